From an optimization exercise on the open Yosys and OpenROAD flow, aimed at small area; shortcuts taken in it are not production practice. Where RTL was checked, it was by simulation tests only, not by an equivalence proof against the original. Order is by start time. A run may have started before the one above it ended, and the first run may already hold edits. Not every run is shown, and edits may drop behaviour that the tests do not exercise. No functional check of the RTL was part of runs 1 to 4.

[flow/design.v]
`timescale 1ns / 1ps
module baud_rate_generator (
    input          clk,          
    input          rst,          
    input          load_divisor, 
    input  [7:0]   dll,          
    input  [7:0]   dlm,          
    output reg     baud_tick,    
    output reg     tick16        
);
    reg [15:0] divisor_reg;       
    reg [15:0] count_16x;         
    reg [3:0]  baud_tick_counter; 
    wire [15:0] divisor_value = {dlm, dll};
    always @(posedge clk or posedge rst) begin
        if (rst) begin
            divisor_reg       <= 16'd651;  
            count_16x         <= 16'd0;
            baud_tick_counter <= 4'd0;
            baud_tick         <= 1'b0;
            tick16            <= 1'b0;
        end else begin
            if (load_divisor) begin
                divisor_reg       <= divisor_value;
                count_16x         <= 16'd0;
                baud_tick_counter <= 4'd0;
                baud_tick         <= 1'b0;
                tick16            <= 1'b0;
            end else begin
                baud_tick <= 1'b0;
                tick16    <= 1'b0;
                if (count_16x == divisor_reg - 1) begin
                    count_16x <= 16'd0;    
                    tick16    <= 1'b1;     
                    if (baud_tick_counter == 4'd15) begin
                        baud_tick_counter <= 4'd0;    
                        baud_tick         <= 1'b1;    
                    end else begin
                        baud_tick_counter <= baud_tick_counter + 1; 
                    end
                end else begin
                    count_16x <= count_16x + 1; 
                end
            end
        end
    end
endmodule
`timescale 1ns / 1ps
module fifo (
    input clk,
    input rst,
    input wr_en,
    input rd_en,
    input [7:0] din,
    output wire [7:0] dout,  
    output reg [4:0] count,
    output full,
    output empty
);
    reg [7:0] mem [0:15];  
    reg [3:0] rd_ptr, wr_ptr;
    assign full  = (count == 5'd16);  
    assign empty = (count == 0);
    assign dout = mem[rd_ptr];  
    always @(posedge clk or posedge rst) begin
        if (rst) begin
            count <= 0;
            rd_ptr <= 0;
            wr_ptr <= 0;
        end else begin
            if (wr_en && !full) begin
                mem[wr_ptr] <= din;
                wr_ptr <= (wr_ptr == 15) ? 0 : wr_ptr + 1;
            end
            if (rd_en && !empty) begin
                rd_ptr <= (rd_ptr == 15) ? 0 : rd_ptr + 1;
            end
            case ({wr_en && !full, rd_en && !empty})
                2'b01: count <= count - 1;  
                2'b10: count <= count + 1;  
                2'b11: count <= count;      
                default: count <= count;    
            endcase
        end
    end
endmodule
`timescale 1ns/1ps
module registers (
    input clk, rst, cs, wr,
    input [2:0] addr,
    input [7:0] wdata, rbr, iir, lsr, thr,
    output [7:0]  dll, dlm, ier, lcr, scr,
    output reg write_thr, read_rbr, load_divisor, fifo_rst_tx, fifo_rst_rx,
    output reg [7:0] rdata
);
    reg [7:0] fcr;
    wire dlab = lcr[7];   
    reg [7:0] scr_reg;
    reg [7:0] lcr_reg;
    reg [7:0] dll_reg;
    reg [7:0] dlm_reg;
    reg [7:0] ier_reg;
    reg [7:0] iir_reg;
    reg [7:0] lsr_reg;
    always @(posedge clk or posedge rst) begin
        if (rst) begin
            dll_reg <= 8'd0;
            dlm_reg <= 8'd0;
            ier_reg <= 8'd0;
            lcr_reg <= 8'd0;
            scr_reg <= 8'd0;
            fcr <= 8'd0;
            write_thr <= 1'b0;
            load_divisor <= 1'b0;
            fifo_rst_tx <= 1'b0;
            fifo_rst_rx <= 1'b0;
        end else begin
            write_thr <= 1'b0;
            load_divisor <= 1'b0;
            fifo_rst_tx <= 1'b0;
            fifo_rst_rx <= 1'b0;
            if (cs && wr) begin
                case (addr)
                    3'd0: begin
                        if (dlab) begin
                            dll_reg <= wdata;
                            load_divisor <= 1'b1;
                        end else begin
                            write_thr <= 1'b1;
                        end
                    end
                    3'd1: begin
                        if (dlab) begin
                            dlm_reg <= wdata;
                            load_divisor <= 1'b1;
                        end else begin
                            ier_reg <= wdata;
                        end
                    end
                    3'd2: begin
                        fcr <= wdata;
                        fifo_rst_rx <= wdata[1];  
                        fifo_rst_tx <= wdata[2];
                    end
                    3'd3: lcr_reg <= wdata;
                    3'd7: scr_reg <= wdata;
                    default: ;  
                endcase
            end
        end
    end
    assign dll = dll_reg;
    assign dlm = dlm_reg;
    assign ier = ier_reg;
    assign lcr = lcr_reg;
    assign scr = scr_reg;
    always @(*) begin
        rdata = 8'd0;
        read_rbr = 1'b0;
        if (cs && !wr) begin
            case (addr)
                3'd0: begin
                    if (dlab) begin
                        rdata = dll_reg;
                   end else begin
                        rdata = rbr;
                        read_rbr = 1'b1;
                    end
                end
                3'd1: begin  
                    if (dlab) begin
                        rdata = dlm_reg;
                    end else begin
                        rdata = ier_reg;
                    end
                end
                3'd2: begin  
                    rdata = iir;
                end
                3'd3: begin  
                    rdata = lcr_reg;
                end
                3'd5: begin  
                    rdata = lsr;
                end
                3'd7: begin  
                    rdata = scr_reg;
                end
                default: begin
                    rdata = 8'h00;  
                end
            endcase
        end
    end
endmodule
`timescale 1ns/1ps
module tx (
    input        clk,
    input        rst,
    input        baud_tick,
    input        write_thr,
    input  [7:0] thr_data,
    input  [7:0] lcr,
    output       stx,
    output reg   thr_empty,
    output reg   tx_done
);
    localparam IDLE   = 3'd0,
               START  = 3'd1,
               DATA   = 3'd2,
               PARITY = 3'd3,
               STOP   = 3'd4;
    reg [2:0]  state, next_state;
    reg [3:0]  tick_count;
    reg [7:0]  shift_reg;
    reg [7:0]  tx_data_latched;   
    reg        parity_bit;
    reg        stx_reg;
    reg [2:0]  bit_count;
    wire [1:0] word_len_sel = lcr[1:0];
    wire [3:0] word_len = (word_len_sel == 2'b00) ? 4'd5 :
                          (word_len_sel == 2'b01) ? 4'd6 :
                          (word_len_sel == 2'b10) ? 4'd7 : 4'd8;
    wire       parity_en   = lcr[3];
    wire       even_parity = lcr[4];
    wire       stop_bit2   = lcr[2];
    always @(posedge clk or posedge rst) begin
        if (rst)
            state <= IDLE;
        else
            state <= next_state;
    end
    always @(*) begin
        next_state = state;
        case (state)
            IDLE:   if (write_thr) next_state = START;
            START:  if (baud_tick) next_state = DATA;
            DATA:   if (baud_tick && (bit_count == word_len - 1))
                        next_state = parity_en ? PARITY : STOP;
            PARITY: if (baud_tick) next_state = STOP;
            STOP:   if (baud_tick) next_state = IDLE;
        endcase
    end
    always @(posedge clk or posedge rst) begin
        if (rst) begin
            tick_count     <= 0;
            bit_count      <= 0;
            tx_done        <= 0;
            shift_reg      <= 0;
            tx_data_latched <= 8'h00;
            parity_bit     <= 1'b0;
        end else begin
            tx_done <= 0;
            if (write_thr) begin
                tx_data_latched <= thr_data;
            end
            if (baud_tick) begin
                tick_count <= 0;
                case (state)
                    START: begin
                        shift_reg <= tx_data_latched;  
                        bit_count <= 0;
                        if (parity_en)
                            parity_bit <= even_parity ? ~(^tx_data_latched) : ^tx_data_latched;
                    end
                    DATA: begin
                        if (bit_count < word_len - 1) begin
                            shift_reg <= shift_reg >> 1;
                            bit_count <= bit_count + 1;
                        end
                    end
                    STOP: begin
                        tx_done <= 1;
                    end
                endcase
            end else if (state != IDLE) begin
                tick_count <= tick_count + 1;
            end
        end
    end
    always @(*) begin
        case (state)
            IDLE:    stx_reg = 1'b1;
            START:   stx_reg = 1'b0;
            DATA:    stx_reg = shift_reg[0];
            PARITY:  stx_reg = parity_bit;
            STOP:    stx_reg = 1'b1;
            default: stx_reg = 1'b1;
        endcase
    end
    assign stx = stx_reg;
    always @(*) begin
        thr_empty = (state == IDLE);
    end
endmodule
`timescale 1ns/1ps
module rx(
  input        clk, rst,
  input        baud_tick,    
  input        tick16,       
  input        srx,          
  input  [7:0] lcr,          
  output reg [7:0] rbr,      
  output reg     rbr_full,   
  output reg     frame_err,  
  output reg     parity_err  
);
  localparam IDLE=0, START=1, DATA=2, STOP=3;
  reg [1:0]  state;
  reg [3:0]  os_count;     
  reg [2:0]  bit_count;    
  reg [7:0]  shift_reg;    
  reg [1:0]  srx_sync;     
  reg        srx_prev;     
  reg calculated_parity;
  integer j;
  reg rbr_full_d;
  wire [3:0] word_len = (lcr[1:0]==2'b11) ? 8 :
                         (lcr[1:0]==2'b10) ? 7 :
                         (lcr[1:0]==2'b01) ? 6 : 5;
  wire parity_en = lcr[3];  
  wire even_parity = lcr[4];  
  reg expected_parity_bit_value;
  always @(posedge clk) begin
    srx_sync <= {srx_sync[0], srx};
    srx_prev <= srx_sync[1]; 
  end
  always @(posedge clk or posedge rst) begin
    if (rst) begin
        state       <= IDLE;
        os_count    <= 4'd0;
        bit_count   <= 3'd0;
        rbr_full    <= 1'b0;
        rbr_full_d<=1'b0;
        frame_err   <= 1'b0;
        parity_err  <= 1'b0;
        shift_reg   <= 8'd0;
    end else begin
        rbr_full    <= 1'b0; 
        rbr_full_d<=rbr_full;
        frame_err   <= 1'b0; 
        case (state)
            IDLE: begin
                if (srx_sync[1] == 1'b0) begin 
                    state    <= START;
                    os_count <= 4'd0; 
                end
            end
            START: begin
                if (tick16) begin 
                    os_count <= os_count + 1;
                    if (os_count == 8) begin  
                        if (srx_sync[1] == 1'b0) begin 
                            state       <= DATA;
                            os_count    <= 4'd0; 
                            bit_count   <= 3'd0; 
                        end else begin
                            frame_err <= 1'b1;
                            state     <= IDLE;
                        end
                    end
                end
            end
            DATA: begin
                if (tick16) begin 
                    os_count <= os_count + 1;
                    if (os_count == 8) begin 
                        shift_reg[bit_count] <= srx_sync[1]; 
                    end
                    if (os_count == 15) begin 
                        if (bit_count == word_len - 1) begin  
                            state       <= STOP;
                            os_count    <= 4'd0; 
                        end else begin
                            bit_count   <= bit_count + 1; 
                            os_count    <= 4'd0; 
                        end
                    end
                end
            end
            STOP: begin
                if (tick16) begin 
                    os_count <= os_count + 1;
                    if (os_count == 8) begin
                        if (srx_sync[1] != 1'b1) frame_err <= 1'b1; 
                    end
                    if (os_count == 15) begin 
                        rbr_full <= 1'b1; 
                        rbr      <= shift_reg; 
                        state    <= IDLE; 
                        os_count <= 4'd0; 
                    end
                end
            end
            default: state <= IDLE; 
        endcase
    end
end
endmodule
`timescale 1ns / 1ps
module uart_16550 (
    input         clk,         
    input         rst,         
    input         cs,          
    input         wr,          
    input  [2:0]  addr,        
    input  [7:0]  wdata,       
    output [7:0]  rdata,       
    output        irq,         
    input         rx,          
    output        tx,          
    output        out1,        
    output        out2         
);
    wire [7:0] rbr, iir, lsr, thr;
    wire [7:0] dll, dlm, ier, lcr, scr;
    wire write_thr, read_rbr, load_divisor;
    wire fifo_rst_tx, fifo_rst_rx;
    wire tick16;
    wire baud_tick;
    wire tx_done, thr_empty;
    wire rbr_full, frame_err, parity_err;
    wire [7:0] tx_fifo_out, rx_fifo_out;
    wire [4:0] tx_fifo_count, rx_fifo_count;
    wire tx_fifo_full, tx_fifo_empty;
    wire rx_fifo_full, rx_fifo_empty;
    wire tx_fifo_wr = write_thr && !lcr[7];  
    wire tx_fifo_rd = (thr_empty && !tx_fifo_empty);  
    wire rx_fifo_wr = rbr_full;
    wire rx_fifo_rd = read_rbr;
     wire [7:0] rx_rbr_output;  
    wire rx_rbr_full_output;   
    assign rbr_full = rx_rbr_full_output;
    reg rx_fifo_wr_delayed;
    always @(posedge clk or posedge rst) begin
        if (rst) begin
            rx_fifo_wr_delayed <= 1'b0;
        end else begin
            rx_fifo_wr_delayed <= rx_rbr_full_output;  
        end
    end
    assign lsr = {
        1'b0,                       
        (thr_empty && tx_fifo_empty),  
        thr_empty,                  
        frame_err,                  
        parity_err,                 
        1'b0,                       
        (rx_fifo_full && rbr_full),  
        !rx_fifo_empty              
    };
    assign iir = 8'b0000_0100;  
    assign out1 = 1'b0;
    assign out2 = 1'b0;
    registers reg_file (
        .clk(clk),
        .rst(rst),
        .cs(cs),
        .wr(wr),
        .addr(addr),
        .wdata(wdata),
        .rbr(rx_fifo_empty ? 8'h00 : rx_fifo_out),  
        .iir(iir),
        .lsr(lsr),
        .thr(tx_fifo_out),  
        .rdata(rdata),
        .dll(dll),
        .dlm(dlm),
        .ier(ier),
        .lcr(lcr),
        .scr(scr),
        .write_thr(write_thr),
        .read_rbr(read_rbr),
        .load_divisor(load_divisor),
        .fifo_rst_tx(fifo_rst_tx),
        .fifo_rst_rx(fifo_rst_rx)
    );
    baud_rate_generator baud_gen (
        .clk(clk),
        .rst(rst),
        .load_divisor(load_divisor),
        .dll(dll),
        .dlm(dlm),
        .baud_tick(baud_tick),
        .tick16(tick16)
    );
    fifo tx_fifo (
        .clk(clk),
        .rst(rst | fifo_rst_tx),
        .wr_en(tx_fifo_wr),
        .rd_en(tx_fifo_rd),
        .din(wdata),  
        .dout(tx_fifo_out),  
        .count(tx_fifo_count),
        .full(tx_fifo_full),
        .empty(tx_fifo_empty)
    );
    fifo rx_fifo (
        .clk(clk),
        .rst(rst | fifo_rst_rx),
        .wr_en(rx_fifo_wr_delayed),
        .rd_en(read_rbr),
        .din(rx_rbr_output),  
        .dout(rx_fifo_out),  
        .count(rx_fifo_count),
        .full(rx_fifo_full),
        .empty(rx_fifo_empty)
    );
    tx transmitter (
        .clk(clk),
        .rst(rst),
        .baud_tick(baud_tick),
        .write_thr(tx_fifo_rd),  
        .thr_data(tx_fifo_out),
        .lcr(lcr),
        .stx(tx),
        .thr_empty(thr_empty),
        .tx_done(tx_done)
    );
    rx receiver (
        .clk(clk),
        .rst(rst),
        .baud_tick(baud_tick),
        .tick16(tick16),
        .srx(rx),  
        .lcr(lcr),
        .rbr(rx_rbr_output),
        .rbr_full(rx_rbr_full_output),
        .frame_err(frame_err),
        .parity_err(parity_err)
    );
    assign irq = !rx_fifo_empty && ier[0];
endmodule
[flow/run.sh]
#!/bin/bash
# synth_recipe.tcl (not shown) runs the flow's synth.tcl, then flattens the netlist and writes it again
# the make line also repeats each setting of config.mk as NAME=value (left out here)
make -C /OpenROAD-flow-scripts/flow DESIGN_CONFIG=/design/flow/config.mk WORK_HOME=/design/flow/orfs CLKGATE_MAP_FILE= SYNTH_SCRIPT=/design/flow/synth_recipe.tcl finish
[flow/config.mk]
export PLATFORM = sky130hd
export DESIGN_NAME = uart_16550
export DESIGN_NICKNAME = uart_16550
export VERILOG_FILES = /design/flow/design.v
export SDC_FILE = /design/flow/constraint.sdc
export NUM_CORES = 4
export LEC_CHECK = 0
export CAP_MARGIN = 20
export CORE_MARGIN = 2
export CORE_UTILIZATION = 40
export PLACE_DENSITY = 0.6
export SLEW_MARGIN = 20
[flow/constraint.sdc]
create_clock -name core_clock -period 10.0 [get_ports {clk}]
set_input_delay 2.0000 -clock core_clock [delete_from_list [all_inputs] [get_ports {clk}]]
set_output_delay 2.0000 -clock core_clock [all_outputs]
set_load 0.01 [all_outputs]
==> flow_summary.json, run 1 <==
{
  "hold_path.class": "reg -> async",
  "io_pins": 28,
  "fin_setup_tns_ns": 0,
  "grt_setup_unrepaired": "no",
  "dpl.hpwl_um": 28110,
  "overflow": 0,
  "grtUsageTotal": 0.1889,
  "drv_slew": 0,
  "synthMuxAreaShare": 0.06414,
  "synth_top_family_by_area": "compound AO/OA/AOI/OAI gates",
  "min_period_ns": 6.983,
  "place.gp.congestion": 0.8486,
  "seq_area_frac_synth": 0.6388,
  "die_y_um": 218.5,
  "end_kind": "output pin",
  "cp_max_fo": 22,
  "worst_pin_slew_ns": 1.097,
  "n_fill_cell": 4071,
  "antenna_left": 0,
  "synth_fa_ha_area_frac": 0.02938,
  "hold_violations": 0,
  "grt_max_degree": 65,
  "syn_to_final_growth_pct": 12.45,
  "relSlewSlack": 0.2662,
  "worstSetupPathType": "in -> out",
  "die_w_um": 218.5,
  "synth_xor_area_frac": 0.02666,
  "die_area_um2": 47720,
  "start_util": 0.4054,
  "cts_setup_buffers": 0,
  "ctsResizeCount": 0,
  "syn-cell-area_um2": 18400,
  "grt_pass1_wl_um": 68920,
  "async_flop_share": 0.3621,
  "critPathRequiredTime_ns": 8.00,
  "yosys_warnings": 7,
  "antenna_found_initial": 2,
  "nNetsFinal": 1495,
  "cap_viol_max_count": 0,
  "cts_tree": "done",
  "clock_path_buffers": 3,
  "post-route-period-util": 0.6983,
  "ys_ff_latch": 417,
  "synth-simple-area-share": 0.09950,
  "vias": 11676,
  "cp.arrival_ns": 4.98,
  "h-tree-depth": 2,
  "synth_compound_area_frac": 0.1143,
  "rows": 78,
  "final_common_cell": "edfxtp_1",
  "setup_violations": 0,
  "drive_gt1_frac": 0.1250,
  "drcViolationCount": 0,
  "routed_wl_um": 44220,
  "synth_edf_count": 264,
  "synthCells": 1420,
  "drt_iter0_markers": 1374,
  "core_area_um2": 45380,
  "max_freq_mhz": 143.2,
  "clk_pin_slew_ns": 0.06,
  "avgRoutedWirePerCell_um": 21.32,
  "yosysTopAreaCell": "edfxtp_1",
  "root_buffer": "clkbuf_16",
  "numPortBuffers": 25,
  "stdcell_count": 2074,
  "dr.pass1.iters": 6,
  "via_per_inst": 5.630,
  "yosysUniqueCellTypes": 78,
  "avgSynthCellArea_um2": 12.96,
  "synth_top_area_frac": 0.4309,
  "startpoint_type": "primary input",
  "grt_pass1_vias": 11416,
  "synthTopCellsByArea": "edfxtp_1 43%, dfrtp_1 20%, mux2_2 4.0%",
  "layout_common_cells": "264 x edfxtp_1, 146 x dfrtp_1, 122 x nand2_1, 102 x nor2_1, 70 x o21ai_0",
  "reg2reg_depth": 12,
  "postCtsHoldBufs": 0,
  "holdWs_ns": 0.3103,
  "status": "no timing/DRC/antenna violations",
  "placedCellCount": 1991,
  "clock_skew_ns": 0.02919,
  "cts_made_buffers": 44,
  "synth_top_flop_cell": "edfxtp_1",
  "clock-sinks": 417,
  "clkLatencyLatePin_ns": 0.58
}
## synthesized netlist by cell type, drive strengths merged (9+ instances only)
master	number
mux4	10
a22oi	27
xnor2	38
o21ai	72
a221oi	19
edfxtp	264
a21oi	45
clkbuf	55
nor2b	14
nor2	103
and2	14
ha	40
inv	45
nor3	29
and3	9
a31oi	13
a22o	23
a21o	11
mux2	67
nand2b	9
mux2i	20
nand4	10
dfrtp	146
buf	23
nand2	122
a222oi	28
xor2	18
nand3	50
## worst max-delay path, stage by stage
cell             delay (ns)
clkdlybuf4s50_1        0.81
nor3_1                 0.69
and2_1                 0.33
o21ai_0                0.15
a21oi_1                0.38
clkdlybuf4s50_1        0.62
## per-layer routing
metal  vias up  track usage  share of wire
li1       5374            -              -
met1      5873       0.2773           0.46
met2       359       0.2833           0.45
met3        68      0.03605          0.064
met4         2      0.05760          0.025
met5         -            0        0.00018
## kinds of logic after synthesis
group | after synthesis
flops | 417
mux | 97
xor+xnor | 56
simple gates | 389
compound gates | 295
other cells | 1
fa+ha+maj | 42
buf+inv | 123
## metrics by stage
step	setup WS, ns	area (um^2)	utilization
3_3_place_gp	3.237	19260	0.4243
6_report	3.017	20690	0.4558
2_1_floorplan	4.681	18400	-
4_1_cts	3.141	20670	0.4556
5_1_grt	2.888	20680	0.4558
3_5_place_dp	3.150	19270	0.4246
## worst paths after layout
| kind | from | to | slack (ns) |
|---|---|---|---|
| worst min register to register | reg_file.fifo_rst_rx | rx_fifo.rd_ptr[1] | 0.31 |
| worst max register to register | rx_fifo.count[1] | rx_fifo.count[4] | 6.53 |
| worst max-delay path | addr[1] | rdata[1] | 3.02 |
| worst min-delay path | reg_file.fifo_rst_rx | rx_fifo.rd_ptr[1] | 0.31 |
| max in group asynchronous | rst | baud_gen.baud_tick_counter[3] | 6.43 |
| min in group core_clock | receiver.srx_sync[0] | receiver.srx_sync[1] | 0.33 |
## layout make-up
type,count,area [um^2],area share
diodes,2,5.005,0.0002419
flip-flops and latches,417,11750,0.5681
repair buffers,48,422.9,0.02044
clock inverters,23,220.2,0.01065
clock buffers,58,1184,0.05722
multi-input cells,881,6180,0.2987
well taps,600,750.7,0.03629
inverters,45,171.4,0.008286
Power of run 1 is not shown: the default activity estimate is doubtful for this run.
==> run 2, diff against run 1 <==
==> flow/design.v (replaced) <==
`timescale 1ns / 1ps
module fifo (
    input        clk,
    input        rst,
    input        wr_en,
    input        rd_en,
    input  [7:0] din,
    output [7:0] dout,
    output       full,
    output       empty
);
    reg [7:0] mem [0:15];
    reg [4:0] wp, rp;
    wire same = (wp[3:0] == rp[3:0]);
    assign empty = same & (wp[4] == rp[4]);
    assign full  = same & (wp[4] != rp[4]);
    assign dout  = mem[rp[3:0]];
    wire do_wr = wr_en & ~full;
    wire do_rd = rd_en & ~empty;
    always @(posedge clk)
        if (do_wr) mem[wp[3:0]] <= din;
    always @(posedge clk or posedge rst) begin
        if (rst) begin
            wp <= 5'd0;
            rp <= 5'd0;
        end else begin
            if (do_wr) wp <= wp + 5'd1;
            if (do_rd) rp <= rp + 5'd1;
        end
    end
endmodule
`timescale 1ns / 1ps
module uart_16550 (
    input         clk,
    input         rst,
    input         cs,
    input         wr,
    input  [2:0]  addr,
    input  [7:0]  wdata,
    output reg [7:0] rdata,
    output        irq,
    input         rx,
    output        tx,
    output        out1,
    output        out2
);
    reg [7:0] dll, dlm, ier, lcr, scr;
    reg       write_thr, load_div, frst_tx, frst_rx;
    wire dlab = lcr[7];
    wire wen  = cs & wr;
    wire ren  = cs & ~wr;
    always @(posedge clk or posedge rst) begin
        if (rst) begin
            dll <= 8'd0;
            dlm <= 8'd0;
            ier <= 8'd0;
            lcr <= 8'd0;
            scr <= 8'd0;
            write_thr <= 1'b0;
            load_div  <= 1'b0;
            frst_tx   <= 1'b0;
            frst_rx   <= 1'b0;
        end else begin
            write_thr <= wen & (addr == 3'd0) & ~dlab;
            load_div  <= wen & (addr[2:1] == 2'd0) & dlab;
            frst_rx   <= wen & (addr == 3'd2) & wdata[1];
            frst_tx   <= wen & (addr == 3'd2) & wdata[2];
            if (wen & (addr == 3'd0) & dlab)  dll <= wdata;
            if (wen & (addr == 3'd1) & dlab)  dlm <= wdata;
            if (wen & (addr == 3'd1) & ~dlab) ier <= wdata;
            if (wen & (addr == 3'd3))         lcr <= wdata;
            if (wen & (addr == 3'd7))         scr <= wdata;
        end
    end
    wire [2:0] wlm1 = {1'b1, lcr[1:0]};    
    reg [15:0] bcnt;
    reg [3:0]  btc;
    reg        tick16, baud_tick, loaded;
    wire [15:0] binc = bcnt + 16'd1;
    wire [15:0] div  = loaded ? {dlm, dll} : 16'd651;
    wire        hit  = (binc == div);
    always @(posedge clk or posedge rst) begin
        if (rst) begin
            bcnt      <= 16'd0;
            btc       <= 4'd0;
            tick16    <= 1'b0;
            baud_tick <= 1'b0;
            loaded    <= 1'b0;
        end else begin
            if (load_div) loaded <= 1'b1;
            bcnt      <= (load_div | hit) ? 16'd0 : binc;
            tick16    <= ~load_div & hit;
            baud_tick <= ~load_div & hit & (btc == 4'd15);
            if (load_div)  btc <= 4'd0;
            else if (hit)  btc <= btc + 4'd1;
        end
    end
    wire [7:0] txf_dout, rxf_dout;
    wire       txf_full, txf_empty, rxf_full, rxf_empty;
    wire [7:0] rsh;
    reg        rbr_full, rxf_wr;
    wire read_rbr = ren & (addr == 3'd0) & ~dlab;
    localparam T_IDLE = 3'd0, T_START = 3'd1, T_DATA = 3'd2, T_PAR = 3'd3, T_STOP = 3'd4;
    reg  [2:0] ts;
    wire tidle  = (ts == T_IDLE);
    wire tx_pop = tidle & ~txf_empty;
    fifo tx_fifo (
        .clk(clk), .rst(rst | frst_tx),
        .wr_en(write_thr), .rd_en(tx_pop), .din(wdata),
        .dout(txf_dout), .full(txf_full), .empty(txf_empty)
    );
    fifo rx_fifo (
        .clk(clk), .rst(rst | frst_rx),
        .wr_en(rxf_wr), .rd_en(read_rbr), .din(rsh),
        .dout(rxf_dout), .full(rxf_full), .empty(rxf_empty)
    );
    reg [2:0] tbc;
    reg [7:0] tlat;
    reg       tpar;
    always @(posedge clk or posedge rst) begin
        if (rst) begin
            ts   <= T_IDLE;
            tpar <= 1'b0;
        end else begin
            case (ts)
                T_IDLE:  if (tx_pop) ts <= T_START;
                T_START: if (baud_tick) ts <= T_DATA;
                T_DATA:  if (baud_tick && tbc == wlm1) ts <= lcr[3] ? T_PAR : T_STOP;
                T_PAR:   if (baud_tick) ts <= T_STOP;
                T_STOP:  if (baud_tick) ts <= T_IDLE;
                default: ts <= ts;
            endcase
            if (baud_tick && ts == T_START && lcr[3])
                tpar <= lcr[4] ? ~^tlat : ^tlat;
        end
    end
    always @(posedge clk) begin
        if (tx_pop) tlat <= txf_dout;
        if (baud_tick) begin
            if (ts == T_START) tbc <= 3'd0;
            else if (ts == T_DATA && tbc < wlm1) tbc <= tbc + 3'd1;
        end
    end
    reg stx;
    always @(*) begin
        case (ts)
            T_START: stx = 1'b0;
            T_DATA:  stx = tlat[tbc];
            T_PAR:   stx = tpar;
            default: stx = 1'b1;
        endcase
    end
    assign tx = stx;
    reg [1:0] sync;
    wire      s = sync[1];
    always @(posedge clk) sync <= {sync[0], rx};
    localparam R_IDLE = 2'd0, R_START = 2'd1, R_DATA = 2'd2, R_STOP = 2'd3;
    reg [1:0] rs;
    reg [3:0] ros;
    reg [2:0] rbc;
    reg [4:0] rsh_lo;    
    reg [2:0] rsh_hi;    
    reg       ferr;
    assign rsh = {rsh_hi, rsh_lo};
    wire os8  = (ros == 4'd8);
    wire os15 = (ros == 4'd15);
    wire smp  = tick16 & os8;
    wire rend = tick16 & os15;
    always @(posedge clk or posedge rst) begin
        if (rst) begin
            rs       <= R_IDLE;
            rbr_full <= 1'b0;
            rxf_wr   <= 1'b0;
            ferr     <= 1'b0;
            rsh_hi   <= 3'd0;
        end else begin
            rxf_wr   <= rbr_full;
            rbr_full <= (rs == R_STOP) & rend;
            ferr     <= smp & (((rs == R_START) & s) | ((rs == R_STOP) & ~s));
            case (rs)
                R_IDLE:  if (~s) rs <= R_START;
                R_START: if (smp) rs <= s ? R_IDLE : R_DATA;
                R_DATA:  if (rend && rbc == wlm1) rs <= R_STOP;
                R_STOP:  if (rend) rs <= R_IDLE;
            endcase
            if (rs == R_DATA && smp) begin
                if (rbc == 3'd5) rsh_hi[0] <= s;
                if (rbc == 3'd6) rsh_hi[1] <= s;
                if (rbc == 3'd7) rsh_hi[2] <= s;
            end
        end
    end
    always @(posedge clk) begin
        if (rs == R_IDLE) begin
            if (~s) ros <= 4'd0;
        end else if (tick16) begin
            ros <= (rs == R_START && os8 && ~s) ? 4'd0 : ros + 4'd1;
        end
        if (rs == R_START && smp && ~s) rbc <= 3'd0;
        else if (rs == R_DATA && rend && rbc != wlm1) rbc <= rbc + 3'd1;
        if (rs == R_DATA && smp) begin
            if (rbc == 3'd0) rsh_lo[0] <= s;
            if (rbc == 3'd1) rsh_lo[1] <= s;
            if (rbc == 3'd2) rsh_lo[2] <= s;
            if (rbc == 3'd3) rsh_lo[3] <= s;
            if (rbc == 3'd4) rsh_lo[4] <= s;
        end
    end
    wire [7:0] lsr = {1'b0, tidle & txf_empty, tidle, ferr, 1'b0, 1'b0,
                      rxf_full & rbr_full, ~rxf_empty};
    always @(*) begin
        rdata = 8'd0;
        if (ren) begin
            case (addr)
                3'd0: rdata = dlab ? dll : (rxf_empty ? 8'd0 : rxf_dout);
                3'd1: rdata = dlab ? dlm : ier;
                3'd2: rdata = 8'h04;
                3'd3: rdata = lcr;
                3'd5: rdata = lsr;
                3'd7: rdata = scr;
                default: rdata = 8'd0;
            endcase
        end
    end
    assign irq  = ~rxf_empty & ier[0];
    assign out1 = 1'b0;
    assign out2 = 1'b0;
endmodule
--- a/flow/config.mk
+++ b/flow/config.mk
@@ -9,4 +9,5 @@
 export CORE_MARGIN = 2
 export CORE_UTILIZATION = 40
+export CTS_BUF_LIST = sky130_fd_sc_hd__clkbuf_4
 export PLACE_DENSITY = 0.6
 export SLEW_MARGIN = 20
==> flow_summary.json, run 2 <==
{
  "synthCells": 1066,
  "io_pins": 28,
  "crit_family": "buffers and inverters",
  "yosysTopAreaCell": "edfxtp_1",
  "synth_common_cells": "276 x edfxtp_1, 99 x dfrtp_1, 82 x mux4_2",
  "drv_slew": 0,
  "n_fill_cell": 3631,
  "post-synth-top-count-cell": "edfxtp_1",
  "worst_pin_slew_ns": 1.030,
  "r2r_slack_ns": 6.51,
  "postCtsHoldBufs": 0,
  "post-route-period-util": 0.7408,
  "final_common_cell": "edfxtp_1",
  "drive_gt1_frac": 0.2563,
  "startpoint_type": "primary input",
  "cp_slowest_cell": "a211oi_1",
  "rows": 74,
  "min_period_ns": 7.408,
  "place.gp.congestion": 0.8678,
  "synth_edf_count": 276,
  "seq_area_frac_synth": 0.6502,
  "synth_top_family_by_area": "multiplexers",
  "numPortBuffers": 25,
  "synth_top_area_frac": 0.4960,
  "ys_ff_latch": 380,
  "drt_iter0_markers": 718,
  "max_freq_mhz": 135.0,
  "yosysUniqueCellTypes": 74,
  "layout_common_cells": "276 x edfxtp_1, 138 x clkbuf_4, 97 x dfrtp_1, 82 x mux4_2, 79 x nor2_1",
  "grt_pass1_wl_um": 57120,
  "avgSynthCellArea_um2": 15.68,
  "r2r_start": "bcnt[0]",
  "h-tree-depth": 3,
  "status": "no timing/DRC/antenna violations",
  "antenna_found_initial": 2,
  "cts_made_buffers": 98,
  "nNetsFinal": 1188,
  "synthTopCellsByArea": "edfxtp_1 50%, dfrtp_1 15%, mux4_2 11%",
  "min_from": "sync[0]",
  "fin_setup_tns_ns": 0,
  "synth_compound_area_frac": 0.04185,
  "antenna_left": 0,
  "root_buffer": "clkbuf_4",
  "cp_num_buf_inv": 2,
  "clock_skew_ns": 0.04528,
  "die_w_um": 208.4,
  "clock_path_buffers": 3,
  "grt_max_degree": 61,
  "synth_xor_area_frac": 0.03377,
  "critPathRequiredTime_ns": 8.00,
  "end_kind": "output pin",
  "via_per_inst": 5.365,
  "cts_tree": "done",
  "grt_pass1_vias": 9696,
  "cp_cell_sequence": "clkdlybuf4s50_1 > or3_1 > a211oi_1 > a21oi_1 > nor2_1 > clkdlybuf4s50_1",
  "routed_wl_um": 36600,
  "placed_cell_area_um2": 17510,
  "die_area_um2": 43430,
  "finalInstanceArea_um2": 18790,
  "async_flop_share": 0.2605,
  "overflow": 0,
  "vias": 9454,
  "clock-sinks": 380,
  "grtUsageTotal": 0.1739,
  "synth_top_flop_cell": "edfxtp_1",
  "cp_max_fo": 20,
  "synth-simple-area-share": 0.08708,
  "hold_violations": 0,
  "synth_fa_ha_area_frac": 0.01722,
  "drcViolationCount": 0,
  "clkLatencyLatePin_ns": 0.82,
  "cap_viol_max_count": 0,
  "critPathMaxStageDelay_ns": 0.80,
  "relSlewSlack": 0.3038,
  "fin_util": 0.4580,
  "worstSetupPathType": "in -> out",
  "clk_pin_slew_ns": 0.06,
  "crit_top_cell": "clkdlybuf4s50_1",
  "avgRoutedWirePerCell_um": 20.77,
  "yosys_warnings": 2,
  "grt_setup_unrepaired": "no",
  "cp.arrival_ns": 5.41,
  "dpl.hpwl_um": 23530,
  "synthMuxAreaShare": 0.1491,
  "hold_path.class": "reg -> reg",
  "ctsResizeCount": 0,
  "syn_to_final_growth_pct": 12.41,
  "die_y_um": 208.4,
  "cts_setup_buffers": 0,
  "start_util": 0.4074,
  "crit_start": "addr[2]",
  "syn-cell-area_um2": 16710,
  "setup_violations": 0,
  "core_area_um2": 41020,
  "dr.pass1.iters": 5
}
[run 2: changes by cell type in the layout (fill, tap and decap cells not counted), moves of 25 or more]
cell	before	now
a22oi_1	27	2
mux4_2	10	82
clkbuf_4	0	138
nand3_1	50	24
a222oi_1	28	2
dfrtp_1	146	97
nand2_1	122	55
o21ai_0	70	22
clkbuf_16	44	0
[run 2: layer usage]
layer	vias up	global-route usage	share of wire
li1	4336	-	-
met5	-	0	0
met1	4797	0.2304	0.44
met3	57	0.04347	0.055
met2	264	0.2763	0.48
met4	0	0.06847	0.024
[run 2: metrics by stage]
step,setup slack [ns],hold WS [ns],cells
finish,2.592,0.3429,1762
global route,2.397,0.3430,1762
CTS,2.671,0.3494,1757
detailed placement,2.682,0.3419,1581
global placement,2.716,0.3449,1581
floorplan,4.466,0.3096,1067
[run 2: final timing paths]
check,endpoint,depth (start not counted)
setup reg to reg,bcnt[6],8
hold reg to reg,sync[1],0
setup / recovery,rdata[7],6
max in group asynchronous,btc[3],3
hold / removal,sync[1],0
min in group asynchronous,rx_fifo.rp[3],1
[run 2: layout make-up]
type	instances	area (um^2)	area share
Sequential cell	380	10870	0.5785
Multi-Input combinational cell	604	5518	0.2937
Clock buffer	138	1036	0.05515
Tap cell	532	665.6	0.03543
Timing Repair Buffer	40	362.8	0.01932
Clock inverter	38	227.7	0.01212
Inverter	25	95.09	0.005062
Antenna cell	5	12.51	0.0006660
[run 2: kinds of logic (layout without fill, tap and decap cells)]
logic type,count (synthesis),in the layout
flops,380,380
simple gates,278,278
mux,141,141
compound gates,99,99
buf+inv,83,241
xor+xnor,61,61
fa+ha+maj,23,23
other cells,1,7
Power of run 2 is not shown: the default activity estimate is doubtful for this run.
==> run 3, diff against run 2 <==
--- a/flow/config.mk
+++ b/flow/config.mk
@@ -6,8 +6,10 @@
 export NUM_CORES = 4
 export LEC_CHECK = 0
+export ABC_AREA = 1
 export CAP_MARGIN = 20
 export CORE_MARGIN = 2
-export CORE_UTILIZATION = 40
-export CTS_BUF_LIST = sky130_fd_sc_hd__clkbuf_4
-export PLACE_DENSITY = 0.6
+export CORE_UTILIZATION = 60
+export CTS_BUF_LIST = sky130_fd_sc_hd__clkbuf_2 sky130_fd_sc_hd__clkbuf_4
+export CTS_CLUSTER_SIZE = 30
+export PLACE_DENSITY = 0.75
 export SLEW_MARGIN = 20
==> flow_summary.json, run 3 <==
{
  "via_per_inst": 5.750,
  "grt_pass1_vias": 11326,
  "cp.arrival_ns": 4.41,
  "cp_num_buf_inv": 4,
  "root_buffer": "clkbuf_4",
  "stdcell_count": 2075,
  "rows": 60,
  "whs_endpoint": "sync[1]",
  "core_area_um2": 27100,
  "antenna_left": 0,
  "wl_met1_um": 16160,
  "hold_violations": 0,
  "yosys_warnings": 2,
  "ctsResizeCount": 0,
  "synth_top_flop_cell": "edfxtp_1",
  "min_period_ns": 6.411,
  "drcViolationCount": 0,
  "cp_slowest_cell": "clkdlybuf4s50_1",
  "crit_family": "buffers and inverters",
  "drt_iter0_markers": 1490,
  "drive_gt1_frac": 0.09577,
  "vias": 11932,
  "synthCells": 1559,
  "grt_max_degree": 70,
  "numPortBuffers": 25,
  "syn_to_final_growth_pct": 10.73,
  "cts_tree": "done",
  "worstSetupPathType": "in -> out",
  "cap_viol_max_count": 0,
  "clock_skew_ns": 0.05487,
  "critPathMaxStageDelay_ns": 0.56,
  "r2r-end": "rx_fifo.mem[11][7]",
  "avgSynthCellArea_um2": 10.67,
  "routed_wl_um": 38110,
  "n_fill_cell": 2043,
  "die_w_um": 170.5,
  "worst_pin_slew_ns": 1.036,
  "clock-sinks": 380,
  "clk_pin_slew_ns": 0.06,
  "fin_setup_tns_ns": 0,
  "postCtsHoldBufs": 0,
  "grt_setup_unrepaired": "no",
  "met2_wirelength_um": 17790,
  "grt_pass1_wl_um": 59870,
  "nNetsFinal": 1667,
  "holdPathStages": 0,
  "overflow": 0,
  "max_freq_mhz": 156.0,
  "synth_common_cells": "276 x edfxtp_1, 262 x nand2_1, 259 x nor2_1",
  "die_area_um2": 29080,
  "grtUsageTotal": 0.2690,
  "final_common_cell": "edfxtp_1",
  "clock_path_buffers": 3,
  "fin_util": 0.6799,
  "dpl.hpwl_um": 24420,
  "setup_violations": 0,
  "cts_setup_buffers": 0,
  "post-synth-top-count-cell": "edfxtp_1",
  "top_layer_used": "met4",
  "io_pins": 28,
  "placedCellCount": 1907,
  "setup_ws_ns": 3.589,
  "end_kind": "output pin",
  "post-route-period-util": 0.6411,
  "reg2reg_depth": 8,
  "ys_ff_latch": 380,
  "r2r_start": "rx_fifo.rp[0]",
  "startpoint_type": "primary input",
  "avgRoutedWirePerCell_um": 18.37,
  "hold_path.class": "reg -> reg",
  "synth_top_area_frac": 0.4980,
  "syn-cell-area_um2": 16640,
  "h-tree-depth": 3,
  "r2r_slack_ns": 7.12,
  "min_from": "sync[0]",
  "async_flop_share": 0.2605,
  "dr_wl_met3_um": 3423,
  "layout_common_cells": "276 x edfxtp_1, 262 x nand2_1, 259 x nor2_1, 154 x o21ai_0, 129 x clkbuf_4",
  "cp_cell_sequence": "clkdlybuf4s50_1 > inv_1 > nand2_1 > nor2_1 > clkinv_1 > o311ai_0 > nor2_1 > a21oi_1 > clkdlybuf4s50_1",
  "yosysUniqueCellTypes": 42,
  "die_y_um": 170.5,
  "synthTopCellsByArea": "edfxtp_1 50%, dfrtp_1 15%, nand2_1 5.9%",
  "clkLatencyLatePin_ns": 0.70,
  "start_util": 0.6140,
  "dpl_worst_slack_ns": 3.647,
  "cp_max_fo": 10,
  "place.gp.congestion": 0.8647,
  "yosysTopAreaCell": "edfxtp_1",
  "dr.pass1.iters": 6,
  "cts_made_buffers": 91,
  "antenna_found_initial": 1,
  "drv_slew": 0,
  "relSlewSlack": 0.3071,
  "seq_area_frac_synth": 0.6529,
  "critPathRequiredTime_ns": 8.00,
  "synth_edf_count": 276,
  "status": "no timing/DRC/antenna violations"
}
run 3: cell types whose count changed in the layout (fill, tap and decap cells not counted), moves of 17 or more:
cell      change
inv_1        +93
mux2_2       -43
mux4_2       -82
nand2_1     +207
nand3_1      +52
nor2_1      +180
o21ai_0     +132
o221ai_1     +29
o22ai_1      +17
o32ai_1      +20
xnor2_1      -22
run 3: routing by layer:
| metal | up-vias | GRT usage |
|---|---|---|
| met5 | - | 0 |
| met4 | 0 | 0.08175 |
| met3 | 67 | 0.06084 |
| met2 | 514 | 0.4154 |
| met1 | 5738 | 0.3861 |
| li1 | 5613 | - |
run 3: final cells by class:
type	count	area (um^2)	area share
antenna	1	2.502	0.0001358
clock buffer	129	968.4	0.05256
clock inverter	38	267.8	0.01453
inverter	126	474.2	0.02574
multi-input combinational	996	5066	0.2749
sequential	380	10870	0.5900
tap	372	465.4	0.02526
timing repair buffer	33	310.3	0.01684
run 3: worst register-to-register path, cell delays in order, from the launching register on:
cell and delay (ns):
dfrtp_2 0.34, buf_4 0.55, xor2_1 0.19, nor4_1 0.08, nand2_1 0.15, nand2_1 0.18, nor2_1 0.18, nand2_1 0.11
nor2_1 0.71
run 3: per-stage QoR:
stage | hold WS [ns] | instance area, um^2
after floorplan | 0.3096 | 16640
after global placement | 0.3099 | 17190
after detailed placement | 0.3259 | 17190
after CTS | 0.3395 | 18420
after global routing | 0.3398 | 18430
final | 0.3331 | 18430
run 3: worst max path at each step:
stage                       start       end  slack (ns)  depth (start not counted)
final                     addr[2]  rdata[6]        3.59                          9
after global routing      addr[2]  rdata[6]        3.38                          9
after CTS                 addr[2]  rdata[6]        3.63                          9
after detailed placement  addr[2]  rdata[6]        3.65                          9
after global placement    addr[1]  rdata[6]        3.67                          9
after floorplan           addr[1]  rdata[6]        4.93                          7
run 3: logic make-up after synthesis:
| family | share of synthesized area |
|---|---|
| simple gates | 0.1569 |
| fa+ha+maj | 0.01729 |
| xor+xnor | 0.02158 |
| other cells | 0.0002253 |
| mux | 0.009022 |
| compound gates | 0.09917 |
| flops | 0.6529 |
| buf+inv | 0.04286 |
Power of run 3 is not shown: the default activity estimate is doubtful for this run.
==> run 4, diff against run 3 <==
--- a/flow/design.v
+++ b/flow/design.v
@@ -10,22 +10,20 @@
     output       empty
 );
-    reg [7:0] mem [0:15];
-    reg [4:0] wp, rp;
-    wire same = (wp[3:0] == rp[3:0]);
-    assign empty = same & (wp[4] == rp[4]);
-    assign full  = same & (wp[4] != rp[4]);
-    assign dout  = mem[rp[3:0]];
+    reg [127:0] mem;
+    reg [4:0]   head;
+    assign empty = head[4];
+    assign full  = (head == 5'd15);
+    assign dout  = mem[head[3:0]*8 +: 8];
     wire do_wr = wr_en & ~full;
     wire do_rd = rd_en & ~empty;
     always @(posedge clk)
-        if (do_wr) mem[wp[3:0]] <= din;
-    always @(posedge clk or posedge rst) begin
-        if (rst) begin
-            wp <= 5'd0;
-            rp <= 5'd0;
-        end else begin
-            if (do_wr) wp <= wp + 5'd1;
-            if (do_rd) rp <= rp + 5'd1;
-        end
+        if (do_wr) mem <= {mem[119:0], din};
+    always @(posedge clk or posedge rst) begin
+        if (rst)
+            head <= 5'h1f;
+        else if (do_wr & ~do_rd)
+            head <= head + 5'd1;
+        else if (do_rd & ~do_wr)
+            head <= head - 5'd1;
     end
 endmodule
==> flow/config.mk (replaced) <==
export PLATFORM = sky130hd
export DESIGN_NAME = uart_16550
export DESIGN_NICKNAME = uart_16550
export VERILOG_FILES = /design/flow/design.v
export SDC_FILE = /design/flow/constraint.sdc
export NUM_CORES = 4
export LEC_CHECK = 0
export CAP_MARGIN = 20
export CORE_MARGIN = 2
export CORE_UTILIZATION = 60
export CTS_BUF_LIST = sky130_fd_sc_hd__clkbuf_8
export PLACE_DENSITY = 0.75
export SLEW_MARGIN = 20
==> flow_summary.json, run 4 <==
{
  "status": "no timing/DRC/antenna violations",
  "startpoint_type": "primary input",
  "critPathRequiredTime_ns": 8.00,
  "numPortBuffers": 25,
  "drive_gt1_frac": 0.2308,
  "end_kind": "output pin",
  "root_buffer": "clkbuf_8",
  "rows": 59,
  "place.gp.congestion": 0.8868,
  "cts_made_buffers": 58,
  "grt_setup_unrepaired": "no",
  "cts_setup_buffers": 0,
  "critPathMaxStageDelay_ns": 0.85,
  "yosysTopAreaCell": "edfxtp_1",
  "synth_edf_count": 276,
  "grt_pass1_vias": 8619,
  "hold_violations": 0,
  "post-route-period-util": 0.7056,
  "via_per_inst": 6.111,
  "relSlewSlack": 0.3910,
  "overflow": 0,
  "h-tree-depth": 2,
  "clock-sinks": 370,
  "dpl.hpwl_um": 18150,
  "dr.pass1.iters": 6,
  "hold_path.class": "reg -> reg",
  "setup_violations": 0,
  "postCtsHoldBufs": 0,
  "avgSynthCellArea_um2": 16.60,
  "antenna_found_initial": 0,
  "cts_tree": "done",
  "grt_pass1_wl_um": 47110,
  "synth_top_area_frac": 0.5180,
  "clock_path_buffers": 3,
  "max_freq_mhz": 141.7,
  "die_area_um2": 27990,
  "cap_viol_max_count": 0,
  "yosys_warnings": 2,
  "seq_area_frac_synth": 0.6643,
  "cp_max_fo": 24,
  "start_util": 0.6122,
  "drt_iter0_markers": 830,
  "syn_to_final_growth_pct": 11.16,
  "vias": 8562,
  "routed_wl_um": 29270,
  "clk_pin_slew_ns": 0.05,
  "fin_setup_tns_ns": 0,
  "nNetsFinal": 1055,
  "core_area_um2": 26130,
  "synth_top_flop_cell": "edfxtp_1",
  "antenna_left": 0,
  "syn-cell-area_um2": 16000,
  "grt_max_degree": 98,
  "drv_slew": 0,
  "min_period_ns": 7.056,
  "clkLatencyLatePin_ns": 0.61,
  "drcViolationCount": 0,
  "post-synth-top-count-cell": "edfxtp_1",
  "io_pins": 28,
  "ys_ff_latch": 370,
  "final_common_cell": "edfxtp_1",
  "clock_skew_ns": 0.03138,
  "async_flop_share": 0.2405,
  "r2r_slack_ns": 6.51,
  "ctsResizeCount": 0,
  "layout_common_cells": "276 x edfxtp_1, 82 x mux4_2, 79 x dfrtp_1, 65 x nor2_1, 65 x clkbuf_8",
  "crit_family": "buffers and inverters",
  "crit_top_cell": "clkdlybuf4s50_1",
  "worstSetupPathType": "in -> out",
  "cp_slowest_cell": "clkdlybuf4s50_1",
  "synthCells": 964,
  "insertedDiodeCount": 0,
  "synth_common_cells": "276 x edfxtp_1, 82 x mux4_2, 79 x dfrtp_1",
  "worst_pin_slew_ns": 0.9020,
  "n_fill_cell": 1743,
  "cp.arrival_ns": 5.06,
  "cp_cell_sequence": "clkdlybuf4s50_1 > or2_2 > nor4_1 > buf_4 > nand2_1 > a31oi_1 > clkdlybuf4s50_1",
  "grtUsageTotal": 0.2161,
  "avgRoutedWirePerCell_um": 20.89,
  "synthTopCellsByArea": "edfxtp_1 52%, dfrtp_1 12%, mux4_2 12%",
  "yosysUniqueCellTypes": 79,
  "die_w_um": 167.3,
  "cp_num_buf_inv": 3,
  "die_y_um": 167.3
}
[run 4: cell count changes after synthesis, moves of 21 or more]
| cell | previous run | this run |
|---|---|---|
| nand2_1 | 262 | 41 |
| o22ai_1 | 22 | 1 |
| nor2_1 | 259 | 65 |
| o21ai_0 | 154 | 21 |
| inv_1 | 118 | 28 |
| clkbuf_1 | 48 | 24 |
| mux4_2 | 0 | 82 |
| nand3_1 | 76 | 25 |
| o221ai_1 | 30 | 0 |
| mux2_2 | 0 | 48 |
[run 4: cell families after synthesis]
logic type      Yosys count  synth area share
fa+ha+maj                23           0.01893
buf+inv                  69           0.01752
compound gates          104           0.04450
mux                     143            0.1575
flops                   370            0.6643
simple gates            209           0.06796
xor+xnor                 45           0.02909
other cells               1         0.0002344
[run 4: metal layers]
| metal | up-vias | GRT usage | wire length [um] |
|---|---|---|---|
| met3 | 52 | 0.04396 | 2034 |
| met2 | 261 | 0.3182 | 13200 |
| li1 | 3884 | - | - |
| met5 | - | 0 | 0 |
| met4 | 0 | 0.07032 | 703 |
| met1 | 4365 | 0.3307 | 13340 |
[run 4: cell type report]
class	instances	area (um^2)	area share
Clock inverter	45	316.6	0.01780
Multi-Input combinational cell	526	5110	0.2873
Sequential cell	370	10630	0.5976
Timing Repair Buffer	32	310.3	0.01745
Clock buffer	65	894.6	0.05030
Inverter	28	106.4	0.005980
Tap cell	335	419.2	0.02357
[run 4: final timing paths]
kind	end	from	depth (start not counted)
setup / recovery	rdata[6]	addr[1]	7
hold / removal	sync[1]	sync[0]	0
setup reg to reg	baud_tick	bcnt[4]	7
hold reg to reg	sync[1]	sync[0]	0
max in group asynchronous	bcnt[13]	rst	3
min in group asynchronous	rx_fifo.head[0]	frst_rx	1
[run 4: per-stage QoR]
step	util	setup WS (ns)	instance area [um^2]	hold WS (ns)	cells
floorplan	-	1.103	16000	0.3096	965
finish	0.6806	2.944	17780	0.3452	1401
detailed placement	0.6339	2.994	16570	0.3302	1291
global placement	0.6339	3.026	16570	0.3151	1291
CTS	0.6803	2.983	17780	0.3432	1401
global route	0.6806	2.730	17780	0.3599	1401
Power of run 4 is not shown: the default activity estimate is doubtful for this run.
==> run 5, diff against run 4 <==
==> flow/design.v (replaced) <==
`timescale 1ns / 1ps
module baud_rate_generator (
    input        clk,
    input        rst,
    input        load_div,
    input  [7:0] dll,
    input  [7:0] dlm,
    output reg   tick16,
    output       baud_tick
);
    reg [15:0] cnt;      
    reg [3:0]  sub;
    reg        loaded;
    wire [15:0] div = loaded ? {dlm, dll} : 16'd651;
    wire        hit = (cnt == 16'd1);
    always @(posedge clk or posedge rst) begin
        if (rst) begin
            cnt    <= 16'd651;
            sub    <= 4'd0;
            tick16 <= 1'b0;
            loaded <= 1'b0;
        end else begin
            if (load_div) loaded <= 1'b1;
            if (load_div)  cnt <= {dlm, dll};
            else if (hit)  cnt <= div;
            else           cnt <= cnt - 16'd1;
            tick16 <= ~load_div & hit;
            if (load_div)  sub <= 4'd0;
            else if (hit)  sub <= sub + 4'd1;
        end
    end
    assign baud_tick = tick16 & (sub == 4'd0);
endmodule
`timescale 1ns / 1ps
module fifo (
    input        clk,
    input        rst,
    input        wr_en,
    input        rd_en,
    input  [7:0] din,
    output [7:0] dout,
    output       full,
    output       empty
);
    reg [127:0] mem;
    reg [4:0]   head;
    assign empty = head[4];
    assign full  = (head == 5'd15);
    assign dout  = mem[head[3:0]*8 +: 8];
    wire do_wr = wr_en & ~full;
    wire do_rd = rd_en & ~empty;
    always @(posedge clk)
        if (do_wr) mem <= {mem[119:0], din};
    always @(posedge clk or posedge rst) begin
        if (rst)
            head <= 5'h1f;
        else if (do_wr & ~do_rd)
            head <= head + 5'd1;
        else if (do_rd & ~do_wr)
            head <= head - 5'd1;
    end
endmodule
`timescale 1ns / 1ps
module registers (
    input            clk,
    input            rst,
    input            cs,
    input            wr,
    input      [2:0] addr,
    input      [7:0] wdata,
    output reg [7:0] dll,
    output reg [7:0] dlm,
    output reg [7:0] ier,
    output reg [7:0] lcr,
    output reg [7:0] scr,
    output reg       write_thr,
    output reg       load_div,
    output reg       frst_tx,
    output reg       frst_rx
);
    wire dlab = lcr[7];
    wire wen  = cs & wr;
    always @(posedge clk or posedge rst) begin
        if (rst) begin
            dll <= 8'd0;
            dlm <= 8'd0;
            ier <= 8'd0;
            lcr <= 8'd0;
            scr <= 8'd0;
            write_thr <= 1'b0;
            load_div  <= 1'b0;
            frst_tx   <= 1'b0;
            frst_rx   <= 1'b0;
        end else begin
            write_thr <= wen & (addr == 3'd0) & ~dlab;
            load_div  <= wen & (addr[2:1] == 2'd0) & dlab;
            frst_rx   <= wen & (addr == 3'd2) & wdata[1];
            frst_tx   <= wen & (addr == 3'd2) & wdata[2];
            if (wen & (addr == 3'd0) & dlab)  dll <= wdata;
            if (wen & (addr == 3'd1) & dlab)  dlm <= wdata;
            if (wen & (addr == 3'd1) & ~dlab) ier <= wdata;
            if (wen & (addr == 3'd3))         lcr <= wdata;
            if (wen & (addr == 3'd7))         scr <= wdata;
        end
    end
endmodule
`timescale 1ns / 1ps
module tx (
    input        clk,
    input        rst,
    input        baud_tick,
    input        fifo_empty,
    input  [7:0] fifo_dout,
    input  [7:0] lcr,
    output       pop,
    output       idle,
    output reg   stx
);
    localparam IDLE = 3'd0, START = 3'd1, DATA = 3'd2, PAR = 3'd3, STOP = 3'd4;
    reg [2:0] st;
    reg [2:0] bitc;
    reg [7:0] dat;
    reg       par;
    wire [2:0] last = {1'b1, lcr[1:0]};    
    assign idle = (st == IDLE);
    assign pop  = idle & ~fifo_empty;
    always @(posedge clk or posedge rst) begin
        if (rst) begin
            st  <= IDLE;
            par <= 1'b0;
        end else begin
            case (st)
                IDLE:  if (pop) st <= START;
                START: if (baud_tick) st <= DATA;
                DATA:  if (baud_tick && bitc == last) st <= lcr[3] ? PAR : STOP;
                PAR:   if (baud_tick) st <= STOP;
                STOP:  if (baud_tick) st <= IDLE;
                default: st <= st;
            endcase
            if (baud_tick && st == START && lcr[3])
                par <= lcr[4] ? ~^dat : ^dat;
        end
    end
    always @(posedge clk) begin
        if (pop) dat <= fifo_dout;
        if (baud_tick) begin
            if (st == START) bitc <= 3'd0;
            else if (st == DATA && bitc < last) bitc <= bitc + 3'd1;
        end
    end
    always @(*) begin
        case (st)
            START:   stx = 1'b0;
            DATA:    stx = dat[bitc];
            PAR:     stx = par;
            default: stx = 1'b1;
        endcase
    end
endmodule
`timescale 1ns / 1ps
module rx (
    input            clk,
    input            rst,
    input            tick16,
    input            srx,
    input      [7:0] lcr,
    output     [7:0] sh,
    output reg       done,
    output reg       ferr
);
    localparam IDLE = 2'd0, START = 2'd1, DATA = 2'd2, STOP = 2'd3;
    reg [1:0] sync;
    reg [1:0] st;
    reg [3:0] os;
    reg [2:0] bitc;
    reg [4:0] sh_lo;    
    reg [2:0] sh_hi;
    wire s = sync[1];
    always @(posedge clk) sync <= {sync[0], srx};
    wire [2:0] last = {1'b1, lcr[1:0]};
    wire smp  = tick16 & (os == 4'd8);
    wire bend = tick16 & (os == 4'd15);
    assign sh = {sh_hi, sh_lo};
    always @(posedge clk or posedge rst) begin
        if (rst) begin
            st    <= IDLE;
            done  <= 1'b0;
            ferr  <= 1'b0;
            sh_hi <= 3'd0;
        end else begin
            done <= (st == STOP) & bend;
            ferr <= smp & (((st == START) & s) | ((st == STOP) & ~s));
            case (st)
                IDLE:  if (~s) st <= START;
                START: if (smp) st <= s ? IDLE : DATA;
                DATA:  if (bend && bitc == last) st <= STOP;
                STOP:  if (bend) st <= IDLE;
            endcase
            if (st == DATA && smp) begin
                if (bitc == 3'd5) sh_hi[0] <= s;
                if (bitc == 3'd6) sh_hi[1] <= s;
                if (bitc == 3'd7) sh_hi[2] <= s;
            end
        end
    end
    always @(posedge clk) begin
        if (st == IDLE) begin
            if (~s) os <= 4'd0;
        end else if (tick16) begin
            os <= (st == START && os == 4'd8 && ~s) ? 4'd0 : os + 4'd1;
        end
        if (st == START && smp && ~s) bitc <= 3'd0;
        else if (st == DATA && bend && bitc != last) bitc <= bitc + 3'd1;
        if (st == DATA && smp) begin
            if (bitc == 3'd0) sh_lo[0] <= s;
            if (bitc == 3'd1) sh_lo[1] <= s;
            if (bitc == 3'd2) sh_lo[2] <= s;
            if (bitc == 3'd3) sh_lo[3] <= s;
            if (bitc == 3'd4) sh_lo[4] <= s;
        end
    end
endmodule
`timescale 1ns / 1ps
module uart_16550 (
    input         clk,
    input         rst,
    input         cs,
    input         wr,
    input  [2:0]  addr,
    input  [7:0]  wdata,
    output reg [7:0] rdata,
    output        irq,
    input         rx,
    output        tx,
    output        out1,
    output        out2
);
    wire [7:0] dll, dlm, ier, lcr, scr;
    wire       write_thr, load_div, frst_tx, frst_rx;
    wire       tick16, baud_tick;
    wire [7:0] txf_dout, rxf_dout, rsh;
    wire       txf_full, txf_empty, rxf_full, rxf_empty;
    wire       tx_pop, tx_idle;
    wire       rx_done, ferr;
    reg        rxf_wr;
    wire dlab     = lcr[7];
    wire read_rbr = cs & ~wr & (addr == 3'd0) & ~dlab;
    registers reg_file (
        .clk(clk), .rst(rst), .cs(cs), .wr(wr), .addr(addr), .wdata(wdata),
        .dll(dll), .dlm(dlm), .ier(ier), .lcr(lcr), .scr(scr),
        .write_thr(write_thr), .load_div(load_div), .frst_tx(frst_tx), .frst_rx(frst_rx)
    );
    baud_rate_generator baud_gen (
        .clk(clk), .rst(rst), .load_div(load_div), .dll(dll), .dlm(dlm),
        .tick16(tick16), .baud_tick(baud_tick)
    );
    fifo tx_fifo (
        .clk(clk), .rst(rst | frst_tx),
        .wr_en(write_thr), .rd_en(tx_pop), .din(wdata),
        .dout(txf_dout), .full(txf_full), .empty(txf_empty)
    );
    always @(posedge clk or posedge rst)
        if (rst) rxf_wr <= 1'b0;
        else     rxf_wr <= rx_done;
    fifo rx_fifo (
        .clk(clk), .rst(rst | frst_rx),
        .wr_en(rxf_wr), .rd_en(read_rbr), .din(rsh),
        .dout(rxf_dout), .full(rxf_full), .empty(rxf_empty)
    );
    tx transmitter (
        .clk(clk), .rst(rst), .baud_tick(baud_tick),
        .fifo_empty(txf_empty), .fifo_dout(txf_dout), .lcr(lcr),
        .pop(tx_pop), .idle(tx_idle), .stx(tx)
    );
    rx receiver (
        .clk(clk), .rst(rst), .tick16(tick16), .srx(rx), .lcr(lcr),
        .sh(rsh), .done(rx_done), .ferr(ferr)
    );
    wire [7:0] lsr = {1'b0, tx_idle & txf_empty, tx_idle, ferr, 1'b0, 1'b0,
                      rxf_full & rx_done, ~rxf_empty};
    always @(*) begin
        rdata = 8'd0;
        if (cs & ~wr) begin
            case (addr)
                3'd0: rdata = dlab ? dll : (rxf_empty ? 8'd0 : rxf_dout);
                3'd1: rdata = dlab ? dlm : ier;
                3'd2: rdata = 8'h04;
                3'd3: rdata = lcr;
                3'd5: rdata = lsr;
                3'd7: rdata = scr;
                default: rdata = 8'd0;
            endcase
        end
    end
    assign irq  = ~rxf_empty & ier[0];
    assign out1 = 1'b0;
    assign out2 = 1'b0;
endmodule
--- a/flow/config.mk
+++ b/flow/config.mk
@@ -9,5 +9,7 @@
 export CORE_MARGIN = 2
 export CORE_UTILIZATION = 60
-export CTS_BUF_LIST = sky130_fd_sc_hd__clkbuf_8
+export CTS_BUF_LIST = sky130_fd_sc_hd__clkbuf_16
+export CTS_CLUSTER_DIAMETER = 80
+export CTS_CLUSTER_SIZE = 22
 export PLACE_DENSITY = 0.75
 export SLEW_MARGIN = 20
==> flow_summary.json, run 5 <==
{
  "status": "no timing/DRC/antenna violations",
  "clock-sinks": 369,
  "synthTopCellsByArea": "edfxtp_1 53%, dfrtp_1 12%, mux4_2 10%",
  "cp_num_buf_inv": 2,
  "min_period_ns": 6.845,
  "syn_to_final_growth_pct": 7.288,
  "fin_util": 0.6589,
  "grt_max_degree": 87,
  "stdcell_count": 1277,
  "h-tree-depth": 1,
  "dpl.hpwl_um": 16850,
  "yosysTopAreaCell": "edfxtp_1",
  "yosys_warnings": 6,
  "cts_tree": "done",
  "drt_iter0_markers": 759,
  "overflow": 0,
  "synth_top_area_frac": 0.5328,
  "placedCellCount": 1241,
  "routed_wl_um": 26890,
  "drive_gt1_frac": 0.1932,
  "cts_made_buffers": 20,
  "whs_endpoint": "receiver.sync[1]",
  "die_area_um2": 27230,
  "cp_slowest_cell": "clkdlybuf4s50_1",
  "cp_max_fo": 25,
  "start_util": 0.6142,
  "drv_slew": 0,
  "synthCells": 928,
  "worstSetupPathType": "in -> out",
  "rows": 58,
  "post-synth-top-count-cell": "edfxtp_1",
  "async_flop_share": 0.2385,
  "yosysUniqueCellTypes": 66,
  "numPortBuffers": 25,
  "fin_setup_tns_ns": 0,
  "grtUsageTotal": 0.2068,
  "nNetsFinal": 974,
  "seq_area_frac_synth": 0.6820,
  "r2r_slack_ns": 6.61,
  "dr.pass1.iters": 4,
  "antenna_left": 0,
  "syn-cell-area_um2": 15550,
  "die_w_um": 165.0,
  "reg2reg_depth": 10,
  "post-route-period-util": 0.6845,
  "insertedDiodeCount": 0,
  "drcViolationCount": 0,
  "crit_top_cell": "clkdlybuf4s50_1",
  "holdPathStages": 0,
  "avgRoutedWirePerCell_um": 21.06,
  "layout_common_cells": "276 x edfxtp_1, 73 x dfrtp_1, 70 x mux4_2, 54 x mux2_2, 43 x nor2_1",
  "setup_violations": 0,
  "postCtsHoldBufs": 0,
  "io_pins": 28,
  "clock_skew_ns": 0.01659,
  "synth_edf_count": 276,
  "place.gp.congestion": 0.8707,
  "r2r-end": "tx_fifo.head[4]",
  "worst_pin_slew_ns": 1.030,
  "startpoint_type": "primary input",
  "hold_violations": 0,
  "clk_pin_slew_ns": 0.08,
  "critPathRequiredTime_ns": 8.00,
  "critPathMaxStageDelay_ns": 0.85,
  "cp_cell_sequence": "clkdlybuf4s50_1 > or3b_1 > nor4b_1 > a31oi_1 > o21ai_0 > clkdlybuf4s50_1",
  "core_area_um2": 25330,
  "holdWs_ns": 0.3353,
  "vias": 7875,
  "cts_setup_buffers": 0,
  "grt_pass1_vias": 7632,
  "root_buffer": "clkbuf_16",
  "clkLatencyLatePin_ns": 0.52,
  "clock_path_buffers": 3,
  "hold_path.class": "reg -> reg",
  "r2r_start": "tx_fifo.head[1]",
  "cap_viol_max_count": 0,
  "relSlewSlack": 0.3135,
  "crit_family": "buffers and inverters",
  "via_per_inst": 6.167,
  "die_y_um": 165.0,
  "min_from": "receiver.sync[0]",
  "grt_setup_unrepaired": "no",
  "final_common_cell": "edfxtp_1",
  "synth_common_cells": "276 x edfxtp_1, 73 x dfrtp_1, 70 x mux4_2",
  "max_freq_mhz": 146.1,
  "antenna_found_initial": 0,
  "synth_top_flop_cell": "edfxtp_1",
  "cp.arrival_ns": 4.85,
  "grt_pass1_wl_um": 43210,
  "ctsResizeCount": 0,
  "ys_ff_latch": 369,
  "avgSynthCellArea_um2": 16.76,
  "end_kind": "output pin"
}
==> run 5: per-stage QoR <==
stage | area [um^2] | setup slack (ns)
final | 16690 | 3.155
after global routing | 16690 | 2.984
after CTS | 16680 | 3.167
after detailed placement | 16090 | 3.155
after global placement | 16050 | 3.268
after floorplan | 15560 | 1.097
==> run 5: routing by layer <==
layer  vias to the layer above  global-route usage  share of wire
li1                       3588                   -              -
met1                      4084              0.3417           0.48
met2                       175              0.3006           0.45
met3                        28             0.02486          0.045
met4                         0             0.04387          0.018
met5                         -                   0              0
==> run 5: how the worst max path moves through the flow <==
stage          cells after the start              end       startpoint  slack, ns
2_1_floorplan                     14  rx_fifo.head[4]  rx_fifo.head[0]       1.10
3_3_place_gp                       6         rdata[3]          addr[1]       3.27
3_5_place_dp                       6         rdata[3]          addr[1]       3.16
4_1_cts                            6         rdata[3]          addr[1]       3.17
5_1_grt                            7         rdata[1]          addr[1]       2.98
6_report                           6         rdata[3]          addr[1]       3.15
==> run 5: cell type report <==
cell class / instances / area, um^2
timing repair buffer: 31 / 319.1
clock buffer: 21 / 525.5
fill: 1712 / 8638
tap: 330 / 412.9
clock inverter: 15 / 70.07
inverter: 24 / 91.34
multi-input combinational: 487 / 4661
sequential: 369 / 10610
==> run 5: cell families (layout without fill, tap and decap cells) <==
family,after synthesis,after routing,share of synthesized area
AO/OA/AOI/OAI,109,109,0.04311
AND/OR/NAND/NOR,169,169,0.05832
flip-flops,369,369,0.6820
XOR/XNOR,38,38,0.02140
adder cells (fa/ha/maj),25,25,0.02108
buffers and inverters,73,91,0.02051
other,1,2,0.0002411
multiplexers,144,144,0.1533
==> run 5: worst reg2reg max path: cells and delay by family (launching register included) <==
family | cells | cell delay [ns]
AO/OA/AOI/OAI | 3 | 0.86
AND/OR/NAND/NOR | 2 | 0.32
buffers and inverters | 1 | 0.15
XOR/XNOR | 2 | 0.24
adder cells (fa/ha/maj) | 2 | 0.66
flip-flops | 1 | 1.10
Power of run 5 is not shown: the default activity estimate is doubtful for this run.
==> run 6, diff against run 5 <==
==> flow/flow/run.sh (new file) <==
#!/bin/bash
# Layout flow: the standard ORFS flow (standard.sh) with three changes.
#  1. Synthesis is synth_recipe.tcl unchanged except that Yosys's abc pass maps
#     the combinational logic with flow/area.abc, an area-oriented ABC script,
#     instead of ORFS's speed script. Registers are mapped before abc runs, so
#     they are the same cells with the same names as in the standard synthesis.
#  2. CTS uses clkbuf_16 only, with larger sink clusters, and no dummy loads.
#  3. The port buffers are buf_1 cells.
# Every tool's output goes to orfs/logs (ORFS's own per-step logs) and to
# flow.log in this folder.
set -euo pipefail
W=$(pwd)

{
  printf 'proc abc {args} {\n'
  printf '  set i [lsearch -exact $args -script]\n'
  printf '  if {$i >= 0} { lset args [expr {$i + 1}] %s }\n' "$W/flow/area.abc"
  printf '  yosys abc {*}$args\n'
  printf '}\n'
  cat synth_recipe.tcl
} > own_synth.tcl
sed "s#$W/synth_recipe.tcl#$W/own_synth.tcl#g" standard.sh > own_standard.sh
grep -q own_synth.tcl own_standard.sh

export CTS_ARGS="-sink_clustering_enable -repair_clock_nets -dont_use_dummy_load -buf_list sky130_fd_sc_hd__clkbuf_16 -sink_clustering_size 22 -sink_clustering_max_diameter 80"
export BUFFER_PORTS_ARGS="-buffer_cell sky130_fd_sc_hd__buf_1"

bash own_standard.sh > flow.log 2>&1
test -f out/final.def
==> flow/flow/area.abc (new file) <==
strash
dc2
dch -f
amap
==> flow/standard.sh (new file) <==
#!/bin/bash
# synth_recipe.tcl (not shown) runs the flow's synth.tcl, then flattens the netlist and writes it again
# the make line also repeats each setting of config.mk as NAME=value (left out here)
make -C /OpenROAD-flow-scripts/flow DESIGN_CONFIG=/design/flow/config.mk WORK_HOME=/design/flow/orfs CLKGATE_MAP_FILE= SYNTH_SCRIPT=/design/flow/synth_recipe.tcl "${@:-finish}"
--- a/flow/config.mk
+++ b/flow/config.mk
@@ -9,7 +9,4 @@
 export CORE_MARGIN = 2
 export CORE_UTILIZATION = 60
-export CTS_BUF_LIST = sky130_fd_sc_hd__clkbuf_16
-export CTS_CLUSTER_DIAMETER = 80
-export CTS_CLUSTER_SIZE = 22
 export PLACE_DENSITY = 0.75
 export SLEW_MARGIN = 20
removed: flow/run.sh
==> flow_summary.json, run 6 <==
{
  "status": "no timing/DRC/antenna violations",
  "cp.arrival_ns": 3.91,
  "layout_common_cells": "276 x edfxtp_1, 126 x o22ai_1, 118 x clkinv_1, 91 x nor2_1, 73 x dfrtp_1",
  "avgRoutedWirePerCell_um": 21.21,
  "clk_pin_slew_ns": 0.08,
  "die_y_um": 162.1,
  "post-route-period-util": 0.5914,
  "io_pins": 28,
  "min_period_ns": 5.914,
  "critPathRequiredTime_ns": 8.00,
  "r2r_start": "tx_fifo.head[1]",
  "ys_ff_latch": 369,
  "whs_endpoint": "receiver.sync[1]",
  "yosysUniqueCellTypes": 48,
  "synth-simple-area-share": 0.06575,
  "clock_path_buffers": 3,
  "relSlewSlack": 0.2889,
  "synth_top_area_frac": 0.5527,
  "cap_viol_max_count": 0,
  "via_per_inst": 6.490,
  "post-synth-top-count-cell": "edfxtp_1",
  "dpl.hpwl_um": 20230,
  "clkLatencyLatePin_ns": 0.52,
  "cts_tree": "done",
  "hold_violations": 0,
  "avgSynthCellArea_um2": 13.46,
  "startpoint_type": "primary input",
  "grtUsageTotal": 0.2423,
  "r2r_slack_ns": 5.08,
  "synth_top_flop_cell": "edfxtp_1",
  "worstSetupPathType": "in -> out",
  "drcViolationCount": 0,
  "synth_xor_area_frac": 0.001168,
  "synth_top_family_by_area": "compound AO/OA/AOI/OAI gates",
  "async_flop_share": 0.2385,
  "seq_area_frac_synth": 0.7075,
  "setup_violations": 0,
  "drt_iter0_markers": 1132,
  "yosys_warnings": 6,
  "synth_edf_count": 276,
  "holdPathStages": 0,
  "overflow": 0,
  "grt_pass1_vias": 9278,
  "drive_gt1_frac": 0.04110,
  "cts_setup_buffers": 0,
  "reg2reg_depth": 11,
  "syn-cell-area_um2": 15000,
  "antenna_left": 0,
  "ctsResizeCount": 0,
  "numPortBuffers": 25,
  "dr.pass1.iters": 6,
  "grt_pass1_wl_um": 50400,
  "core_area_um2": 24460,
  "clock-sinks": 369,
  "vias": 9690,
  "die_w_um": 162.1,
  "synth_fa_ha_area_frac": 0.02186,
  "max_freq_mhz": 169.1,
  "drv_slew": 0,
  "routed_wl_um": 31660,
  "h-tree-depth": 1,
  "grt_max_degree": 90,
  "start_util": 0.6130,
  "min_from": "receiver.sync[0]",
  "n_fill_cell": 1764,
  "fin_setup_tns_ns": 0,
  "hold_path.class": "reg -> reg",
  "final_common_cell": "edfxtp_1",
  "rows": 57,
  "synth_common_cells": "276 x edfxtp_1, 126 x o22ai_1, 119 x clkinv_1",
  "cts_made_buffers": 20,
  "synth_compound_area_frac": 0.1727,
  "nNetsFinal": 1211,
  "end_kind": "output pin",
  "synthTopCellsByArea": "edfxtp_1 55%, dfrtp_1 12%, o22ai_1 5.3%",
  "antenna_found_initial": 1,
  "grt_setup_unrepaired": "no",
  "place.gp.congestion": 0.9127,
  "worst_pin_slew_ns": 1.067,
  "die_area_um2": 26270,
  "synthCells": 1114,
  "clock_skew_ns": 0.01664,
  "r2r-end": "tx_fifo.head[4]",
  "cp_max_fo": 9,
  "root_buffer": "clkbuf_16",
  "yosysTopAreaCell": "edfxtp_1",
  "synthMuxAreaShare": 0,
  "postCtsHoldBufs": 0,
  "syn_to_final_growth_pct": 7.267
}
==> run 6: cell count changes after synthesis, moves of 25 or more <==
cell / previous run / this run
clkbuf_1: 25 / 0
clkinv_1: 0 / 119
mux2_2: 54 / 0
mux4_2: 70 / 0
nor2_1: 43 / 91
o221ai_1: 0 / 45
o22ai_1: 4 / 126
==> run 6: critical path, stage by stage <==
cell	delay (ns)
buf_1	0.12
clkinv_1	0.12
nand3_1	0.28
nor3_1	0.53
clkinv_1	0.26
nor2_1	0.15
o31ai_1	0.10
a21oi_1	0.16
buf_1	0.19
==> run 6: layer usage <==
layer  track usage  share of wire  vias up
li1              -              -     4503
met1        0.3673           0.44     4739
met2        0.3660           0.46      399
met3       0.04418          0.080       49
met4       0.06798          0.021        0
met5             0              0        -
==> run 6: kinds of logic after synthesis <==
logic type | Yosys count
compound gates | 374
xor+xnor | 2
fa+ha+maj | 25
buf+inv | 121
flops | 369
other cells | 1
simple gates | 222
==> run 6: final cells by class <==
type                            count  area (um^2)  share of cell area
Tap cell                          324        405.4             0.02520
Inverter                          119        446.7             0.02777
Clock buffer                       20        500.5             0.03111
Timing Repair Buffer               35        188.9             0.01175
Multi-Input combinational cell    625         3933              0.2445
Antenna cell                        1        2.502           0.0001556
Sequential cell                   369        10610              0.6595
==> run 6: worst max-delay path by stage <==
| stage | to | start | depth (start not counted) | slack (ns) |
|---|---|---|---|---|
| 2_1_floorplan | rx_fifo.head[4] | rx_fifo.head[2] | 14 | 2.04 |
| 3_3_place_gp | rdata[2] | addr[1] | 8 | 4.23 |
| 3_5_place_dp | rdata[4] | addr[0] | 9 | 4.16 |
| 4_1_cts | rdata[4] | addr[0] | 9 | 4.13 |
| 5_1_grt | rdata[4] | addr[0] | 9 | 3.88 |
| 6_report | rdata[4] | addr[0] | 9 | 4.09 |
==> run 6: per-stage QoR <==
step | util | instance area, um^2 | hold slack [ns] | setup slack [ns] | instances
finish | 0.6576 | 16090 | 0.3439 | 4.086 | 1493
global route | 0.6575 | 16080 | 0.3448 | 3.883 | 1492
CTS | 0.6563 | 16060 | 0.3433 | 4.133 | 1491
detailed placement | 0.6359 | 15550 | 0.3233 | 4.157 | 1471
global placement | 0.6359 | 15550 | 0.3147 | 4.234 | 1471
floorplan | - | 15000 | 0.3096 | 2.040 | 1115
Power of run 6 is not shown: the default activity estimate is doubtful for this run.
==> run 7, diff against run 6 <==
==> flow/run.sh (new file) <==
#!/bin/bash
# synth_recipe.tcl (not shown) runs the flow's synth.tcl, then flattens the netlist and writes it again
# the make line also repeats each setting of config.mk as NAME=value (left out here)
make -C /OpenROAD-flow-scripts/flow DESIGN_CONFIG=/design/flow/config.mk WORK_HOME=/design/flow/orfs CLKGATE_MAP_FILE= SYNTH_SCRIPT=/design/flow/synth_recipe.tcl finish
--- a/flow/config.mk
+++ b/flow/config.mk
@@ -9,4 +9,7 @@
 export CORE_MARGIN = 2
 export CORE_UTILIZATION = 60
+export CTS_BUF_LIST = sky130_fd_sc_hd__clkbuf_16
+export CTS_CLUSTER_DIAMETER = 100
+export CTS_CLUSTER_SIZE = 28
 export PLACE_DENSITY = 0.75
 export SLEW_MARGIN = 20
removed: flow/flow/run.sh
removed: flow/flow/area.abc
removed: flow/standard.sh
==> flow_summary.json, run 7 <==
{
  "status": "no timing/DRC/antenna violations",
  "post-route-period-util": 0.6872,
  "yosysTopAreaCell": "edfxtp_1",
  "die_area_um2": 27230,
  "cp_max_fo": 25,
  "cts_tree": "done",
  "whs_endpoint": "receiver.sync[1]",
  "hold_path.class": "reg -> reg",
  "via_per_inst": 6.166,
  "drt_iter0_markers": 737,
  "routed_wl_um": 26820,
  "clock-sinks": 369,
  "synth_common_cells": "276 x edfxtp_1, 73 x dfrtp_1, 70 x mux4_2",
  "r2r-end": "tx_fifo.head[4]",
  "drv_slew": 0,
  "rows": 58,
  "clk_pin_slew_ns": 0.10,
  "synthTopCellsByArea": "edfxtp_1 53%, dfrtp_1 12%, mux4_2 10%",
  "io_pins": 28,
  "layout_common_cells": "276 x edfxtp_1, 73 x dfrtp_1, 70 x mux4_2, 54 x mux2_2, 43 x nor2_1",
  "synth_top_area_frac": 0.5328,
  "die_w_um": 165.0,
  "grt_max_degree": 87,
  "r2r_start": "tx_fifo.head[0]",
  "drive_gt1_frac": 0.1904,
  "placedCellCount": 1241,
  "fin_setup_tns_ns": 0,
  "grt_pass1_vias": 7589,
  "clkLatencyLatePin_ns": 0.51,
  "yosysUniqueCellTypes": 66,
  "worstSetupPathType": "in -> out",
  "grt_setup_unrepaired": "no",
  "postCtsHoldBufs": 0,
  "holdWs_ns": 0.3412,
  "h-tree-depth": 1,
  "critPathMaxStageDelay_ns": 0.85,
  "place.gp.congestion": 0.8707,
  "reg2reg_depth": 11,
  "root_buffer": "clkbuf_16",
  "hold_violations": 0,
  "cp.arrival_ns": 4.87,
  "avgSynthCellArea_um2": 16.76,
  "r2r_slack_ns": 6.62,
  "final_common_cell": "edfxtp_1",
  "core_area_um2": 25330,
  "startpoint_type": "primary input",
  "cts_made_buffers": 17,
  "clock_skew_ns": 0.03059,
  "nNetsFinal": 971,
  "syn-cell-area_um2": 15550,
  "yosys_warnings": 6,
  "end_kind": "output pin",
  "insertedDiodeCount": 0,
  "drcViolationCount": 0,
  "synth_edf_count": 276,
  "stdcell_count": 1270,
  "multi_input_area_um2": 4661,
  "async_flop_share": 0.2385,
  "dpl.hpwl_um": 16850,
  "cp_slowest_cell": "clkdlybuf4s50_1",
  "ctsResizeCount": 0,
  "grt_pass1_wl_um": 42960,
  "seq_area_frac_synth": 0.6820,
  "avgRoutedWirePerCell_um": 21.12,
  "antenna_found_initial": 0,
  "max_freq_mhz": 145.5,
  "min_period_ns": 6.872,
  "min_from": "receiver.sync[0]",
  "holdPathStages": 0,
  "cp_cell_sequence": "clkdlybuf4s50_1 > or3b_1 > nor4b_1 > a31oi_1 > o21ai_0 > clkdlybuf4s50_1",
  "ff_latch_area_um2": 10610,
  "synth_top_flop_cell": "edfxtp_1",
  "dr.pass1.iters": 5,
  "die_y_um": 165.0,
  "worst_pin_slew_ns": 1.031,
  "overflow": 0,
  "cap_viol_max_count": 0,
  "synthCells": 928,
  "vias": 7831,
  "critPathRequiredTime_ns": 8.00,
  "relSlewSlack": 0.3127,
  "clock_path_buffers": 3,
  "start_util": 0.6142,
  "post-synth-top-count-cell": "edfxtp_1",
  "numPortBuffers": 25,
  "ys_ff_latch": 369,
  "antenna_left": 0,
  "crit_top_cell": "clkdlybuf4s50_1",
  "syn_to_final_growth_pct": 6.596,
  "grtUsageTotal": 0.2053,
  "setup_violations": 0,
  "cts_setup_buffers": 0,
  "n_fill_cell": 1722
}
-- run 7: cell count changes after synthesis, moves of 16 or more --
cell / delta
o221ai_1: -45
nand2_1: -24
mux2_2: +54
o22ai_1: -122
nor2_1: -48
xnor2_1: +24
a221oi_1: -16
clkinv_1: -119
clkbuf_1: +25
mux2i_1: +20
inv_1: +24
a22oi_1: -23
mux4_2: +70
-- run 7: kinds of logic after synthesis --
logic type,synth area share
AOI/OAI and AO/OA,0.04311
xor gates and xnor gates,0.02140
adders and majority gates,0.02108
buffers and inverters,0.02051
DFF,0.6820
muxes,0.1533
other,0.0002411
and+or+nand+nor,0.05832
-- run 7: per-layer routing --
layer / part of all wire / track usage
met4: 0.015 / 0.03913
met2: 0.45 / 0.3004
met3: 0.058 / 0.02536
met1: 0.47 / 0.3391
met5: 0 / 0
-- run 7: critical path: cells and delay by family --
kind                   cells  cell delay [ns]
AO/OA/AOI/OAI              2             0.36
buffers and inverters      2             1.48
AND/OR/NAND/NOR            2             1.02
-- run 7: final cells by class --
class / instances / share of cell area
Multi-Input combinational cell: 487 / 0.2811
Sequential cell: 369 / 0.6398
Timing Repair Buffer: 31 / 0.01924
Clock buffer: 17 / 0.02566
Clock inverter: 12 / 0.003773
Inverter: 24 / 0.005509
Tap cell: 330 / 0.02490
-- run 7: worst max-delay path by stage --
stage / startpoint / to / depth (start not counted)
after detailed placement: addr[1] / rdata[3] / 6
after global routing: addr[1] / rdata[1] / 7
after CTS: addr[1] / rdata[3] / 6
after global placement: addr[1] / rdata[3] / 6
final: addr[1] / rdata[3] / 6
after floorplan: rx_fifo.head[0] / rx_fifo.head[4] / 14
-- run 7: stage by stage --
| step | util | area (um^2) | setup WS [ns] |
|---|---|---|---|
| after floorplan | - | 15560 | 1.097 |
| after global routing | 0.6547 | 16580 | 2.984 |
| final | 0.6547 | 16580 | 3.128 |
| after CTS | 0.6545 | 16580 | 3.167 |
| after detailed placement | 0.6353 | 16090 | 3.155 |
| after global placement | 0.6338 | 16050 | 3.268 |
Power of run 7 is not shown: the default activity estimate is doubtful for this run.
==> run 8, diff against run 7 <==
==> flow/flow/run.sh (new file) <==
#!/bin/bash
# Layout flow: the standard ORFS flow (standard.sh) with three changes.
#  1. Synthesis is synth_recipe.tcl unchanged except that Yosys's abc pass maps
#     the combinational logic with flow/area.abc, an area-oriented ABC script,
#     instead of ORFS's speed script. Registers are mapped before abc runs, so
#     they are the same cells with the same names as in the standard synthesis.
#  2. CTS uses clkbuf_16 only, with larger sink clusters, and no dummy loads.
#  3. The port buffers are buf_1 cells.
# Every tool's output goes to orfs/logs (ORFS's own per-step logs) and to
# flow.log in this folder.
set -euo pipefail
W=$(pwd)

{
  printf 'proc abc {args} {\n'
  printf '  set i [lsearch -exact $args -script]\n'
  printf '  if {$i >= 0} { lset args [expr {$i + 1}] %s }\n' "$W/flow/area.abc"
  printf '  yosys abc {*}$args\n'
  printf '}\n'
  cat synth_recipe.tcl
} > own_synth.tcl
sed "s#$W/synth_recipe.tcl#$W/own_synth.tcl#g" standard.sh > own_standard.sh
grep -q own_synth.tcl own_standard.sh

export CTS_ARGS="-sink_clustering_enable -repair_clock_nets -dont_use_dummy_load -buf_list sky130_fd_sc_hd__clkbuf_16 -sink_clustering_size 30 -sink_clustering_max_diameter 100"
export BUFFER_PORTS_ARGS="-buffer_cell sky130_fd_sc_hd__buf_1"

bash own_standard.sh > flow.log 2>&1
test -f out/final.def
==> flow/flow/area.abc (new file) <==
strash
dc2
dch -f
amap
==> flow/standard.sh (new file) <==
#!/bin/bash
# synth_recipe.tcl (not shown) runs the flow's synth.tcl, then flattens the netlist and writes it again
# the make line also repeats each setting of config.mk as NAME=value (left out here)
make -C /OpenROAD-flow-scripts/flow DESIGN_CONFIG=/design/flow/config.mk WORK_HOME=/design/flow/orfs CLKGATE_MAP_FILE= SYNTH_SCRIPT=/design/flow/synth_recipe.tcl "${@:-finish}"
--- a/flow/config.mk
+++ b/flow/config.mk
@@ -9,7 +9,4 @@
 export CORE_MARGIN = 2
 export CORE_UTILIZATION = 60
-export CTS_BUF_LIST = sky130_fd_sc_hd__clkbuf_16
-export CTS_CLUSTER_DIAMETER = 100
-export CTS_CLUSTER_SIZE = 28
 export PLACE_DENSITY = 0.75
 export SLEW_MARGIN = 20
removed: flow/run.sh
==> flow_summary.json, run 8 <==
{
  "status": "no timing/DRC/antenna violations",
  "vias": 9697,
  "postCtsHoldBufs": 0,
  "synth_top_area_frac": 0.5527,
  "routed_wl_um": 31430,
  "fin_setup_tns_ns": 0,
  "dr_wl_met3_um": 2494,
  "die_area_um2": 26270,
  "drt_iter0_markers": 1190,
  "syn_to_final_growth_pct": 6.600,
  "relSlewSlack": 0.2863,
  "dpl_worst_slack_ns": 4.157,
  "crit_family": "simple AND/OR/NAND/NOR gates",
  "synth_common_cells": "276 x edfxtp_1, 126 x o22ai_1, 119 x clkinv_1",
  "place.gp.congestion": 0.9127,
  "max_freq_mhz": 169.7,
  "setup_ws_ns": 4.107,
  "n_fill_cell": 1783,
  "cp_num_cells": 9,
  "clkLatencyLatePin_ns": 0.52,
  "cp_num_buf_inv": 4,
  "grt_pass1_vias": 9187,
  "clock_path_buffers": 3,
  "ys_ff_latch": 369,
  "grtUsageTotal": 0.2400,
  "met2_wirelength_um": 14380,
  "layout_common_cells": "276 x edfxtp_1, 126 x o22ai_1, 118 x clkinv_1, 91 x nor2_1, 73 x dfrtp_1",
  "root_buffer": "clkbuf_16",
  "fin_util": 0.6535,
  "h-tree-depth": 1,
  "post-synth-top-count-cell": "edfxtp_1",
  "drive_gt1_frac": 0.03780,
  "avgRoutedWirePerCell_um": 21.11,
  "dpl.hpwl_um": 20230,
  "avgSynthCellArea_um2": 13.46,
  "cp.arrival_ns": 3.89,
  "dr.pass1.iters": 5,
  "grt_max_degree": 90,
  "yosysUniqueCellTypes": 48,
  "cp_max_fo": 9,
  "grt_pass1_wl_um": 50000,
  "synthTopCellsByArea": "edfxtp_1 55%, dfrtp_1 12%, o22ai_1 5.3%",
  "reg2reg_depth": 11,
  "drcViolationCount": 0,
  "cts_tree": "done",
  "synthCells": 1114,
  "holdWs_ns": 0.3479,
  "holdPathStages": 0,
  "die_w_um": 162.1,
  "seq_area_frac_synth": 0.7075,
  "cts_setup_buffers": 0,
  "nNetsFinal": 1207,
  "setup_violations": 0,
  "clock-sinks": 369,
  "antenna_left": 0,
  "antenna_found_initial": 1,
  "rows": 57,
  "cap_viol_max_count": 0,
  "clk_pin_slew_ns": 0.11,
  "critPathRequiredTime_ns": 8.00,
  "yosysTopAreaCell": "edfxtp_1",
  "top_layer_used": "met4",
  "hold_path.class": "reg -> reg",
  "drv_slew": 0,
  "die_y_um": 162.1,
  "yosys_warnings": 6,
  "cp_slowest_cell": "nor3_1",
  "numPortBuffers": 25,
  "clock_skew_ns": 0.05281,
  "startpoint_type": "primary input",
  "critPathMaxStageDelay_ns": 0.54,
  "core_area_um2": 24460,
  "hold_violations": 0,
  "wl_met1_um": 13810,
  "ctsResizeCount": 0,
  "start_util": 0.6130,
  "worstSetupPathType": "in -> out",
  "overflow": 0,
  "worst_pin_slew_ns": 1.071,
  "io_pins": 28,
  "post-route-period-util": 0.5893,
  "cp_cell_sequence": "buf_1 > clkinv_1 > nand3_1 > nor3_1 > clkinv_1 > nor2_1 > o31ai_1 > a21oi_1 > buf_1",
  "final_common_cell": "edfxtp_1",
  "async_flop_share": 0.2385,
  "end_kind": "output pin",
  "syn-cell-area_um2": 15000,
  "via_per_inst": 6.512,
  "grt_setup_unrepaired": "no",
  "synth_edf_count": 276,
  "cts_made_buffers": 16,
  "synth_top_flop_cell": "edfxtp_1",
  "min_period_ns": 5.893
}
[run 8: cells by family after synthesis]
family / Yosys count / share of synthesized area
buf+inv: 121 / 0.03079
simple gates: 222 / 0.06575
flops: 369 / 0.7075
other cells: 1 / 0.0002501
compound gates: 374 / 0.1727
fa+ha+maj: 25 / 0.02186
xor+xnor: 2 / 0.001168
[run 8: area by class of cell]
type                    count  area, um^2  area share
clock buffers              16       400.4     0.02505
multi-input cells         625        3933      0.2460
diodes                      1       2.502   0.0001565
repair buffers             35       188.9     0.01182
inverters                 119       446.7     0.02794
flip-flops and latches    369       10610      0.6637
well taps                 324       405.4     0.02536
[run 8: worst paths after layout]
| kind | from | endpoint | slack [ns] |
|---|---|---|---|
| max in group asynchronous | rst | baud_gen.cnt[5] | 7.22 |
| hold reg to reg | receiver.sync[0] | receiver.sync[1] | 0.35 |
| min in group asynchronous | reg_file.frst_rx | rx_fifo.head[4] | 0.60 |
| setup / recovery | addr[0] | rdata[4] | 4.11 |
| hold / removal | receiver.sync[0] | receiver.sync[1] | 0.35 |
| setup reg to reg | tx_fifo.head[1] | tx_fifo.head[4] | 5.16 |
[run 8: per-stage QoR]
step,cell area [um^2],cells
2_1_floorplan,15000,1115
3_3_place_gp,15550,1471
3_5_place_dp,15550,1471
4_1_cts,15960,1487
5_1_grt,15980,1488
6_report,15990,1489
[run 8: layer usage]
metal  global-route usage  up-vias
li1                     -     4500
met1               0.3693     4787
met2               0.3573      353
met3              0.04520       57
met4              0.06396        0
met5                    0        -
Power of run 8 is not shown: the default activity estimate is doubtful for this run.
==> run 9, diff against run 8 <==
--- a/flow/flow/run.sh
+++ b/flow/flow/run.sh
@@ -23,5 +23,5 @@
 grep -q own_synth.tcl own_standard.sh
 
-export CTS_ARGS="-sink_clustering_enable -repair_clock_nets -dont_use_dummy_load -buf_list sky130_fd_sc_hd__clkbuf_16 -sink_clustering_size 30 -sink_clustering_max_diameter 100"
+export CTS_ARGS="-sink_clustering_enable -repair_clock_nets -dont_use_dummy_load -buf_list sky130_fd_sc_hd__clkbuf_8 -sink_clustering_size 14 -sink_clustering_max_diameter 60"
 export BUFFER_PORTS_ARGS="-buffer_cell sky130_fd_sc_hd__buf_1"
 
==> flow_summary.json, run 9 <==
{
  "synthCells": 1114,
  "r2r_slack_ns": 5.09,
  "seq_area_frac_synth": 0.7075,
  "cts_made_buffers": 30,
  "n_fill_cell": 1786,
  "synth_common_cells": "276 x edfxtp_1, 126 x o22ai_1, 119 x clkinv_1",
  "drt_iter0_markers": 1152,
  "synth_compound_area_frac": 0.1727,
  "grt_max_degree": 90,
  "fin_setup_tns_ns": 0,
  "hold_path.class": "reg -> reg",
  "start_util": 0.6130,
  "met2_wirelength_um": 14410,
  "synth_top_area_frac": 0.5527,
  "dpl.hpwl_um": 20230,
  "synthMuxAreaShare": 0,
  "dr_wl_met3_um": 2490,
  "cp_max_fo": 9,
  "synth_top_family_by_area": "compound AO/OA/AOI/OAI gates",
  "synth_edf_count": 276,
  "yosysUniqueCellTypes": 48,
  "place.gp.congestion": 0.9127,
  "cp.arrival_ns": 3.88,
  "die_y_um": 162.1,
  "die_w_um": 162.1,
  "post-route-period-util": 0.5882,
  "critPathRequiredTime_ns": 8.00,
  "avgSynthCellArea_um2": 13.46,
  "antenna_left": 0,
  "cp_slowest_cell": "nor3_1",
  "nNetsFinal": 1221,
  "yosys_warnings": 6,
  "holdWs_ns": 0.3344,
  "syn_to_final_growth_pct": 6.616,
  "async_flop_share": 0.2385,
  "drv_slew": 0,
  "clock_path_buffers": 3,
  "clock-sinks": 369,
  "rows": 57,
  "layout_common_cells": "276 x edfxtp_1, 126 x o22ai_1, 118 x clkinv_1, 91 x nor2_1, 73 x dfrtp_1",
  "cts_setup_buffers": 0,
  "die_area_um2": 26270,
  "worst_pin_slew_ns": 1.061,
  "end_kind": "output pin",
  "grt_setup_unrepaired": "no",
  "cp_num_buf_inv": 4,
  "final_common_cell": "edfxtp_1",
  "synth_xor_area_frac": 0.001168,
  "clock_skew_ns": 0.02252,
  "vias": 9733,
  "grtUsageTotal": 0.2432,
  "status": "no timing/DRC/antenna violations",
  "drive_gt1_frac": 0.04924,
  "synth_top_flop_cell": "edfxtp_1",
  "cp_cell_sequence": "buf_1 > clkinv_1 > nand3_1 > nor3_1 > clkinv_1 > nor2_1 > o31ai_1 > a21oi_1 > buf_1",
  "dr.pass1.iters": 5,
  "core_area_um2": 24460,
  "crit_family": "simple AND/OR/NAND/NOR gates",
  "yosysTopAreaCell": "edfxtp_1",
  "worstSetupPathType": "in -> out",
  "startpoint_type": "primary input",
  "overflow": 0,
  "ctsResizeCount": 0,
  "synth_fa_ha_area_frac": 0.02186,
  "numPortBuffers": 25,
  "grt_pass1_vias": 9368,
  "wl_met1_um": 14080,
  "routed_wl_um": 31790,
  "drcViolationCount": 0,
  "insertedDiodeCount": 0,
  "max_freq_mhz": 170.0,
  "hold_violations": 0,
  "clk_pin_slew_ns": 0.09,
  "grt_pass1_wl_um": 50600,
  "clkLatencyLatePin_ns": 0.59,
  "min_period_ns": 5.882,
  "setup_violations": 0,
  "io_pins": 28,
  "syn-cell-area_um2": 15000,
  "top_layer_used": "met4",
  "synthTopCellsByArea": "edfxtp_1 55%, dfrtp_1 12%, o22ai_1 5.3%",
  "h-tree-depth": 1,
  "root_buffer": "clkbuf_8",
  "critPathMaxStageDelay_ns": 0.53,
  "postCtsHoldBufs": 0,
  "antenna_found_initial": 0,
  "relSlewSlack": 0.2924,
  "via_per_inst": 6.480,
  "ys_ff_latch": 369,
  "synth-simple-area-share": 0.06575,
  "post-synth-top-count-cell": "edfxtp_1",
  "cts_tree": "done",
  "avgRoutedWirePerCell_um": 21.16,
  "cap_viol_max_count": 0
}
## run 9: kinds of logic (layout without fill, tap and decap cells)
group | count (synthesis) | in the layout
compound gates | 374 | 374
xor+xnor | 2 | 2
fa+ha+maj | 25 | 25
buf+inv | 121 | 184
flops | 369 | 369
other cells | 1 | 2
simple gates | 222 | 222
## run 9: worst reg2reg max path, cell delays in order (launching register included)
cell and delay (ns):
dfstp_2 0.97, clkinv_1 0.92, o41a_2 1.17, ha_1 0.43, clkinv_1 0.12, ha_1 0.28
a21o_1 0.19, a21oi_1 0.18, nor2_1 0.06, a211oi_1 0.31, nand2_1 0.09, o21ai_0 0.09
## run 9: final timing paths
kind,from,cells after the start,to
setup reg to reg,tx_fifo.head[1],11,tx_fifo.head[4]
min in group asynchronous,reg_file.frst_rx,1,rx_fifo.head[3]
hold reg to reg,receiver.sync[0],0,receiver.sync[1]
max in group asynchronous,rst,3,baud_gen.cnt[12]
hold / removal,receiver.sync[0],0,receiver.sync[1]
setup / recovery,addr[0],9,rdata[4]
## run 9: per-stage QoR
stage                 util  instance area, um^2  cells  setup slack (ns)
floorplan                -                15000   1115             2.040
global placement    0.6359                15550   1471             4.234
detailed placement  0.6359                15550   1471             4.157
CTS                 0.6528                15970   1501             4.133
global route        0.6536                15990   1502             3.843
finish              0.6536                15990   1502             4.118
## run 9: per-layer routing
layer  global-route usage  vias up
li1                     -     4530
met3              0.04494       70
met5                    0        -
met4              0.07160        0
met1               0.3707     4733
met2               0.3632      400
## run 9: cell type report
class	instances	area, um^2	area share
flip-flops and latches	369	10610	0.6636
multi-input cells	625	3933	0.2460
inverters	119	446.7	0.02794
clock buffers	30	412.9	0.02583
well taps	324	405.4	0.02536
repair buffers	35	181.4	0.01135
Power of run 9 is not shown: the default activity estimate is doubtful for this run.
==> run 10, diff against run 9 <==
--- a/flow/design.v
+++ b/flow/design.v
@@ -9,12 +9,12 @@
     output       baud_tick
 );
-    reg [15:0] cnt;      
+    reg [15:0] ncnt;     
     reg [3:0]  sub;
     reg        loaded;
-    wire [15:0] div = loaded ? {dlm, dll} : 16'd651;
-    wire        hit = (cnt == 16'd1);
-    always @(posedge clk or posedge rst) begin
-        if (rst) begin
-            cnt    <= 16'd651;
+    wire [15:0] div = (loaded | load_div) ? {dlm, dll} : 16'd651;
+    wire        hit = (ncnt == 16'hfffe);    
+    always @(posedge clk or posedge rst) begin
+        if (rst) begin
+            ncnt   <= ~16'd651;
             sub    <= 4'd0;
             tick16 <= 1'b0;
@@ -22,7 +22,5 @@
         end else begin
             if (load_div) loaded <= 1'b1;
-            if (load_div)  cnt <= {dlm, dll};
-            else if (hit)  cnt <= div;
-            else           cnt <= cnt - 16'd1;
+            ncnt   <= (load_div | hit) ? ~div : ncnt + 16'd1;
             tick16 <= ~load_div & hit;
             if (load_div)  sub <= 4'd0;
@@ -144,8 +142,6 @@
     always @(posedge clk) begin
         if (pop) dat <= fifo_dout;
-        if (baud_tick) begin
-            if (st == START) bitc <= 3'd0;
-            else if (st == DATA && bitc < last) bitc <= bitc + 3'd1;
-        end
+        if (st != DATA)                   bitc <= 3'd0;
+        else if (baud_tick && bitc < last) bitc <= bitc + 3'd1;
     end
     always @(*) begin
@@ -169,5 +165,5 @@
     output reg       ferr
 );
-    localparam IDLE = 2'd0, START = 2'd1, DATA = 2'd2, STOP = 2'd3;
+    localparam IDLE = 2'd0, START = 2'd3, DATA = 2'd2, STOP = 2'd1;
     reg [1:0] sync;
     reg [1:0] st;
@@ -179,6 +175,6 @@
     always @(posedge clk) sync <= {sync[0], srx};
     wire [2:0] last = {1'b1, lcr[1:0]};
-    wire smp  = tick16 & (os == 4'd8);
-    wire bend = tick16 & (os == 4'd15);
+    wire smp  = tick16 & (os == 4'd1);
+    wire bend = tick16 & (os == 4'd8);
     assign sh = {sh_hi, sh_lo};
     always @(posedge clk or posedge rst) begin
@@ -190,8 +186,8 @@
         end else begin
             done <= (st == STOP) & bend;
-            ferr <= smp & (((st == START) & s) | ((st == STOP) & ~s));
+            ferr <= ((st == START) & bend & s) | ((st == STOP) & smp & ~s);
             case (st)
                 IDLE:  if (~s) st <= START;
-                START: if (smp) st <= s ? IDLE : DATA;
+                START: if (bend) st <= s ? IDLE : DATA;
                 DATA:  if (bend && bitc == last) st <= STOP;
                 STOP:  if (bend) st <= IDLE;
@@ -205,11 +201,8 @@
     end
     always @(posedge clk) begin
-        if (st == IDLE) begin
-            if (~s) os <= 4'd0;
-        end else if (tick16) begin
-            os <= (st == START && os == 4'd8 && ~s) ? 4'd0 : os + 4'd1;
-        end
-        if (st == START && smp && ~s) bitc <= 3'd0;
-        else if (st == DATA && bend && bitc != last) bitc <= bitc + 3'd1;
+        if (st == IDLE)  os <= 4'd0;
+        else if (tick16) os <= os + 4'd1;
+        if (st != DATA)  bitc <= 3'd0;
+        else if (bend)   bitc <= bitc + 3'd1;
         if (st == DATA && smp) begin
             if (bitc == 3'd0) sh_lo[0] <= s;
--- a/flow/flow/run.sh
+++ b/flow/flow/run.sh
@@ -23,5 +23,5 @@
 grep -q own_synth.tcl own_standard.sh
 
-export CTS_ARGS="-sink_clustering_enable -repair_clock_nets -dont_use_dummy_load -buf_list sky130_fd_sc_hd__clkbuf_8 -sink_clustering_size 14 -sink_clustering_max_diameter 60"
+export CTS_ARGS="-sink_clustering_enable -repair_clock_nets -dont_use_dummy_load -buf_list sky130_fd_sc_hd__clkbuf_8 -sink_clustering_size 18 -sink_clustering_max_diameter 70"
 export BUFFER_PORTS_ARGS="-buffer_cell sky130_fd_sc_hd__buf_1"
 
==> flow/flow/area.abc (replaced) <==
&get -n
&st
&syn2
&synch2
&put
dch -f
amap
==> flow_summary.json, run 10 <==
{
  "hold_violations": 0,
  "holdWs_ns": 0.3409,
  "rows": 57,
  "final_common_cell": "edfxtp_1",
  "synth_top_flop_cell": "edfxtp_1",
  "insertedDiodeCount": 0,
  "syn_to_final_growth_pct": 6.390,
  "antenna_left": 0,
  "yosys_warnings": 6,
  "async_flop_share": 0.2385,
  "avgSynthCellArea_um2": 13.83,
  "via_per_inst": 6.581,
  "drcViolationCount": 0,
  "nNetsFinal": 1178,
  "clock-sinks": 369,
  "setup_violations": 0,
  "avgRoutedWirePerCell_um": 21.03,
  "numPortBuffers": 25,
  "syn-cell-area_um2": 14840,
  "vias": 9588,
  "h-tree-depth": 1,
  "cp.arrival_ns": 4.15,
  "worst_pin_slew_ns": 0.9955,
  "layout_common_cells": "269 x edfxtp_1, 98 x nor2_1, 79 x clkinv_1, 67 x dfrtp_1, 66 x a221oi_1",
  "overflow": 0,
  "worstSetupPathType": "reg -> out",
  "drv_slew": 0,
  "clk_pin_slew_ns": 0.11,
  "grt_pass1_vias": 8898,
  "synth_common_cells": "269 x edfxtp_1, 98 x nor2_1, 81 x clkinv_1",
  "clkLatencyLatePin_ns": 0.57,
  "stdcell_count": 1457,
  "drive_gt1_frac": 0.05384,
  "cap_viol_max_count": 0,
  "root_buffer": "clkbuf_8",
  "yosysUniqueCellTypes": 48,
  "die_w_um": 161.3,
  "cts_tree": "done",
  "min_period_ns": 6.152,
  "end_kind": "output pin",
  "post-synth-top-count-cell": "edfxtp_1",
  "fin_setup_tns_ns": 0,
  "grt_setup_unrepaired": "no",
  "ctsResizeCount": 0,
  "synthCells": 1073,
  "synthTopCellsByArea": "edfxtp_1 54%, dfrtp_1 11%, a221oi_1 3.9%",
  "start_util": 0.6103,
  "cp_max_fo": 34,
  "grt_pass1_wl_um": 48310,
  "postCtsHoldBufs": 0,
  "n_fill_cell": 1809,
  "die_area_um2": 26010,
  "cts_setup_buffers": 0,
  "grt_max_degree": 83,
  "critPathRequiredTime_ns": 8.00,
  "clock_path_buffers": 3,
  "place.gp.congestion": 0.8717,
  "synth_edf_count": 269,
  "startpoint_type": "flip-flop",
  "dr.pass1.iters": 5,
  "placedCellCount": 1432,
  "seq_area_frac_synth": 0.7106,
  "io_pins": 28,
  "post-route-period-util": 0.6152,
  "max_freq_mhz": 162.6,
  "die_y_um": 161.3,
  "relSlewSlack": 0.3364,
  "hold_path.class": "reg -> reg",
  "antenna_found_initial": 0,
  "dpl.hpwl_um": 19060,
  "ys_ff_latch": 369,
  "cts_made_buffers": 24,
  "core_area_um2": 24320,
  "drt_iter0_markers": 1352,
  "grtUsageTotal": 0.2328,
  "routed_wl_um": 30640,
  "yosysTopAreaCell": "edfxtp_1",
  "status": "no timing/DRC/antenna violations",
  "clock_skew_ns": 0.02791,
  "synth_top_area_frac": 0.5443
}
[run 10: cells by family (layout without fill, tap and decap cells)]
kind of cell | after synthesis | after routing | share of synthesized area
DFF | 369 | 369 | 0.7106
AOI/OAI and AO/OA | 347 | 347 | 0.1712
and+or+nand+nor | 245 | 245 | 0.07208
buffers and inverters | 83 | 142 | 0.02150
adders and majority gates | 27 | 27 | 0.02377
other | 1 | 2 | 0.0002527
xor gates and xnor gates | 1 | 1 | 0.0005902
[run 10: metal layers]
layer	up-vias	global-route usage	share of wire	routed length (um)
met5	-	0	0	0
met3	54	0.03287	0.074	2260
met1	4701	0.3702	0.46	14050
met2	395	0.3461	0.45	13680
li1	4438	-	-	-
met4	0	0.05479	0.021	646
[run 10: worst max-delay path: stages, from the launching register on]
cell	delay (ns)
dfstp_2	1.01
clkinv_1	0.54
clkbuf_16	0.35
a221oi_1	0.27
nor3_1	0.09
nor4_1	0.60
o21ai_0	0.19
a22oi_1	0.26
nor2_1	0.07
buf_1	0.16
[run 10: metrics by stage]
stage | util | setup slack [ns] | instance area, um^2
after detailed placement | 0.6341 | 4.076 | 15420
after global routing | 0.6493 | 3.729 | 15790
final | 0.6493 | 3.848 | 15790
after floorplan | - | 0.5856 | 14850
after CTS | 0.6477 | 3.403 | 15750
after global placement | 0.6341 | 4.079 | 15420
[run 10: layout make-up]
| cell class | instances | area, um^2 | area share |
|---|---|---|---|
| multi-input cells | 622 | 3998 | 0.2532 |
| flip-flops and latches | 369 | 10550 | 0.6679 |
| inverters | 81 | 305.3 | 0.01933 |
| well taps | 324 | 405.4 | 0.02567 |
| repair buffers | 37 | 205.2 | 0.01300 |
| clock buffers | 24 | 330.3 | 0.02092 |
[run 10: worst paths after layout]
check                                    to              from  depth (start not counted)  slack (ns)
setup / recovery                   rdata[3]   rx_fifo.head[1]                          9        3.85
hold / removal             receiver.sync[1]  receiver.sync[0]                          0        0.34
setup reg to reg            rx_fifo.head[4]   rx_fifo.head[1]                         12        5.37
hold reg to reg            receiver.sync[1]  receiver.sync[0]                          0        0.34
max in group asynchronous   reg_file.dlm[2]               rst                          3        7.79
min in group asynchronous   rx_fifo.head[4]  reg_file.frst_rx                          1        0.57
Power of run 10 is not shown: the default activity estimate is doubtful for this run.
==> run 11, diff against run 10 <==
--- a/flow/flow/run.sh
+++ b/flow/flow/run.sh
@@ -23,5 +23,5 @@
 grep -q own_synth.tcl own_standard.sh
 
-export CTS_ARGS="-sink_clustering_enable -repair_clock_nets -dont_use_dummy_load -buf_list sky130_fd_sc_hd__clkbuf_8 -sink_clustering_size 18 -sink_clustering_max_diameter 70"
+export CTS_ARGS="-sink_clustering_enable -repair_clock_nets -dont_use_dummy_load -buf_list sky130_fd_sc_hd__clkbuf_8 -sink_clustering_size 15 -sink_clustering_max_diameter 60"
 export BUFFER_PORTS_ARGS="-buffer_cell sky130_fd_sc_hd__buf_1"
 
==> flow_summary.json, run 11 <==
{
  "drcViolationCount": 0,
  "cp_cell_sequence": "clkinv_1 > buf_16 > a221oi_1 > nor3_1 > nor4_1 > o21ai_0 > a22oi_1 > nor2_1 > buf_1",
  "critPathRequiredTime_ns": 8.00,
  "seq_area_frac_synth": 0.7106,
  "yosysUniqueCellTypes": 48,
  "h-tree-depth": 1,
  "clock-sinks": 369,
  "grt_max_degree": 83,
  "startpoint_type": "flip-flop",
  "cap_viol_max_count": 0,
  "cp.arrival_ns": 4.10,
  "syn-cell-area_um2": 14840,
  "cts_setup_buffers": 0,
  "multi_input_area_um2": 3998,
  "overflow": 0,
  "die_w_um": 161.3,
  "grt_setup_unrepaired": "no",
  "yosys_warnings": 6,
  "clkLatencyLatePin_ns": 0.61,
  "async_flop_share": 0.2385,
  "synth_edf_count": 269,
  "synth_top_area_frac": 0.5443,
  "hold_path.class": "reg -> reg",
  "avgRoutedWirePerCell_um": 20.96,
  "ys_ff_latch": 369,
  "worstSetupPathType": "reg -> out",
  "drt_iter0_markers": 1247,
  "ctsResizeCount": 0,
  "start_util": 0.6103,
  "final_common_cell": "edfxtp_1",
  "dpl.hpwl_um": 19060,
  "n_fill_cell": 1798,
  "core_area_um2": 24320,
  "clock_skew_ns": 0.06249,
  "avgSynthCellArea_um2": 13.83,
  "r2r_slack_ns": 5.51,
  "status": "no timing/DRC/antenna violations",
  "post-route-period-util": 0.6096,
  "dr.pass1.iters": 5,
  "rows": 57,
  "yosysTopAreaCell": "edfxtp_1",
  "nNetsFinal": 1185,
  "synth_top_flop_cell": "edfxtp_1",
  "postCtsHoldBufs": 0,
  "fin_setup_tns_ns": 0,
  "die_y_um": 161.3,
  "ff_latch_area_um2": 10550,
  "end_kind": "output pin",
  "cp_max_fo": 34,
  "grt_pass1_wl_um": 48600,
  "post-synth-top-count-cell": "edfxtp_1",
  "root_buffer": "clkbuf_8",
  "insertedDiodeCount": 0,
  "setup_violations": 0,
  "layout_common_cells": "269 x edfxtp_1, 98 x nor2_1, 79 x clkinv_1, 67 x dfrtp_1, 66 x a221oi_1",
  "relSlewSlack": 0.3370,
  "synthCells": 1073,
  "clock_path_buffers": 3,
  "io_pins": 28,
  "vias": 9653,
  "clk_pin_slew_ns": 0.09,
  "routed_wl_um": 30690,
  "cts_made_buffers": 31,
  "antenna_found_initial": 0,
  "critPathMaxStageDelay_ns": 1.00,
  "syn_to_final_growth_pct": 7.056,
  "cts_tree": "done",
  "antenna_left": 0,
  "min_period_ns": 6.096,
  "synth_common_cells": "269 x edfxtp_1, 98 x nor2_1, 81 x clkinv_1",
  "die_area_um2": 26010,
  "place.gp.congestion": 0.8717,
  "via_per_inst": 6.594,
  "max_freq_mhz": 164.1,
  "cp_slowest_cell": "dfstp_2",
  "drv_slew": 0,
  "grt_pass1_vias": 8940,
  "synthTopCellsByArea": "edfxtp_1 54%, dfrtp_1 11%, a221oi_1 3.9%",
  "hold_violations": 0,
  "drive_gt1_frac": 0.05965,
  "grtUsageTotal": 0.2349,
  "worst_pin_slew_ns": 0.9945,
  "numPortBuffers": 25
}
run 11: cell count changes in the layout (fill, tap and decap cells not counted):
cell	previous run	this run
clkbuf_16	1	0
buf_16	0	1
clkbuf_8	24	31
run 11: worst max-delay path, delay by kind of cell (launching register included):
kind / cells / cell delay [ns]
AO/OA/AOI/OAI: 3 / 0.72
flip-flops: 1 / 1.00
AND/OR/NAND/NOR: 3 / 0.74
buffers and inverters: 3 / 0.99
run 11: path summary, 6_finish.rpt:
kind	startpoint	depth (start not counted)	to
worst min-delay path	receiver.sync[0]	0	receiver.sync[1]
worst max register to register	rx_fifo.head[1]	12	rx_fifo.head[4]
min in group asynchronous	reg_file.frst_rx	1	rx_fifo.head[4]
max in group asynchronous	rst	3	reg_file.dlm[2]
worst max-delay path	rx_fifo.head[1]	9	rdata[3]
worst min register to register	receiver.sync[0]	0	receiver.sync[1]
run 11: kinds of logic after synthesis:
family | share of synthesized area
DFF | 0.7106
AOI/OAI and AO/OA | 0.1712
and+or+nand+nor | 0.07208
buffers and inverters | 0.02150
adders and majority gates | 0.02377
xor gates and xnor gates | 0.0005902
other | 0.0002527
run 11: per-stage QoR:
stage	util	setup slack [ns]	instances	hold WS (ns)	cell area, um^2
final	0.6533	3.904	1464	0.3367	15890
after floorplan	-	0.5856	1074	0.3096	14850
after global routing	0.6533	3.756	1464	0.3590	15890
after CTS	0.6516	3.375	1463	0.3396	15850
after detailed placement	0.6341	4.076	1432	0.3147	15420
after global placement	0.6341	4.079	1432	0.3158	15420
run 11: area by class of cell:
class | count | area share
Tap cell | 324 | 0.02551
Timing Repair Buffer | 37 | 0.01307
Clock buffer | 31 | 0.02685
Multi-Input combinational cell | 622 | 0.2516
Sequential cell | 369 | 0.6638
Inverter | 81 | 0.01921
run 11: metal layers:
metal  vias up  track usage  part of all wire
met4         0      0.06250             0.027
met2       405       0.3480              0.44
met5         -            0                 0
met1      4733       0.3702              0.46
met3        59      0.03467             0.068
li1       4456            -                 -
Power of run 11 is not shown: the default activity estimate is doubtful for this run.
==> run 12, diff against run 11 <==
--- a/flow/flow/run.sh
+++ b/flow/flow/run.sh
@@ -23,5 +23,5 @@
 grep -q own_synth.tcl own_standard.sh
 
-export CTS_ARGS="-sink_clustering_enable -repair_clock_nets -dont_use_dummy_load -buf_list sky130_fd_sc_hd__clkbuf_8 -sink_clustering_size 15 -sink_clustering_max_diameter 60"
+export CTS_ARGS="-sink_clustering_enable -repair_clock_nets -dont_use_dummy_load -buf_list sky130_fd_sc_hd__clkbuf_8 -sink_clustering_size 20 -sink_clustering_max_diameter 50"
 export BUFFER_PORTS_ARGS="-buffer_cell sky130_fd_sc_hd__buf_1"
 
==> flow_summary.json, run 12 <==
{
  "via_per_inst": 6.572,
  "placed_cell_area_um2": 15420,
  "async_flop_share": 0.2385,
  "routed_wl_um": 30660,
  "seq_area_frac_synth": 0.7106,
  "met2_wirelength_um": 13670,
  "cts_tree": "done",
  "yosysTopAreaCell": "edfxtp_1",
  "clkLatencyLatePin_ns": 0.55,
  "clock-sinks": 369,
  "synth_edf_count": 269,
  "io_pins": 28,
  "ff_latch_area_um2": 10550,
  "antenna_found_initial": 0,
  "post-synth-top-count-cell": "edfxtp_1",
  "grt_pass1_wl_um": 48450,
  "ys_ff_latch": 369,
  "cts_made_buffers": 35,
  "drt_iter0_markers": 1206,
  "root_buffer": "clkbuf_8",
  "clk_pin_slew_ns": 0.10,
  "wl_met1_um": 14040,
  "finalInstanceArea_um2": 15940,
  "min_period_ns": 6.104,
  "grt_setup_unrepaired": "no",
  "die_y_um": 161.3,
  "drv_slew": 0,
  "place.gp.congestion": 0.8717,
  "die_area_um2": 26010,
  "vias": 9648,
  "drive_gt1_frac": 0.06294,
  "avgSynthCellArea_um2": 13.83,
  "layout_common_cells": "269 x edfxtp_1, 98 x nor2_1, 79 x clkinv_1, 67 x dfrtp_1, 66 x a221oi_1",
  "rows": 57,
  "final_common_cell": "edfxtp_1",
  "stdcell_count": 1468,
  "h-tree-depth": 2,
  "core_area_um2": 24320,
  "placedCellCount": 1432,
  "cp_max_fo": 34,
  "n_fill_cell": 1778,
  "fin_setup_tns_ns": 0,
  "nNetsFinal": 1189,
  "worstSetupPathType": "reg -> out",
  "cp.arrival_ns": 4.10,
  "avgRoutedWirePerCell_um": 20.89,
  "clock_skew_ns": 0.09119,
  "dpl.hpwl_um": 19060,
  "end_kind": "output pin",
  "synth_common_cells": "269 x edfxtp_1, 98 x nor2_1, 81 x clkinv_1",
  "cts_setup_buffers": 0,
  "critPathRequiredTime_ns": 8.00,
  "grt_max_degree": 83,
  "grtUsageTotal": 0.2343,
  "die_w_um": 161.3,
  "synthTopCellsByArea": "edfxtp_1 54%, dfrtp_1 11%, a221oi_1 3.9%",
  "status": "no timing/DRC/antenna violations",
  "dr_wl_met3_um": 2167,
  "yosysUniqueCellTypes": 48,
  "start_util": 0.6103,
  "cap_viol_max_count": 0,
  "hold_path.class": "reg -> reg",
  "synth_top_area_frac": 0.5443,
  "grt_pass1_vias": 8975,
  "clock_path_buffers": 3,
  "top_layer_used": "met4",
  "drcViolationCount": 0,
  "hold_violations": 0,
  "setup_violations": 0,
  "max_freq_mhz": 163.8,
  "synth_top_flop_cell": "edfxtp_1",
  "yosys_warnings": 6,
  "syn_to_final_growth_pct": 7.427,
  "overflow": 0,
  "dr.pass1.iters": 7,
  "antenna_left": 0,
  "postCtsHoldBufs": 0,
  "startpoint_type": "flip-flop",
  "post-route-period-util": 0.6104,
  "numPortBuffers": 25,
  "synthCells": 1073,
  "multi_input_area_um2": 3998,
  "syn-cell-area_um2": 14840,
  "worst_pin_slew_ns": 0.9890,
  "relSlewSlack": 0.3407,
  "ctsResizeCount": 0,
  "insertedDiodeCount": 0
}
## run 12: cell types whose count changed in the layout (fill, tap and decap cells not counted)
| cell | previous run | this run |
|---|---|---|
| clkbuf_8 | 31 | 35 |
## run 12: per-layer routing
layer,GRT usage,up-vias
met4,0.07589,0
met2,0.3435,410
li1,-,4458
met1,0.3651,4722
met3,0.03647,58
met5,0,-
## run 12: final cells by class
type	count	share of cell area
Sequential cell	369	0.6615
Timing Repair Buffer	37	0.01303
Clock buffer	35	0.03021
Multi-Input combinational cell	622	0.2507
Tap cell	324	0.02543
Inverter	81	0.01915
## run 12: stage by stage
step	hold WS, ns	setup slack (ns)	util
global placement	0.3158	4.079	0.6341
global route	0.3423	3.819	0.6556
CTS	0.3259	3.428	0.6539
floorplan	0.3096	0.5856	-
finish	0.3220	3.896	0.6556
detailed placement	0.3147	4.076	0.6341
## run 12: critical path, stage by stage (launching register included)
cell and delay [ns]:
dfstp_2 1.00, clkinv_1 0.51, buf_16 0.30, a221oi_1 0.27, nor3_1 0.09, nor4_1 0.65
o21ai_0 0.21, a22oi_1 0.26, nor2_1 0.07, buf_1 0.16
## run 12: kinds of logic after synthesis
kind of cell	after synthesis	synth area share
xor+xnor	1	0.0005902
flops	369	0.7106
other cells	1	0.0002527
fa+ha+maj	27	0.02377
buf+inv	83	0.02150
compound gates	347	0.1712
simple gates	245	0.07208
## run 12: final timing paths
check	start	endpoint	slack, ns	depth (start not counted)
worst min register to register	receiver.sync[0]	receiver.sync[1]	0.32	0
worst max register to register	rx_fifo.head[1]	rx_fifo.head[4]	5.49	12
worst max-delay path	rx_fifo.head[1]	rdata[3]	3.90	9
worst min-delay path	receiver.sync[0]	receiver.sync[1]	0.32	0
max in group asynchronous	rst	reg_file.scr[7]	7.71	3
min in group asynchronous	reg_file.frst_rx	rx_fifo.head[1]	0.56	1
Power of run 12 is not shown: the default activity estimate is doubtful for this run.
==> run 13, diff against run 12 <==
--- a/flow/flow/run.sh
+++ b/flow/flow/run.sh
@@ -23,5 +23,5 @@
 grep -q own_synth.tcl own_standard.sh
 
-export CTS_ARGS="-sink_clustering_enable -repair_clock_nets -dont_use_dummy_load -buf_list sky130_fd_sc_hd__clkbuf_8 -sink_clustering_size 20 -sink_clustering_max_diameter 50"
+export CTS_ARGS="-sink_clustering_enable -repair_clock_nets -dont_use_dummy_load -buf_list sky130_fd_sc_hd__clkbuf_8 -sink_clustering_size 22 -sink_clustering_max_diameter 55"
 export BUFFER_PORTS_ARGS="-buffer_cell sky130_fd_sc_hd__buf_1"
 
==> flow_summary.json, run 13 <==
{
  "grt_setup_unrepaired": "no",
  "post-synth-top-count-cell": "edfxtp_1",
  "syn_to_final_growth_pct": 7.427,
  "grt_pass1_vias": 8965,
  "drv_slew": 0,
  "hold_violations": 0,
  "ys_ff_latch": 369,
  "post-route-period-util": 0.6155,
  "dr.pass1.iters": 5,
  "antenna_left": 0,
  "multi_input_area_um2": 3998,
  "antenna_found_initial": 0,
  "n_fill_cell": 1786,
  "clock-sinks": 369,
  "root_buffer": "clkbuf_8",
  "fin_setup_tns_ns": 0,
  "drt_iter0_markers": 1285,
  "overflow": 0,
  "die_y_um": 161.3,
  "synthTopCellsByArea": "edfxtp_1 54%, dfrtp_1 11%, a221oi_1 3.9%",
  "via_per_inst": 6.534,
  "start_util": 0.6103,
  "cts_setup_buffers": 0,
  "nNetsFinal": 1189,
  "r2r_slack_ns": 5.42,
  "relSlewSlack": 0.3361,
  "cp_max_fo": 34,
  "routed_wl_um": 30690,
  "min_period_ns": 6.155,
  "vias": 9592,
  "grt_pass1_wl_um": 48560,
  "die_w_um": 161.3,
  "drcViolationCount": 0,
  "startpoint_type": "flip-flop",
  "async_flop_share": 0.2385,
  "cts_made_buffers": 35,
  "cap_viol_max_count": 0,
  "hold_path.class": "reg -> reg",
  "syn-cell-area_um2": 14840,
  "synthCells": 1073,
  "yosys_warnings": 6,
  "setup_violations": 0,
  "synth_top_flop_cell": "edfxtp_1",
  "synth_common_cells": "269 x edfxtp_1, 98 x nor2_1, 81 x clkinv_1",
  "grtUsageTotal": 0.2355,
  "yosysUniqueCellTypes": 48,
  "end_kind": "output pin",
  "layout_common_cells": "269 x edfxtp_1, 98 x nor2_1, 79 x clkinv_1, 67 x dfrtp_1, 66 x a221oi_1",
  "worstSetupPathType": "reg -> out",
  "yosysTopAreaCell": "edfxtp_1",
  "status": "no timing/DRC/antenna violations",
  "clk_pin_slew_ns": 0.10,
  "avgRoutedWirePerCell_um": 20.91,
  "h-tree-depth": 2,
  "rows": 57,
  "dpl.hpwl_um": 19060,
  "ctsResizeCount": 0,
  "synth_edf_count": 269,
  "avgSynthCellArea_um2": 13.83,
  "ff_latch_area_um2": 10550,
  "die_area_um2": 26010,
  "clock_skew_ns": 0.07844,
  "critPathRequiredTime_ns": 8.00,
  "fin_util": 0.6556,
  "cp.arrival_ns": 4.16,
  "numPortBuffers": 25,
  "place.gp.congestion": 0.8717,
  "insertedDiodeCount": 0,
  "io_pins": 28,
  "clkLatencyLatePin_ns": 0.56,
  "seq_area_frac_synth": 0.7106,
  "postCtsHoldBufs": 0,
  "clock_path_buffers": 3,
  "max_freq_mhz": 162.5,
  "grt_max_degree": 83,
  "final_common_cell": "edfxtp_1",
  "cts_tree": "done",
  "worst_pin_slew_ns": 0.9958,
  "synth_top_area_frac": 0.5443,
  "drive_gt1_frac": 0.06294,
  "core_area_um2": 24320
}
run 13: path summary, 6_finish.rpt:
check,from,cells after the start,endpoint
worst max register to register,rx_fifo.head[1],12,rx_fifo.head[4]
min in group asynchronous,reg_file.frst_rx,1,rx_fifo.head[0]
worst min-delay path,receiver.sync[0],0,receiver.sync[1]
max in group asynchronous,rst,3,reg_file.ier[3]
worst min register to register,receiver.sync[0],0,receiver.sync[1]
worst max-delay path,rx_fifo.head[1],9,rdata[3]
run 13: critical path, cell delays in order (launching register included):
cell and delay (ns):
dfstp_2 1.02, clkinv_1 0.54, buf_16 0.32, a221oi_1 0.27, nor3_1 0.09, nor4_1 0.62, o21ai_0 0.21, a22oi_1 0.27
nor2_1 0.07, buf_1 0.16
run 13: area by class of cell:
type,count,area share
clock buffers,35,0.03021
inverters,81,0.01915
multi-input cells,622,0.2507
flip-flops and latches,369,0.6615
well taps,324,0.02543
repair buffers,37,0.01303
run 13: routing by layer:
layer | wire length, um | GRT usage | up-vias
met3 | 2079 | 0.03724 | 56
li1 | - | - | 4455
met4 | 705 | 0.07224 | 0
met1 | 14150 | 0.3662 | 4691
met2 | 13760 | 0.3478 | 390
met5 | 0 | 0 | -
run 13: per-stage QoR:
stage | setup slack, ns | std cells | area [um^2] | hold WS (ns)
6_report | 3.845 | 1468 | 15940 | 0.3474
5_1_grt | 3.796 | 1468 | 15940 | 0.3715
4_1_cts | 3.421 | 1467 | 15900 | 0.3500
3_5_place_dp | 4.076 | 1432 | 15420 | 0.3147
3_3_place_gp | 4.079 | 1432 | 15420 | 0.3158
2_1_floorplan | 0.5856 | 1074 | 14850 | 0.3096
run 13: kinds of logic (layout without fill, tap and decap cells):
group,Yosys count,count (layout),synth area share
AOI/OAI and AO/OA,347,347,0.1712
xor gates and xnor gates,1,1,0.0005902
adders and majority gates,27,27,0.02377
buffers and inverters,83,153,0.02150
DFF,369,369,0.7106
other,1,2,0.0002527
and+or+nand+nor,245,245,0.07208
Power of run 13 is not shown: the default activity estimate is doubtful for this run.
==> run 14, diff against run 13 <==
--- a/flow/design.v
+++ b/flow/design.v
@@ -272,17 +272,17 @@
     wire [7:0] lsr = {1'b0, tx_idle & txf_empty, tx_idle, ferr, 1'b0, 1'b0,
                       rxf_full & rx_done, ~rxf_empty};
+    wire rd    = cs & ~wr;
+    wire s_dll = rd & (addr == 3'd0) & dlab;
+    wire s_rbr = rd & (addr == 3'd0) & ~dlab & ~rxf_empty;
+    wire s_dlm = rd & (addr == 3'd1) & dlab;
+    wire s_ier = rd & (addr == 3'd1) & ~dlab;
+    wire s_iir = rd & (addr == 3'd2);
+    wire s_lcr = rd & (addr == 3'd3);
+    wire s_lsr = rd & (addr == 3'd5);
+    wire s_scr = rd & (addr == 3'd7);
     always @(*) begin
-        rdata = 8'd0;
-        if (cs & ~wr) begin
-            case (addr)
-                3'd0: rdata = dlab ? dll : (rxf_empty ? 8'd0 : rxf_dout);
-                3'd1: rdata = dlab ? dlm : ier;
-                3'd2: rdata = 8'h04;
-                3'd3: rdata = lcr;
-                3'd5: rdata = lsr;
-                3'd7: rdata = scr;
-                default: rdata = 8'd0;
-            endcase
-        end
+        rdata = ({8{s_dll}} & dll) | ({8{s_rbr}} & rxf_dout) | ({8{s_dlm}} & dlm) |
+                ({8{s_ier}} & ier) | ({8{s_lcr}} & lcr) | ({8{s_lsr}} & lsr) |
+                ({8{s_scr}} & scr) | {5'd0, s_iir, 2'd0};
     end
     assign irq  = ~rxf_empty & ier[0];
--- a/flow/flow/run.sh
+++ b/flow/flow/run.sh
@@ -23,5 +23,5 @@
 grep -q own_synth.tcl own_standard.sh
 
-export CTS_ARGS="-sink_clustering_enable -repair_clock_nets -dont_use_dummy_load -buf_list sky130_fd_sc_hd__clkbuf_8 -sink_clustering_size 22 -sink_clustering_max_diameter 55"
+export CTS_ARGS="-sink_clustering_enable -repair_clock_nets -dont_use_dummy_load -buf_list {sky130_fd_sc_hd__clkbuf_4 sky130_fd_sc_hd__clkbuf_8} -sink_clustering_size 18 -sink_clustering_max_diameter 70"
 export BUFFER_PORTS_ARGS="-buffer_cell sky130_fd_sc_hd__buf_1"
 
==> flow_summary.json, run 14 <==
{
  "clock-sinks": 369,
  "r2r-end": "rx_fifo.head[4]",
  "grt_max_degree": 79,
  "grt_pass1_vias": 9063,
  "core_area_um2": 24250,
  "cts_tree": "done",
  "post-route-period-util": 0.6172,
  "clock_path_buffers": 3,
  "cts_made_buffers": 24,
  "dpl.hpwl_um": 19900,
  "routed_wl_um": 31150,
  "clock_skew_ns": 0.03909,
  "relSlewSlack": 0.3695,
  "critPathRequiredTime_ns": 8.00,
  "met2_wirelength_um": 14160,
  "r2r_start": "rx_fifo.head[0]",
  "die_y_um": 160.9,
  "n_fill_cell": 1841,
  "ff_latch_area_um2": 10550,
  "grtUsageTotal": 0.2432,
  "dr.pass1.iters": 5,
  "antenna_found_initial": 1,
  "multi_input_area_um2": 3877,
  "synth_common_cells": "269 x edfxtp_1, 106 x nor2_1, 94 x clkinv_1",
  "clkLatencyLatePin_ns": 0.58,
  "cp_max_fo": 8,
  "postCtsHoldBufs": 0,
  "max_freq_mhz": 162.0,
  "startpoint_type": "primary input",
  "drv_slew": 0,
  "overflow": 0,
  "synth_top_area_frac": 0.5466,
  "min_from": "receiver.sync[0]",
  "reg2reg_depth": 13,
  "avgRoutedWirePerCell_um": 21.35,
  "worstSetupPathType": "in -> out",
  "place.gp.congestion": 0.8827,
  "rows": 57,
  "die_area_um2": 25900,
  "drt_iter0_markers": 1057,
  "cap_viol_max_count": 0,
  "start_util": 0.6095,
  "synth_edf_count": 269,
  "dr_wl_met3_um": 2057,
  "clk_pin_slew_ns": 0.10,
  "final_common_cell": "edfxtp_1",
  "synth_top_flop_cell": "edfxtp_1",
  "numPortBuffers": 25,
  "hold_violations": 0,
  "whs_endpoint": "receiver.sync[1]",
  "insertedDiodeCount": 0,
  "io_pins": 28,
  "min_period_ns": 6.172,
  "syn-cell-area_um2": 14780,
  "holdPathStages": 0,
  "die_w_um": 160.9,
  "hold_path.class": "reg -> reg",
  "drcViolationCount": 0,
  "grt_pass1_wl_um": 49520,
  "worst_pin_slew_ns": 0.9457,
  "drive_gt1_frac": 0.05374,
  "synthTopCellsByArea": "edfxtp_1 55%, dfrtp_1 11%, a221oi_1 4.0%",
  "async_flop_share": 0.2385,
  "setup_violations": 0,
  "via_per_inst": 6.532,
  "fin_setup_tns_ns": 0,
  "grt_setup_unrepaired": "no",
  "cp.arrival_ns": 4.17,
  "root_buffer": "clkbuf_8",
  "yosys_warnings": 6,
  "syn_to_final_growth_pct": 6.425,
  "h-tree-depth": 1,
  "post-synth-top-count-cell": "edfxtp_1",
  "vias": 9530,
  "end_kind": "output pin",
  "yosysTopAreaCell": "edfxtp_1",
  "yosysUniqueCellTypes": 44,
  "nNetsFinal": 1179,
  "status": "no timing/DRC/antenna violations",
  "seq_area_frac_synth": 0.7136,
  "r2r_slack_ns": 5.88,
  "wl_met1_um": 13970,
  "cts_setup_buffers": 0,
  "top_layer_used": "met5",
  "synthCells": 1074,
  "avgSynthCellArea_um2": 13.76,
  "antenna_left": 0,
  "layout_common_cells": "269 x edfxtp_1, 106 x nor2_1, 93 x clkinv_1, 71 x a21oi_1",
  "ys_ff_latch": 369,
  "ctsResizeCount": 0
}
## run 14: kinds of logic after synthesis
| family | Yosys count | share of synthesized area |
|---|---|---|
| XOR/XNOR | 1 | 0.0005927 |
| flip-flops | 369 | 0.7136 |
| AND/OR/NAND/NOR | 243 | 0.07289 |
| other | 1 | 0.0002537 |
| AO/OA/AOI/OAI | 338 | 0.1647 |
| buffers and inverters | 96 | 0.02489 |
| adder cells (fa/ha/maj) | 26 | 0.02303 |
## run 14: metrics by stage
stage	setup WS (ns)	instances	hold slack (ns)	instance area (um^2)	utilization
detailed placement	4.015	1434	0.3374	15370	0.6337
global placement	3.996	1433	0.3125	15360	0.6334
floorplan	0.5550	1075	0.3096	14780	-
finish	3.828	1459	0.3544	15730	0.6487
CTS	4.006	1458	0.3585	15700	0.6474
global route	3.818	1459	0.3673	15730	0.6487
## run 14: routing by layer
metal	track usage	vias to the layer above
li1	-	4407
met1	0.3743	4720
met2	0.3625	340
met3	0.03848	61
met4	0.07630	2
met5	0	-
## run 14: worst max-delay path by stage
| stage | from | endpoint | slack (ns) |
|---|---|---|---|
| final | addr[0] | rdata[2] | 3.83 |
| after global routing | rx_fifo.head[0] | rdata[4] | 3.82 |
| after CTS | addr[0] | rdata[2] | 4.01 |
| after detailed placement | addr[0] | rdata[2] | 4.01 |
| after global placement | addr[0] | rdata[2] | 4.00 |
| after floorplan | rx_fifo.head[1] | rx_fifo.head[4] | 0.55 |
## run 14: critical path: stages
cell	delay [ns]
buf_1	0.28
clkinv_1	0.26
o21ai_0	0.21
a21oi_1	0.09
a2111oi_0	0.73
o21ai_0	0.38
buf_1	0.22
## run 14: area by class of cell
cell class                      count  share of cell area
Sequential cell                   369              0.6708
Multi-Input combinational cell    610              0.2465
Tap cell                          324             0.02577
Inverter                           94             0.02251
Clock buffer                       24             0.02100
Timing Repair Buffer               38             0.01344
Power of run 14 is not shown: the default activity estimate is doubtful for this run.
==> run 15, diff against run 14 <==
--- a/flow/flow/run.sh
+++ b/flow/flow/run.sh
@@ -23,5 +23,5 @@
 grep -q own_synth.tcl own_standard.sh
 
-export CTS_ARGS="-sink_clustering_enable -repair_clock_nets -dont_use_dummy_load -buf_list {sky130_fd_sc_hd__clkbuf_4 sky130_fd_sc_hd__clkbuf_8} -sink_clustering_size 18 -sink_clustering_max_diameter 70"
+export CTS_ARGS="-sink_clustering_enable -repair_clock_nets -dont_use_dummy_load -buf_list sky130_fd_sc_hd__clkbuf_8 -sink_clustering_size 18 -sink_clustering_max_diameter 70"
 export BUFFER_PORTS_ARGS="-buffer_cell sky130_fd_sc_hd__buf_1"
 
==> flow_summary.json, run 15 <==
{
  "rows": 57,
  "cp_slowest_cell": "a2111oi_0",
  "r2r_slack_ns": 5.88,
  "layout_common_cells": "269 x edfxtp_1, 106 x nor2_1, 93 x clkinv_1, 71 x a21oi_1",
  "fin_setup_tns_ns": 0,
  "hold_path.class": "reg -> reg",
  "end_kind": "output pin",
  "synth_top_area_frac": 0.5466,
  "routed_wl_um": 31150,
  "cts_setup_buffers": 0,
  "yosys_warnings": 6,
  "ctsResizeCount": 0,
  "die_y_um": 160.9,
  "min_from": "receiver.sync[0]",
  "worstSetupPathType": "in -> out",
  "synth_top_flop_cell": "edfxtp_1",
  "seq_area_frac_synth": 0.7136,
  "synthTopCellsByArea": "edfxtp_1 55%, dfrtp_1 11%, a221oi_1 4.0%",
  "overflow": 0,
  "stdcell_count": 1459,
  "syn_to_final_growth_pct": 6.425,
  "place.gp.congestion": 0.8827,
  "cts_made_buffers": 24,
  "clock-sinks": 369,
  "yosysUniqueCellTypes": 44,
  "startpoint_type": "primary input",
  "numPortBuffers": 25,
  "post-synth-top-count-cell": "edfxtp_1",
  "grt_pass1_wl_um": 49520,
  "relSlewSlack": 0.3695,
  "drcViolationCount": 0,
  "placedCellCount": 1434,
  "vias": 9530,
  "wl_met1_um": 13970,
  "drv_slew": 0,
  "status": "no timing/DRC/antenna violations",
  "postCtsHoldBufs": 0,
  "clock_path_buffers": 3,
  "cp.arrival_ns": 4.17,
  "r2r-end": "rx_fifo.head[4]",
  "drive_gt1_frac": 0.05374,
  "avgRoutedWirePerCell_um": 21.35,
  "h-tree-depth": 1,
  "grt_max_degree": 79,
  "io_pins": 28,
  "clkLatencyLatePin_ns": 0.58,
  "min_period_ns": 6.172,
  "dpl.hpwl_um": 19900,
  "whs_endpoint": "receiver.sync[1]",
  "die_w_um": 160.9,
  "fin_util": 0.6487,
  "cp_max_fo": 8,
  "dr.pass1.iters": 5,
  "setup_violations": 0,
  "hold_violations": 0,
  "synth_edf_count": 269,
  "die_area_um2": 25900,
  "antenna_found_initial": 1,
  "synthCells": 1074,
  "critPathRequiredTime_ns": 8.00,
  "synth_common_cells": "269 x edfxtp_1, 106 x nor2_1, 94 x clkinv_1",
  "cap_viol_max_count": 0,
  "nNetsFinal": 1179,
  "antenna_left": 0,
  "grt_pass1_vias": 9063,
  "cp_num_buf_inv": 3,
  "final_common_cell": "edfxtp_1",
  "syn-cell-area_um2": 14780,
  "r2r_start": "rx_fifo.head[0]",
  "holdPathStages": 0,
  "ys_ff_latch": 369,
  "grt_setup_unrepaired": "no",
  "async_flop_share": 0.2385,
  "avgSynthCellArea_um2": 13.76,
  "clk_pin_slew_ns": 0.10,
  "clock_skew_ns": 0.03909,
  "grtUsageTotal": 0.2432,
  "cp_cell_sequence": "buf_1 > clkinv_1 > o21ai_0 > a21oi_1 > a2111oi_0 > o21ai_0 > buf_1",
  "critPathMaxStageDelay_ns": 0.73,
  "max_freq_mhz": 162.0,
  "crit_family": "compound AO/OA/AOI/OAI gates",
  "root_buffer": "clkbuf_8",
  "start_util": 0.6095,
  "insertedDiodeCount": 0,
  "met2_wirelength_um": 14160,
  "yosysTopAreaCell": "edfxtp_1",
  "post-route-period-util": 0.6172,
  "core_area_um2": 24250,
  "drt_iter0_markers": 1057,
  "reg2reg_depth": 13,
  "cts_tree": "done",
  "top_layer_used": "met5",
  "via_per_inst": 6.532,
  "worst_pin_slew_ns": 0.9457,
  "dr_wl_met3_um": 2057
}
## run 15: worst max-delay path by stage
stage,start,endpoint,depth (start not counted)
after floorplan,rx_fifo.head[1],rx_fifo.head[4],12
after global routing,rx_fifo.head[0],rdata[4],7
after CTS,addr[0],rdata[2],7
after global placement,addr[0],rdata[2],7
after detailed placement,addr[0],rdata[2],7
final,addr[0],rdata[2],7
## run 15: kinds of logic (layout without fill, tap and decap cells)
kind of cell             count (synthesis)  count (layout)  synth area share
buffers and inverters                   96             156           0.02489
XOR/XNOR                                 1               1         0.0005927
flip-flops                             369             369            0.7136
adder cells (fa/ha/maj)                 26              26           0.02303
AND/OR/NAND/NOR                        243             243           0.07289
other                                    1               2         0.0002537
AO/OA/AOI/OAI                          338             338            0.1647
## run 15: per-layer routing
layer / track usage / vias up
met1: 0.3743 / 4720
li1: - / 4407
met4: 0.07630 / 2
met2: 0.3625 / 340
met3: 0.03848 / 61
met5: 0 / -
## run 15: area by class of cell
class	instances	area, um^2
fill	1841	8519
multi-input combinational	610	3877
sequential	369	10550
timing repair buffer	38	211.5
tap	324	405.4
inverter	94	354.1
clock buffer	24	330.3
## run 15: stage by stage
| step | worst slack, ns | hold slack (ns) | area [um^2] |
|---|---|---|---|
| CTS | 4.006 | 0.3585 | 15700 |
| finish | 3.828 | 0.3544 | 15730 |
| floorplan | 0.5550 | 0.3096 | 14780 |
| global route | 3.818 | 0.3673 | 15730 |
| detailed placement | 4.015 | 0.3374 | 15370 |
| global placement | 3.996 | 0.3125 | 15360 |
Power of run 15 is not shown: the default activity estimate is doubtful for this run.
==> run 16, diff against run 15 <==
--- a/flow/config.mk
+++ b/flow/config.mk
@@ -8,5 +8,5 @@
 export CAP_MARGIN = 20
 export CORE_MARGIN = 2
-export CORE_UTILIZATION = 60
-export PLACE_DENSITY = 0.75
+export CORE_UTILIZATION = 50
+export PLACE_DENSITY = 0.65
 export SLEW_MARGIN = 20
==> flow_summary.json, run 16 <==
{
  "yosysTopAreaCell": "edfxtp_1",
  "hold_path.class": "reg -> reg",
  "drive_gt1_frac": 0.05467,
  "ctsResizeCount": 0,
  "max_freq_mhz": 159.4,
  "die_y_um": 175.9,
  "drv_slew": 0,
  "via_per_inst": 6.156,
  "end_kind": "output pin",
  "yosys_warnings": 6,
  "drt_iter0_markers": 905,
  "dr.pass1.iters": 5,
  "cap_viol_max_count": 0,
  "synth_top_area_frac": 0.5466,
  "nNetsFinal": 1178,
  "worstSetupPathType": "in -> out",
  "routed_wl_um": 31630,
  "die_w_um": 175.9,
  "ys_ff_latch": 369,
  "yosysUniqueCellTypes": 44,
  "grt_setup_unrepaired": "no",
  "antenna_found_initial": 0,
  "setup_violations": 0,
  "async_flop_share": 0.2385,
  "fin_setup_tns_ns": 0,
  "synth_edf_count": 269,
  "startpoint_type": "primary input",
  "cts_tree": "done",
  "insertedDiodeCount": 0,
  "drcViolationCount": 0,
  "vias": 9345,
  "start_util": 0.5108,
  "rows": 62,
  "relSlewSlack": 0.3393,
  "die_area_um2": 30950,
  "cp.arrival_ns": 4.28,
  "grt_pass1_wl_um": 49980,
  "synthCells": 1074,
  "grtUsageTotal": 0.2039,
  "synthTopCellsByArea": "edfxtp_1 55%, dfrtp_1 11%, a221oi_1 4.0%",
  "final_common_cell": "edfxtp_1",
  "clk_pin_slew_ns": 0.10,
  "synth_top_flop_cell": "edfxtp_1",
  "cts_made_buffers": 24,
  "syn-cell-area_um2": 14780,
  "cp_max_fo": 8,
  "root_buffer": "clkbuf_8",
  "postCtsHoldBufs": 0,
  "clkLatencyLatePin_ns": 0.57,
  "core_area_um2": 28940,
  "grt_max_degree": 79,
  "post-synth-top-count-cell": "edfxtp_1",
  "avgRoutedWirePerCell_um": 20.84,
  "overflow": 0,
  "seq_area_frac_synth": 0.7136,
  "h-tree-depth": 1,
  "avgSynthCellArea_um2": 13.76,
  "critPathRequiredTime_ns": 8.00,
  "dpl.hpwl_um": 19550,
  "io_pins": 28,
  "post-route-period-util": 0.6275,
  "layout_common_cells": "269 x edfxtp_1, 105 x nor2_1, 92 x clkinv_1, 71 x a21oi_1",
  "syn_to_final_growth_pct": 6.773,
  "min_period_ns": 6.275,
  "worst_pin_slew_ns": 0.9820,
  "place.gp.congestion": 0.9279,
  "cts_setup_buffers": 0,
  "synth_common_cells": "269 x edfxtp_1, 106 x nor2_1, 94 x clkinv_1",
  "clock_path_buffers": 3,
  "numPortBuffers": 25,
  "status": "no timing/DRC/antenna violations",
  "antenna_left": 0,
  "clock-sinks": 369,
  "hold_violations": 0,
  "grt_pass1_vias": 8907,
  "clock_skew_ns": 0.01406
}
[run 16: through the flow]
stage	area (um^2)	setup WS [ns]	utilization	instances	hold slack, ns
after floorplan	14780	0.5550	-	1075	0.3096
after global placement	15440	4.014	0.5337	1494	0.3179
after global routing	15780	3.745	0.5454	1518	0.3423
final	15780	3.725	0.5454	1518	0.3349
after CTS	15780	3.917	0.5452	1518	0.3425
after detailed placement	15440	3.927	0.5338	1494	0.3154
[run 16: cells by family after synthesis]
family,synth area share
compound gates,0.1647
xor+xnor,0.0005927
fa+ha+maj,0.02303
buf+inv,0.02489
flops,0.7136
other cells,0.0002537
simple gates,0.07289
[run 16: area by class of cell]
cell class              instances  area [um^2]
inverters                      94        355.3
flip-flops and latches        369        10550
fillers                      2347        13160
multi-input cells             610         3880
clock buffers                  24        330.3
well taps                     384        480.5
repair buffers                 37        187.7
[run 16: routing by layer]
layer | vias up | part of all wire | GRT usage
li1 | 4396 | - | -
met1 | 4634 | 0.47 | 0.3120
met2 | 259 | 0.45 | 0.3074
met3 | 56 | 0.055 | 0.02662
met4 | 0 | 0.026 | 0.06061
met5 | - | 0 | 0
[run 16: critical path: stages]
cell       delay, ns
buf_1           0.25
clkinv_1        0.24
o21ai_0         0.30
a21oi_1         0.13
a2111oi_0       0.78
o21ai_0         0.36
buf_1           0.22
[run 16: final timing paths]
check	cells after the start	to	slack (ns)	from
min in group asynchronous	1	tx_fifo.head[4]	0.56	reg_file.frst_tx
hold reg to reg	0	receiver.sync[1]	0.33	receiver.sync[0]
setup reg to reg	12	rx_fifo.head[4]	6.20	rx_fifo.head[1]
setup / recovery	7	rdata[2]	3.72	addr[0]
max in group asynchronous	3	baud_gen.sub[0]	7.84	rst
hold / removal	0	receiver.sync[1]	0.33	receiver.sync[0]
Power of run 16 is not shown: the default activity estimate is doubtful for this run.
==> run 17, diff against run 16 <==
--- a/flow/flow/run.sh
+++ b/flow/flow/run.sh
@@ -23,5 +23,5 @@
 grep -q own_synth.tcl own_standard.sh
 
-export CTS_ARGS="-sink_clustering_enable -repair_clock_nets -dont_use_dummy_load -buf_list sky130_fd_sc_hd__clkbuf_8 -sink_clustering_size 18 -sink_clustering_max_diameter 70"
+export CTS_ARGS="-sink_clustering_enable -repair_clock_nets -dont_use_dummy_load -buf_list sky130_fd_sc_hd__clkbuf_8 -sink_clustering_size 20 -sink_clustering_max_diameter 75"
 export BUFFER_PORTS_ARGS="-buffer_cell sky130_fd_sc_hd__buf_1"
 
--- a/flow/config.mk
+++ b/flow/config.mk
@@ -8,5 +8,5 @@
 export CAP_MARGIN = 20
 export CORE_MARGIN = 2
-export CORE_UTILIZATION = 50
-export PLACE_DENSITY = 0.65
+export CORE_UTILIZATION = 60
+export PLACE_DENSITY = 0.75
 export SLEW_MARGIN = 20
==> flow_summary.json, run 17 <==
{
  "critPathRequiredTime_ns": 8.00,
  "postCtsHoldBufs": 0,
  "clock_path_buffers": 3,
  "dr.pass1.iters": 5,
  "seq_area_frac_synth": 0.7136,
  "cap_viol_max_count": 0,
  "clock_skew_ns": 0.05795,
  "grt_pass1_wl_um": 49600,
  "avgSynthCellArea_um2": 13.76,
  "vias": 9563,
  "clock-sinks": 369,
  "syn-cell-area_um2": 14780,
  "post-route-period-util": 0.6120,
  "cp_num_buf_inv": 3,
  "post-synth-top-count-cell": "edfxtp_1",
  "holdPathStages": 0,
  "drive_gt1_frac": 0.05207,
  "h-tree-depth": 1,
  "worstSetupPathType": "in -> out",
  "die_w_um": 160.9,
  "critPathMaxStageDelay_ns": 0.71,
  "whs_endpoint": "receiver.sync[1]",
  "die_y_um": 160.9,
  "synthCells": 1074,
  "routed_wl_um": 31240,
  "core_area_um2": 24250,
  "layout_common_cells": "269 x edfxtp_1, 106 x nor2_1, 93 x clkinv_1, 71 x a21oi_1",
  "cp_num_cells": 7,
  "crit_family": "compound AO/OA/AOI/OAI gates",
  "root_buffer": "clkbuf_8",
  "drt_iter0_markers": 974,
  "drcViolationCount": 0,
  "synth_top_flop_cell": "edfxtp_1",
  "cts_tree": "done",
  "setup_violations": 0,
  "dpl.hpwl_um": 19900,
  "cp.arrival_ns": 4.12,
  "io_pins": 28,
  "crit_start": "addr[0]",
  "final_common_cell": "edfxtp_1",
  "async_flop_share": 0.2385,
  "clkLatencyLatePin_ns": 0.57,
  "synth_top_area_frac": 0.5466,
  "yosysTopAreaCell": "edfxtp_1",
  "antenna_left": 0,
  "reg2reg_depth": 13,
  "grt_pass1_vias": 9004,
  "yosysUniqueCellTypes": 44,
  "min_period_ns": 6.120,
  "cp_cell_sequence": "buf_1 > clkinv_1 > o21ai_0 > a21oi_1 > a2111oi_0 > o21ai_0 > buf_1",
  "insertedDiodeCount": 0,
  "n_fill_cell": 1849,
  "synthTopCellsByArea": "edfxtp_1 55%, dfrtp_1 11%, a221oi_1 4.0%",
  "status": "no timing/DRC/antenna violations",
  "overflow": 0,
  "synth_edf_count": 269,
  "antenna_found_initial": 1,
  "startpoint_type": "primary input",
  "ctsResizeCount": 0,
  "grt_max_degree": 79,
  "grt_setup_unrepaired": "no",
  "drv_slew": 0,
  "clk_pin_slew_ns": 0.11,
  "min_from": "receiver.sync[0]",
  "cts_setup_buffers": 0,
  "r2r-end": "rx_fifo.head[4]",
  "place.gp.congestion": 0.8827,
  "numPortBuffers": 25,
  "via_per_inst": 6.563,
  "relSlewSlack": 0.3688,
  "cp_slowest_cell": "a2111oi_0",
  "fin_setup_tns_ns": 0,
  "r2r_slack_ns": 5.85,
  "die_area_um2": 25900,
  "start_util": 0.6095,
  "yosys_warnings": 6,
  "cp_max_fo": 8,
  "avgRoutedWirePerCell_um": 21.44,
  "ys_ff_latch": 369,
  "hold_path.class": "reg -> reg",
  "grtUsageTotal": 0.2431,
  "rows": 57,
  "syn_to_final_growth_pct": 6.239,
  "nNetsFinal": 1177,
  "end_kind": "output pin",
  "hold_violations": 0,
  "r2r_start": "rx_fifo.head[0]",
  "worst_pin_slew_ns": 0.9468,
  "cts_made_buffers": 22,
  "synth_common_cells": "269 x edfxtp_1, 106 x nor2_1, 94 x clkinv_1",
  "max_freq_mhz": 163.4
}
-- run 17: layer usage --
metal / wire length, um / part of all wire / track usage
met5: 13 / 0.00042 / 0
met2: 14300 / 0.46 / 0.3636
met3: 2240 / 0.072 / 0.03667
met4: 790 / 0.025 / 0.07183
met1: 13890 / 0.44 / 0.3763
-- run 17: stage by stage --
stage | hold WS (ns) | cell area, um^2 | setup WS (ns) | instances | utilization
finish | 0.3613 | 15700 | 3.880 | 1457 | 0.6475
detailed placement | 0.3374 | 15370 | 4.015 | 1434 | 0.6337
global placement | 0.3125 | 15360 | 3.996 | 1433 | 0.6334
CTS | 0.3670 | 15670 | 4.006 | 1456 | 0.6462
global route | 0.3776 | 15700 | 3.824 | 1457 | 0.6475
floorplan | 0.3096 | 14780 | 0.5550 | 1075 | -
-- run 17: cells by family (layout without fill, tap and decap cells) --
| logic type | Yosys count | count (layout) | synth area share |
|---|---|---|---|
| other | 1 | 2 | 0.0002537 |
| buffers and inverters | 96 | 154 | 0.02489 |
| adder cells (fa/ha/maj) | 26 | 26 | 0.02303 |
| AND/OR/NAND/NOR | 243 | 243 | 0.07289 |
| XOR/XNOR | 1 | 1 | 0.0005927 |
| flip-flops | 369 | 369 | 0.7136 |
| AO/OA/AOI/OAI | 338 | 338 | 0.1647 |
-- run 17: worst reg2reg max path, stage by stage (launching register included) --
cell and delay (ns):
dfstp_2 1.08, clkinv_1 0.40, buf_4 0.35, nor4_1 0.67
nor2b_4 0.09, ha_1 0.26, clkinv_1 0.11, ha_1 0.26
a21o_1 0.18, a21oi_1 0.19, nor2_1 0.06, a211oi_1 0.25
nor2_1 0.07, a21oi_1 0.12
-- run 17: how the worst max path moves through the flow --
stage / end / slack, ns
6_report: rdata[2] / 3.88
5_1_grt: rdata[4] / 3.82
4_1_cts: rdata[2] / 4.01
3_5_place_dp: rdata[2] / 4.01
3_3_place_gp: rdata[2] / 4.00
2_1_floorplan: rx_fifo.head[4] / 0.55
-- run 17: final cells by class --
type | count | area, um^2 | share of cell area
flip-flops and latches | 369 | 10550 | 0.6719
multi-input cells | 610 | 3877 | 0.2470
well taps | 324 | 405.4 | 0.02582
inverters | 94 | 354.1 | 0.02255
clock buffers | 22 | 302.8 | 0.01928
repair buffers | 38 | 211.5 | 0.01347
Power of run 17 is not shown: the default activity estimate is doubtful for this run.
==> run 18, diff against run 17 <==
--- a/flow/design.v
+++ b/flow/design.v
@@ -6,4 +6,6 @@
     input  [7:0] dll,
     input  [7:0] dlm,
+    input        dll_ok,
+    input        dlm_ok,
     output reg   tick16,
     output       baud_tick
@@ -11,6 +13,6 @@
     reg [15:0] ncnt;     
     reg [3:0]  sub;
-    reg        loaded;
-    wire [15:0] div = (loaded | load_div) ? {dlm, dll} : 16'd651;
+    wire        loaded = dll_ok | dlm_ok;
+    wire [15:0] div = loaded ? {dlm & {8{dlm_ok}}, dll & {8{dll_ok}}} : 16'd651;
     wire        hit = (ncnt == 16'hfffe);    
     always @(posedge clk or posedge rst) begin
@@ -19,7 +21,5 @@
             sub    <= 4'd0;
             tick16 <= 1'b0;
-            loaded <= 1'b0;
         end else begin
-            if (load_div) loaded <= 1'b1;
             ncnt   <= (load_div | hit) ? ~div : ncnt + 16'd1;
             tick16 <= ~load_div & hit;
@@ -72,4 +72,8 @@
     output reg [7:0] lcr,
     output reg [7:0] scr,
+    output reg       dll_ok,
+    output reg       dlm_ok,
+    output reg       ier_ok,
+    output reg       scr_ok,
     output reg       write_thr,
     output reg       load_div,
@@ -79,11 +83,15 @@
     wire dlab = lcr[7];
     wire wen  = cs & wr;
+    wire we_dll = wen & (addr == 3'd0) & dlab;
+    wire we_dlm = wen & (addr == 3'd1) & dlab;
+    wire we_ier = wen & (addr == 3'd1) & ~dlab;
+    wire we_scr = wen & (addr == 3'd7);
     always @(posedge clk or posedge rst) begin
         if (rst) begin
-            dll <= 8'd0;
-            dlm <= 8'd0;
-            ier <= 8'd0;
-            lcr <= 8'd0;
-            scr <= 8'd0;
+            lcr       <= 8'd0;
+            dll_ok    <= 1'b0;
+            dlm_ok    <= 1'b0;
+            ier_ok    <= 1'b0;
+            scr_ok    <= 1'b0;
             write_thr <= 1'b0;
             load_div  <= 1'b0;
@@ -92,13 +100,19 @@
         end else begin
             write_thr <= wen & (addr == 3'd0) & ~dlab;
-            load_div  <= wen & (addr[2:1] == 2'd0) & dlab;
+            load_div  <= we_dll | we_dlm;
             frst_rx   <= wen & (addr == 3'd2) & wdata[1];
             frst_tx   <= wen & (addr == 3'd2) & wdata[2];
-            if (wen & (addr == 3'd0) & dlab)  dll <= wdata;
-            if (wen & (addr == 3'd1) & dlab)  dlm <= wdata;
-            if (wen & (addr == 3'd1) & ~dlab) ier <= wdata;
-            if (wen & (addr == 3'd3))         lcr <= wdata;
-            if (wen & (addr == 3'd7))         scr <= wdata;
-        end
+            if (we_dll) dll_ok <= 1'b1;
+            if (we_dlm) dlm_ok <= 1'b1;
+            if (we_ier) ier_ok <= 1'b1;
+            if (we_scr) scr_ok <= 1'b1;
+            if (wen & (addr == 3'd3)) lcr <= wdata;
+        end
+    end
+    always @(posedge clk) begin
+        if (we_dll) dll <= wdata;
+        if (we_dlm) dlm <= wdata;
+        if (we_ier) ier <= wdata;
+        if (we_scr) scr <= wdata;
     end
 endmodule
@@ -230,4 +244,5 @@
 );
     wire [7:0] dll, dlm, ier, lcr, scr;
+    wire       dll_ok, dlm_ok, ier_ok, scr_ok;
     wire       write_thr, load_div, frst_tx, frst_rx;
     wire       tick16, baud_tick;
@@ -242,8 +257,10 @@
         .clk(clk), .rst(rst), .cs(cs), .wr(wr), .addr(addr), .wdata(wdata),
         .dll(dll), .dlm(dlm), .ier(ier), .lcr(lcr), .scr(scr),
+        .dll_ok(dll_ok), .dlm_ok(dlm_ok), .ier_ok(ier_ok), .scr_ok(scr_ok),
         .write_thr(write_thr), .load_div(load_div), .frst_tx(frst_tx), .frst_rx(frst_rx)
     );
     baud_rate_generator baud_gen (
         .clk(clk), .rst(rst), .load_div(load_div), .dll(dll), .dlm(dlm),
+        .dll_ok(dll_ok), .dlm_ok(dlm_ok),
         .tick16(tick16), .baud_tick(baud_tick)
     );
@@ -273,12 +290,12 @@
                       rxf_full & rx_done, ~rxf_empty};
     wire rd    = cs & ~wr;
-    wire s_dll = rd & (addr == 3'd0) & dlab;
+    wire s_dll = rd & (addr == 3'd0) & dlab & dll_ok;
     wire s_rbr = rd & (addr == 3'd0) & ~dlab & ~rxf_empty;
-    wire s_dlm = rd & (addr == 3'd1) & dlab;
-    wire s_ier = rd & (addr == 3'd1) & ~dlab;
+    wire s_dlm = rd & (addr == 3'd1) & dlab & dlm_ok;
+    wire s_ier = rd & (addr == 3'd1) & ~dlab & ier_ok;
     wire s_iir = rd & (addr == 3'd2);
     wire s_lcr = rd & (addr == 3'd3);
     wire s_lsr = rd & (addr == 3'd5);
-    wire s_scr = rd & (addr == 3'd7);
+    wire s_scr = rd & (addr == 3'd7) & scr_ok;
     always @(*) begin
         rdata = ({8{s_dll}} & dll) | ({8{s_rbr}} & rxf_dout) | ({8{s_dlm}} & dlm) |
@@ -286,5 +303,5 @@
                 ({8{s_scr}} & scr) | {5'd0, s_iir, 2'd0};
     end
-    assign irq  = ~rxf_empty & ier[0];
+    assign irq  = ~rxf_empty & ier[0] & ier_ok;
     assign out1 = 1'b0;
     assign out2 = 1'b0;
--- a/flow/flow/run.sh
+++ b/flow/flow/run.sh
@@ -23,5 +23,5 @@
 grep -q own_synth.tcl own_standard.sh
 
-export CTS_ARGS="-sink_clustering_enable -repair_clock_nets -dont_use_dummy_load -buf_list sky130_fd_sc_hd__clkbuf_8 -sink_clustering_size 20 -sink_clustering_max_diameter 75"
+export CTS_ARGS="-sink_clustering_enable -repair_clock_nets -dont_use_dummy_load -buf_list sky130_fd_sc_hd__clkbuf_8 -sink_clustering_size 18 -sink_clustering_max_diameter 70"
 export BUFFER_PORTS_ARGS="-buffer_cell sky130_fd_sc_hd__buf_1"
 
--- a/flow/config.mk
+++ b/flow/config.mk
@@ -8,5 +8,5 @@
 export CAP_MARGIN = 20
 export CORE_MARGIN = 2
-export CORE_UTILIZATION = 60
-export PLACE_DENSITY = 0.75
+export CORE_UTILIZATION = 50
+export PLACE_DENSITY = 0.65
 export SLEW_MARGIN = 20
==> flow_summary.json, run 18 <==
{
  "status": "no timing/DRC/antenna violations",
  "crit_family": "buffers and inverters",
  "ctsResizeCount": 0,
  "overflow": 0,
  "critPathMaxStageDelay_ns": 0.96,
  "clock-sinks": 372,
  "relSlewSlack": 0.3329,
  "die_y_um": 175.7,
  "clock_skew_ns": 0.03926,
  "postCtsHoldBufs": 0,
  "multi_input_area_um2": 3676,
  "die_area_um2": 30870,
  "drv_slew": 0,
  "nNetsFinal": 1114,
  "avgRoutedWirePerCell_um": 21.08,
  "die_w_um": 175.7,
  "drt_iter0_markers": 1061,
  "startpoint_type": "flip-flop",
  "avgSynthCellArea_um2": 14.66,
  "min_period_ns": 6.678,
  "dpl.hpwl_um": 19150,
  "fin_setup_tns_ns": 0,
  "cp.arrival_ns": 4.68,
  "setup_violations": 0,
  "worstSetupPathType": "reg -> out",
  "end_kind": "output pin",
  "synth_top_area_frac": 0.6133,
  "max_freq_mhz": 149.7,
  "dr.pass1.iters": 5,
  "clock_path_buffers": 3,
  "core_area_um2": 28860,
  "antenna_left": 0,
  "synth_common_cells": "301 x edfxtp_1, 83 x nor2_1, 74 x clkinv_1",
  "async_flop_share": 0.1586,
  "start_util": 0.5107,
  "rows": 62,
  "io_pins": 28,
  "via_per_inst": 6.239,
  "worst_pin_slew_ns": 1.001,
  "layout_common_cells": "301 x edfxtp_1, 83 x nor2_1, 73 x clkinv_1, 69 x a221oi_1, 51 x a21oi_1",
  "clk_pin_slew_ns": 0.11,
  "crit_top_cell": "buf_4",
  "syn_to_final_growth_pct": 7.030,
  "grt_max_degree": 83,
  "grt_pass1_wl_um": 48560,
  "ys_ff_latch": 372,
  "insertedDiodeCount": 0,
  "drcViolationCount": 0,
  "grtUsageTotal": 0.1980,
  "syn-cell-area_um2": 14740,
  "yosysUniqueCellTypes": 51,
  "h-tree-depth": 1,
  "synth_edf_count": 301,
  "routed_wl_um": 30650,
  "grt_setup_unrepaired": "no",
  "final_common_cell": "edfxtp_1",
  "synth_top_flop_cell": "edfxtp_1",
  "drive_gt1_frac": 0.06075,
  "antenna_found_initial": 0,
  "root_buffer": "clkbuf_8",
  "post-synth-top-count-cell": "edfxtp_1",
  "place.gp.congestion": 0.8047,
  "clkLatencyLatePin_ns": 0.58,
  "grt_pass1_vias": 8610,
  "cap_viol_max_count": 0,
  "cts_tree": "done",
  "cp_cell_sequence": "buf_4 > clkinv_1 > buf_4 > a221oi_1 > nor3_1 > nor4_1 > o2111ai_1 > buf_1",
  "vias": 9072,
  "hold_violations": 0,
  "post-route-period-util": 0.6678,
  "cp_slowest_cell": "clkinv_1",
  "seq_area_frac_synth": 0.7316,
  "numPortBuffers": 25,
  "cts_made_buffers": 25,
  "synthTopCellsByArea": "edfxtp_1 61%, dfrtp_1 6.5%, a221oi_1 4.1%",
  "critPathRequiredTime_ns": 8.00,
  "yosys_warnings": 6,
  "cp_num_buf_inv": 4,
  "hold_path.class": "reg -> reg",
  "ff_latch_area_um2": 10780,
  "cp_max_fo": 67,
  "yosysTopAreaCell": "edfxtp_1",
  "cts_setup_buffers": 0,
  "synthCells": 1005,
  "n_fill_cell": 2403
}
==> run 18: cell types whose count changed after synthesis, sizes merged, moves of 4 or more <==
cell / previous run / this run
edfxtp: 269 / 301
dfrtp: 67 / 38
nor2: 106 / 83
a21oi: 71 / 51
clkinv: 94 / 74
o22ai: 55 / 40
o21ai: 25 / 17
nand2: 48 / 41
or2: 3 / 9
a31oi: 6 / 10
==> run 18: path summary, 6_finish.rpt <==
path	startpoint	endpoint	slack [ns]	cells past startpoint
max in group asynchronous	rst	transmitter.par	7.84	3
min in group asynchronous	reg_file.frst_rx	rx_fifo.head[4]	0.61	1
min reg2reg	receiver.sync[0]	receiver.sync[1]	0.35	0
max reg2reg	rx_fifo.head[1]	rx_fifo.head[4]	4.69	15
min	receiver.sync[0]	receiver.sync[1]	0.35	0
max	rx_fifo.head[1]	rdata[2]	3.32	8
==> run 18: cell type report <==
cell class                      count  share of cell area
Sequential cell                   372              0.6835
Multi-Input combinational cell    558              0.2330
Tap cell                          384             0.03046
Clock buffer                       25             0.02181
Inverter                           74             0.01761
Timing Repair Buffer               41             0.01356
==> run 18: kinds of logic (layout without fill, tap and decap cells) <==
group,after synthesis,after routing,synth area share
AOI/OAI and AO/OA,305,305,0.1544
xor gates and xnor gates,1,1,0.0005944
adders and majority gates,26,26,0.02309
buffers and inverters,76,140,0.01987
DFF,372,372,0.7316
other,1,2,0.0002544
and+or+nand+nor,224,224,0.07021
==> run 18: layer usage <==
metal / vias up / share of wire / global-route usage
li1: 4213 / - / -
met1: 4564 / 0.49 / 0.3184
met2: 256 / 0.45 / 0.2940
met3: 39 / 0.046 / 0.01818
met4: 0 / 0.017 / 0.04477
met5: - / 0 / 0
==> run 18: per-stage QoR <==
step	worst slack (ns)	utilization	area [um^2]	hold WS [ns]	instances
floorplan	0.5558	-	14740	0.3096	1006
global placement	3.928	0.5347	15430	0.3173	1429
detailed placement	3.888	0.5347	15430	0.3135	1429
CTS	3.255	0.5466	15770	0.3470	1454
global route	2.996	0.5466	15770	0.3611	1454
finish	3.322	0.5466	15770	0.3459	1454
Power of run 18 is not shown: the default activity estimate is doubtful for this run.
==> run 19, diff against run 18 <==
--- a/flow/flow/run.sh
+++ b/flow/flow/run.sh
@@ -23,5 +23,5 @@
 grep -q own_synth.tcl own_standard.sh
 
-export CTS_ARGS="-sink_clustering_enable -repair_clock_nets -dont_use_dummy_load -buf_list sky130_fd_sc_hd__clkbuf_8 -sink_clustering_size 18 -sink_clustering_max_diameter 70"
+export CTS_ARGS="-sink_clustering_enable -repair_clock_nets -dont_use_dummy_load -buf_list sky130_fd_sc_hd__clkbuf_8 -sink_clustering_size 16 -sink_clustering_max_diameter 70"
 export BUFFER_PORTS_ARGS="-buffer_cell sky130_fd_sc_hd__buf_1"
 
==> flow_summary.json, run 19 <==
{
  "die_y_um": 175.7,
  "root_buffer": "clkbuf_8",
  "min_period_ns": 6.678,
  "clkLatencyLatePin_ns": 0.59,
  "place.gp.congestion": 0.8047,
  "post-route-period-util": 0.6678,
  "grt_setup_unrepaired": "no",
  "async_flop_share": 0.1586,
  "yosys_warnings": 6,
  "layout_common_cells": "301 x edfxtp_1, 83 x nor2_1, 73 x clkinv_1, 69 x a221oi_1, 51 x a21oi_1",
  "cp.arrival_ns": 4.68,
  "dr.pass1.iters": 5,
  "die_area_um2": 30870,
  "hold_violations": 0,
  "cap_viol_max_count": 0,
  "clock-sinks": 372,
  "yosysTopAreaCell": "edfxtp_1",
  "relSlewSlack": 0.3298,
  "synthTopCellsByArea": "edfxtp_1 61%, dfrtp_1 6.5%, a221oi_1 4.1%",
  "clk_pin_slew_ns": 0.10,
  "nNetsFinal": 1117,
  "overflow": 0,
  "seq_area_frac_synth": 0.7316,
  "numPortBuffers": 25,
  "setup_violations": 0,
  "drv_slew": 0,
  "rows": 62,
  "clock_path_buffers": 3,
  "start_util": 0.5107,
  "avgSynthCellArea_um2": 14.66,
  "postCtsHoldBufs": 0,
  "critPathRequiredTime_ns": 8.00,
  "crit_top_cell": "buf_4",
  "cp_cell_sequence": "buf_4 > clkinv_1 > buf_4 > a221oi_1 > nor3_1 > nor4_1 > o221ai_1 > buf_1",
  "vias": 9118,
  "status": "no timing/DRC/antenna violations",
  "via_per_inst": 6.258,
  "synth_top_area_frac": 0.6133,
  "n_fill_cell": 2411,
  "routed_wl_um": 30590,
  "clock_skew_ns": 0.05930,
  "io_pins": 28,
  "h-tree-depth": 1,
  "die_w_um": 175.7,
  "grt_pass1_vias": 8601,
  "cts_made_buffers": 28,
  "ctsResizeCount": 0,
  "syn-cell-area_um2": 14740,
  "core_area_um2": 28860,
  "grt_max_degree": 83,
  "antenna_left": 0,
  "startpoint_type": "flip-flop",
  "synth_edf_count": 301,
  "r2r_slack_ns": 4.72,
  "cts_setup_buffers": 0,
  "grt_pass1_wl_um": 48510,
  "cts_tree": "done",
  "synthCells": 1005,
  "avgRoutedWirePerCell_um": 21.00,
  "drcViolationCount": 0,
  "ys_ff_latch": 372,
  "max_freq_mhz": 149.7,
  "worstSetupPathType": "reg -> out",
  "yosysUniqueCellTypes": 51,
  "grtUsageTotal": 0.1978,
  "synth_common_cells": "301 x edfxtp_1, 83 x nor2_1, 74 x clkinv_1",
  "drt_iter0_markers": 1050,
  "insertedDiodeCount": 0,
  "worst_pin_slew_ns": 1.005,
  "drive_gt1_frac": 0.06337,
  "synth_top_flop_cell": "edfxtp_1",
  "cp_slowest_cell": "clkinv_1",
  "hold_path.class": "reg -> reg",
  "critPathMaxStageDelay_ns": 0.94,
  "final_common_cell": "edfxtp_1",
  "syn_to_final_growth_pct": 7.310,
  "end_kind": "output pin",
  "dpl.hpwl_um": 19150,
  "fin_setup_tns_ns": 0,
  "antenna_found_initial": 0,
  "cp_max_fo": 67,
  "post-synth-top-count-cell": "edfxtp_1"
}
run 19: cell types whose count changed in the layout (fill, tap and decap cells not counted), sizes merged:
cell	delta
clkbuf	+3
run 19: path summary, 6_finish.rpt:
path                                  start                to  depth (start not counted)
setup / recovery            rx_fifo.head[1]          rdata[4]                          8
hold / removal             receiver.sync[0]  receiver.sync[1]                          0
setup reg to reg            rx_fifo.head[1]   rx_fifo.head[4]                         15
hold reg to reg            receiver.sync[0]  receiver.sync[1]                          0
max in group asynchronous               rst  baud_gen.ncnt[9]                          3
min in group asynchronous  reg_file.frst_rx   rx_fifo.head[4]                          1
run 19: through the flow:
step / std cells / utilization / hold slack [ns] / setup slack, ns / area (um^2)
after floorplan: 1006 / - / 0.3096 / 0.5558 / 14740
after global placement: 1429 / 0.5347 / 0.3173 / 3.928 / 15430
after detailed placement: 1429 / 0.5347 / 0.3135 / 3.888 / 15430
after CTS: 1457 / 0.5480 / 0.3446 / 3.253 / 15820
after global routing: 1457 / 0.5480 / 0.3593 / 2.930 / 15820
final: 1457 / 0.5480 / 0.3423 / 3.322 / 15820
run 19: metal layers:
layer / vias up / track usage / routed length (um)
met3: 36 / 0.02489 / 1468
met1: 4631 / 0.3153 / 15040
met5: - / 0 / 0
li1: 4221 / - / -
met4: 0 / 0.03753 / 434
met2: 230 / 0.2953 / 13650
run 19: area by class of cell:
type | count | area [um^2] | share of cell area
clock buffers | 28 | 385.4 | 0.02437
inverters | 74 | 277.8 | 0.01756
multi-input cells | 558 | 3676 | 0.2324
flip-flops and latches | 372 | 10780 | 0.6817
well taps | 384 | 480.5 | 0.03038
repair buffers | 41 | 214.0 | 0.01353
run 19: cell families after synthesis:
kind of cell / after synthesis / share of synthesized area
XOR/XNOR: 1 / 0.0005944
AND/OR/NAND/NOR: 224 / 0.07021
adder cells (fa/ha/maj): 26 / 0.02309
other: 1 / 0.0002544
AO/OA/AOI/OAI: 305 / 0.1544
buffers and inverters: 76 / 0.01987
flip-flops: 372 / 0.7316
run 19: worst max-delay path: cells and delay by family (launching register included):
family / cells / cell delay [ns]
buffers and inverters: 4 / 2.20
AND/OR/NAND/NOR: 2 / 0.74
AO/OA/AOI/OAI: 2 / 0.59
flip-flops: 1 / 0.53
Power of run 19 is not shown: the default activity estimate is doubtful for this run.
==> run 20, diff against run 19 <==
--- a/flow/flow/run.sh
+++ b/flow/flow/run.sh
@@ -23,5 +23,5 @@
 grep -q own_synth.tcl own_standard.sh
 
-export CTS_ARGS="-sink_clustering_enable -repair_clock_nets -dont_use_dummy_load -buf_list sky130_fd_sc_hd__clkbuf_8 -sink_clustering_size 16 -sink_clustering_max_diameter 70"
+export CTS_ARGS="-sink_clustering_enable -repair_clock_nets -dont_use_dummy_load -buf_list sky130_fd_sc_hd__clkbuf_8 -sink_clustering_size 17 -sink_clustering_max_diameter 65"
 export BUFFER_PORTS_ARGS="-buffer_cell sky130_fd_sc_hd__buf_1"
 
==> flow_summary.json, run 20 <==
{
  "cts_tree": "done",
  "grt_setup_unrepaired": "no",
  "routed_wl_um": 30500,
  "cp_max_fo": 67,
  "cap_viol_max_count": 0,
  "drive_gt1_frac": 0.06337,
  "numPortBuffers": 25,
  "synthCells": 1005,
  "cp.arrival_ns": 4.67,
  "seq_area_frac_synth": 0.7316,
  "worst_pin_slew_ns": 0.9990,
  "grt_pass1_wl_um": 48590,
  "end_kind": "output pin",
  "die_w_um": 175.7,
  "overflow": 0,
  "nNetsFinal": 1117,
  "avgRoutedWirePerCell_um": 20.93,
  "crit_top_cell": "buf_4",
  "die_y_um": 175.7,
  "ctsResizeCount": 0,
  "status": "no timing/DRC/antenna violations",
  "synth_common_cells": "301 x edfxtp_1, 83 x nor2_1, 74 x clkinv_1",
  "drt_iter0_markers": 1028,
  "drcViolationCount": 0,
  "stdcell_count": 1457,
  "hold_path.class": "reg -> reg",
  "synthTopCellsByArea": "edfxtp_1 61%, dfrtp_1 6.5%, a221oi_1 4.1%",
  "synth_top_flop_cell": "edfxtp_1",
  "r2r_slack_ns": 4.71,
  "antenna_left": 0,
  "grtUsageTotal": 0.1980,
  "clkLatencyLatePin_ns": 0.59,
  "die_area_um2": 30870,
  "layout_common_cells": "301 x edfxtp_1, 83 x nor2_1, 73 x clkinv_1, 69 x a221oi_1, 51 x a21oi_1",
  "worstSetupPathType": "reg -> out",
  "postCtsHoldBufs": 0,
  "min_period_ns": 6.672,
  "setup_violations": 0,
  "dpl_worst_slack_ns": 3.888,
  "vias": 9043,
  "root_buffer": "clkbuf_8",
  "cp_cell_sequence": "buf_4 > clkinv_1 > buf_4 > a221oi_1 > nor3_1 > nor4_1 > o221ai_1 > buf_1",
  "relSlewSlack": 0.3340,
  "dpl.hpwl_um": 19150,
  "ys_ff_latch": 372,
  "cp_num_buf_inv": 4,
  "clock_skew_ns": 0.03152,
  "fin_setup_tns_ns": 0,
  "syn-cell-area_um2": 14740,
  "cp_num_cells": 8,
  "crit_family": "buffers and inverters",
  "antenna_found_initial": 0,
  "async_flop_share": 0.1586,
  "synth_edf_count": 301,
  "hold_violations": 0,
  "cts_setup_buffers": 0,
  "cts_made_buffers": 28,
  "post-synth-top-count-cell": "edfxtp_1",
  "post-route-period-util": 0.6672,
  "avgSynthCellArea_um2": 14.66,
  "startpoint_type": "flip-flop",
  "h-tree-depth": 1,
  "critPathMaxStageDelay_ns": 0.96,
  "dr.pass1.iters": 5,
  "drv_slew": 0,
  "io_pins": 28,
  "insertedDiodeCount": 0,
  "reg2reg_depth": 15,
  "synth_top_area_frac": 0.6133,
  "yosys_warnings": 6,
  "yosysTopAreaCell": "edfxtp_1",
  "cp_slowest_cell": "clkinv_1",
  "start_util": 0.5107,
  "place.gp.congestion": 0.8047,
  "clock-sinks": 372,
  "core_area_um2": 28860,
  "clock_path_buffers": 3,
  "max_freq_mhz": 149.9,
  "syn_to_final_growth_pct": 7.310,
  "rows": 62,
  "final_common_cell": "edfxtp_1",
  "grt_pass1_vias": 8568,
  "critPathRequiredTime_ns": 8.00,
  "placedCellCount": 1429,
  "via_per_inst": 6.207,
  "n_fill_cell": 2397,
  "setup_ws_ns": 3.328,
  "yosysUniqueCellTypes": 51,
  "holdPathStages": 0,
  "grt_max_degree": 83,
  "clk_pin_slew_ns": 0.10
}
run 20: final timing paths:
path / startpoint / to
max: rx_fifo.head[1] / rdata[4]
min: receiver.sync[0] / receiver.sync[1]
max reg2reg: rx_fifo.head[1] / rx_fifo.head[4]
min reg2reg: receiver.sync[0] / receiver.sync[1]
max in group asynchronous: rst / transmitter.par
min in group asynchronous: reg_file.frst_rx / rx_fifo.head[3]
run 20: area by class of cell:
type,instances,area [um^2],area share
clock buffer,28,385.4,0.02437
tap,384,480.5,0.03038
sequential,372,10780,0.6817
timing repair buffer,41,214.0,0.01353
multi-input combinational,558,3676,0.2324
inverter,74,277.8,0.01756
run 20: stage by stage:
stage	hold slack, ns	util	cell area, um^2
6_report	0.3422	0.5480	15820
5_1_grt	0.3597	0.5480	15820
4_1_cts	0.3454	0.5480	15820
3_5_place_dp	0.3135	0.5347	15430
3_3_place_gp	0.3173	0.5347	15430
2_1_floorplan	0.3096	-	14740
run 20: per-layer routing:
layer,track usage,vias up,share of wire
met2,0.2956,244,0.44
met4,0.03685,0,0.015
li1,-,4216,-
met3,0.02316,35,0.053
met1,0.3172,4548,0.49
met5,0,-,0
run 20: cell families (layout without fill, tap and decap cells):
group / Yosys count / in the layout / share of synthesized area
xor+xnor: 1 / 1 / 0.0005944
other cells: 1 / 2 / 0.0002544
fa+ha+maj: 26 / 26 / 0.02309
compound gates: 305 / 305 / 0.1544
simple gates: 224 / 224 / 0.07021
buf+inv: 76 / 143 / 0.01987
flops: 372 / 372 / 0.7316
Power of run 20 is not shown: the default activity estimate is doubtful for this run.
==> run 21, diff against run 20 <==
--- a/flow/flow/run.sh
+++ b/flow/flow/run.sh
@@ -23,5 +23,5 @@
 grep -q own_synth.tcl own_standard.sh
 
-export CTS_ARGS="-sink_clustering_enable -repair_clock_nets -dont_use_dummy_load -buf_list sky130_fd_sc_hd__clkbuf_8 -sink_clustering_size 17 -sink_clustering_max_diameter 65"
+export CTS_ARGS="-sink_clustering_enable -repair_clock_nets -dont_use_dummy_load -buf_list sky130_fd_sc_hd__clkbuf_8 -sink_clustering_size 18 -sink_clustering_max_diameter 70"
 export BUFFER_PORTS_ARGS="-buffer_cell sky130_fd_sc_hd__buf_1"
 
--- a/flow/config.mk
+++ b/flow/config.mk
@@ -9,4 +9,5 @@
 export CORE_MARGIN = 2
 export CORE_UTILIZATION = 50
+export GPL_TIMING_DRIVEN = 0
 export PLACE_DENSITY = 0.65
 export SLEW_MARGIN = 20
==> flow_summary.json, run 21 <==
{
  "io_pins": 28,
  "worst_pin_slew_ns": 1.011,
  "via_per_inst": 6.212,
  "grt_setup_unrepaired": "no",
  "ctsResizeCount": 0,
  "holdWs_ns": 0.3388,
  "grtUsageTotal": 0.1991,
  "die_area_um2": 30870,
  "rows": 62,
  "yosysUniqueCellTypes": 51,
  "relSlewSlack": 0.3220,
  "cts_setup_buffers": 0,
  "drt_iter0_markers": 832,
  "drcViolationCount": 0,
  "synthCells": 1005,
  "syn-cell-area_um2": 14740,
  "numPortBuffers": 25,
  "clkLatencyLatePin_ns": 0.59,
  "clock_path_buffers": 3,
  "vias": 9032,
  "grt_pass1_vias": 8701,
  "critPathRequiredTime_ns": 8.00,
  "yosysTopAreaCell": "edfxtp_1",
  "cap_viol_max_count": 0,
  "start_util": 0.5107,
  "post-route-period-util": 0.6230,
  "fin_util": 0.5556,
  "layout_common_cells": "301 x edfxtp_1, 83 x nor2_1, 70 x clkinv_1, 69 x a221oi_1, 51 x a21oi_1",
  "dr.pass1.iters": 8,
  "grt_pass1_wl_um": 48760,
  "nNetsFinal": 1114,
  "core_area_um2": 28860,
  "clk_pin_slew_ns": 0.10,
  "place.gp.congestion": 0.7854,
  "hold_path.class": "reg -> reg",
  "avgSynthCellArea_um2": 14.66,
  "setup_violations": 0,
  "die_w_um": 175.7,
  "overflow": 0,
  "root_buffer": "clkbuf_8",
  "cp_max_fo": 36,
  "seq_area_frac_synth": 0.7316,
  "die_y_um": 175.7,
  "min_period_ns": 6.230,
  "startpoint_type": "flip-flop",
  "status": "no timing/DRC/antenna violations",
  "h-tree-depth": 1,
  "clock-sinks": 372,
  "ys_ff_latch": 372,
  "cp.arrival_ns": 4.23,
  "routed_wl_um": 30320,
  "cp_num_buf_inv": 2,
  "synth_top_flop_cell": "edfxtp_1",
  "antenna_found_initial": 0,
  "drv_slew": 0,
  "cts_made_buffers": 26,
  "antenna_left": 0,
  "cp_slowest_cell": "dfstp_2",
  "synth_common_cells": "301 x edfxtp_1, 83 x nor2_1, 74 x clkinv_1",
  "hold_violations": 0,
  "dpl.hpwl_um": 19230,
  "crit_family": "flip-flops",
  "critPathMaxStageDelay_ns": 1.10,
  "final_common_cell": "edfxtp_1",
  "insertedDiodeCount": 0,
  "avgRoutedWirePerCell_um": 20.85,
  "setup_ws_ns": 3.770,
  "cp_cell_sequence": "clkinv_2 > a221oi_1 > nor3_1 > nor4_1 > o221ai_1 > buf_1",
  "max_freq_mhz": 160.5,
  "synth_top_area_frac": 0.6133,
  "async_flop_share": 0.1586,
  "end_kind": "output pin",
  "worstSetupPathType": "reg -> out",
  "dpl_worst_slack_ns": 3.868,
  "synthTopCellsByArea": "edfxtp_1 61%, dfrtp_1 6.5%, a221oi_1 4.1%",
  "yosys_warnings": 6,
  "grt_max_degree": 68,
  "post-synth-top-count-cell": "edfxtp_1",
  "postCtsHoldBufs": 0,
  "syn_to_final_growth_pct": 8.787,
  "cts_tree": "done",
  "drive_gt1_frac": 0.06822,
  "clock_skew_ns": 0.05049,
  "synth_edf_count": 301
}
==> run 21: cell counts after synthesis <==
Identical to the previous run, type by type.
==> run 21: final timing paths <==
path                                        from                 to  slack, ns  cells after the start
worst min register to register  receiver.sync[0]   receiver.sync[1]       0.34                      0
min in group asynchronous       reg_file.frst_rx    rx_fifo.head[4]       0.56                      1
worst max-delay path             rx_fifo.head[0]           rdata[4]       3.77                      6
max in group asynchronous                    rst  baud_gen.ncnt[12]       7.97                      3
worst max register to register   tx_fifo.head[1]    tx_fifo.head[4]       5.52                     10
worst min-delay path            receiver.sync[0]   receiver.sync[1]       0.34                      0
==> run 21: logic make-up (layout without fill, tap and decap cells) <==
logic type | Yosys count | in the layout | share of synthesized area
XOR/XNOR | 1 | 1 | 0.0005944
buffers and inverters | 76 | 140 | 0.01987
other | 1 | 2 | 0.0002544
AO/OA/AOI/OAI | 305 | 305 | 0.1544
AND/OR/NAND/NOR | 224 | 224 | 0.07021
flip-flops | 372 | 372 | 0.7316
adder cells (fa/ha/maj) | 26 | 26 | 0.02309
==> run 21: through the flow <==
step	area, um^2	TNS (ns)	instances
after global placement	15320	-75.89	1415
after detailed placement	15680	0	1428
after CTS	16030	0	1454
after floorplan	14740	0	1006
final	16030	0	1454
after global routing	16030	0	1454
==> run 21: area by class of cell <==
cell class | count | area (um^2)
inverter | 74 | 282.8
timing repair buffer | 38 | 406.6
sequential | 372 | 10790
multi-input combinational | 558 | 3701
clock buffer | 26 | 357.8
fill | 2359 | 12820
tap | 384 | 480.5
buffer | 2 | 15.01
==> run 21: per-layer routing <==
layer  track usage  vias to the layer above  part of all wire
met3       0.01991                       39             0.058
met1        0.3153                     4509              0.47
met2        0.2987                      259              0.45
li1              -                     4225                 -
met5             0                        -                 0
met4       0.04683                        0             0.020
Power of run 21 is not shown: the default activity estimate is doubtful for this run.
==> run 22, diff against run 21 <==
--- a/flow/flow/run.sh
+++ b/flow/flow/run.sh
@@ -23,5 +23,5 @@
 grep -q own_synth.tcl own_standard.sh
 
-export CTS_ARGS="-sink_clustering_enable -repair_clock_nets -dont_use_dummy_load -buf_list sky130_fd_sc_hd__clkbuf_8 -sink_clustering_size 18 -sink_clustering_max_diameter 70"
+export CTS_ARGS="-sink_clustering_enable -repair_clock_nets -dont_use_dummy_load -buf_list sky130_fd_sc_hd__clkbuf_8 -sink_clustering_size 17 -sink_clustering_max_diameter 70"
 export BUFFER_PORTS_ARGS="-buffer_cell sky130_fd_sc_hd__buf_1"
 
--- a/flow/config.mk
+++ b/flow/config.mk
@@ -9,5 +9,4 @@
 export CORE_MARGIN = 2
 export CORE_UTILIZATION = 50
-export GPL_TIMING_DRIVEN = 0
 export PLACE_DENSITY = 0.65
 export SLEW_MARGIN = 20
==> flow_summary.json, run 22 <==
{
  "synthCells": 1005,
  "hold_violations": 0,
  "rows": 62,
  "insertedDiodeCount": 0,
  "place.gp.congestion": 0.8047,
  "async_flop_share": 0.1586,
  "synthMuxAreaShare": 0,
  "dr.pass1.iters": 5,
  "ctsResizeCount": 0,
  "avgSynthCellArea_um2": 14.66,
  "drive_gt1_frac": 0.06250,
  "core_area_um2": 28860,
  "vias": 9083,
  "max_freq_mhz": 149.7,
  "antenna_found_initial": 0,
  "cts_tree": "done",
  "antenna_left": 0,
  "synthTopCellsByArea": "edfxtp_1 61%, dfrtp_1 6.5%, a221oi_1 4.1%",
  "syn_to_final_growth_pct": 7.216,
  "yosysTopAreaCell": "edfxtp_1",
  "seq_area_frac_synth": 0.7316,
  "fin_setup_tns_ns": 0,
  "ff_latch_area_um2": 10780,
  "whs_endpoint": "receiver.sync[1]",
  "die_y_um": 175.7,
  "post-route-period-util": 0.6678,
  "clock_skew_ns": 0.03977,
  "r2r-end": "rx_fifo.head[4]",
  "reg2reg_depth": 15,
  "h-tree-depth": 1,
  "r2r_slack_ns": 4.72,
  "synth_top_flop_cell": "edfxtp_1",
  "r2r_start": "rx_fifo.head[1]",
  "avgRoutedWirePerCell_um": 21.00,
  "synth_common_cells": "301 x edfxtp_1, 83 x nor2_1, 74 x clkinv_1",
  "cts_made_buffers": 27,
  "final_common_cell": "edfxtp_1",
  "cts_setup_buffers": 0,
  "root_buffer": "clkbuf_8",
  "startpoint_type": "flip-flop",
  "clock_path_buffers": 3,
  "numPortBuffers": 25,
  "synth_fa_ha_area_frac": 0.02309,
  "via_per_inst": 6.238,
  "cp_max_fo": 67,
  "clkLatencyLatePin_ns": 0.59,
  "synth_edf_count": 301,
  "io_pins": 28,
  "clock-sinks": 372,
  "routed_wl_um": 30580,
  "n_fill_cell": 2399,
  "worst_pin_slew_ns": 0.9939,
  "grt_setup_unrepaired": "no",
  "cap_viol_max_count": 0,
  "drt_iter0_markers": 1019,
  "hold_path.class": "reg -> reg",
  "synth_xor_area_frac": 0.0005943,
  "die_area_um2": 30870,
  "grt_pass1_wl_um": 48550,
  "drcViolationCount": 0,
  "critPathRequiredTime_ns": 8.00,
  "post-synth-top-count-cell": "edfxtp_1",
  "overflow": 0,
  "synth_top_family_by_area": "compound AO/OA/AOI/OAI gates",
  "drv_slew": 0,
  "min_period_ns": 6.678,
  "cp.arrival_ns": 4.68,
  "clk_pin_slew_ns": 0.11,
  "end_kind": "output pin",
  "nNetsFinal": 1116,
  "relSlewSlack": 0.3374,
  "synth_compound_area_frac": 0.1544,
  "synth-simple-area-share": 0.07021,
  "dpl.hpwl_um": 19150,
  "setup_violations": 0,
  "grtUsageTotal": 0.1980,
  "yosysUniqueCellTypes": 51,
  "multi_input_area_um2": 3676,
  "layout_common_cells": "301 x edfxtp_1, 83 x nor2_1, 73 x clkinv_1, 69 x a221oi_1, 51 x a21oi_1",
  "syn-cell-area_um2": 14740,
  "status": "no timing/DRC/antenna violations",
  "synth_top_area_frac": 0.6133,
  "yosys_warnings": 6,
  "ys_ff_latch": 372,
  "grt_pass1_vias": 8576,
  "die_w_um": 175.7,
  "postCtsHoldBufs": 0,
  "min_from": "receiver.sync[0]",
  "holdPathStages": 0,
  "start_util": 0.5107,
  "grt_max_degree": 83,
  "worstSetupPathType": "reg -> out"
}
run 22: cell counts after synthesis:
Identical to the previous run, type by type.
run 22: cell type report:
| type | instances | area share |
|---|---|---|
| Inverter | 74 | 0.01758 |
| Timing Repair Buffer | 41 | 0.01354 |
| Clock buffer | 27 | 0.02352 |
| Tap cell | 384 | 0.03041 |
| Multi-Input combinational cell | 558 | 0.2326 |
| Sequential cell | 372 | 0.6823 |
run 22: logic make-up after synthesis:
| logic type | Yosys count |
|---|---|
| other | 1 |
| DFF | 372 |
| xor gates and xnor gates | 1 |
| adders and majority gates | 26 |
| AOI/OAI and AO/OA | 305 |
| buffers and inverters | 76 |
| and+or+nand+nor | 224 |
run 22: per-layer routing:
metal  track usage  routed length (um)
met4       0.03788                 421
met2        0.2940               13740
met3       0.02273                1408
met5             0                   0
met1        0.3184               15000
run 22: worst max-delay path: stages (launching register included):
cell and delay [ns]:
dfstp_2 0.53, buf_4 0.53, clkinv_1 0.94, buf_4 0.54, a221oi_1 0.32, nor3_1 0.08, nor4_1 0.65, o221ai_1 0.27
buf_1 0.19
run 22: per-stage QoR:
step / hold WS (ns) / instance area, um^2 / utilization / worst slack [ns] / std cells
2_1_floorplan: 0.3096 / 14740 / - / 0.5558 / 1006
3_3_place_gp: 0.3173 / 15430 / 0.5347 / 3.928 / 1429
3_5_place_dp: 0.3135 / 15430 / 0.5347 / 3.888 / 1429
4_1_cts: 0.3455 / 15800 / 0.5476 / 3.259 / 1456
5_1_grt: 0.3599 / 15800 / 0.5476 / 3.004 / 1456
6_report: 0.3423 / 15800 / 0.5476 / 3.322 / 1456
run 22: how the worst max path moves through the flow:
stage / slack [ns] / startpoint / depth (start not counted) / endpoint
after floorplan: 0.56 / rx_fifo.head[1] / 12 / rx_fifo.head[4]
after global placement: 3.93 / wr / 9 / rdata[4]
after detailed placement: 3.89 / rx_fifo.head[1] / 8 / rdata[4]
after CTS: 3.26 / rx_fifo.head[1] / 8 / rdata[4]
after global routing: 3.00 / rx_fifo.head[1] / 8 / rdata[4]
final: 3.32 / rx_fifo.head[1] / 8 / rdata[4]
Power of run 22 is not shown: the default activity estimate is doubtful for this run.
==> run 23, diff against run 22 <==
--- a/flow/flow/run.sh
+++ b/flow/flow/run.sh
@@ -23,5 +23,5 @@
 grep -q own_synth.tcl own_standard.sh
 
-export CTS_ARGS="-sink_clustering_enable -repair_clock_nets -dont_use_dummy_load -buf_list sky130_fd_sc_hd__clkbuf_8 -sink_clustering_size 17 -sink_clustering_max_diameter 70"
+export CTS_ARGS="-sink_clustering_enable -repair_clock_nets -dont_use_dummy_load -buf_list sky130_fd_sc_hd__clkbuf_8 -sink_clustering_size 18 -sink_clustering_max_diameter 70"
 export BUFFER_PORTS_ARGS="-buffer_cell sky130_fd_sc_hd__buf_1"
 
--- a/flow/config.mk
+++ b/flow/config.mk
@@ -8,5 +8,5 @@
 export CAP_MARGIN = 20
 export CORE_MARGIN = 2
-export CORE_UTILIZATION = 50
-export PLACE_DENSITY = 0.65
+export CORE_UTILIZATION = 60
+export PLACE_DENSITY = 0.75
 export SLEW_MARGIN = 20
==> flow_summary.json, run 23 <==
{
  "syn-cell-area_um2": 14740,
  "seq_area_frac_synth": 0.7316,
  "yosys_warnings": 6,
  "finalInstanceArea_um2": 15700,
  "r2r_slack_ns": 5.83,
  "ff_latch_area_um2": 10780,
  "cts_tree": "done",
  "holdWs_ns": 0.3506,
  "dr.pass1.iters": 5,
  "min_period_ns": 6.080,
  "root_buffer": "clkbuf_8",
  "synth_top_area_frac": 0.6133,
  "grt_max_degree": 78,
  "globalRouteMet3Util": 0.02867,
  "end_kind": "output pin",
  "grtUsageMet1": 0.3776,
  "status": "no timing/DRC/antenna violations",
  "cts_made_buffers": 25,
  "vias": 9225,
  "clock_skew_ns": 0.06392,
  "cp_num_buf_inv": 3,
  "avgRoutedWirePerCell_um": 21.93,
  "yosysTopAreaCell": "edfxtp_1",
  "worst_pin_slew_ns": 1.011,
  "grt_pass1_wl_um": 48200,
  "min_from": "receiver.sync[0]",
  "antenna_found_initial": 0,
  "h-tree-depth": 1,
  "setup_violations": 0,
  "ys_ff_latch": 372,
  "cp_num_cells": 9,
  "hold_path.class": "reg -> reg",
  "numPortBuffers": 25,
  "post-route-period-util": 0.6080,
  "synth_top_flop_cell": "edfxtp_1",
  "hold_violations": 0,
  "grtUsageTotal": 0.2374,
  "clock_path_buffers": 3,
  "crit_family": "simple AND/OR/NAND/NOR gates",
  "use_met2": 0.3515,
  "dpl.hpwl_um": 19290,
  "synthTopCellsByArea": "edfxtp_1 61%, dfrtp_1 6.5%, a221oi_1 4.1%",
  "crit_end": "rdata[4]",
  "cp.arrival_ns": 4.08,
  "synth_common_cells": "301 x edfxtp_1, 83 x nor2_1, 74 x clkinv_1",
  "fin_setup_tns_ns": 0,
  "die_y_um": 160.7,
  "critPathMaxStageDelay_ns": 0.75,
  "insertedDiodeCount": 0,
  "globalRoute.busiestLayer": "met1",
  "clkLatencyLatePin_ns": 0.60,
  "via_per_inst": 6.627,
  "n_fill_cell": 1796,
  "overflow": 0,
  "yosysUniqueCellTypes": 51,
  "startpoint_type": "primary input",
  "synth_edf_count": 301,
  "core_area_um2": 24250,
  "critPathRequiredTime_ns": 8.00,
  "drive_gt1_frac": 0.05993,
  "async_flop_share": 0.1586,
  "clk_pin_slew_ns": 0.11,
  "drcViolationCount": 0,
  "grt_pass1_vias": 8556,
  "crit_start": "wr",
  "postCtsHoldBufs": 0,
  "io_pins": 28,
  "rows": 57,
  "nNetsFinal": 1112,
  "cp_cell_sequence": "buf_1 > nand2b_1 > or2_0 > nor3_1 > clkinv_1 > o221ai_1 > a21oi_1 > o221ai_1 > buf_1",
  "drv_slew": 0,
  "antenna_left": 0,
  "clock-sinks": 372,
  "drt_iter0_markers": 1223,
  "grt_setup_unrepaired": "no",
  "max_freq_mhz": 164.5,
  "cts_setup_buffers": 0,
  "cp_slowest_cell": "nor3_1",
  "multi_input_area_um2": 3690,
  "post-synth-top-count-cell": "edfxtp_1",
  "r2r-end": "rx_fifo.head[4]",
  "avgSynthCellArea_um2": 14.66,
  "syn_to_final_growth_pct": 6.512,
  "routed_wl_um": 30520,
  "reg2reg_depth": 14,
  "placed_cell_area_um2": 15350,
  "layout_common_cells": "301 x edfxtp_1, 83 x nor2_1, 73 x clkinv_1, 69 x a221oi_1, 51 x a21oi_1",
  "cp_max_fo": 7,
  "ctsResizeCount": 0,
  "relSlewSlack": 0.3247,
  "synthCells": 1005,
  "cap_viol_max_count": 0,
  "final_common_cell": "edfxtp_1",
  "worstSetupPathType": "in -> out",
  "start_util": 0.6078,
  "place.gp.congestion": 0.9315,
  "die_area_um2": 25830,
  "r2r_start": "rx_fifo.head[1]",
  "die_w_um": 160.7
}
run 23: cell types whose count changed in the layout (fill, tap and decap cells not counted):
cell	delta
buf_4	-2
clkbuf_8	-2
nor3_1	-1
nor3_2	+1
o41a_2	-1
o41a_4	+1
run 23: layer usage:
layer | wire, um | vias to the layer above
met5 | 0 | -
met4 | 781 | 0
met1 | 13880 | 4570
met3 | 1927 | 54
li1 | - | 4228
met2 | 13930 | 373
run 23: logic make-up (layout without fill, tap and decap cells):
logic type / count (synthesis) / count (layout) / synth area share
other: 1 / 2 / 0.0002544
flip-flops: 372 / 372 / 0.7316
AND/OR/NAND/NOR: 224 / 224 / 0.07021
XOR/XNOR: 1 / 1 / 0.0005944
adder cells (fa/ha/maj): 26 / 26 / 0.02309
buffers and inverters: 76 / 138 / 0.01987
AO/OA/AOI/OAI: 305 / 305 / 0.1544
run 23: layout make-up:
type / instances / area share
Sequential cell: 372 / 0.6868
Multi-Input combinational cell: 558 / 0.2351
Tap cell: 324 / 0.02582
Clock buffer: 25 / 0.02192
Inverter: 74 / 0.01769
Timing Repair Buffer: 39 / 0.01267
run 23: worst min path at each step:
| stage | end | slack [ns] | cells after the start |
|---|---|---|---|
| 2_1_floorplan | receiver.sync[1] | 0.31 | 0 |
| 3_3_place_gp | receiver.sync[1] | 0.32 | 0 |
| 3_5_place_dp | receiver.sync[1] | 0.32 | 0 |
| 4_1_cts | receiver.sync[1] | 0.35 | 0 |
| 5_1_grt | receiver.sync[1] | 0.36 | 0 |
| 6_report | receiver.sync[1] | 0.35 | 0 |
run 23: through the flow:
step                        util  instances  worst slack, ns
final                     0.6474       1392            3.920
after global routing      0.6474       1392            3.731
after CTS                 0.6472       1392            3.957
after detailed placement  0.6330       1367            3.952
after global placement    0.6326       1367            3.985
after floorplan                -       1006           0.5558
Power of run 23 is not shown: the default activity estimate is doubtful for this run.
==> run 24, diff against run 23 <==
--- a/flow/config.mk
+++ b/flow/config.mk
@@ -6,7 +6,7 @@
 export NUM_CORES = 4
 export LEC_CHECK = 0
-export CAP_MARGIN = 20
+export CAP_MARGIN = 0
 export CORE_MARGIN = 2
 export CORE_UTILIZATION = 60
 export PLACE_DENSITY = 0.75
-export SLEW_MARGIN = 20
+export SLEW_MARGIN = 0
==> flow_summary.json, run 24 <==
{
  "status": "no timing/DRC/antenna violations",
  "cts_made_buffers": 25,
  "clk_pin_slew_ns": 0.10,
  "synth_xor_area_frac": 0.0005943,
  "drive_gt1_frac": 0.05899,
  "antenna_found_initial": 0,
  "synthCells": 1005,
  "root_buffer": "clkbuf_8",
  "grt_setup_unrepaired": "no",
  "hold_violations": 0,
  "relSlewSlack": 0.1942,
  "async_flop_share": 0.1586,
  "grt_pass1_wl_um": 47890,
  "critPathRequiredTime_ns": 8.00,
  "ys_ff_latch": 372,
  "die_area_um2": 25830,
  "reg2reg_depth": 10,
  "synthMuxAreaShare": 0,
  "worstSetupPathType": "in -> out",
  "grt_max_degree": 78,
  "postCtsHoldBufs": 0,
  "final_common_cell": "edfxtp_1",
  "cts_tree": "done",
  "synth_fa_ha_area_frac": 0.02309,
  "die_w_um": 160.7,
  "numPortBuffers": 25,
  "drcViolationCount": 0,
  "cts_setup_buffers": 0,
  "drv_slew": 0,
  "synthTopCellsByArea": "edfxtp_1 61%, dfrtp_1 6.5%, a221oi_1 4.1%",
  "dpl_worst_slack_ns": 3.931,
  "r2r-end": "tx_fifo.head[4]",
  "routed_wl_um": 30020,
  "holdWs_ns": 0.3479,
  "dr.pass1.iters": 8,
  "yosysUniqueCellTypes": 51,
  "seq_area_frac_synth": 0.7316,
  "overflow": 0,
  "clkLatencyLatePin_ns": 0.58,
  "start_util": 0.6078,
  "grt_pass1_vias": 8591,
  "h-tree-depth": 1,
  "drt_iter0_markers": 1151,
  "synth_edf_count": 301,
  "cp.arrival_ns": 4.03,
  "setup_violations": 0,
  "r2r_slack_ns": 5.73,
  "yosys_warnings": 6,
  "via_per_inst": 6.583,
  "antenna_left": 0,
  "clock_path_buffers": 3,
  "yosysTopAreaCell": "edfxtp_1",
  "synth-simple-area-share": 0.07021,
  "hold_path.class": "reg -> reg",
  "worst_pin_slew_ns": 1.209,
  "grtUsageTotal": 0.2351,
  "end_kind": "output pin",
  "fin_setup_tns_ns": 0,
  "synth_common_cells": "301 x edfxtp_1, 83 x nor2_1, 74 x clkinv_1",
  "cp_max_fo": 7,
  "io_pins": 28,
  "insertedDiodeCount": 0,
  "dpl.hpwl_um": 19190,
  "core_area_um2": 24250,
  "post-route-period-util": 0.6029,
  "r2r_start": "tx_fifo.head[3]",
  "crit_end": "rdata[4]",
  "syn_to_final_growth_pct": 6.418,
  "die_y_um": 160.7,
  "clock-sinks": 372,
  "vias": 9163,
  "startpoint_type": "primary input",
  "synth_top_flop_cell": "edfxtp_1",
  "nNetsFinal": 1112,
  "max_freq_mhz": 165.9,
  "crit_start": "wr",
  "clock_skew_ns": 0.07447,
  "avgSynthCellArea_um2": 14.66,
  "min_period_ns": 6.029,
  "layout_common_cells": "301 x edfxtp_1, 83 x nor2_1, 73 x clkinv_1, 69 x a221oi_1, 51 x a21oi_1",
  "avgRoutedWirePerCell_um": 21.57,
  "synth_compound_area_frac": 0.1544,
  "ctsResizeCount": 0,
  "synth_top_family_by_area": "compound AO/OA/AOI/OAI gates",
  "setup_ws_ns": 3.971,
  "synth_top_area_frac": 0.6133,
  "post-synth-top-count-cell": "edfxtp_1",
  "rows": 57,
  "cap_viol_max_count": 0,
  "place.gp.congestion": 0.9315,
  "syn-cell-area_um2": 14740
}
-- run 24: how the worst min path moves through the flow --
stage / startpoint / to / cells past startpoint / slack, ns
global route: receiver.sync[0] / receiver.sync[1] / 0 / 0.36
CTS: receiver.sync[0] / receiver.sync[1] / 0 / 0.35
detailed placement: receiver.sync[0] / receiver.sync[1] / 0 / 0.33
finish: receiver.sync[0] / receiver.sync[1] / 0 / 0.35
floorplan: receiver.sync[0] / receiver.sync[1] / 0 / 0.31
global placement: receiver.sync[0] / receiver.sync[1] / 0 / 0.32
-- run 24: critical path, cell delays in order --
cell      delay, ns
buf_1          0.08
nand2b_1       0.19
or2_0          0.24
nor3_1         0.69
clkinv_1       0.21
o221ai_1       0.22
a21oi_1        0.07
o221ai_1       0.14
buf_1          0.18
-- run 24: kinds of logic after synthesis --
family | Yosys count
buffers and inverters | 76
XOR/XNOR | 1
AO/OA/AOI/OAI | 305
other | 1
AND/OR/NAND/NOR | 224
adder cells (fa/ha/maj) | 26
flip-flops | 372
-- run 24: cell type report --
class / instances / area, um^2
inverter: 74 / 277.8
tap: 324 / 405.4
timing repair buffer: 39 / 198.9
sequential: 372 / 10780
multi-input combinational: 558 / 3676
fill: 1818 / 8564
clock buffer: 25 / 344.1
-- run 24: through the flow --
stage,instances,utilization,cell area [um^2]
CTS,1392,0.6468,15680
floorplan,1006,-,14740
global route,1392,0.6468,15680
global placement,1367,0.6326,15340
detailed placement,1367,0.6326,15340
finish,1392,0.6468,15680
-- run 24: metal layers --
layer | track usage | share of wire
met1 | 0.3752 | 0.45
met2 | 0.3468 | 0.46
met3 | 0.03177 | 0.069
met4 | 0.06209 | 0.022
met5 | 0 | 0
Power of run 24 is not shown: the default activity estimate is doubtful for this run.

[port drivers added, routing unchanged]
In the flow no input, the clock included, has a driving cell. The finished layouts below were timed again as built, in two steps.
Step 1 (the two cells are an assumption about what drives the block):
set clk [get_ports {clk}]
set_driving_cell -lib_cell sky130_fd_sc_hd__clkbuf_16 $clk
set_driving_cell -lib_cell sky130_fd_sc_hd__buf_2 [delete_from_list [all_inputs] $clk]
Step 2 also shifts input and output timing later by t, the mid clock arrival at the registers, as if the neighbouring blocks saw the same clock.
Slacks: no drivers / after step 1 / after step 2; pairs: no drivers / after step 1.
run	t (ns)	slack for setup (ns)	clock arrival spread, ns	slew at the worst register clock pin (ns)	pins driven straight from the clock port
run 1	0.621	3.017 / 2.947 / 2.947	0.031 / 0.031	0.06 / 0.06	1
run 2	0.853	2.592 / 2.570 / 2.570	0.057 / 0.057	0.08 / 0.08	1
run 3	0.718	3.589 / 3.568 / 3.568	0.055 / 0.055	0.08 / 0.08	1
run 4	0.648	2.944 / 2.921 / 2.921	0.040 / 0.040	0.07 / 0.07	1
run 5	0.558	3.155 / 3.134 / 3.134	0.021 / 0.021	0.09 / 0.09	1
run 6	0.562	4.086 / 4.065 / 4.065	0.019 / 0.019	0.09 / 0.09	1
run 7	0.548	3.128 / 3.107 / 3.107	0.036 / 0.036	0.11 / 0.11	1
run 8	0.540	4.107 / 4.085 / 4.085	0.053 / 0.054	0.11 / 0.11	1
run 9	0.627	4.118 / 4.096 / 4.096	0.026 / 0.026	0.10 / 0.10	1
run 10	0.607	3.848 / 3.803 / 4.026	0.030 / 0.030	0.11 / 0.11	1
run 11	0.625	3.904 / 3.856 / 4.031	0.067 / 0.067	0.10 / 0.10	1
run 12	0.556	3.896 / 3.853 / 4.032	0.103 / 0.103	0.10 / 0.10	1
run 13	0.574	3.845 / 3.799 / 4.025	0.094 / 0.094	0.12 / 0.12	1
run 14	0.605	3.828 / 3.804 / 3.804	0.040 / 0.041	0.11 / 0.11	1
run 15	0.605	3.828 / 3.804 / 3.804	0.040 / 0.041	0.11 / 0.11	1
run 16	0.607	3.725 / 3.696 / 3.696	0.019 / 0.019	0.11 / 0.11	1
run 17	0.591	3.880 / 3.856 / 3.856	0.061 / 0.060	0.12 / 0.12	1
run 18	0.595	3.322 / 3.277 / 3.871	0.056 / 0.057	0.12 / 0.12	1
run 19	0.609	3.322 / 3.277 / 3.886	0.060 / 0.060	0.11 / 0.11	1
run 20	0.609	3.328 / 3.284 / 3.893	0.046 / 0.046	0.10 / 0.10	1
run 21	0.612	3.770 / 3.720 / 3.821	0.062 / 0.062	0.11 / 0.11	1
run 22	0.613	3.322 / 3.277 / 3.890	0.043 / 0.043	0.11 / 0.11	1
run 23	0.598	3.920 / 3.900 / 3.900	0.087 / 0.087	0.11 / 0.11	1
run 24	0.591	3.971 / 3.952 / 3.952	0.076 / 0.076	0.11 / 0.11	1
After both steps setup and hold are still met in every run listed. The setup slack of run 1, which loses most, moves by -0.070 ns with the drivers and by -0.070 ns with both steps.
